Background: an optimization exercise with open tools, aiming at small area. Do not read the settings as production practice. At most, simulation tests tie the RTL to the original design; equivalence was not proved. Runs are listed by start time; runs that overlapped did not see each other's results, and the first one shown may already differ from the original design. The series may have gaps, and a smaller design here may also do less where the tests do not look. No functional check of the RTL was part of runs 23 to 26 and 28. The clock cells of runs 14 to 24 and 26 to 29 come from the design's own scripts or RTL, not from TritonCTS. The clock port is modelled as an ideal driver, which makes a skipped or thinned clock tree look cheaper than it is; a real chip needs a root buffer or a tree. Power is estimated from default activity; no workload was simulated.

==> design.v <==
`timescale 1ns / 1ps
module lfsr # 
(
  parameter width_p = 3,
  parameter mask_p = 3'b110
)
(
  input clk,
  input rst,
  input srst,
  input en,
  input [7:0] sel_div_i,
  input [2:0] rep_i,
  output flag_o,
  output sig_o
);
  localparam BIT_CLEAR = 1'b0;
  localparam BIT_SET = 1'b1;
  reg en_last_r;
  localparam CNT_CLEAR = {{7{BIT_CLEAR}}, 1'b1};  
  reg [7:0] cnt_r;
  reg div_clk_r;
  localparam LFSR_CLEAR = {{width_p-1{BIT_CLEAR}}, 1'b1}; 
  reg [width_p - 1 : 0] result_r;
  reg feedback_r;
  reg busy_r;
  reg pos;
  localparam REP_CNT_CLEAR = 3'b001;
  reg [2:0] rep_cnt_r;
  always @ (posedge clk)
  begin
    if(rst) begin
      en_last_r <= BIT_CLEAR;
      pos <= BIT_CLEAR;
    end
    else begin
    en_last_r <= en;
    if(srst) begin
      pos <= BIT_CLEAR;
    end
    else if(~en_last_r & en) begin
      pos <= BIT_SET;
    end
    else begin
      if(div_clk_r) begin
        if(rep_cnt_r == rep_i) begin
          if((result_r == LFSR_CLEAR) && busy_r) begin
            pos <= BIT_CLEAR;
          end
        end
      end
    end
    end
  end
  always @ (posedge clk)
  begin
    if(rst) begin
      div_clk_r <= BIT_CLEAR;
      cnt_r <= CNT_CLEAR;
    end
    else if(cnt_r == sel_div_i) begin
      div_clk_r <= 1'b1;
      cnt_r <= CNT_CLEAR;
    end
    else begin
      cnt_r <= cnt_r + 1;
      div_clk_r <= BIT_CLEAR;
    end
  end
  always @ (posedge clk)
  begin
    if(rst | srst) begin
      busy_r <= BIT_CLEAR;
      result_r <= LFSR_CLEAR;
      rep_cnt_r <= REP_CNT_CLEAR;
    end
    else begin
      if(pos) begin
        if(div_clk_r) begin
          busy_r <= BIT_SET;
          result_r <= {result_r[width_p-2:0], feedback_r};
          if((result_r == LFSR_CLEAR) && busy_r) begin
            if(rep_cnt_r == rep_i) begin
              busy_r <= BIT_CLEAR;
              rep_cnt_r <= REP_CNT_CLEAR;
            end
            else begin
              rep_cnt_r <= rep_cnt_r + 1;
            end
          end
        end
      end
    end
  end
  always @*
  begin
    feedback_r <= ^~(result_r & mask_p);
  end
  assign sig_o = result_r[width_p-1]; 
  assign flag_o = busy_r; 
endmodule
`timescale 1ns / 1ps
module mul_lfsr 
(
  input clk,
  input rst,
  input srst,
  input en,
  input [7:0] sel_div_i,
  input [2:0] rep_i,
  input [3:0] order_i,
  output flag_o,
  output sig_o
);
  wire [15:0] mux_sigs;
  lfsr #(.width_p(6), .mask_p(6'b110000)) inst_lfsr0  (
    .clk(clk),
    .rst(rst),
    .srst(srst),
    .en(en),
    .sel_div_i(sel_div_i),
    .rep_i(rep_i),
    .flag_o(mux_sigs[0]),
    .sig_o(mux_sigs[1])
  );
  lfsr #(.width_p(7), .mask_p(7'b1100000)) inst_lfsr1 (
    .clk(clk),
    .rst(rst),
    .srst(srst),
    .en(en),
    .sel_div_i(sel_div_i),
    .rep_i(rep_i),
    .flag_o(mux_sigs[2]),
    .sig_o(mux_sigs[3])
  );
  lfsr #(.width_p(8), .mask_p(8'b10111000)) inst_lfsr2 (
    .clk(clk),
    .rst(rst),
    .srst(srst),
    .en(en),
    .sel_div_i(sel_div_i),
    .rep_i(rep_i),
    .flag_o(mux_sigs[4]),
    .sig_o(mux_sigs[5])
  );
  lfsr #(.width_p(9), .mask_p(9'b100010000)) inst_lfsr3 (
    .clk(clk),
    .rst(rst),
    .srst(srst),
    .en(en),
    .sel_div_i(sel_div_i),
    .rep_i(rep_i),
    .flag_o(mux_sigs[6]),
    .sig_o(mux_sigs[7])
  );
  lfsr #(.width_p(10), .mask_p(10'b1001000000)) inst_lfsr4 (
    .clk(clk),
    .rst(rst),
    .srst(srst),
    .en(en),
    .sel_div_i(sel_div_i),
    .rep_i(rep_i),
    .flag_o(mux_sigs[8]),
    .sig_o(mux_sigs[9])
  );
  lfsr #(.width_p(11), .mask_p(11'b10100000000)) inst_lfsr5 (
    .clk(clk),
    .rst(rst),
    .srst(srst),
    .en(en),
    .sel_div_i(sel_div_i),
    .rep_i(rep_i),
    .flag_o(mux_sigs[10]),
    .sig_o(mux_sigs[11])
  );
  lfsr #(.width_p(12), .mask_p(12'b100000101001)) inst_lfsr6 (
    .clk(clk),
    .rst(rst),
    .srst(srst),
    .en(en),
    .sel_div_i(sel_div_i),
    .rep_i(rep_i),
    .flag_o(mux_sigs[12]),
    .sig_o(mux_sigs[13])
  );
  lfsr #(.width_p(13), .mask_p(13'b1000000001101)) inst_lfsr7 (
    .clk(clk),
    .rst(rst),
    .srst(srst),
    .en(en),
    .sel_div_i(sel_div_i),
    .rep_i(rep_i),
    .flag_o(mux_sigs[14]),
    .sig_o(mux_sigs[15])
  );
  assign flag_o = mux_sigs[2*order_i];
  assign sig_o = mux_sigs[2*order_i + 1];
endmodule
`timescale 1 ns / 1 ps
module axis_red_pitaya_dac #
(
  parameter integer DAC_DATA_WIDTH = 14,
  parameter integer AXIS_TDATA_WIDTH = 32
)
(
  input  wire                        aclk,
  input  wire                        aresetn,
  input  wire                        locked,
  output wire                        dac_rst,
  output wire [DAC_DATA_WIDTH-1:0]   dac_dat_a,
  output wire [DAC_DATA_WIDTH-1:0]   dac_dat_b,
  output wire                        s_axis_tready,
  input  wire [AXIS_TDATA_WIDTH-1:0] s_axis_tdata,
  input  wire                        s_axis_tvalid,
  input wire [31:0]                 tx_cfg_i,
  output wire                       tx_flag_o
);
  wire lfsr_sig;
  mul_lfsr inst_mul_lfsr(
    .clk(aclk),
    .rst(~aresetn),
    .srst(tx_cfg_i[15]),
    .en(tx_cfg_i[14]),
    .sel_div_i(tx_cfg_i[7:0]),
    .rep_i(tx_cfg_i[10:8]),
    .order_i(tx_cfg_i[13:11]),
    .flag_o(tx_flag_o),
    .sig_o(lfsr_sig)
  );
  localparam fullp = 14'b00111111111111;  
  localparam fulln = 14'b10111111111111;  
  localparam zero = 14'b10000000000000;   
  reg [DAC_DATA_WIDTH-1:0] int_dat_a_reg;
  reg [DAC_DATA_WIDTH-1:0] int_dat_b_reg;
  reg int_rst_reg;
  wire [DAC_DATA_WIDTH-1:0] int_dat_a_wire;
  wire [DAC_DATA_WIDTH-1:0] int_dat_b_wire;
  assign int_dat_a_wire = s_axis_tdata[DAC_DATA_WIDTH-1:0];
  assign int_dat_b_wire = s_axis_tdata[AXIS_TDATA_WIDTH/2+DAC_DATA_WIDTH-1:AXIS_TDATA_WIDTH/2];
  always @(posedge aclk)
  begin
    if(~locked | ~s_axis_tvalid) begin
      int_dat_a_reg <= {(DAC_DATA_WIDTH){1'b0}};
      int_dat_b_reg <= {(DAC_DATA_WIDTH){1'b0}};
    end
    else begin
      int_dat_a_reg <= zero;
      if(tx_flag_o) begin
        if(lfsr_sig) begin
          int_dat_a_reg <= fullp;
        end
        else begin
          int_dat_a_reg <= fulln;
        end
      end
      if(tx_flag_o) begin
        int_dat_b_reg <= fullp; 
      end
      else begin
        int_dat_b_reg <= fulln;  
      end
    end
    int_rst_reg <= ~locked | ~s_axis_tvalid;
  end
  assign dac_rst = int_rst_reg;
  assign dac_dat_a = int_dat_a_reg;
  assign dac_dat_b = int_dat_b_reg;
  assign s_axis_tready = 1'b1;
endmodule
`timescale 1 ns / 1 ps
module axis_red_pitaya_adc #
(
  parameter integer ADC_DATA_WIDTH = 14,
  parameter integer AXIS_TDATA_WIDTH = 32
)
(
  input  wire                        adc_clk,
  input  wire [ADC_DATA_WIDTH-1:0]   adc_dat_a,
  input  wire [ADC_DATA_WIDTH-1:0]   adc_dat_b,
  output wire [AXIS_TDATA_WIDTH-1:0] m_axis_tdata
);
  localparam PADDING_WIDTH = AXIS_TDATA_WIDTH/2 - ADC_DATA_WIDTH;
  reg  [ADC_DATA_WIDTH-1:0] int_dat_a_reg;
  reg  [ADC_DATA_WIDTH-1:0] int_dat_b_reg;
  always @(posedge adc_clk)
  begin
    int_dat_a_reg <= adc_dat_a;
    int_dat_b_reg <= adc_dat_b;
  end
  assign m_axis_tdata = {
    {(PADDING_WIDTH+1){int_dat_b_reg[ADC_DATA_WIDTH-1]}}, ~int_dat_b_reg[ADC_DATA_WIDTH-2:0],
    {(PADDING_WIDTH+1){int_dat_a_reg[ADC_DATA_WIDTH-1]}}, ~int_dat_a_reg[ADC_DATA_WIDTH-2:0]};
endmodule
`timescale 1ns / 1ps
module signal_split # 
(
    parameter ADC_DATA_WIDTH = 16,
    parameter AXIS_TDATA_WIDTH = 32
)
(
    (* X_INTERFACE_PARAMETER = "FREQ_HZ 125000000" *)
    input [AXIS_TDATA_WIDTH-1:0]        S_AXIS_tdata,
    input                               S_AXIS_tvalid,
    (* X_INTERFACE_PARAMETER = "FREQ_HZ 125000000" *)
    output wire [AXIS_TDATA_WIDTH-1:0]  M_AXIS_PORT1_tdata,
    output wire                         M_AXIS_PORT1_tvalid,
    (* X_INTERFACE_PARAMETER = "FREQ_HZ 125000000" *)
    output wire [AXIS_TDATA_WIDTH-1:0]  M_AXIS_PORT2_tdata,
    output wire                         M_AXIS_PORT2_tvalid
);
    assign M_AXIS_PORT1_tdata = {{(AXIS_TDATA_WIDTH-ADC_DATA_WIDTH+1){S_AXIS_tdata[ADC_DATA_WIDTH-1]}},S_AXIS_tdata[ADC_DATA_WIDTH-1:0]};
    assign M_AXIS_PORT2_tdata = {{(AXIS_TDATA_WIDTH-ADC_DATA_WIDTH+1){S_AXIS_tdata[AXIS_TDATA_WIDTH-1]}},S_AXIS_tdata[AXIS_TDATA_WIDTH-1:ADC_DATA_WIDTH]};
    assign M_AXIS_PORT1_tvalid = S_AXIS_tvalid;
    assign M_AXIS_PORT2_tvalid = S_AXIS_tvalid;
endmodule
`timescale 1 ns / 1 ps
module axis_daq #
(
  parameter integer AXIS_TDATA_WIDTH = 32,
  parameter integer BRAM_DATA_WIDTH  = 16,
  parameter integer BRAM_ADDR_WIDTH  = 16
)
(
  input  wire                           aclk,
  input  wire                           aresetn,
  input  wire                           meas_flag_i,
  input  wire [31:0]                    daq_control,
  output wire [31:0]                    daq_status,
  output wire                           s_axis_tready,
  input  wire [AXIS_TDATA_WIDTH-1:0]    s_axis_tdata,
  input  wire                           s_axis_tvalid,
  output wire                           bram_porta_clk,
  output wire [BRAM_ADDR_WIDTH-1:0]     bram_porta_addr,
  output wire [BRAM_DATA_WIDTH-1:0]     bram_porta_wrdata,
  output wire                           bram_porta_we
);
  reg [3:0] st_reg, st_reg_next;             
  localparam st_idle             = 4'b0000;
  localparam st_triggered        = 4'b0001;
  localparam st_done             = 4'b0010;
  reg daq_done_reg;                              
  reg [BRAM_ADDR_WIDTH-1:0] bram_addr_reg;       
  reg [BRAM_DATA_WIDTH-1:0] bram_data_reg;
  reg bram_wr_reg;
  reg signed [15:0] daq_threshold_reg;
  reg [BRAM_ADDR_WIDTH-1:0] cnt_samples;
  reg daq_full_reg;
  reg rst_cnt_samples;
  reg en_cnt_samples;
  wire daq_enable;
  wire signed [15:0] s_axis_tdata_i;
  localparam C_CNT_SAMPLES_FULL = 16'hFFFF;
  localparam C_delimiter = 16'h7FFF;
  assign daq_status        =  { 31'd0 , daq_done_reg };
  assign s_axis_tready     =  1'b1;
  assign bram_porta_clk    =  aclk;
  assign bram_porta_addr   =  bram_addr_reg;
  assign bram_porta_wrdata =  bram_data_reg;
  assign bram_porta_we = bram_wr_reg;
  assign daq_enable = meas_flag_i;
  assign s_axis_tdata_i = s_axis_tdata[15:0];
  always @(posedge aclk)
  begin
    if (~aresetn)  
      st_reg <= st_idle;
    else
      st_reg <= st_reg_next;
  end
  always @*
  begin
    st_reg_next <= st_reg;
    case(st_reg)
      st_idle: if(daq_enable == 1'b1)
                  st_reg_next <= st_triggered;
      st_triggered: if(daq_full_reg == 1'b1)
                       st_reg_next <= st_done;
      st_done: if(daq_enable == 1'b0)
                  st_reg_next <= st_idle;
    endcase;
  end
  always @(posedge aclk)
  begin
    if (~aresetn) begin
      rst_cnt_samples         <=  1'b0;
      en_cnt_samples          <=  1'b0;
      daq_done_reg            <=  1'b0;
      daq_threshold_reg       <= 16'b0;
    end
    else begin
      rst_cnt_samples         <=  1'b0;
      en_cnt_samples          <=  1'b0;
      daq_done_reg            <=  1'b0;
      case(st_reg)
        st_idle: begin
        rst_cnt_samples <= 1'b1;
        if (daq_enable == 1'b1)
          daq_threshold_reg  <= daq_control[31:16];
        end
        st_triggered:
          en_cnt_samples <= 1'b1;
        st_done: begin
          daq_done_reg <= 1'b1;
          rst_cnt_samples <= 1'b1;
        end
      endcase;
    end
  end
  always @(posedge aclk)
  begin
    if (~aresetn || (st_reg == st_idle))
      bram_addr_reg <= 1'b0;
    else
      if (s_axis_tvalid == 1'b1)
        bram_addr_reg <= bram_addr_reg + 1;
  end
  always @(posedge aclk)
  begin
    bram_wr_reg <=  1'b0;
    bram_data_reg <= 32'b0;
    case(st_reg)
      st_idle: bram_wr_reg <= 1'b0;
      st_triggered: if (s_axis_tvalid == 1'b1) begin
                      if (~daq_enable) begin
                        bram_wr_reg <= 1'b1;
                        bram_data_reg <= C_delimiter;    
                      end
                      else begin
                        bram_wr_reg <= 1'b1;
                        bram_data_reg <= s_axis_tdata_i;
                      end
                    end
      st_done: bram_wr_reg <= 1'b0;
    endcase;
  end
  always @(posedge aclk)
  begin
    if (~aresetn) begin  
      cnt_samples        <= 1'b0;
      daq_full_reg       <= 1'b0;
    end
    else begin
      daq_full_reg       <= 1'b0;
      if (rst_cnt_samples == 1'b1)
        cnt_samples <= 0;
      else
        if (en_cnt_samples == 1'b1)
          cnt_samples <= cnt_samples + 1;
      if (cnt_samples == C_CNT_SAMPLES_FULL)
        daq_full_reg <= 1'b1;
    end
  end
endmodule
`timescale 1 ns / 1 ps
module fdi_core
(
  input  wire         clk,
  input  wire         aresetn,
  input  wire [15:0]  tx_cfg_i,
  input  wire         dac_locked_i,
  input  wire         dac_valid_i,
  output wire         tx_flag_o,
  output wire         dac_rst_o,
  output wire [13:0]  dac_dat_a_o,
  output wire [13:0]  dac_dat_b_o,
  input  wire [13:0]  adc_dat_a_i,
  input  wire         adc_valid_i,
  output wire         daq_done_o,
  output wire [15:0]  bram_addr_o,
  output wire [15:0]  bram_wrdata_o,
  output wire         bram_we_o
);
  wire [31:0] adc_tdata;
  wire [31:0] split_port1_tdata;
  wire [31:0] daq_status;
  axis_red_pitaya_dac inst_dac (
    .aclk(clk),
    .aresetn(aresetn),
    .locked(dac_locked_i),
    .dac_rst(dac_rst_o),
    .dac_dat_a(dac_dat_a_o),
    .dac_dat_b(dac_dat_b_o),
    .s_axis_tready(),
    .s_axis_tdata(32'd0),
    .s_axis_tvalid(dac_valid_i),
    .tx_cfg_i({16'd0, tx_cfg_i}),
    .tx_flag_o(tx_flag_o)
  );
  axis_red_pitaya_adc inst_adc (
    .adc_clk(clk),
    .adc_dat_a(adc_dat_a_i),
    .adc_dat_b(14'd0),
    .m_axis_tdata(adc_tdata)
  );
  signal_split inst_split (
    .S_AXIS_tdata(adc_tdata),
    .S_AXIS_tvalid(adc_valid_i),
    .M_AXIS_PORT1_tdata(split_port1_tdata),
    .M_AXIS_PORT1_tvalid(),
    .M_AXIS_PORT2_tdata(),
    .M_AXIS_PORT2_tvalid()
  );
  axis_daq inst_daq (
    .aclk(clk),
    .aresetn(aresetn),
    .meas_flag_i(tx_flag_o),
    .daq_control(32'd0),
    .daq_status(daq_status),
    .s_axis_tready(),
    .s_axis_tdata(split_port1_tdata),
    .s_axis_tvalid(adc_valid_i),
    .bram_porta_clk(),
    .bram_porta_addr(bram_addr_o),
    .bram_porta_wrdata(bram_wrdata_o),
    .bram_porta_we(bram_we_o)
  );
  assign daq_done_o = daq_status[0];
endmodule
==> run.sh <==
#!/bin/bash
# synth_recipe.tcl (not shown) runs the flow's synth.tcl, then flattens the netlist and writes it again
# the make line also repeats each setting of config.mk as NAME=value (left out here)
make -C /OpenROAD-flow-scripts/flow DESIGN_CONFIG=/design/flow/config.mk WORK_HOME=/design/flow/orfs CLKGATE_MAP_FILE= SYNTH_SCRIPT=/design/flow/synth_recipe.tcl finish
==> config.mk <==
export PLATFORM = sky130hd
export DESIGN_NAME = fdi_core
export DESIGN_NICKNAME = fdi_core
export VERILOG_FILES = /design/flow/design.v
export SDC_FILE = /design/flow/constraint.sdc
export NUM_CORES = 4
export LEC_CHECK = 0
export CAP_MARGIN = 20
export CORE_MARGIN = 2
export CORE_UTILIZATION = 40
export SLEW_MARGIN = 20
==> constraint.sdc <==
create_clock -name core_clock -period 8.0 [get_ports {clk}]
set_input_delay 1.6000 -clock core_clock [delete_from_list [all_inputs] [get_ports {clk}]]
set_output_delay 1.6000 -clock core_clock [all_outputs]
set_load 0.01 [all_outputs]
==> results of run 1 <==
==> worst max-delay path, delay by kind of cell <==
kind | cells | cell delay, ns
buffers and inverters | 2 | 1.09
multiplexers | 2 | 0.97
==> cell usage in the layout (no fill, tap or decap), drive strengths merged, types with 3 or more instances in the layout <==
master and n:
nand3b 11, o211ai 9, dfxtp 262, nand4 22, buf 4, o21ai 29, bufinv 4, nor4 13
mux2i 3, and3 25, nand2b 7, nor2b 13, nand2 197, clkinv 3, nor3 12, nor4b 10
and2 22, a21oi 110, xnor2 112, and4 12, o41ai 9, ha 26, clkbuf 41, clkdlybuf4s50 95
or3b 3, xor2 56, or3 7, inv 27, nor3b 12, mux4 4, or4 3, nor2 93
a32o 5, nand3 55, a31oi 7
==> cell usage after synthesis (3+ instances only) <==
cell      number  area, um2
nor4b_1        9       78.8
a21oi_1      110        551
or4_1          3       22.5
o21ai_0       26        130
xnor2_1      112        981
nor3b_1       12       90.1
and4_1        12        105
nor2_1        93        349
mux2i_1        3       30.0
nand3_1       55        275
dfxtp_1      262       5250
or3_1          7       43.8
o211ai_1       8       60.1
nand4_1       22        138
clkbuf_1      43        161
nand3b_1      11       82.6
a31oi_1        7       43.8
ha_1          26        325
or3b_1         3       26.3
inv_1         27        101
nor4_1        13       81.3
nand2b_1       7       43.8
nor3_1        12       60.1
xor2_1        56        490
o41ai_2        8        130
buf_2          7       35.0
nand2_1      197        739
buf_4         25        188
a32o_1         5       50.1
and2_1        22        138
and3_1        25        156
nor2b_1       13       81.3
o21ai_1        3       15.0
buf_1          5       18.8
==> layout make-up <==
| cell class | instances | area (um2) | share of cell area, % |
|---|---|---|---|
| inverter | 27 | 101 | 0.749 |
| multi-input combinational | 915 | 5710 | 42.2 |
| sequential | 262 | 5250 | 38.8 |
| clock buffer | 41 | 861 | 6.37 |
| timing repair buffer | 99 | 991 | 7.33 |
| tap | 378 | 473 | 3.50 |
| clock inverter | 8 | 143 | 1.05 |
==> layer usage <==
layer | global-route usage [%] | wire, um
met3 | 2.48 | 716
met5 | 0 | 0
met4 | 3.60 | 419
met1 | 20.9 | 11300
met2 | 26.3 | 11100
==> kinds of logic after synthesis <==
family | count (synthesis)
multiplexers | 9
AND/OR/NAND/NOR | 526
AO/OA/AOI/OAI | 184
buffers and inverters | 107
adder cells (fa/ha/maj) | 26
XOR/XNOR | 168
other | 1
flip-flops | 262
==> power by group <==
| part | total (mW) | internal [mW] | switching [mW] |
|---|---|---|---|
| clock | 1.38 | 0.867 | 0.510 |
| sequential | 1.36 | 1.33 | 0.0291 |
| combinational | 0.176 | 0.0835 | 0.0929 |
==> through the flow <==
| step | hold slack, ns | utilization, % | area (um2) | worst slack [ns] |
|---|---|---|---|---|
| after floorplan | 0.385 | - | 11400 | 3.82 |
| after global placement | 0.387 | 44.6 | 12500 | 2.73 |
| after detailed placement | 0.391 | 44.6 | 12500 | 2.72 |
| after CTS | 0.399 | 48.2 | 13500 | 2.72 |
| after global routing | 0.412 | 48.3 | 13500 | 2.66 |
| final | 0.397 | 48.3 | 13500 | 2.73 |
==> path summary, 6_finish.rpt <==
path	end
setup / recovery	tx_flag_o
hold / removal	inst_daq.bram_data_reg[9]
setup reg to reg	inst_daq.st_reg[1]
hold reg to reg	inst_daq.bram_data_reg[9]
==> impl_metrics.py, run 1 <==
metrics = {
    "yosys": {
        "yosysWarnings": 12,
        "synthSimpleGateAreaFrac_pct": 22.8,
        "synthArstFlopShare_pct": 0,
        "yosys-mux-area-fraction_pct": 1.34,
        "syn_area_um2": 11400,
        "synth_cell_types": 61,
        "synth.avg_cell_area_um2": 8.92,
        "ys_seq_area_share_pct": 45.8,
        "synth_xor_area_share_pct": 12.9,
        "synth_fa_ha_area_share_pct": 2.84,
        "synth_enable_flop_cells": 0,
        "synth_top_family_by_area": "simple AND/OR/NAND/NOR gates",
        "postSynthCellCount": 1283,
        "ys_ff_latch": 262,
        "synth_flop_cell": "dfxtp_1",
        "synth-compound-area-share_pct": 9.86,
    },
    "timing": {
        "final.min_clock_period_ns": 5.27,
        "slew_violations": 0,
        "hold_violations": 0,
        "setup_tns_ns": 0,
        "worst_slew_pin_slew_ns": 0.721,
        "rsz0062_at_grt": "no",
        "clock_skew_ns": 0.0120,
        "setup_violations": 0,
        "slew_headroom_pct": 51.4,
        "fin_crit_sh_pct": 65.9,
        "fmax_mhz": 190,
    },
    "critical_path": {
        "required_ns": 6.40,
        "rr_worst_depth": 4,
        "r2r-start": "inst_dac.inst_mul_lfsr.inst_lfsr6.busy_r",
        "critPathKind": "in2out",
        "path_cells": "clkdlybuf4s50_1 > mux4_1 > mux2_4 > clkdlybuf4s50_1",
        "regToRegSetupSlack_ns": 6.19,
        "crit_top_cell": "clkdlybuf4s50_1",
        "critPathMaxStageDelay_ns": 0.57,
        "critPathMaxFanout": 25,
        "end_kind": "primary output",
        "crit_start": "tx_cfg_i[11]",
        "worstPathArrival_ns": 3.67,
        "crit_slowest_cell": "clkdlybuf4s50_1",
        "start_kind": "input pin",
    },
    "global_routing": {
        "grt_max_degree": 96,
        "grt_pass1_wl_um": 39700,
        "grt_pass1_vias": 8051,
        "grt_usage_pct": 15.6,
        "antenna_found_initial": 0,
        "grt-ovfl-total": 0,
    },
    "status": {
        "status": "complete, no violations",
    },
    "cts": {
        "cts.clk_slew.worst_paths_ns": 0.05,
        "clk_latency_ns": 0.54,
        "cts_hold_buf": 0,
        "cts_buffers": 28,
        "cts_tree": "done",
        "ctsLongestPathBuffers": 3,
        "clock_sinks": 262,
        "cts_root_buf": "clkbuf_16",
        "cts_resized": 0,
        "h-tree-depth": 1,
        "cts_setup_buffers": 0,
    },
    "placed_design": {
        "post-dp-hpwl_um": 15600,
        "port_buffers": 96,
        "globalplace.congestion": 0.760,
        "placed_cells": 1680,
    },
    "routing": {
        "antenna_left": 0,
        "wire_per_inst_um": 13.6,
        "firstDrtPassIters": 6,
        "vias": 8626,
        "drt_iter0_markers": 510,
        "avgViaCountPerCell": 4.99,
        "drc_errors": 0,
        "wirelength_um": 23500,
    },
    "floorplanning": {
        "die_width_um": 173,
        "start_util_pct": 40.9,
        "io_pins": 99,
        "fp.dieH_um": 173,
        "rows": 61,
        "core_um2": 28000,
        "die_area_um2": 30000,
    },
    "min_path": {
        "min_path_type": "reg2reg",
        "min_path_cells": 1,
        "min_from": "inst_adc.int_dat_a_reg[9]",
    },
    "power_and_ir_drop": {
        "total_power_mw": 2.92,
        "powerDensity_nw_per_um2": 216,
        "ir_drop_v": 0.000145,
        "leakagePower_nw": 4.79,
    },
    "cells_and_area": {
        "drive_gt1_share_pct": 5.10,
        "layoutNonFillerInstCount": 1730,
        "num-fill-cells": 2674,
        "area_growth_syn_to_layout_pct": 18.2,
        "diodes": 0,
        "nNetsFinal": 1394,
    },
    "run": {
        "drv_cap": 0,
    },
}
==> run 2, diff against run 1 <==
==> design.v (replaced) <==
`timescale 1 ns / 1 ps
module fdi_core
(
  input  wire         clk,
  input  wire         aresetn,
  input  wire [15:0]  tx_cfg_i,
  input  wire         dac_locked_i,
  input  wire         dac_valid_i,
  output wire         tx_flag_o,
  output wire         dac_rst_o,
  output wire [13:0]  dac_dat_a_o,
  output wire [13:0]  dac_dat_b_o,
  input  wire [13:0]  adc_dat_a_i,
  input  wire         adc_valid_i,
  output wire         daq_done_o,
  output wire [15:0]  bram_addr_o,
  output wire [15:0]  bram_wrdata_o,
  output wire         bram_we_o
);
  wire       rst   = ~aresetn;
  wire       srst  = tx_cfg_i[15];
  wire       en    = tx_cfg_i[14];
  wire [2:0] ord   = tx_cfg_i[13:11];
  wire [2:0] rep_i = tx_cfg_i[10:8];
  wire [7:0] sel   = tx_cfg_i[7:0];
  reg       en_last;
  reg       pos;
  reg       busy;
  reg       div_clk;
  reg [7:0] cnt;
  reg [2:0] rep_cnt;
  reg [12:0] p;
  wire match = (cnt == sel);
  always @(posedge clk) begin
    if (rst) begin
      cnt     <= 8'd1;
      div_clk <= 1'b0;
    end else begin
      cnt     <= match ? 8'd1 : cnt + 8'd1;
      div_clk <= match;
    end
  end
  reg tap;
  always @* begin
    case (ord)
      3'd0: tap = p[1];
      3'd1: tap = p[1];
      3'd2: tap = p[2] ^ p[3] ^ p[4];
      3'd3: tap = p[4];
      3'd4: tap = p[3];
      3'd5: tap = p[2];
      3'd6: tap = p[6] ^ p[8] ^ p[11];
      default: tap = p[9] ^ p[10] ^ p[12];
    endcase
  end
  wire fb = ~(p[0] ^ tap);
  wire [7:0] ins = 8'd1 << ord;                
  wire [12:0] p_shift = {1'b0, p[12:1]} | ({13{fb}} & {ins, 5'd0});
  wire zero  = (p == 13'd0);                   
  wire shift = pos & div_clk;
  wire last  = (rep_cnt == rep_i);
  wire wrap  = div_clk & busy & zero;          
  wire term  = wrap & last;                    
  always @(posedge clk) begin
    if (rst) begin
      en_last <= 1'b0;
      pos     <= 1'b0;
    end else begin
      en_last <= en;
      if (srst)
        pos <= 1'b0;
      else if (~en_last & en)
        pos <= 1'b1;
      else if (term)
        pos <= 1'b0;
    end
  end
  always @(posedge clk) begin
    if (rst | srst) begin
      busy    <= 1'b0;
      p       <= 13'd0;
      rep_cnt <= 3'd1;
    end else if (shift) begin
      busy <= ~term;
      p    <= p_shift;
      if (wrap)
        rep_cnt <= last ? 3'd1 : rep_cnt + 3'd1;
    end
  end
  assign tx_flag_o = busy;
  wire dac_ok = dac_locked_i & dac_valid_i;
  reg  dac_rst_r, dac_a_hi, dac_a_lo, dac_b_hi;
  always @(posedge clk) begin
    dac_rst_r <= ~dac_ok;
    dac_a_hi  <= dac_ok & ~(busy & p[1]);
    dac_a_lo  <= dac_ok & busy;
    dac_b_hi  <= dac_ok & ~busy;
  end
  assign dac_rst_o   = dac_rst_r;
  assign dac_dat_a_o = {dac_a_hi, 1'b0, {12{dac_a_lo}}};
  assign dac_dat_b_o = {dac_b_hi, 1'b0, {12{~dac_rst_r}}};
  reg [13:0] adc_r;
  always @(posedge clk)
    adc_r <= adc_dat_a_i;
  reg        trig;
  reg        done;
  reg        done_r;
  reg [16:0] r;
  localparam [16:0] R_END = 17'h00408;    
  wire idle = ~trig & ~done;
  wire r_end;
  always @(posedge clk) begin
    if (rst) begin
      trig   <= 1'b0;
      done   <= 1'b0;
      done_r <= 1'b0;
    end else begin
      done_r <= done;
      if (idle & tx_flag_o)
        trig <= 1'b1;
      else if (trig & r_end) begin
        trig <= 1'b0;
        done <= 1'b1;
      end else if (done & ~tx_flag_o)
        done <= 1'b0;
    end
  end
  always @(posedge clk)
    r <= trig ? {r[15:0], r[16] ^ r[13]} : 17'd1;
  assign r_end = (r == R_END);
  reg [15:0] addr;
  reg [15:0] wdata;
  reg        we;
  always @(posedge clk) begin
    if (rst | idle)
      addr <= 16'd0;
    else if (adc_valid_i)
      addr <= addr + 16'd1;
  end
  always @(posedge clk) begin
    we    <= trig & adc_valid_i;
    wdata <= ~(trig & adc_valid_i) ? 16'd0 :
             tx_flag_o ? {{3{adc_r[13]}}, ~adc_r[12:0]} : 16'h7FFF;
  end
  assign daq_done_o    = done_r;
  assign bram_addr_o   = addr;
  assign bram_wrdata_o = wdata;
  assign bram_we_o     = we;
endmodule
==> run 2 against run 1 <==
  * First-iteration DRC count decreased by 79%
  * Hold slack improved by 0.012 ns
  * Clock-buffer cell count decreased by 32
  * Cell count decreased by 68%
  * Area after synthesis decreased by 68%
==> impl_metrics.py, run 2 <==
metrics = {
    "cells_and_area": {
        "final_cell_mix": "dfxtp_1 (98), clkdlybuf4s50_1 (96), nor2_1 (36)",
        "diodes": 0,
        "final_util_pct": 52.1,
        "postLayoutCellArea_um2": 4750,
        "drive_gt1_share_pct": 4.43,
        "final_common_cell": "dfxtp_1",
        "area_growth_syn_to_layout_pct": 28.6,
        "nNetsFinal": 485,
        "largest_register": "r",
        "largest_reg_flops": 17,
    },
    "routing": {
        "vias": 2695,
        "antenna_left": 0,
        "drt_iter0_markers": 106,
        "wirelength_um": 7220,
        "drc_errors": 0,
        "wire_per_inst_um": 12.9,
        "firstDrtPassIters": 5,
        "avgViaCountPerCell": 4.80,
    },
    "yosys": {
        "yosysWarnings": 1,
        "ys_seq_area_share_pct": 53.1,
        "synth_enable_flop_cells": 0,
        "synthTopCellsByArea": "dfxtp_1 (53%), xor2_1 (6.4%), buf_4 (5.7%), nor2_1 (3.7%), a21oi_1 (3.3%)",
        "syn_area_um2": 3690,
        "yosysMostFrequentCell": "dfxtp_1",
        "postSynthCellCount": 378,
        "synth.avg_cell_area_um2": 9.77,
        "synth_cell_types": 39,
        "synthTopCellsByCount": "dfxtp_1 (98), nor2_1 (36), buf_4 (28)",
        "yosysTopAreaCellShare_pct": 53.1,
        "synthArstFlopShare_pct": 0,
        "synth_top_area_cell": "dfxtp_1",
        "synth_flop_cell": "dfxtp_1",
        "ys_ff_latch": 98,
    },
    "critical_path": {
        "worstSetupEndpoint": "tx_flag_o",
        "worstPathArrival_ns": 1.94,
        "start_kind": "flip-flop",
        "required_ns": 6.40,
        "critPathKind": "reg2out",
        "rr_worst_depth": 5,
        "end_kind": "primary output",
        "path_cells": "clkdlybuf4s50_1",
        "r2r-start": "busy",
        "regToRegSetupSlack_ns": 5.80,
        "crit_start": "busy",
        "crit_buf_inv": 1,
        "r2r_end": "rep_cnt[2]",
        "critPathTopFamily": "flip-flops",
        "critPathMaxStageDelay_ns": 0.90,
        "path_depth": 1,
        "critPathMaxFanout": 23,
        "crit_slowest_cell": "dfxtp_1",
    },
    "global_routing": {
        "grt_pass1_vias": 2579,
        "grt_usage_pct": 15.1,
        "grt_pass1_wl_um": 12000,
        "antenna_found_initial": 0,
        "grt_max_degree": 24,
        "grt-ovfl-total": 0,
    },
    "timing": {
        "final.min_clock_period_ns": 3.54,
        "hold_violations": 0,
        "setup_tns_ns": 0,
        "clock_skew_ns": 0.0147,
        "slew_violations": 0,
        "setup_violations": 0,
        "fin_crit_sh_pct": 44.2,
        "rsz0062_at_grt": "no",
        "slew_headroom_pct": 42.0,
        "fmax_mhz": 283,
        "worst_slew_pin_slew_ns": 0.868,
    },
    "cts": {
        "h-tree-depth": 3,
        "cts_tree": "done",
        "cts_resized": 0,
        "ctsLongestPathBuffers": 2,
        "clock_sinks": 98,
        "cts_root_buf": "clkbuf_8",
        "cts_buffers": 9,
        "cts.clk_slew.worst_paths_ns": 0.11,
        "clk_latency_ns": 0.36,
        "cts_setup_buffers": 0,
        "cts_hold_buf": 0,
    },
    "floorplanning": {
        "rows": 35,
        "core_um2": 9110,
        "fp.dieH_um": 100,
        "io_pins": 99,
        "die_area_um2": 10000,
        "start_util_pct": 40.5,
        "die_width_um": 100,
    },
    "power_and_ir_drop": {
        "ir_drop_v": 0.000101,
        "leakagePower_nw": 1.74,
        "powerDensity_nw_per_um2": 181,
        "total_power_uw": 859,
    },
    "placed_design": {
        "globalplace.congestion": 0.850,
        "placed_area_um2": 4540,
        "post-dp-hpwl_um": 5250,
        "port_buffers": 96,
    },
    "run": {
        "drv_cap": 0,
    },
    "min_path": {
        "min_path_type": "reg2reg",
    },
    "status": {
        "status": "complete, no violations",
    },
}
[run 2: changes by cell type in the layout (fill, tap and decap cells not counted), sizes merged, moves of 38 or more]
cell | previous run | this run
dfxtp | 262 | 98
nor2 | 93 | 36
nand3 | 55 | 17
a21oi | 110 | 24
xnor2 | 112 | 13
nand2 | 197 | 24
[run 2: worst min path at each step]
stage          depth (start not counted)  startpoint  slack [ns]        end
4_1_cts                                1    adc_r[3]        0.41   wdata[3]
3_3_place_gp                           1    adc_r[9]        0.39   wdata[9]
6_report                               1    adc_r[4]        0.41   wdata[4]
2_1_floorplan                          1    adc_r[0]        0.39   wdata[0]
5_1_grt                                1   adc_r[10]        0.43  wdata[10]
3_5_place_dp                           1    adc_r[3]        0.39   wdata[3]
[run 2: worst reg2reg max path, cell delays in order (launching register included)]
cell and delay (ns):
dfxtp_1 0.90, nor4bb_1 0.42, and4_1 0.33, nand2b_1 0.10, o21ai_0 0.27, nor2_1 0.08
[run 2: through the flow]
step / worst slack, ns / hold WS, ns / instances
floorplan: 5.33 / 0.389 / 379
global placement: 4.72 / 0.392 / 546
detailed placement: 4.60 / 0.392 / 546
CTS: 4.41 / 0.411 / 562
global route: 4.32 / 0.427 / 562
finish: 4.46 / 0.409 / 562
[run 2: report_power, final]
part | internal, mW | switching [mW]
clock | 0.125 | 0.189
sequential | 0.495 | 0.00494
combinational | 0.0282 | 0.0175
total | 0.648 | 0.211
[run 2: routing by layer]
layer | global-route usage (%) | vias to the layer above | part of all wire (%)
li1 | - | 1374 | -
met1 | 19.4 | 1249 | 46
met2 | 24.8 | 65 | 48
met3 | 2.92 | 7 | 4.3
met4 | 6.95 | 0 | 1.4
met5 | 0 | - | 0
[run 2: layout make-up]
| cell class | count | area [um2] |
|---|---|---|
| tap | 111 | 139 |
| multi-input combinational | 232 | 1450 |
| sequential | 98 | 1960 |
| timing repair buffer | 96 | 961 |
| fill | 855 | 4360 |
| inverter | 9 | 33.8 |
| clock buffer | 9 | 124 |
| clock inverter | 7 | 81.3 |
[run 2: cell families (layout without fill, tap and decap cells)]
| kind of cell | count (synthesis) | count (layout) | synth area share (%) |
|---|---|---|---|
| AOI/OAI and AO/OA | 39 | 39 | 6.20 |
| other | 1 | 2 | 0.102 |
| DFF | 98 | 98 | 53.1 |
| buffers and inverters | 49 | 121 | 7.89 |
| and+or+nand+nor | 139 | 139 | 19.7 |
| muxes | 8 | 8 | 2.17 |
| xor gates and xnor gates | 40 | 40 | 9.49 |
| adders and majority gates | 4 | 4 | 1.36 |
==> run 3, diff against run 2 <==
==> flow/run.sh (new file) <==
#!/bin/bash
# Standard layout, with the ports buffered by the smallest buffer cell.
set -euo pipefail
bash standard.sh BUFFER_PORTS_ARGS="-buffer_cell sky130_fd_sc_hd__buf_1" finish > make_finish.log 2>&1
==> standard.sh (new file) <==
#!/bin/bash
# synth_recipe.tcl (not shown) runs the flow's synth.tcl, then flattens the netlist and writes it again
# the make line also repeats each setting of config.mk as NAME=value (left out here)
make -C /OpenROAD-flow-scripts/flow DESIGN_CONFIG=/design/flow/config.mk WORK_HOME=/design/flow/orfs CLKGATE_MAP_FILE= SYNTH_SCRIPT=/design/flow/synth_recipe.tcl "${@:-finish}"
removed: run.sh
==> run 3 against run 2 <==
  * Still clean
  * Setup slack better by 0.44 ns
  * Synthesized cell count stayed put
  * Clock power is 4% lower
  * Area after synthesis stayed put
  * Routed wire length is 3.8% lower
  * Critical path type unchanged
  * Highest routed layer unchanged
==> impl_metrics.py, run 3 <==
metrics = {
    "status": {
        "status": "complete, no violations",
    },
    "power_and_ir_drop": {
        "ir_drop_v": 0.0000794,
        "leakagePower_nw": 1.50,
        "powerDensity_nw_per_um2": 201,
    },
    "cts": {
        "cts_buffers": 9,
        "cts.clk_slew.worst_paths_ns": 0.11,
        "clk_latency_ns": 0.36,
        "cts_setup_buffers": 0,
        "cts_tree": "done",
        "ctsLongestPathBuffers": 2,
        "cts_resized": 0,
        "cts_hold_buf": 0,
        "clock_sinks": 98,
        "cts_root_buf": "clkbuf_8",
        "h-tree-depth": 3,
    },
    "cells_and_area": {
        "final_util_pct": 45.3,
        "final_cell_mix": "dfxtp_1 (98), buf_1 (96), nor2_1 (36)",
        "largest_register": "r",
        "diodes": 0,
        "largest_reg_flops": 17,
        "area_growth_syn_to_layout_pct": 11.8,
        "nNetsFinal": 485,
        "final_common_cell": "dfxtp_1",
        "num-fill-cells": 885,
        "drive_gt1_share_pct": 4.43,
    },
    "critical_path": {
        "end_kind": "primary output",
        "start_kind": "flip-flop",
        "critPathKind": "reg2out",
        "critPathMaxFanout": 23,
        "regToRegSetupSlack_ns": 5.75,
        "critPathTopFamily": "flip-flops",
        "required_ns": 6.40,
        "critPathMaxStageDelay_ns": 0.92,
        "rr_worst_depth": 5,
        "r2r-start": "busy",
        "path_cells": "buf_1",
        "crit_slowest_cell": "dfxtp_1",
        "worstPathArrival_ns": 1.50,
        "r2r_end": "rep_cnt[2]",
        "crit_buf_inv": 1,
    },
    "yosys": {
        "synth_enable_flop_cells": 0,
        "ys_seq_area_share_pct": 53.1,
        "synth_flop_cell": "dfxtp_1",
        "yosysTopAreaCellShare_pct": 53.1,
        "synthTopCellsByArea": "dfxtp_1 (53%), xor2_1 (6.4%), buf_4 (5.7%), nor2_1 (3.7%), a21oi_1 (3.3%)",
        "ys_ff_latch": 98,
        "synthArstFlopShare_pct": 0,
        "yosysMostFrequentCell": "dfxtp_1",
        "synth_top_area_cell": "dfxtp_1",
        "synthTopCellsByCount": "dfxtp_1 (98), nor2_1 (36), buf_4 (28)",
        "syn_area_um2": 3690,
        "yosysWarnings": 1,
        "synth_cell_types": 39,
        "synth.avg_cell_area_um2": 9.77,
        "postSynthCellCount": 378,
    },
    "floorplanning": {
        "io_pins": 99,
        "core_um2": 9110,
        "fp.dieH_um": 100,
        "start_util_pct": 40.5,
        "rows": 35,
        "die_width_um": 100,
        "die_area_um2": 10000,
    },
    "timing": {
        "fin_crit_sh_pct": 38.7,
        "hold_violations": 0,
        "fmax_mhz": 323,
        "whs_ns": 0.411,
        "clock_skew_ns": 0.0142,
        "slew_violations": 0,
        "worst_slew_pin_slew_ns": 0.903,
        "setup_violations": 0,
        "rsz0062_at_grt": "no",
        "slew_headroom_pct": 39.7,
        "setup_tns_ns": 0,
        "final.min_clock_period_ns": 3.10,
    },
    "routing": {
        "drc_errors": 0,
        "antenna_left": 0,
        "avgViaCountPerCell": 4.79,
        "drt_iter0_markers": 63,
        "firstDrtPassIters": 4,
        "wire_per_inst_um": 12.4,
        "vias": 2691,
        "wirelength_um": 6950,
    },
    "min_path": {
        "min_path_cells": 1,
        "min_path_type": "reg2reg",
        "min_from": "adc_r[4]",
        "holdPathEnd": "wdata[4]",
    },
    "placed_design": {
        "port_buffers": 96,
        "globalplace.congestion": 0.861,
        "post-dp-hpwl_um": 5000,
    },
    "global_routing": {
        "grt_max_degree": 24,
        "grt_usage_pct": 14.5,
        "grt_pass1_wl_um": 11600,
        "grt_pass1_vias": 2530,
        "antenna_found_initial": 0,
        "grt-ovfl-total": 0,
    },
    "run": {
        "drv_cap": 0,
    },
}
==> run 3: cell count changes in the layout (fill, tap and decap cells not counted) <==
cell	before	now
buf_1	0	96
clkdlybuf4s50_1	96	0
clkinv_2	0	1
clkinv_8	2	0
clkinvlp_4	0	1
==> run 3: logic make-up after synthesis <==
group / share of synthesized area, %
other: 0.102
buffers and inverters: 7.89
and+or+nand+nor: 19.7
adders and majority gates: 1.36
muxes: 2.17
DFF: 53.1
AOI/OAI and AO/OA: 6.20
xor gates and xnor gates: 9.49
==> run 3: cell type report <==
type                            count  area, um2  share of cell area [%]
Sequential cell                    98       1960                    47.5
Multi-Input combinational cell    232       1450                    35.1
Timing Repair Buffer               96        360                    8.73
Tap cell                          111        139                    3.36
Clock buffer                        9        124                    3.00
Clock inverter                      7       61.3                    1.49
Inverter                            9       33.8                   0.818
==> run 3: layer usage <==
metal / part of all wire (%) / GRT usage (%)
met1: 48 / 18.8
met2: 46 / 23.0
met3: 4.3 / 3.69
met4: 1.9 / 6.43
met5: 0 / 0
==> run 3: worst max path at each step <==
stage                 startpoint        end  slack [ns]  depth (start not counted)
floorplan           tx_cfg_i[11]       p[7]        5.33                          5
global placement         aresetn      p[12]        5.07                          4
detailed placement       aresetn      p[12]        4.98                          4
CTS                         busy  tx_flag_o        4.87                          1
global route                busy  tx_flag_o        4.80                          1
finish                      busy  tx_flag_o        4.90                          1
==> run 3: power breakdown <==
group / leakage (nW) / switching [mW] / internal, mW / total [mW]
sequential: 0.797 / 0.00493 / 0.495 / 0.500
combinational: 0.610 / 0.0177 / 0.0126 / 0.0303
clock: 0.0936 / 0.181 / 0.119 / 0.300
total: 1.50 / 0.204 / 0.626 / 0.830
==> run 3: metrics by stage <==
step | worst slack, ns | power [mW] | cell area (um2) | std cells
floorplan | 5.33 | 0.532 | 3700 | 379
global placement | 5.07 | 0.540 | 3940 | 546
detailed placement | 4.98 | 0.542 | 3940 | 546
CTS | 4.87 | 0.842 | 4130 | 562
global route | 4.80 | 0.865 | 4130 | 562
finish | 4.90 | 0.830 | 4130 | 562
==> run 4, diff against run 3 <==
==> run.sh (new file) <==
#!/bin/bash
# synth_recipe.tcl (not shown) runs the flow's synth.tcl, then flattens the netlist and writes it again
# the make line also repeats each setting of config.mk as NAME=value (left out here)
make -C /OpenROAD-flow-scripts/flow DESIGN_CONFIG=/design/flow/config.mk WORK_HOME=/design/flow/orfs CLKGATE_MAP_FILE= SYNTH_SCRIPT=/design/flow/synth_recipe.tcl finish
--- a/config.mk
+++ b/config.mk
@@ -6,4 +6,5 @@
 export NUM_CORES = 4
 export LEC_CHECK = 0
+export ABC_AREA = 1
 export CAP_MARGIN = 20
 export CORE_MARGIN = 2
removed: flow/run.sh
removed: standard.sh
==> run 4 against run 3 <==
  * Clock-buffer cell count increased by 1
  * Sequential cell count stayed put
  * Routed wire length rose by 13%
  * First-iteration DRC count grew 84%
  * Highest routed layer unchanged
  * Still clean
  * Sequential share of layout area decreased by 8.0 points
  * Clock skew decreased by 0.0044 ns
  * Setup slack worse by 0.30 ns
  * Via count grew 17%
  * Synthesized cell count increased by 25%
  * Critical path depth is the same
  * Die area increased by 5.7%
  * Total power rose by 3.2%
==> impl_metrics.py, run 4 <==
metrics = {
    "power_and_ir_drop": {
        "leakagePower_nw": 2.07,
        "switchingPower_uw": 206,
        "ir_drop_v": 0.000135,
        "total_power_uw": 857,
        "internal_power_uw": 651,
        "swShare_pct": 24.0,
        "power.share.sequential_pct": 58.2,
        "p_comb_share_pct": 5.6,
        "clkPwrFrac_pct": 36.3,
        "powerDensity_nw_per_um2": 173,
    },
    "yosys": {
        "synth_xor_area_share_pct": 3.36,
        "yosysWarnings": 1,
        "synth_top_family_by_area": "simple AND/OR/NAND/NOR gates",
        "synth-compound-area-share_pct": 9.53,
        "synth_enable_flop_cells": 0,
        "yosys-mux-area-fraction_pct": 0,
        "synthSimpleGateAreaFrac_pct": 22.6,
        "ys_ff_latch": 98,
        "syn_area_um2": 3910,
        "synthTopCellsByArea": "dfxtp_1 (50%), nand2_1 (6.6%), buf_4 (5.8%), inv_1 (5.8%), a21oi_1 (5.6%)",
        "postSynthCellCount": 473,
        "yosysMostFrequentCell": "dfxtp_1",
        "synth_flop_cell": "dfxtp_1",
        "synthTopCellsByCount": "dfxtp_1 (98), nand2_1 (69), inv_1 (60)",
        "yosysTopAreaCellShare_pct": 50.1,
        "synth_top_area_cell": "dfxtp_1",
        "synth_cell_types": 37,
        "ys_seq_area_share_pct": 50.1,
        "synthArstFlopShare_pct": 0,
        "synth.avg_cell_area_um2": 8.27,
        "synth_fa_ha_area_share_pct": 1.28,
    },
    "critical_path": {
        "start_kind": "flip-flop",
        "regToRegSetupSlack_ns": 6.14,
        "crit_slowest_cell": "dfxtp_1",
        "critPathTopFamily": "flip-flops",
        "required_ns": 6.40,
        "crit_buf_inv": 1,
        "critPathMaxStageDelay_ns": 0.78,
        "r2r_end": "rep_cnt[2]",
        "critPathMaxFanout": 20,
        "path_cells": "clkdlybuf4s50_1",
        "end_kind": "primary output",
        "crit_start": "busy",
        "r2r-start": "busy",
        "worstPathArrival_ns": 1.80,
        "rr_worst_depth": 5,
        "critPathKind": "reg2out",
    },
    "timing": {
        "clock_skew_ns": 0.00980,
        "setup_violations": 0,
        "fin_crit_sh_pct": 42.5,
        "whs_ns": 0.410,
        "final.min_clock_period_ns": 3.40,
        "slew_headroom_pct": 39.1,
        "worst_slew_pin_slew_ns": 0.910,
        "slew_violations": 0,
        "hold_violations": 0,
        "fmax_mhz": 294,
        "rsz0062_at_grt": "no",
        "setup_tns_ns": 0,
    },
    "placed_design": {
        "port_buffers": 96,
        "post-dp-hpwl_um": 5920,
        "globalplace.congestion": 0.822,
        "placed_cells": 663,
    },
    "floorplanning": {
        "core_um2": 9640,
        "die_width_um": 103,
        "io_pins": 99,
        "start_util_pct": 40.6,
        "rows": 36,
        "fp.dieH_um": 103,
        "die_area_um2": 10600,
    },
    "cells_and_area": {
        "final_util_pct": 51.5,
        "final_common_cell": "dfxtp_1",
        "num-fill-cells": 964,
        "diodes": 0,
        "layoutNonFillerInstCount": 679,
        "largest_reg_flops": 17,
        "drive_gt1_share_pct": 6.96,
        "nNetsFinal": 580,
        "area_growth_syn_to_layout_pct": 26.8,
        "largest_register": "r",
        "final_cell_mix": "dfxtp_1 (98), clkdlybuf4s50_1 (96), nand2_1 (69)",
    },
    "global_routing": {
        "antenna_found_initial": 0,
        "grt_max_degree": 21,
        "grt_usage_pct": 15.0,
        "grt-ovfl-total": 0,
        "grt_pass1_vias": 2824,
        "grt_pass1_wl_um": 12600,
    },
    "run": {
        "drv_cap": 0,
    },
    "routing": {
        "firstDrtPassIters": 4,
        "drt_iter0_markers": 116,
        "drc_errors": 0,
        "avgViaCountPerCell": 4.63,
        "vias": 3143,
        "wirelength_um": 7850,
        "wire_per_inst_um": 11.6,
        "antenna_left": 0,
    },
    "min_path": {
        "min_from": "adc_r[3]",
        "min_path_cells": 1,
        "holdPathEnd": "wdata[3]",
        "min_path_type": "reg2reg",
    },
    "cts": {
        "ctsLongestPathBuffers": 2,
        "clock_sinks": 98,
        "cts.clk_slew.worst_paths_ns": 0.10,
        "cts_tree": "done",
        "cts_buffers": 9,
        "cts_hold_buf": 0,
        "cts_resized": 0,
        "cts_root_buf": "clkbuf_8",
        "clk_latency_ns": 0.36,
        "cts_setup_buffers": 0,
        "h-tree-depth": 3,
    },
    "status": {
        "status": "complete, no violations",
    },
}
## run 4: final cells by class
class                      count  area (um2)  share of cell area, %
multi-input combinational    275        1450                   29.1
tap                          133         166                   3.35
timing repair buffer          96         961                   19.4
sequential                    98        1960                   39.5
clock buffer                  10         138                   2.77
inverter                      61         229                   4.61
clock inverter                 6        61.3                   1.24
## run 4: per-layer routing
layer | GRT usage [%] | up-vias | wire, um
met5 | 0 | - | 0
met1 | 18.8 | 1421 | 3490
met4 | 4.45 | 0 | 110
met2 | 25.3 | 83 | 3820
met3 | 4.34 | 13 | 430
li1 | - | 1626 | -
## run 4: how the worst max path moves through the flow
| stage | endpoint | slack, ns | depth (start not counted) |
|---|---|---|---|
| CTS | tx_flag_o | 4.56 | 1 |
| finish | tx_flag_o | 4.60 | 1 |
| detailed placement | p[3] | 4.49 | 5 |
| global route | tx_flag_o | 4.45 | 1 |
| floorplan | addr[15] | 5.38 | 10 |
| global placement | p[4] | 4.60 | 5 |
## run 4: power by group through the flow
| stage | Clock [mW] | Sequential (mW) | Combinational [mW] |
|---|---|---|---|
| 2_1_floorplan | 0 | 0.509 | 0.0255 |
| 3_3_place_gp | 0 | 0.510 | 0.0468 |
| 3_5_place_dp | 0 | 0.510 | 0.0480 |
| 4_1_cts | 0.324 | 0.499 | 0.0482 |
| 5_1_grt | 0.342 | 0.500 | 0.0526 |
| 6_report | 0.311 | 0.498 | 0.0476 |
## run 4: metrics by stage
stage	worst slack, ns	area, um2
after floorplan	5.38	3920
after global placement	4.60	4760
after detailed placement	4.49	4760
after CTS	4.56	4960
after global routing	4.45	4960
final	4.60	4960
## run 4: cell families (layout without fill, tap and decap cells)
logic type	after synthesis	in the layout
AO/OA/AOI/OAI	72	72
XOR/XNOR	15	15
AND/OR/NAND/NOR	182	182
adder cells (fa/ha/maj)	4	4
flip-flops	98	98
other	1	2
buffers and inverters	101	173
## run 4: worst reg2reg max path: cells and delay by family, from the launching register on
| kind | cells | cell delay (ns) |
|---|---|---|
| and+or+nand+nor | 4 | 0.81 |
| DFF | 1 | 0.78 |
| AOI/OAI and AO/OA | 1 | 0.17 |
==> run 5, diff against run 4 <==
==> flow/run.sh (new file) <==
#!/bin/bash
# Standard layout, with the ports buffered by the smallest buffer cell.
set -euo pipefail
bash standard.sh BUFFER_PORTS_ARGS="-buffer_cell sky130_fd_sc_hd__buf_1" finish > make_finish.log 2>&1
==> standard.sh (new file) <==
#!/bin/bash
# synth_recipe.tcl (not shown) runs the flow's synth.tcl, then flattens the netlist and writes it again
# the make line also repeats each setting of config.mk as NAME=value (left out here)
make -C /OpenROAD-flow-scripts/flow DESIGN_CONFIG=/design/flow/config.mk WORK_HOME=/design/flow/orfs CLKGATE_MAP_FILE= SYNTH_SCRIPT=/design/flow/synth_recipe.tcl "${@:-finish}"
--- a/config.mk
+++ b/config.mk
@@ -6,7 +6,7 @@
 export NUM_CORES = 4
 export LEC_CHECK = 0
-export ABC_AREA = 1
 export CAP_MARGIN = 20
 export CORE_MARGIN = 2
-export CORE_UTILIZATION = 40
+export CORE_UTILIZATION = 70
+export PLACE_DENSITY = 0.8
 export SLEW_MARGIN = 20
removed: run.sh
==> run 5 against run 4 <==
  * Non-clock buffer count grew 1
  * First-iteration DRC count grew 5.2%
  * Critical path type unchanged
  * Critical endpoint unchanged
  * Die area shrank 45%
  * Still clean on timing, DRC and antenna
  * Highest routed layer unchanged
  * Design area shrank 17%
  * Routed wire length shrank 11%
  * Setup slack gained 0.37 ns
==> impl_metrics.py, run 5 <==
metrics = {
    "status": {
        "status": "complete, no violations",
    },
    "yosys": {
        "postSynthCellCount": 378,
        "synthArstFlopShare_pct": 0,
        "yosysMostFrequentCell": "dfxtp_1",
        "ys_ff_latch": 98,
        "synth.avg_cell_area_um2": 9.77,
        "synth_xor_area_share_pct": 9.49,
        "yosysTopAreaCellShare_pct": 53.1,
        "synthSimpleGateAreaFrac_pct": 19.7,
        "synth_fa_ha_area_share_pct": 1.36,
        "synthTopCellsByCount": "dfxtp_1 (98), nor2_1 (36), buf_4 (28)",
        "synth_top_family_by_area": "simple AND/OR/NAND/NOR gates",
        "synth_cell_types": 39,
        "synth_flop_cell": "dfxtp_1",
        "yosysWarnings": 1,
        "synth_top_area_cell": "dfxtp_1",
        "yosys-mux-area-fraction_pct": 2.17,
        "ys_seq_area_share_pct": 53.1,
        "syn_area_um2": 3690,
        "synth_enable_flop_cells": 0,
        "synthTopCellsByArea": "dfxtp_1 (53%), xor2_1 (6.4%), buf_4 (5.7%), nor2_1 (3.7%), a21oi_1 (3.3%)",
        "synth-compound-area-share_pct": 6.20,
    },
    "power_and_ir_drop": {
        "ir_drop_v": 0.000217,
        "powerDensity_nw_per_um2": 213,
        "leakagePower_nw": 1.52,
        "total_power_uw": 875,
    },
    "floorplanning": {
        "core_um2": 5110,
        "start_util_pct": 72.3,
        "fp.dieH_um": 76.6,
        "io_pins": 99,
        "die_width_um": 76.6,
        "die_area_um2": 5870,
        "rows": 26,
    },
    "placed_design": {
        "placed_cells": 506,
        "globalplace.congestion": 0.851,
        "post-dp-hpwl_um": 4970,
        "port_buffers": 96,
    },
    "min_path": {
        "min_path_type": "reg2reg",
    },
    "cts": {
        "cts_buffers": 9,
        "ctsLongestPathBuffers": 2,
        "h-tree-depth": 3,
        "clk_latency_ns": 0.35,
        "cts_resized": 0,
        "cts_root_buf": "clkbuf_8",
        "cts.clk_slew.worst_paths_ns": 0.09,
        "cts_hold_buf": 0,
        "cts_tree": "done",
        "clock_sinks": 98,
        "cts_setup_buffers": 0,
    },
    "global_routing": {
        "grt_pass1_wl_um": 11300,
        "grt_max_degree": 24,
        "grt_usage_pct": 24.6,
        "grt-ovfl-total": 0,
        "antenna_found_initial": 0,
        "grt_pass1_vias": 2445,
    },
    "timing": {
        "hold_violations": 0,
        "fmax_mhz": 330,
        "worst_slew_pin_slew_ns": 0.811,
        "rsz0062_at_grt": "no",
        "fin_crit_sh_pct": 37.9,
        "clock_skew_ns": 0.00537,
        "setup_violations": 0,
        "slew_violations": 0,
        "final.min_clock_period_ns": 3.03,
        "setup_tns_ns": 0,
        "whs_ns": 0.407,
        "slew_headroom_pct": 45.9,
    },
    "cells_and_area": {
        "largest_register": "r",
        "nNetsFinal": 486,
        "final_cell_mix": "dfxtp_1 (98), buf_1 (96), nor2_1 (36)",
        "area_growth_syn_to_layout_pct": 11.4,
        "drive_gt1_share_pct": 3.98,
        "diodes": 0,
        "largest_reg_flops": 17,
        "layoutNonFillerInstCount": 522,
        "final_common_cell": "dfxtp_1",
        "final_util_pct": 80.5,
    },
    "routing": {
        "drc_errors": 0,
        "wire_per_inst_um": 13.4,
        "vias": 2756,
        "drt_iter0_markers": 122,
        "avgViaCountPerCell": 5.28,
        "antenna_left": 0,
        "wirelength_um": 7000,
        "firstDrtPassIters": 4,
    },
    "critical_path": {
        "critPathKind": "reg2out",
        "crit_slowest_cell": "dfxtp_1",
        "path_cells": "buf_1",
        "worstPathArrival_ns": 1.43,
        "required_ns": 6.40,
        "critPathMaxFanout": 23,
        "end_kind": "primary output",
        "start_kind": "flip-flop",
        "crit_buf_inv": 1,
        "critPathTopFamily": "flip-flops",
        "critPathMaxStageDelay_ns": 0.86,
    },
    "run": {
        "drv_cap": 0,
    },
}
run 5: changes by cell type after synthesis, sizes merged, moves of 7 or more:
cell   previous run  this run
inv              61         9
nand2            74        24
and3              1         8
and2              0        19
xor2             10        27
xnor2             5        13
nor3             17         2
mux2i             0         8
a21oi            44        24
nand3            25        17
o21ai            24         4
run 5: layout make-up:
type                    count  area [um2]
repair buffers             97         368
multi-input cells         232        1440
inverters                   9        33.8
clock inverters             4        73.8
flip-flops and latches     98        1960
fillers                   349         993
clock buffers              12         145
well taps                  70        87.6
run 5: metrics by stage:
step                      instance area [um2]  setup WS (ns)
after global placement                   3890           5.12
after global routing                     4110           4.85
final                                    4110           4.97
after CTS                                4110           4.97
after detailed placement                 3890           5.01
after floorplan                          3700           5.33
run 5: kinds of logic after synthesis:
family | after synthesis
and+or+nand+nor | 139
buffers and inverters | 49
muxes | 8
xor gates and xnor gates | 40
AOI/OAI and AO/OA | 39
adders and majority gates | 4
other | 1
DFF | 98
run 5: report_power, final:
part	internal [mW]	switching, mW	total [mW]	leakage, nW
clock	0.186	0.160	0.345	0.111
combinational	0.0126	0.0181	0.0308	0.614
sequential	0.494	0.00489	0.499	0.797
run 5: worst paths after layout:
check	from	end	slack [ns]	depth (start not counted)
setup / recovery	busy	tx_flag_o	4.97	1
hold / removal	adc_r[8]	wdata[8]	0.41	1
setup reg to reg	busy	rep_cnt[2]	5.88	5
hold reg to reg	adc_r[8]	wdata[8]	0.41	1
run 5: routing by layer:
layer / up-vias / global-route usage [%] / part of all wire (%)
met5: - / 0 / 0
met4: 0 / 10.2 / 1.6
met3: 14 / 6.52 / 5.4
met2: 106 / 42.4 / 51
met1: 1257 / 29.1 / 42
li1: 1379 / - / -
==> run 6, diff against run 5 <==
==> flow/run.sh (replaced) <==
#!/bin/bash
# Standard layout, with the ports buffered by the smallest buffer cell and a
# clock tree without dummy load cells.
set -euo pipefail
bash standard.sh \
  BUFFER_PORTS_ARGS="-buffer_cell sky130_fd_sc_hd__buf_1" \
  CTS_ARGS="-sink_clustering_enable -repair_clock_nets -dont_use_dummy_load -sink_clustering_size 30 -sink_clustering_max_diameter 100" \
  finish > make_finish.log 2>&1
--- a/config.mk
+++ b/config.mk
@@ -8,5 +8,4 @@
 export CAP_MARGIN = 20
 export CORE_MARGIN = 2
-export CORE_UTILIZATION = 70
-export PLACE_DENSITY = 0.8
+export CORE_UTILIZATION = 40
 export SLEW_MARGIN = 20
==> run 6 against run 5 <==
  * Synthesized cell count unchanged
  * Critical path depth is the same
  * Clock skew rose by 0.030 ns
  * Total power is 11% lower
  * Via count shrank 3.0%
  * Combinational power down 1%
  * Cell count up 6.3%
  * Area after synthesis unchanged
  * Utilization decreased by 36 points
  * Critical path type unchanged
==> impl_metrics.py, run 6 <==
metrics = {
    "status": {
        "status": "complete, no violations",
    },
    "critical_path": {
        "worstPathArrival_ns": 1.46,
        "regToRegSetupSlack_ns": 5.77,
        "start_kind": "flip-flop",
        "r2r-start": "busy",
        "crit_buf_inv": 1,
        "end_kind": "primary output",
        "worstSetupEndpoint": "tx_flag_o",
        "r2r_end": "rep_cnt[2]",
        "crit_start": "busy",
        "path_cells": "buf_1",
        "rr_worst_depth": 5,
        "required_ns": 6.40,
        "critPathMaxStageDelay_ns": 0.91,
        "critPathMaxFanout": 23,
        "crit_slowest_cell": "dfxtp_1",
        "critPathTopFamily": "flip-flops",
        "path_depth": 1,
        "critPathKind": "reg2out",
    },
    "floorplanning": {
        "die_area_um2": 10000,
        "io_pins": 99,
        "rows": 35,
        "fp.dieH_um": 100,
        "core_um2": 9110,
        "die_width_um": 100,
        "start_util_pct": 40.5,
    },
    "routing": {
        "antenna_left": 0,
        "vias": 2673,
        "avgViaCountPerCell": 4.82,
        "firstDrtPassIters": 4,
        "wirelength_um": 6910,
        "drc_errors": 0,
        "drt_iter0_markers": 54,
        "wire_per_inst_um": 12.4,
    },
    "yosys": {
        "synth.avg_cell_area_um2": 9.77,
        "synthTopCellsByCount": "dfxtp_1 (98), nor2_1 (36), buf_4 (28)",
        "postSynthCellCount": 378,
        "syn_area_um2": 3690,
        "synth_flop_cell": "dfxtp_1",
        "synthTopCellsByArea": "dfxtp_1 (53%), xor2_1 (6.4%), buf_4 (5.7%), nor2_1 (3.7%), a21oi_1 (3.3%)",
        "yosysMostFrequentCell": "dfxtp_1",
        "synth_top_area_cell": "dfxtp_1",
        "synth_enable_flop_cells": 0,
        "yosysTopAreaCellShare_pct": 53.1,
        "ys_seq_area_share_pct": 53.1,
        "synth_cell_types": 39,
        "synthArstFlopShare_pct": 0,
        "yosysWarnings": 1,
        "ys_ff_latch": 98,
    },
    "cells_and_area": {
        "diodes": 0,
        "largest_reg_flops": 17,
        "final_cell_mix": "dfxtp_1 (98), buf_1 (96), nor2_1 (36)",
        "drive_gt1_share_pct": 2.93,
        "final_util_pct": 44.6,
        "area_growth_syn_to_layout_pct": 10.1,
        "largest_register": "r",
        "final_common_cell": "dfxtp_1",
        "layoutNonFillerInstCount": 555,
        "nNetsFinal": 485,
    },
    "placed_design": {
        "post-dp-hpwl_um": 5000,
        "globalplace.congestion": 0.861,
        "placed_cells": 546,
        "port_buffers": 96,
    },
    "timing": {
        "hold_violations": 0,
        "final.min_clock_period_ns": 3.06,
        "fin_crit_sh_pct": 38.2,
        "worst_slew_pin_slew_ns": 0.898,
        "slew_violations": 0,
        "whs_ns": 0.390,
        "clock_skew_ns": 0.0357,
        "fmax_mhz": 327,
        "setup_tns_ns": 0,
        "slew_headroom_pct": 40.1,
        "setup_violations": 0,
        "rsz0062_at_grt": "no",
    },
    "cts": {
        "cts_setup_buffers": 0,
        "cts_resized": 0,
        "cts_buffers": 9,
        "cts.clk_slew.worst_paths_ns": 0.11,
        "clk_latency_ns": 0.36,
        "h-tree-depth": 3,
        "ctsLongestPathBuffers": 2,
        "cts_hold_buf": 0,
        "cts_root_buf": "clkbuf_8",
        "clock_sinks": 98,
        "cts_tree": "done",
    },
    "power_and_ir_drop": {
        "power.share.sequential_pct": 64.5,
        "swShare_pct": 21.5,
        "ir_drop_v": 0.0000746,
        "internal_power_uw": 609,
        "powerDensity_nw_per_um2": 191,
        "p_comb_share_pct": 3.9,
        "clkPwrFrac_pct": 31.6,
        "leakagePower_nw": 1.47,
        "switchingPower_uw": 166,
    },
    "min_path": {
        "min_path_type": "reg2reg",
        "min_path_cells": 1,
    },
    "global_routing": {
        "grt_use_met3_pct": 3.69,
        "use_met1_pct": 18.6,
        "grt_pass1_wl_um": 11600,
        "grt_util_met2_pct": 23.0,
        "grt_max_degree": 24,
        "grt_pass1_vias": 2511,
        "grt_usage_pct": 14.5,
        "top_usage_layer": "met2",
        "antenna_found_initial": 0,
        "grt-ovfl-total": 0,
    },
    "run": {
        "drv_cap": 0,
    },
}
-- run 6: cell count changes in the layout (fill, tap and decap cells not counted) --
cell	delta
bufinv_16	-2
inv_6	-1
buf_4	-1
clkbuf_8	-1
clkinv_2	-1
o21ai_1	-1
clkbuf_1	-2
o21ai_2	+1
-- run 6: cell type report --
type | instances | area [um2]
Tap cell | 111 | 139
Fill cell | 888 | 5040
Clock buffer | 9 | 124
Inverter | 9 | 33.8
Timing Repair Buffer | 96 | 360
Sequential cell | 98 | 1960
Multi-Input combinational cell | 232 | 1450
-- run 6: worst register-to-register path: stages, from the launching register on --
cell and delay (ns):
dfxtp_1 0.91, nor4bb_1 0.43, and4_1 0.32, nand2b_1 0.10, o21ai_0 0.27, nor2_1 0.10
-- run 6: how the worst min path moves through the flow --
stage | to | startpoint
2_1_floorplan | wdata[0] | adc_r[0]
3_3_place_gp | wdata[4] | adc_r[4]
4_1_cts | wdata[4] | adc_r[4]
6_report | wdata[4] | adc_r[4]
3_5_place_dp | wdata[12] | adc_r[12]
5_1_grt | wdata[2] | adc_r[2]
-- run 6: kinds of logic after synthesis --
family,Yosys count,share of synthesized area (%)
multiplexers,8,2.17
adder cells (fa/ha/maj),4,1.36
AO/OA/AOI/OAI,39,6.20
buffers and inverters,49,7.89
XOR/XNOR,40,9.49
flip-flops,98,53.1
other,1,0.102
AND/OR/NAND/NOR,139,19.7
-- run 6: stage by stage --
stage / instance area [um2] / power [mW] / worst slack, ns
floorplan: 3700 / 0.532 / 5.33
global placement: 3940 / 0.540 / 5.07
detailed placement: 3940 / 0.542 / 4.98
CTS: 4070 / 0.787 / 4.91
global route: 4070 / 0.809 / 4.83
finish: 4070 / 0.775 / 4.94
-- run 6: power by group through the flow --
stage / logic, mW / clock network [mW] / registers (mW)
after detailed placement: 0.0306 / 0 / 0.511
after global routing: 0.0342 / 0.274 / 0.501
after global placement: 0.0297 / 0 / 0.511
final: 0.0304 / 0.245 / 0.500
after CTS: 0.0308 / 0.256 / 0.500
after floorplan: 0.0226 / 0 / 0.510
-- run 6: metal layers --
metal | vias to the layer above | wire [um]
met4 | 0 | 171
met5 | - | 0
met2 | 69 | 3190
met3 | 14 | 276
met1 | 1221 | 3270
li1 | 1369 | -
==> run 7, diff against run 6 <==
==> flow/run.sh (replaced) <==
#!/bin/bash
# Standard layout, with the ports buffered by the smallest buffer cell and a
# clock tree without dummy load cells.
set -euo pipefail
bash standard.sh \
  BUFFER_PORTS_ARGS="-buffer_cell sky130_fd_sc_hd__buf_1" \
  CTS_ARGS="-sink_clustering_enable -repair_clock_nets -dont_use_dummy_load -sink_clustering_size 100 -sink_clustering_max_diameter 500 -buf_list sky130_fd_sc_hd__clkbuf_16" \
  finish > make_finish.log 2>&1
==> run 7 against run 6 <==
  * Setup slack improved by 0.022 ns
  * Sequential share of layout area fell by 1.2 points
  * Hold slack improved by 0.0095 ns
  * Sequential cell count did not move
  * Synthesized cell count did not move
  * Clock skew fell by 0.016 ns
  * Register-to-register slack barely moved
  * Area after synthesis did not move
  * Utilization rose by 1.1 points
  * Highest routed layer unchanged
==> impl_metrics.py, run 7 <==
metrics = {
    "routing": {
        "wirelength_um": 6960,
        "drc_errors": 0,
        "antenna_left": 0,
        "wire_per_inst_um": 12.5,
        "wl_met3_um": 290,
        "avgViaCountPerCell": 4.81,
        "highest_layer": "met4",
        "drt_iter0_markers": 81,
        "wl_met1_um": 3250,
        "vias": 2670,
        "wl_met2_um": 3270,
        "firstDrtPassIters": 4,
    },
    "floorplanning": {
        "die_width_um": 100,
        "start_util_pct": 40.5,
        "rows": 35,
        "core_um2": 9110,
        "die_area_um2": 10000,
        "fp.dieH_um": 100,
        "io_pins": 99,
    },
    "cells_and_area": {
        "diodes": 0,
        "largest_reg_flops": 17,
        "final_cell_mix": "dfxtp_1 (98), buf_1 (96), nor2_1 (36)",
        "num-fill-cells": 875,
        "final_common_cell": "dfxtp_1",
        "drive_gt1_share_pct": 2.93,
        "area_growth_syn_to_layout_pct": 12.8,
        "nNetsFinal": 485,
        "multi_input_area_um2": 1450,
        "seq_area_um2": 1960,
        "largest_register": "r",
    },
    "critical_path": {
        "r2r_end": "rep_cnt[2]",
        "path_depth": 1,
        "start_kind": "flip-flop",
        "path_cells": "buf_1",
        "critPathMaxFanout": 23,
        "end_kind": "primary output",
        "r2r-start": "busy",
        "critPathTopFamily": "flip-flops",
        "critPathKind": "reg2out",
        "worstSetupEndpoint": "tx_flag_o",
        "critPathMaxStageDelay_ns": 0.90,
        "required_ns": 6.40,
        "crit_start": "busy",
        "regToRegSetupSlack_ns": 5.76,
        "worstPathArrival_ns": 1.44,
        "crit_slowest_cell": "dfxtp_1",
        "rr_worst_depth": 5,
        "crit_buf_inv": 1,
    },
    "power_and_ir_drop": {
        "leakagePower_nw": 1.52,
        "powerDensity_nw_per_um2": 212,
        "total_power_uw": 883,
        "ir_drop_v": 0.000112,
    },
    "yosys": {
        "ys_seq_area_share_pct": 53.1,
        "yosysWarnings": 1,
        "synthTopCellsByCount": "dfxtp_1 (98), nor2_1 (36), buf_4 (28)",
        "synthTopCellsByArea": "dfxtp_1 (53%), xor2_1 (6.4%), buf_4 (5.7%), nor2_1 (3.7%), a21oi_1 (3.3%)",
        "synth_flop_cell": "dfxtp_1",
        "synthArstFlopShare_pct": 0,
        "synth_cell_types": 39,
        "yosysTopAreaCellShare_pct": 53.1,
        "ys_ff_latch": 98,
        "synth.avg_cell_area_um2": 9.77,
        "synth_top_area_cell": "dfxtp_1",
        "synth_enable_flop_cells": 0,
        "postSynthCellCount": 378,
        "yosysMostFrequentCell": "dfxtp_1",
        "syn_area_um2": 3690,
    },
    "timing": {
        "fin_crit_sh_pct": 37.9,
        "hold_violations": 0,
        "rsz0062_at_grt": "no",
        "fmax_mhz": 329,
        "whs_ns": 0.400,
        "final.min_clock_period_ns": 3.04,
        "setup_tns_ns": 0,
        "slew_violations": 0,
        "setup_violations": 0,
        "clock_skew_ns": 0.0200,
        "worst_slew_pin_slew_ns": 0.892,
        "slew_headroom_pct": 40.4,
    },
    "global_routing": {
        "grt_max_degree": 24,
        "grt_usage_pct": 14.3,
        "antenna_found_initial": 0,
        "grt-ovfl-total": 0,
        "grt_pass1_wl_um": 11600,
        "grt_pass1_vias": 2533,
    },
    "cts": {
        "clock_sinks": 98,
        "cts_root_buf": "clkbuf_16",
        "cts_hold_buf": 0,
        "cts_setup_buffers": 0,
        "cts.clk_slew.worst_paths_ns": 0.06,
        "cts_buffers": 9,
        "cts_tree": "done",
        "cts_resized": 0,
        "h-tree-depth": 3,
        "clk_latency_ns": 0.33,
        "ctsLongestPathBuffers": 2,
    },
    "placed_design": {
        "globalplace.congestion": 0.861,
        "port_buffers": 96,
        "post-dp-hpwl_um": 5000,
    },
    "status": {
        "status": "complete, no violations",
    },
    "run": {
        "drv_cap": 0,
    },
    "min_path": {
        "min_path_type": "reg2reg",
    },
}
==> run 7: changes by cell type in the layout (fill, tap and decap cells not counted) <==
| cell | previous run | this run |
|---|---|---|
| clkbuf_8 | 9 | 0 |
| clkbuf_16 | 0 | 9 |
==> run 7: worst register-to-register path: stages, from the launching register on <==
cell and delay [ns]:
dfxtp_1 0.90, nor4bb_1 0.43, and4_1 0.32, nand2b_1 0.10, o21ai_0 0.28, nor2_1 0.10
==> run 7: worst min path at each step <==
stage                     end      start  cells past startpoint  slack, ns
finish               wdata[2]   adc_r[2]                      1       0.40
detailed placement  wdata[12]  adc_r[12]                      1       0.40
global route         wdata[2]   adc_r[2]                      1       0.42
CTS                  wdata[2]   adc_r[2]                      1       0.41
floorplan            wdata[0]   adc_r[0]                      1       0.39
global placement     wdata[4]   adc_r[4]                      1       0.39
==> run 7: layout make-up <==
cell class                 instances  area share, %
sequential                        98           47.1
multi-input combinational        232           34.7
timing repair buffer              96           8.65
clock buffer                       9           5.40
tap                              111           3.33
inverter                           9          0.811
==> run 7: metal layers <==
| layer | global-route usage [%] | vias to the layer above |
|---|---|---|
| met1 | 18.4 | 1213 |
| met4 | 6.43 | 0 |
| met2 | 23.4 | 77 |
| li1 | - | 1367 |
| met3 | 2.86 | 13 |
| met5 | 0 | - |
==> run 7: cells by family after synthesis <==
logic type / count (synthesis) / synth area share (%)
buffers and inverters: 49 / 7.89
adders and majority gates: 4 / 1.36
DFF: 98 / 53.1
other: 1 / 0.102
muxes: 8 / 2.17
xor gates and xnor gates: 40 / 9.49
AOI/OAI and AO/OA: 39 / 6.20
and+or+nand+nor: 139 / 19.7
==> run 7: through the flow <==
step / std cells / area [um2] / utilization, % / worst slack, ns
finish: 555 / 4170 / 45.8 / 4.96
global route: 555 / 4170 / 45.8 / 4.87
CTS: 555 / 4170 / 45.8 / 4.93
detailed placement: 546 / 3940 / 43.3 / 4.98
global placement: 546 / 3940 / 43.2 / 5.07
floorplan: 379 / 3700 / - / 5.33
==> run 7: report_power, final <==
part | total [mW] | switching, mW | internal (mW)
clock network | 0.353 | 0.154 | 0.198
logic | 0.0305 | 0.0178 | 0.0126
registers | 0.500 | 0.00496 | 0.495
total | 0.883 | 0.177 | 0.706
==> run 8, diff against run 7 <==
--- a/design.v
+++ b/design.v
@@ -90,14 +90,13 @@
   assign tx_flag_o = busy;
   wire dac_ok = dac_locked_i & dac_valid_i;
-  reg  dac_rst_r, dac_a_hi, dac_a_lo, dac_b_hi;
+  reg  dac_rst_r, dac_a_hi, busy_d;
   always @(posedge clk) begin
     dac_rst_r <= ~dac_ok;
     dac_a_hi  <= dac_ok & ~(busy & p[1]);
-    dac_a_lo  <= dac_ok & busy;
-    dac_b_hi  <= dac_ok & ~busy;
+    busy_d    <= busy;
   end
   assign dac_rst_o   = dac_rst_r;
-  assign dac_dat_a_o = {dac_a_hi, 1'b0, {12{dac_a_lo}}};
-  assign dac_dat_b_o = {dac_b_hi, 1'b0, {12{~dac_rst_r}}};
+  assign dac_dat_a_o = {dac_a_hi, 1'b0, {12{~dac_rst_r & busy_d}}};
+  assign dac_dat_b_o = {~dac_rst_r & ~busy_d, 1'b0, {12{~dac_rst_r}}};
   reg [13:0] adc_r;
   always @(posedge clk)
==> flow/run.sh (replaced) <==
#!/bin/bash
# Layout flow: the standard synthesis, then an area-oriented re-mapping of
# the combinational logic between the unchanged flip-flops (same instances,
# names and cell type), then the standard ORFS layout with the ports buffered
# by the smallest buffer and a clock tree without dummy load cells.
set -euo pipefail
WORK=$(pwd)
PLAT=$FLOW_HOME/platforms/sky130hd
LIB=$PLAT/lib/sky130_fd_sc_hd__tt_025C_1v80.lib
RES=$WORK/orfs/results/sky130hd/fdi_core/base
YOSYS=$(command -v yosys || echo "$FLOW_HOME/../tools/install/yosys/bin/yosys")

KNOBS=(
  BUFFER_PORTS_ARGS="-buffer_cell sky130_fd_sc_hd__buf_1"
  CTS_ARGS="-sink_clustering_enable -repair_clock_nets -dont_use_dummy_load"
)

# 1. standard synthesis
bash standard.sh "${KNOBS[@]}" synth > make_synth.log 2>&1
cp "$RES/1_2_yosys.v" "$WORK/std_netlist.v"

# 2. re-map the combinational logic for area
DONT_USE=$(sed -n '/DONT_USE_CELLS += /,/^#/p' "$PLAT/config.mk" | grep -oE 'sky130_fd_sc_hd__[a-z0-9_]+' | sed 's/^/-dont_use /' | tr '\n' ' ')
cat > "$WORK/reopt.ys" <<EOS
read_liberty -ignore_miss_func $LIB
blackbox sky130_fd_sc_hd__dfxtp_1
read_verilog $WORK/std_netlist.v
hierarchy -top $FLOW_TOP
flatten
opt -purge
abc -liberty $LIB $DONT_USE -script $WORK/flow/area.abc
read_liberty -lib -ignore_redef $LIB
opt_clean -purge
splitnets
opt_clean -purge
hilomap -singleton -hicell sky130_fd_sc_hd__conb_1 HI -locell sky130_fd_sc_hd__conb_1 LO
insbuf -buf sky130_fd_sc_hd__buf_4 A X
stat -liberty $LIB
check -assert -mapped
write_verilog -nohex -nodec $WORK/reopt_netlist.v
EOS
"$YOSYS" -s "$WORK/reopt.ys" > yosys_reopt.log 2>&1

# the flip-flops must be exactly those of the standard synthesis
diff <(grep -E '^\s*sky130_fd_sc_hd__df' "$WORK/std_netlist.v" | sort) \
     <(grep -E '^\s*sky130_fd_sc_hd__df' "$WORK/reopt_netlist.v" | sort) > ff_diff.log

cp "$WORK/reopt_netlist.v" "$RES/1_2_yosys.v"
rm -f "$RES/1_synth.odb"

# 3. layout
bash standard.sh "${KNOBS[@]}" finish > make_finish.log 2>&1
==> flow/area.abc (new file) <==
strash
dc2
strash
&get -n
&deepsyn -T 60
&dch -f
&nf -a
&put
topo
==> run 8 against run 7 <==
  * Still clean
  * Sequential share of layout area up 4.1 points
  * Sequential power down 1%
  * Total power down 14%
  * Global-route usage down 0.66 points
  * Routed wire length down 8.8%
  * Sequential cell count down 1
  * Non-clock buffer count up 1
  * Clock skew up 0.0085 ns
  * Register-to-register slack better by 0.06 ns
  * Largest power group unchanged
  * Highest routed layer unchanged
==> impl_metrics.py, run 8 <==
metrics = {
    "cells_and_area": {
        "postLayoutCellArea_um2": 3800,
        "layoutNonFillerInstCount": 516,
        "final_common_cell": "dfxtp_1",
        "largest_register": "r",
        "drive_gt1_share_pct": 2.70,
        "nNetsFinal": 445,
        "diodes": 0,
        "final_cell_mix": "dfxtp_1 (97), buf_1 (96), a21oi_1 (27)",
        "largest_reg_flops": 17,
        "area_growth_syn_to_layout_pct": 8.24,
    },
    "floorplanning": {
        "fp.dieH_um": 97.6,
        "io_pins": 99,
        "start_util_pct": 40.8,
        "die_width_um": 97.6,
        "die_area_um2": 9530,
        "core_um2": 8590,
        "rows": 34,
    },
    "critical_path": {
        "critPathMaxFanout": 5,
        "critPathMaxStageDelay_ns": 0.29,
        "start_kind": "input pin",
        "regToRegSetupSlack_ns": 5.82,
        "critPathTopFamily": "simple AND/OR/NAND/NOR gates",
        "end_kind": "flip-flop",
        "critPathKind": "in2reg",
        "worstPathArrival_ns": 3.42,
        "r2r_end": "addr[14]",
        "rr_worst_depth": 7,
        "crit_start": "adc_valid_i",
        "crit_slowest_cell": "and4_1",
        "path_cells": "buf_1 > and4_1 > and4_1 > and3_1 > and4_1 > and3_1 > and3_1 > nor3_1",
        "crit_buf_inv": 1,
        "worstSetupEndpoint": "addr[14]",
        "path_depth": 8,
        "required_ns": 8.20,
        "r2r-start": "addr[0]",
    },
    "placed_design": {
        "placed_cells": 507,
        "port_buffers": 96,
        "dp_slack_ns": 4.41,
        "post-dp-hpwl_um": 4560,
        "globalplace.congestion": 0.782,
        "placed_area_um2": 3670,
    },
    "yosys": {
        "postSynthCellCount": 347,
        "yosysWarnings": 1,
        "synth.avg_cell_area_um2": 10.1,
        "syn_area_um2": 3510,
    },
    "timing": {
        "fin_crit_sh_pct": 40.3,
        "final.min_clock_period_ns": 3.22,
        "rsz0062_at_grt": "no",
        "fmax_mhz": 310,
        "setup_violations": 0,
        "clock_skew_ns": 0.0285,
        "worst_slew_pin_slew_ns": 0.918,
        "setup_tns_ns": 0,
        "hold_violations": 0,
        "setup_slack_ns": 4.78,
        "slew_violations": 0,
        "slew_headroom_pct": 38.8,
    },
    "power_and_ir_drop": {
        "total_power_uw": 759,
        "powerDensity_nw_per_um2": 200,
        "leakagePower_nw": 1.38,
        "ir_drop_v": 0.000108,
    },
    "status": {
        "status": "complete, no violations",
    },
    "global_routing": {
        "antenna_found_initial": 0,
        "grt_usage_pct": 13.7,
        "grt_pass1_wl_um": 10600,
        "grt-ovfl-total": 0,
        "grt_max_degree": 22,
        "grt_pass1_vias": 2277,
    },
    "cts": {
        "clk_latency_ns": 0.35,
        "cts_root_buf": "clkbuf_8",
        "cts_hold_buf": 0,
        "cts_tree": "done",
        "cts.clk_slew.worst_paths_ns": 0.09,
        "clock_sinks": 97,
        "h-tree-depth": 3,
        "ctsLongestPathBuffers": 2,
        "cts_setup_buffers": 0,
        "cts_resized": 0,
        "cts_buffers": 9,
    },
    "min_path": {
        "min_path_type": "reg2reg",
    },
    "routing": {
        "vias": 2469,
        "antenna_left": 0,
        "avgViaCountPerCell": 4.78,
        "drt_iter0_markers": 89,
        "wirelength_um": 6350,
        "wire_per_inst_um": 12.3,
        "firstDrtPassIters": 4,
        "drc_errors": 0,
    },
    "run": {
        "drv_cap": 0,
    },
}
==> run 8: area by class of cell <==
type,count,area (um2)
fillers,874,4800
multi-input cells,192,1180
clock buffers,9,124
well taps,108,135
repair buffers,97,368
inverters,13,48.8
flip-flops and latches,97,1940
==> run 8: layer usage <==
| layer | track usage [%] | vias to the layer above | wire, um |
|---|---|---|---|
| met5 | 0 | - | 0 |
| li1 | - | 1259 | - |
| met2 | 21.6 | 65 | 2960 |
| met1 | 17.3 | 1140 | 3000 |
| met4 | 3.21 | 0 | 49 |
| met3 | 5.97 | 5 | 338 |
==> run 8: power breakdown <==
part / switching [mW] / internal [mW] / total (mW)
Clock: 0.138 / 0.101 / 0.240
Combinational: 0.0152 / 0.0108 / 0.0259
Sequential: 0.00418 / 0.489 / 0.493
==> run 8: worst min path at each step <==
stage	depth (start not counted)	slack, ns	endpoint	start
global route	1	0.42	wdata[0]	adc_r[0]
floorplan	1	0.39	wdata[0]	adc_r[0]
finish	1	0.41	wdata[0]	adc_r[0]
global placement	1	0.39	wdata[1]	adc_r[1]
detailed placement	1	0.40	wdata[7]	adc_r[7]
CTS	1	0.41	wdata[0]	adc_r[0]
==> run 8: stage by stage <==
| step | utilization [%] | hold WS (ns) |
|---|---|---|
| 5_1_grt | 44.2 | 0.419 |
| 3_5_place_dp | 42.7 | 0.397 |
| 2_1_floorplan | - | 0.389 |
| 6_report | 44.2 | 0.407 |
| 3_3_place_gp | 42.7 | 0.391 |
| 4_1_cts | 44.2 | 0.412 |
==> run 9, diff against run 8 <==
--- a/design.v
+++ b/design.v
@@ -90,13 +90,14 @@
   assign tx_flag_o = busy;
   wire dac_ok = dac_locked_i & dac_valid_i;
-  reg  dac_rst_r, dac_a_hi, busy_d;
+  reg  dac_rst_r, dac_a_hi, dac_a_lo, dac_b_hi;
   always @(posedge clk) begin
     dac_rst_r <= ~dac_ok;
     dac_a_hi  <= dac_ok & ~(busy & p[1]);
-    busy_d    <= busy;
+    dac_a_lo  <= dac_ok & busy;
+    dac_b_hi  <= dac_ok & ~busy;
   end
   assign dac_rst_o   = dac_rst_r;
-  assign dac_dat_a_o = {dac_a_hi, 1'b0, {12{~dac_rst_r & busy_d}}};
-  assign dac_dat_b_o = {~dac_rst_r & ~busy_d, 1'b0, {12{~dac_rst_r}}};
+  assign dac_dat_a_o = {dac_a_hi, 1'b0, {12{dac_a_lo}}};
+  assign dac_dat_b_o = {dac_b_hi, 1'b0, {12{~dac_rst_r}}};
   reg [13:0] adc_r;
   always @(posedge clk)
==> flow/run.sh (replaced) <==
#!/bin/bash
# Standard layout, with the ports buffered by the smallest buffer cell and a
# clock tree without dummy load cells.
set -euo pipefail
bash standard.sh \
  BUFFER_PORTS_ARGS="-buffer_cell sky130_fd_sc_hd__buf_1" \
  CTS_ARGS="-sink_clustering_enable -repair_clock_nets -dont_use_dummy_load -buf_list sky130_fd_sc_hd__clkbuf_8 -sink_clustering_size 40 -sink_clustering_max_diameter 300 -sink_clustering_levels 1" \
  finish > make_finish.log 2>&1
removed: flow/area.abc
==> run 9 against run 8 <==
  * Via count is 8.3% higher
  * Largest power group unchanged
  * Critical path depth shrank 7
  * Maximum frequency up 5.4%
  * Sequential cell count is 1 higher
  * Setup slack better by 0.16 ns
  * Critical endpoint is now tx_flag_o
  * Sequential share of layout area decreased by 2.9 points
  * Non-clock buffer count is 1 lower
  * First-iteration DRC count decreased by 39%
  * Clock-buffer cell count did not move
  * Synthesized cell count rose by 8.9%
  * Clock power grew 2%
==> impl_metrics.py, run 9 <==
metrics = {
    "floorplanning": {
        "core_um2": 9110,
        "io_pins": 99,
        "rows": 35,
        "fp.dieH_um": 100,
        "die_width_um": 100,
        "die_area_um2": 10000,
        "start_util_pct": 40.5,
    },
    "timing": {
        "fin_crit_sh_pct": 38.2,
        "rsz0062_at_grt": "no",
        "setup_violations": 0,
        "clock_skew_ns": 0.0357,
        "setup_tns_ns": 0,
        "whs_ns": 0.390,
        "slew_headroom_pct": 40.1,
        "fmax_mhz": 327,
        "slew_violations": 0,
        "hold_violations": 0,
        "worst_slew_pin_slew_ns": 0.898,
        "final.min_clock_period_ns": 3.06,
    },
    "yosys": {
        "ys_seq_area_share_pct": 53.1,
        "syn_area_um2": 3690,
        "synth_flop_cell": "dfxtp_1",
        "synth.avg_cell_area_um2": 9.77,
        "synth_top_area_cell": "dfxtp_1",
        "synthArstFlopShare_pct": 0,
        "postSynthCellCount": 378,
        "synthTopCellsByCount": "dfxtp_1 (98), nor2_1 (36), buf_4 (28)",
        "yosysWarnings": 1,
        "synth_enable_flop_cells": 0,
        "synth_cell_types": 39,
        "ys_ff_latch": 98,
        "synthTopCellsByArea": "dfxtp_1 (53%), xor2_1 (6.4%), buf_4 (5.7%), nor2_1 (3.7%), a21oi_1 (3.3%)",
        "yosysMostFrequentCell": "dfxtp_1",
        "yosysTopAreaCellShare_pct": 53.1,
    },
    "cells_and_area": {
        "num-fill-cells": 888,
        "layoutNonFillerInstCount": 555,
        "largest_register": "r",
        "seq_area_um2": 1960,
        "final_cell_mix": "dfxtp_1 (98), buf_1 (96), nor2_1 (36)",
        "largest_reg_flops": 17,
        "multi_input_area_um2": 1450,
        "diodes": 0,
        "drive_gt1_share_pct": 2.93,
        "final_common_cell": "dfxtp_1",
        "postLayoutCellArea_um2": 4070,
        "area_growth_syn_to_layout_pct": 10.1,
        "nNetsFinal": 485,
    },
    "cts": {
        "cts.clk_slew.worst_paths_ns": 0.11,
        "h-tree-depth": 3,
        "cts_buffers": 9,
        "cts_resized": 0,
        "cts_hold_buf": 0,
        "ctsLongestPathBuffers": 2,
        "cts_setup_buffers": 0,
        "clk_latency_ns": 0.36,
        "cts_root_buf": "clkbuf_8",
        "cts_tree": "done",
        "clock_sinks": 98,
    },
    "critical_path": {
        "critPathKind": "reg2out",
        "worstPathArrival_ns": 1.46,
        "critPathMaxStageDelay_ns": 0.91,
        "regToRegSetupSlack_ns": 5.77,
        "critPathMaxFanout": 23,
        "required_ns": 6.40,
        "start_kind": "flip-flop",
        "critPathTopFamily": "flip-flops",
        "crit_slowest_cell": "dfxtp_1",
        "path_cells": "buf_1",
        "end_kind": "primary output",
        "crit_buf_inv": 1,
    },
    "placed_design": {
        "placed_area_um2": 3940,
        "placed_cells": 546,
        "globalplace.congestion": 0.861,
        "port_buffers": 96,
        "post-dp-hpwl_um": 5000,
    },
    "global_routing": {
        "antenna_found_initial": 0,
        "grt_pass1_wl_um": 11600,
        "grt-ovfl-total": 0,
        "grt_usage_pct": 14.5,
        "grt_pass1_vias": 2511,
        "grt_max_degree": 24,
    },
    "routing": {
        "drt_iter0_markers": 54,
        "vias": 2673,
        "wire_per_inst_um": 12.4,
        "drc_errors": 0,
        "firstDrtPassIters": 4,
        "avgViaCountPerCell": 4.82,
        "antenna_left": 0,
        "wirelength_um": 6910,
    },
    "status": {
        "status": "complete, no violations",
    },
    "min_path": {
        "min_path_type": "reg2reg",
    },
    "power_and_ir_drop": {
        "powerDensity_nw_per_um2": 191,
        "total_power_uw": 775,
        "ir_drop_v": 0.0000746,
        "leakagePower_nw": 1.47,
    },
    "run": {
        "drv_cap": 0,
    },
}
run 9: power by group:
group,internal (mW),leakage [nW],total (mW),switching [mW]
logic,0.0126,0.610,0.0304,0.0177
registers,0.495,0.797,0.500,0.00493
clock network,0.101,0.0647,0.245,0.144
run 9: cell families after synthesis:
group / synth area share, %
adder cells (fa/ha/maj): 1.36
multiplexers: 2.17
buffers and inverters: 7.89
flip-flops: 53.1
AND/OR/NAND/NOR: 19.7
XOR/XNOR: 9.49
AO/OA/AOI/OAI: 6.20
other: 0.102
run 9: cell type report:
cell class	instances	share of cell area [%]
inverter	9	0.831
sequential	98	48.2
tap	111	3.42
clock buffer	9	3.05
timing repair buffer	96	8.86
multi-input combinational	232	35.6
run 9: metal layers:
layer  global-route usage, %  up-vias  share of wire [%]
li1                        -     1369                  -
met2                    23.0       69                 46
met1                    18.6     1221                 47
met4                    6.43        0                2.5
met5                       0        -                  0
met3                    3.69       14                4.0
run 9: metrics by stage:
stage | utilization (%) | setup WS [ns]
2_1_floorplan | - | 5.33
3_3_place_gp | 43.2 | 5.07
3_5_place_dp | 43.3 | 4.98
4_1_cts | 44.6 | 4.91
5_1_grt | 44.6 | 4.83
6_report | 44.6 | 4.94
run 9: worst paths after layout:
check,endpoint,from,cells after the start
worst max register to register,rep_cnt[2],busy,5
worst min register to register,wdata[4],adc_r[4],1
worst max-delay path,tx_flag_o,busy,1
worst min-delay path,wdata[4],adc_r[4],1
==> run 10, diff against run 9 <==
==> flow/run.sh (replaced) <==
#!/bin/bash
# Standard layout, with the ports buffered by the smallest buffer cell and a
# clock tree without dummy load cells.
set -euo pipefail
bash standard.sh \
  BUFFER_PORTS_ARGS="-buffer_cell sky130_fd_sc_hd__buf_1" \
  CTS_ARGS="-repair_clock_nets -dont_use_dummy_load -buf_list sky130_fd_sc_hd__clkbuf_8" \
  finish > make_finish.log 2>&1
==> run 10 against run 9 <==
  * Still clean
  * Global-route usage is the same
  * Non-clock buffer count stayed put
  * Maximum frequency is the same
  * Via count did not move
  * Routed wire length unchanged
  * Cell count stayed put
  * Sequential share of layout area is the same
  * Hold slack did not move
  * Combinational power about the same
  * Setup slack unchanged
  * Synthesized cell count unchanged
  * Sequential cell count did not move
  * Critical path type unchanged
  * Critical endpoint unchanged
  * Largest cell class unchanged
  * Largest power group unchanged
==> impl_metrics.py, run 10 <==
metrics = {
    "critical_path": {
        "critPathMaxStageDelay_ns": 0.91,
        "crit_buf_inv": 1,
        "critPathKind": "reg2out",
        "path_cells": "buf_1",
        "critPathMaxFanout": 23,
        "end_kind": "primary output",
        "required_ns": 6.40,
        "worstPathArrival_ns": 1.46,
        "critPathTopFamily": "flip-flops",
        "start_kind": "flip-flop",
        "crit_slowest_cell": "dfxtp_1",
    },
    "global_routing": {
        "grt_pass1_wl_um": 11600,
        "grt_pass1_vias": 2511,
        "grt_max_degree": 24,
        "antenna_found_initial": 0,
        "grt_usage_pct": 14.5,
        "grt-ovfl-total": 0,
    },
    "timing": {
        "slew_headroom_pct": 40.1,
        "clock_skew_ns": 0.0357,
        "rsz0062_at_grt": "no",
        "whs_ns": 0.390,
        "worst_slew_pin_slew_ns": 0.898,
        "fmax_mhz": 327,
        "setup_tns_ns": 0,
        "setup_violations": 0,
        "fin_crit_sh_pct": 38.2,
        "hold_violations": 0,
        "slew_violations": 0,
        "final.min_clock_period_ns": 3.06,
    },
    "yosys": {
        "yosysMostFrequentCell": "dfxtp_1",
        "yosysWarnings": 1,
        "synth_xor_area_share_pct": 9.49,
        "synth_top_family_by_area": "simple AND/OR/NAND/NOR gates",
        "synthTopCellsByArea": "dfxtp_1 (53%), xor2_1 (6.4%), buf_4 (5.7%), nor2_1 (3.7%), a21oi_1 (3.3%)",
        "synthSimpleGateAreaFrac_pct": 19.7,
        "postSynthCellCount": 378,
        "synth_fa_ha_area_share_pct": 1.36,
        "ys_seq_area_share_pct": 53.1,
        "ys_ff_latch": 98,
        "synthArstFlopShare_pct": 0,
        "synth_top_area_cell": "dfxtp_1",
        "synth-compound-area-share_pct": 6.20,
        "synth_flop_cell": "dfxtp_1",
        "syn_area_um2": 3690,
        "synth_enable_flop_cells": 0,
        "yosysTopAreaCellShare_pct": 53.1,
        "synth_cell_types": 39,
        "synth.avg_cell_area_um2": 9.77,
        "synthTopCellsByCount": "dfxtp_1 (98), nor2_1 (36), buf_4 (28)",
        "yosys-mux-area-fraction_pct": 2.17,
    },
    "cells_and_area": {
        "diodes": 0,
        "largest_register": "r",
        "final_cell_mix": "dfxtp_1 (98), buf_1 (96), nor2_1 (36)",
        "final_util_pct": 44.6,
        "drive_gt1_share_pct": 2.93,
        "final_common_cell": "dfxtp_1",
        "nNetsFinal": 485,
        "layoutNonFillerInstCount": 555,
        "area_growth_syn_to_layout_pct": 10.1,
        "largest_reg_flops": 17,
    },
    "routing": {
        "avgViaCountPerCell": 4.82,
        "drt_iter0_markers": 54,
        "antenna_left": 0,
        "wl_met3_um": 276,
        "highest_layer": "met4",
        "wirelength_um": 6910,
        "firstDrtPassIters": 4,
        "wire_per_inst_um": 12.4,
        "drc_errors": 0,
        "wl_met2_um": 3190,
        "vias": 2673,
        "wl_met1_um": 3270,
    },
    "power_and_ir_drop": {
        "leakagePower_nw": 1.47,
        "power.share.sequential_pct": 64.5,
        "total_power_uw": 775,
        "p_comb_share_pct": 3.9,
        "clkPwrFrac_pct": 31.6,
        "switchingPower_uw": 166,
        "ir_drop_v": 0.0000746,
        "swShare_pct": 21.5,
        "powerDensity_nw_per_um2": 191,
        "internal_power_uw": 609,
    },
    "floorplanning": {
        "fp.dieH_um": 100,
        "start_util_pct": 40.5,
        "rows": 35,
        "core_um2": 9110,
        "io_pins": 99,
        "die_area_um2": 10000,
        "die_width_um": 100,
    },
    "cts": {
        "cts.clk_slew.worst_paths_ns": 0.11,
        "cts_root_buf": "clkbuf_8",
        "cts_buffers": 9,
        "cts_hold_buf": 0,
        "h-tree-depth": 3,
        "clk_latency_ns": 0.36,
        "clock_sinks": 98,
        "ctsLongestPathBuffers": 2,
        "cts_resized": 0,
        "cts_tree": "done",
        "cts_setup_buffers": 0,
    },
    "placed_design": {
        "port_buffers": 96,
        "placed_cells": 546,
        "globalplace.congestion": 0.861,
        "post-dp-hpwl_um": 5000,
    },
    "status": {
        "status": "complete, no violations",
    },
    "run": {
        "drv_cap": 0,
    },
    "min_path": {
        "min_path_type": "reg2reg",
    },
}
-- run 10: cells by family (layout without fill, tap and decap cells) --
family / Yosys count / count (layout)
compound gates: 39 / 39
xor+xnor: 40 / 40
fa+ha+maj: 4 / 4
buf+inv: 49 / 114
flops: 98 / 98
mux: 8 / 8
other cells: 1 / 2
simple gates: 139 / 139
-- run 10: path summary, 6_finish.rpt --
check | start | end | slack [ns] | depth (start not counted)
min reg2reg | adc_r[4] | wdata[4] | 0.39 | 1
max reg2reg | busy | rep_cnt[2] | 5.77 | 5
max | busy | tx_flag_o | 4.94 | 1
min | adc_r[4] | wdata[4] | 0.39 | 1
-- run 10: stage by stage --
stage,cell area (um2),setup slack [ns]
global placement,3940,5.07
global route,4070,4.83
detailed placement,3940,4.98
finish,4070,4.94
CTS,4070,4.91
floorplan,3700,5.33
-- run 10: power by group through the flow --
stage	sequential [mW]	combinational (mW)	clock, mW
2_1_floorplan	0.510	0.0226	0
6_report	0.500	0.0304	0.245
3_3_place_gp	0.511	0.0297	0
3_5_place_dp	0.511	0.0306	0
4_1_cts	0.500	0.0308	0.256
5_1_grt	0.501	0.0342	0.274
-- run 10: area by class of cell --
type	count	area, um2
Inverter	9	33.8
Sequential cell	98	1960
Timing Repair Buffer	96	360
Clock buffer	9	124
Tap cell	111	139
Multi-Input combinational cell	232	1450
Fill cell	888	5040
-- run 10: per-layer routing --
| metal | global-route usage [%] | vias to the layer above |
|---|---|---|
| met1 | 18.6 | 1221 |
| li1 | - | 1369 |
| met3 | 3.69 | 14 |
| met2 | 23.0 | 69 |
| met4 | 6.43 | 0 |
| met5 | 0 | - |
==> run 11, diff against run 10 <==
==> flow/run.sh (replaced) <==
#!/bin/bash
# Standard layout, with the ports buffered by the smallest buffer cell and a
# clock tree without dummy load cells.
set -euo pipefail
bash standard.sh \
  BUFFER_PORTS_ARGS="-buffer_cell sky130_fd_sc_hd__buf_1" \
  CTS_ARGS="-sink_clustering_enable -repair_clock_nets -dont_use_dummy_load -buf_list sky130_fd_sc_hd__clkbuf_8 -sink_clustering_size 40 -sink_clustering_max_diameter 300 -sink_buffer_max_cap_derate 1.0" \
  finish > make_finish.log 2>&1
==> run 11 against run 10 <==
  * Register-to-register slack barely moved
  * Total power did not move
  * Highest routed layer unchanged
  * Utilization did not move
  * Critical endpoint unchanged
  * Design area did not move
  * Still clean
  * Via count did not move
  * First-iteration DRC count did not move
==> impl_metrics.py, run 11 <==
metrics = {
    "routing": {
        "avgViaCountPerCell": 4.82,
        "vias": 2673,
        "wirelength_um": 6910,
        "antenna_left": 0,
        "drt_iter0_markers": 54,
        "firstDrtPassIters": 4,
        "drc_errors": 0,
        "wire_per_inst_um": 12.4,
    },
    "cts": {
        "cts_resized": 0,
        "cts_hold_buf": 0,
        "clock_sinks": 98,
        "ctsLongestPathBuffers": 2,
        "h-tree-depth": 3,
        "cts_setup_buffers": 0,
        "cts_tree": "done",
        "cts_root_buf": "clkbuf_8",
        "clk_latency_ns": 0.36,
        "cts_buffers": 9,
        "cts.clk_slew.worst_paths_ns": 0.11,
    },
    "yosys": {
        "ys_ff_latch": 98,
        "postSynthCellCount": 378,
        "synth_cell_types": 39,
        "synthTopCellsByArea": "dfxtp_1 (53%), xor2_1 (6.4%), buf_4 (5.7%), nor2_1 (3.7%), a21oi_1 (3.3%)",
        "yosysWarnings": 1,
        "synth_flop_cell": "dfxtp_1",
        "synth_enable_flop_cells": 0,
        "ys_seq_area_share_pct": 53.1,
        "synth.avg_cell_area_um2": 9.77,
        "synth_top_area_cell": "dfxtp_1",
        "syn_area_um2": 3690,
        "yosysMostFrequentCell": "dfxtp_1",
        "yosysTopAreaCellShare_pct": 53.1,
        "synthTopCellsByCount": "dfxtp_1 (98), nor2_1 (36), buf_4 (28)",
        "synthArstFlopShare_pct": 0,
    },
    "floorplanning": {
        "rows": 35,
        "die_width_um": 100,
        "io_pins": 99,
        "fp.dieH_um": 100,
        "start_util_pct": 40.5,
        "die_area_um2": 10000,
        "core_um2": 9110,
    },
    "min_path": {
        "min_path_type": "reg2reg",
    },
    "global_routing": {
        "antenna_found_initial": 0,
        "grt_max_degree": 24,
        "grt-ovfl-total": 0,
        "grt_pass1_wl_um": 11600,
        "grt_pass1_vias": 2511,
        "grt_usage_pct": 14.5,
    },
    "power_and_ir_drop": {
        "swShare_pct": 21.5,
        "switchingPower_uw": 166,
        "clkPwrFrac_pct": 31.6,
        "p_comb_share_pct": 3.9,
        "powerDensity_nw_per_um2": 191,
        "leakagePower_nw": 1.47,
        "internal_power_uw": 609,
        "ir_drop_v": 0.0000746,
        "power.share.sequential_pct": 64.5,
    },
    "cells_and_area": {
        "area_growth_syn_to_layout_pct": 10.1,
        "largest_register": "r",
        "nNetsFinal": 485,
        "diodes": 0,
        "postLayoutCellArea_um2": 4070,
        "final_cell_mix": "dfxtp_1 (98), buf_1 (96), nor2_1 (36)",
        "largest_reg_flops": 17,
        "drive_gt1_share_pct": 2.93,
        "final_common_cell": "dfxtp_1",
    },
    "placed_design": {
        "globalplace.congestion": 0.861,
        "dp_slack_ns": 4.98,
        "post-dp-hpwl_um": 5000,
        "placed_area_um2": 3940,
        "port_buffers": 96,
    },
    "timing": {
        "slew_headroom_pct": 40.1,
        "clock_skew_ns": 0.0357,
        "fmax_mhz": 327,
        "setup_violations": 0,
        "worst_slew_pin_slew_ns": 0.898,
        "rsz0062_at_grt": "no",
        "final.min_clock_period_ns": 3.06,
        "setup_slack_ns": 4.94,
        "fin_crit_sh_pct": 38.2,
        "hold_violations": 0,
        "slew_violations": 0,
        "setup_tns_ns": 0,
        "whs_ns": 0.390,
    },
    "critical_path": {
        "worstPathArrival_ns": 1.46,
        "required_ns": 6.40,
        "critPathMaxFanout": 23,
        "critPathKind": "reg2out",
        "end_kind": "primary output",
        "path_cells": "buf_1",
        "start_kind": "flip-flop",
        "critPathMaxStageDelay_ns": 0.91,
        "critPathTopFamily": "flip-flops",
        "crit_slowest_cell": "dfxtp_1",
        "crit_buf_inv": 1,
    },
    "run": {
        "drv_cap": 0,
    },
    "status": {
        "status": "complete, no violations",
    },
}
==> run 11: cell counts after synthesis <==
No cell type changed its count.
==> run 11: power by group through the flow <==
stage,sequential [mW],clock [mW],combinational [mW]
final,0.500,0.245,0.0304
after global routing,0.501,0.274,0.0342
after CTS,0.500,0.256,0.0308
after detailed placement,0.511,0,0.0306
after global placement,0.511,0,0.0297
after floorplan,0.510,0,0.0226
==> run 11: final timing paths <==
check,from,endpoint,slack [ns],depth (start not counted)
worst min register to register,adc_r[4],wdata[4],0.39,1
worst min-delay path,adc_r[4],wdata[4],0.39,1
worst max register to register,busy,rep_cnt[2],5.77,5
worst max-delay path,busy,tx_flag_o,4.94,1
==> run 11: layout make-up <==
| class | instances | area (um2) |
|---|---|---|
| clock buffers | 9 | 124 |
| well taps | 111 | 139 |
| flip-flops and latches | 98 | 1960 |
| fillers | 888 | 5040 |
| multi-input cells | 232 | 1450 |
| inverters | 9 | 33.8 |
| repair buffers | 96 | 360 |
==> run 11: kinds of logic (layout without fill, tap and decap cells) <==
family / Yosys count / count (layout) / synth area share (%)
XOR/XNOR: 40 / 40 / 9.49
AO/OA/AOI/OAI: 39 / 39 / 6.20
buffers and inverters: 49 / 114 / 7.89
multiplexers: 8 / 8 / 2.17
AND/OR/NAND/NOR: 139 / 139 / 19.7
adder cells (fa/ha/maj): 4 / 4 / 1.36
flip-flops: 98 / 98 / 53.1
other: 1 / 2 / 0.102
==> run 11: stage by stage <==
step / utilization [%] / instances / power, mW
global route: 44.6 / 555 / 0.809
floorplan: - / 379 / 0.532
detailed placement: 43.3 / 546 / 0.542
CTS: 44.6 / 555 / 0.787
finish: 44.6 / 555 / 0.775
global placement: 43.2 / 546 / 0.540
==> run 11: metal layers <==
layer / up-vias / global-route usage [%] / routed length (um) / part of all wire [%]
met1: 1221 / 18.6 / 3270 / 47
li1: 1369 / - / - / -
met5: - / 0 / 0 / 0
met4: 0 / 6.43 / 171 / 2.5
met3: 14 / 3.69 / 276 / 4.0
met2: 69 / 23.0 / 3190 / 46
==> run 12, diff against run 11 <==
==> flow/run.sh (replaced) <==
#!/bin/bash
# Standard layout, with the ports buffered by the smallest buffer cell and a
# clock tree without dummy load cells.
set -euo pipefail
bash standard.sh \
  BUFFER_PORTS_ARGS="-buffer_cell sky130_fd_sc_hd__buf_1" \
  CTS_ARGS="-sink_clustering_enable -repair_clock_nets -dont_use_dummy_load -buf_list sky130_fd_sc_hd__clkbuf_16 -sink_clustering_size 50 -sink_clustering_max_diameter 300 -sink_buffer_max_cap_derate 1.0" \
  finish > make_finish.log 2>&1
==> run 12 against run 11 <==
  * Still clean
  * Register-to-register slack is essentially flat
  * Global-route usage shrank 0.13 points
  * Maximum frequency grew 0.73%
  * Combinational power is essentially flat
  * Sequential power is essentially flat
  * Clock-buffer cell count is the same
  * Critical path type unchanged
  * Largest power group unchanged
==> impl_metrics.py, run 12 <==
metrics = {
    "status": {
        "status": "complete, no violations",
    },
    "yosys": {
        "synth_enable_flop_cells": 0,
        "synthTopCellsByArea": "dfxtp_1 (53%), xor2_1 (6.4%), buf_4 (5.7%), nor2_1 (3.7%), a21oi_1 (3.3%)",
        "ys_ff_latch": 98,
        "synth_flop_cell": "dfxtp_1",
        "postSynthCellCount": 378,
        "yosysWarnings": 1,
        "synthArstFlopShare_pct": 0,
        "synthTopCellsByCount": "dfxtp_1 (98), nor2_1 (36), buf_4 (28)",
        "synth_cell_types": 39,
        "ys_seq_area_share_pct": 53.1,
        "synth_top_area_cell": "dfxtp_1",
        "synth.avg_cell_area_um2": 9.77,
        "yosysTopAreaCellShare_pct": 53.1,
        "yosysMostFrequentCell": "dfxtp_1",
        "syn_area_um2": 3690,
    },
    "timing": {
        "slew_violations": 0,
        "clock_skew_ns": 0.0200,
        "setup_violations": 0,
        "slew_headroom_pct": 40.4,
        "whs_ns": 0.400,
        "final.min_clock_period_ns": 3.04,
        "hold_violations": 0,
        "setup_slack_ns": 4.96,
        "rsz0062_at_grt": "no",
        "setup_tns_ns": 0,
        "worst_slew_pin_slew_ns": 0.892,
        "fmax_mhz": 329,
        "fin_crit_sh_pct": 37.9,
    },
    "cells_and_area": {
        "num-fill-cells": 875,
        "largest_register": "r",
        "layoutNonFillerInstCount": 555,
        "drive_gt1_share_pct": 2.93,
        "nNetsFinal": 485,
        "area_growth_syn_to_layout_pct": 12.8,
        "multi_input_area_um2": 1450,
        "diodes": 0,
        "final_util_pct": 45.8,
        "final_cell_mix": "dfxtp_1 (98), buf_1 (96), nor2_1 (36)",
        "largest_reg_flops": 17,
        "final_common_cell": "dfxtp_1",
        "seq_area_um2": 1960,
    },
    "critical_path": {
        "crit_slowest_cell": "dfxtp_1",
        "critPathTopFamily": "flip-flops",
        "end_kind": "primary output",
        "critPathKind": "reg2out",
        "worstPathArrival_ns": 1.44,
        "crit_buf_inv": 1,
        "start_kind": "flip-flop",
        "critPathMaxFanout": 23,
        "rr_worst_depth": 5,
        "r2r-start": "busy",
        "r2r_end": "rep_cnt[2]",
        "path_cells": "buf_1",
        "regToRegSetupSlack_ns": 5.76,
        "required_ns": 6.40,
        "critPathMaxStageDelay_ns": 0.90,
    },
    "floorplanning": {
        "die_width_um": 100,
        "core_um2": 9110,
        "io_pins": 99,
        "start_util_pct": 40.5,
        "die_area_um2": 10000,
        "rows": 35,
        "fp.dieH_um": 100,
    },
    "global_routing": {
        "antenna_found_initial": 0,
        "grt-ovfl-total": 0,
        "grt_pass1_vias": 2533,
        "grt_max_degree": 24,
        "grt_pass1_wl_um": 11600,
        "grt_usage_pct": 14.3,
    },
    "routing": {
        "antenna_left": 0,
        "vias": 2670,
        "firstDrtPassIters": 4,
        "wire_per_inst_um": 12.5,
        "wl_met1_um": 3250,
        "drc_errors": 0,
        "wl_met3_um": 290,
        "highest_layer": "met4",
        "wirelength_um": 6960,
        "drt_iter0_markers": 81,
        "avgViaCountPerCell": 4.81,
        "wl_met2_um": 3270,
    },
    "cts": {
        "ctsLongestPathBuffers": 2,
        "cts_tree": "done",
        "cts_resized": 0,
        "cts_buffers": 9,
        "cts_setup_buffers": 0,
        "cts_root_buf": "clkbuf_16",
        "cts_hold_buf": 0,
        "clock_sinks": 98,
        "cts.clk_slew.worst_paths_ns": 0.06,
        "h-tree-depth": 3,
        "clk_latency_ns": 0.33,
    },
    "min_path": {
        "min_from": "adc_r[2]",
        "holdPathEnd": "wdata[2]",
        "min_path_cells": 1,
        "min_path_type": "reg2reg",
    },
    "power_and_ir_drop": {
        "leakagePower_nw": 1.52,
        "powerDensity_nw_per_um2": 212,
        "ir_drop_v": 0.000112,
    },
    "placed_design": {
        "globalplace.congestion": 0.861,
        "port_buffers": 96,
        "dp_slack_ns": 4.98,
        "post-dp-hpwl_um": 5000,
        "placed_cells": 546,
    },
    "run": {
        "drv_cap": 0,
    },
}
==> run 12: through the flow <==
step,power (mW),instance area (um2)
3_3_place_gp,0.540,3940
2_1_floorplan,0.532,3700
3_5_place_dp,0.542,3940
6_report,0.883,4170
4_1_cts,0.895,4170
5_1_grt,0.916,4170
==> run 12: where the power goes <==
group          switching [mW]  internal (mW)  total [mW]
Clock                   0.154          0.198       0.353
Combinational          0.0178         0.0126      0.0305
Sequential            0.00496          0.495       0.500
Total                   0.177          0.706       0.883
==> run 12: worst max-delay path by stage <==
stage,startpoint,cells past startpoint,slack (ns),to
3_5_place_dp,aresetn,4,4.98,p[12]
5_1_grt,busy,1,4.87,tx_flag_o
6_report,busy,1,4.96,tx_flag_o
2_1_floorplan,tx_cfg_i[11],5,5.33,p[7]
4_1_cts,busy,1,4.93,tx_flag_o
3_3_place_gp,aresetn,4,5.07,p[12]
==> run 12: routing by layer <==
metal  vias up  GRT usage, %
met5         -             0
met4         0          6.43
met3        13          2.86
met2        77          23.4
met1      1213          18.4
li1       1367             -
==> run 12: cell families (layout without fill, tap and decap cells) <==
kind of cell | after synthesis | count (layout) | synth area share (%)
multiplexers | 8 | 8 | 2.17
XOR/XNOR | 40 | 40 | 9.49
other | 1 | 2 | 0.102
buffers and inverters | 49 | 114 | 7.89
flip-flops | 98 | 98 | 53.1
adder cells (fa/ha/maj) | 4 | 4 | 1.36
AO/OA/AOI/OAI | 39 | 39 | 6.20
AND/OR/NAND/NOR | 139 | 139 | 19.7
==> run 12: area by class of cell <==
class,count,area share [%]
sequential,98,47.1
inverter,9,0.811
tap,111,3.33
clock buffer,9,5.40
multi-input combinational,232,34.7
timing repair buffer,96,8.65
==> run 13, diff against run 12 <==
--- a/design.v
+++ b/design.v
@@ -90,27 +90,27 @@
   assign tx_flag_o = busy;
   wire dac_ok = dac_locked_i & dac_valid_i;
-  reg  dac_rst_r, dac_a_hi, dac_a_lo, dac_b_hi;
+  reg  dac_rst_r, dac_a_hi, busy_d;
   always @(posedge clk) begin
     dac_rst_r <= ~dac_ok;
     dac_a_hi  <= dac_ok & ~(busy & p[1]);
-    dac_a_lo  <= dac_ok & busy;
-    dac_b_hi  <= dac_ok & ~busy;
+    busy_d    <= busy;
   end
   assign dac_rst_o   = dac_rst_r;
-  assign dac_dat_a_o = {dac_a_hi, 1'b0, {12{dac_a_lo}}};
-  assign dac_dat_b_o = {dac_b_hi, 1'b0, {12{~dac_rst_r}}};
+  assign dac_dat_a_o = {dac_a_hi, 1'b0, {12{~dac_rst_r & busy_d}}};
+  assign dac_dat_b_o = {~dac_rst_r & ~busy_d, 1'b0, {12{~dac_rst_r}}};
   reg [13:0] adc_r;
   always @(posedge clk)
     adc_r <= adc_dat_a_i;
-  reg        trig;
+  reg        ntrig;
   reg        done;
   reg        done_r;
   reg [16:0] r;
-  localparam [16:0] R_END = 17'h00408;    
-  wire idle = ~trig & ~done;
+  localparam [16:0] R_END = 17'h15402;    
+  wire trig = ~ntrig;
+  wire idle = ntrig & ~done;
   wire r_end;
   always @(posedge clk) begin
     if (rst) begin
-      trig   <= 1'b0;
+      ntrig  <= 1'b1;
       done   <= 1'b0;
       done_r <= 1'b0;
@@ -118,14 +118,14 @@
       done_r <= done;
       if (idle & tx_flag_o)
-        trig <= 1'b1;
+        ntrig <= 1'b0;
       else if (trig & r_end) begin
-        trig <= 1'b0;
-        done <= 1'b1;
+        ntrig <= 1'b1;
+        done  <= 1'b1;
       end else if (done & ~tx_flag_o)
-        done <= 1'b0;
+        done  <= 1'b0;
     end
   end
   always @(posedge clk)
-    r <= trig ? {r[15:0], r[16] ^ r[13]} : 17'd1;
+    r <= ntrig ? 17'd0 : {~r[15:0], ~(r[16] ^ r[13])};
   assign r_end = (r == R_END);
   reg [15:0] addr;
==> flow/run.sh (replaced) <==
#!/bin/bash
# Layout flow: the standard synthesis, then an area-oriented re-mapping of
# the combinational logic between the unchanged flip-flops (same instances,
# names and cell type; the smallest of a few ABC scripts is kept), then the
# standard ORFS layout with the ports buffered by the smallest buffer and a
# clock tree without dummy load cells.
set -euo pipefail
WORK=$(pwd)
PLAT=$FLOW_HOME/platforms/sky130hd
LIB=$PLAT/lib/sky130_fd_sc_hd__tt_025C_1v80.lib
RES=$WORK/orfs/results/sky130hd/fdi_core/base
YOSYS=$(command -v yosys || echo "$FLOW_HOME/../tools/install/yosys/bin/yosys")

KNOBS=(
  BUFFER_PORTS_ARGS="-buffer_cell sky130_fd_sc_hd__buf_1"
  CTS_ARGS="-sink_clustering_enable -repair_clock_nets -dont_use_dummy_load"
)

# 1. standard synthesis
bash standard.sh "${KNOBS[@]}" synth > make_synth.log 2>&1
cp "$RES/1_2_yosys.v" "$WORK/std_netlist.v"

# 2. re-map the combinational logic for area
DONT_USE=$(sed -n '/DONT_USE_CELLS += /,/^#/p' "$PLAT/config.mk" | grep -oE 'sky130_fd_sc_hd__[a-z0-9_]+' | sed 's/^/-dont_use /' | tr '\n' ' ')
best=""; best_area=""
for s in "$WORK"/flow/area*.abc; do
  n=$(basename "$s" .abc)
  cat > "$WORK/reopt_$n.ys" <<EOS
read_liberty -ignore_miss_func $LIB
blackbox sky130_fd_sc_hd__dfxtp_1
read_verilog $WORK/std_netlist.v
hierarchy -top $FLOW_TOP
flatten
opt -purge
abc -liberty $LIB $DONT_USE -script $s
read_liberty -lib -ignore_redef $LIB
opt_clean -purge
splitnets
opt_clean -purge
hilomap -singleton -hicell sky130_fd_sc_hd__conb_1 HI -locell sky130_fd_sc_hd__conb_1 LO
insbuf -buf sky130_fd_sc_hd__buf_4 A X
tee -o $WORK/reopt_$n.stat stat -liberty $LIB
check -assert -mapped
write_verilog -nohex -nodec $WORK/reopt_$n.v
EOS
  if "$YOSYS" -s "$WORK/reopt_$n.ys" > "yosys_reopt_$n.log" 2>&1; then
    a=$(grep -oE "Chip area for module .*: [0-9.]+" "$WORK/reopt_$n.stat" | grep -oE "[0-9.]+$")
    echo "$n $a" >> reopt_areas.log
    if [[ -z "$best" ]] || awk "BEGIN{exit !($a < $best_area)}"; then best=$n; best_area=$a; fi
  fi
done
echo "chosen $best $best_area" >> reopt_areas.log

# the flip-flops must be exactly those of the standard synthesis
diff <(grep -E '^\s*sky130_fd_sc_hd__df' "$WORK/std_netlist.v" | sort) \
     <(grep -E '^\s*sky130_fd_sc_hd__df' "$WORK/reopt_$best.v" | sort) > ff_diff.log

cp "$WORK/reopt_$best.v" "$RES/1_2_yosys.v"
rm -f "$RES/1_synth.odb"

# 3. layout
bash standard.sh "${KNOBS[@]}" finish > make_finish.log 2>&1
==> flow/area1.abc (new file) <==
strash
dc2
strash
&get -n
&deepsyn -T 30
&dch -f
&nf -a
&put
topo
==> flow/area2.abc (new file) <==
strash
dc2
strash
&get -n
&deepsyn -T 30
&dch -f
&nf -a -R 1000
&put
topo
==> flow/area3.abc (new file) <==
strash
dc2
strash
&get -n
&deepsyn -T 30 -S 7
&dch -f
&nf -a -R 1000
&put
topo
==> run 13 against run 12 <==
  * Clock-buffer cell count unchanged
  * Cell count decreased by 7.6%
  * Clock power is 33% lower
  * Critical path depth rose by 10
  * Global-route usage decreased by 0.74 points
  * Utilization fell by 0.75 points
  * Non-clock buffer count increased by 1
==> impl_metrics.py, run 13 <==
metrics = {
    "status": {
        "status": "complete, no violations",
    },
    "cells_and_area": {
        "largest_register": "r",
        "area_growth_syn_to_layout_pct": 8.27,
        "nNetsFinal": 445,
        "diodes": 0,
        "drive_gt1_share_pct": 2.70,
        "multi_input_area_um2": 1140,
        "final_cell_mix": "dfxtp_1 (97), buf_1 (96), nor2_1 (38)",
        "largest_reg_flops": 17,
        "seq_area_um2": 1940,
        "final_common_cell": "dfxtp_1",
        "final_util_pct": 45.0,
        "layoutNonFillerInstCount": 513,
        "num-fill-cells": 834,
    },
    "critical_path": {
        "crit_slowest_cell": "and3_1",
        "worstPathArrival_ns": 3.86,
        "critPathMaxFanout": 4,
        "crit_top_cell": "and3_1",
        "start_kind": "input pin",
        "end_kind": "flip-flop",
        "critPathMaxStageDelay_ns": 0.25,
        "required_ns": 8.20,
        "path_cells": "buf_1 > and3_1 > and3_1 > and3_1 > and3_1 > and3_1 > and2_0 > and3_1 > and2_0 > and3_1 > nor3_1",
        "critPathKind": "in2reg",
    },
    "cts": {
        "ctsLongestPathBuffers": 2,
        "cts_hold_buf": 0,
        "clock_sinks": 97,
        "h-tree-depth": 3,
        "cts_root_buf": "clkbuf_8",
        "cts.clk_slew.worst_paths_ns": 0.08,
        "cts_setup_buffers": 0,
        "cts_buffers": 9,
        "clk_latency_ns": 0.34,
        "cts_resized": 0,
        "cts_tree": "done",
    },
    "timing": {
        "final.min_clock_period_ns": 3.66,
        "hold_violations": 0,
        "fin_crit_sh_pct": 45.8,
        "setup_tns_ns": 0,
        "slew_violations": 0,
        "worst_slew_pin_slew_ns": 0.825,
        "setup_violations": 0,
        "clock_skew_ns": 0.0236,
        "rsz0062_at_grt": "no",
        "slew_headroom_pct": 44.8,
        "fmax_mhz": 273,
        "setup_slack_ns": 4.34,
    },
    "yosys": {
        "yosysWarnings": 1,
        "synth.avg_cell_area_um2": 9.94,
        "postSynthCellCount": 347,
        "syn_area_um2": 3450,
    },
    "routing": {
        "wire_per_inst_um": 12.2,
        "antenna_left": 0,
        "vias": 2426,
        "avgViaCountPerCell": 4.73,
        "firstDrtPassIters": 4,
        "drt_iter0_markers": 81,
        "drc_errors": 0,
        "wirelength_um": 6250,
    },
    "floorplanning": {
        "io_pins": 99,
        "core_um2": 8300,
        "fp.dieH_um": 96.9,
        "start_util_pct": 41.6,
        "die_width_um": 96.9,
        "die_area_um2": 9380,
        "rows": 33,
    },
    "placed_design": {
        "placed_cells": 503,
        "dp_slack_ns": 3.97,
        "post-dp-hpwl_um": 4460,
        "port_buffers": 96,
        "globalplace.congestion": 0.829,
    },
    "power_and_ir_drop": {
        "total_power_uw": 758,
        "leakagePower_nw": 1.42,
        "powerDensity_nw_per_um2": 203,
        "ir_drop_v": 0.0000830,
    },
    "run": {
        "drv_cap": 0,
    },
    "global_routing": {
        "grt_usage_pct": 13.6,
        "grt_max_degree": 21,
        "grt-ovfl-total": 0,
        "antenna_found_initial": 0,
        "grt_pass1_vias": 2352,
        "grt_pass1_wl_um": 10500,
    },
    "min_path": {
        "min_path_type": "reg2reg",
    },
}
## run 13: worst paths after layout
path | start | endpoint | slack (ns) | cells past startpoint
setup / recovery | adc_valid_i | addr[15] | 4.34 | 11
hold / removal | r[9] | r[10] | 0.38 | 1
setup reg to reg | addr[0] | addr[15] | 5.40 | 10
hold reg to reg | r[9] | r[10] | 0.38 | 1
## run 13: layout make-up
class	instances	area share (%)
Tap cell	105	3.52
Inverter	9	0.905
Multi-Input combinational cell	196	30.4
Sequential cell	97	52.0
Clock buffer	9	3.32
Timing Repair Buffer	97	9.85
## run 13: metrics by stage
stage / cell area (um2) / hold slack [ns]
6_report: 3730 / 0.378
5_1_grt: 3730 / 0.408
4_1_cts: 3720 / 0.384
3_5_place_dp: 3600 / 0.381
3_3_place_gp: 3600 / 0.383
2_1_floorplan: 3450 / 0.371
## run 13: where the power goes
| part | internal [mW] | switching, mW |
|---|---|---|
| combinational | 0.0115 | 0.0155 |
| sequential | 0.489 | 0.00381 |
| clock | 0.101 | 0.137 |
## run 13: worst max-delay path: cells and delay by family
family	cells	cell delay (ns)
buffers and inverters	1	0.17
and+or+nand+nor	10	2.10
## run 13: layer usage
layer | part of all wire (%) | wire [um] | track usage [%]
met1 | 47 | 2930 | 16.6
met2 | 46 | 2900 | 22.6
met3 | 5.2 | 327 | 3.97
met4 | 1.5 | 92 | 5.31
met5 | 0 | 0 | 0
==> run 14, diff against run 13 <==
--- a/flow/run.sh
+++ b/flow/run.sh
@@ -3,6 +3,6 @@
 # the combinational logic between the unchanged flip-flops (same instances,
 # names and cell type; the smallest of a few ABC scripts is kept), then the
-# standard ORFS layout with the ports buffered by the smallest buffer and a
-# clock tree without dummy load cells.
+# standard ORFS layout with the ports buffered by the smallest buffer and the
+# clock tree rebuilt with fewer buffers (flow/clocktree.tcl).
 set -euo pipefail
 WORK=$(pwd)
@@ -15,4 +15,8 @@
   BUFFER_PORTS_ARGS="-buffer_cell sky130_fd_sc_hd__buf_1"
   CTS_ARGS="-sink_clustering_enable -repair_clock_nets -dont_use_dummy_load"
+  POST_CTS_TCL="$(pwd)/flow/clocktree.tcl"
+  CLK_LEAVES=5
+  CLK_LEAF_CELL=sky130_fd_sc_hd__clkbuf_8
+  CLK_ROOT_CELL=sky130_fd_sc_hd__clkbuf_8
 )
 
==> flow/clocktree.tcl (new file) <==
# Replace the clock tree that CTS built with a smaller one: the clock port
# drives one root buffer (or the leaf buffers directly), which drives
# CLK_LEAVES leaf buffers, each feeding one cluster of flip-flops (k-means on
# the flip-flop locations).
set nleaf [expr {[info exists ::env(CLK_LEAVES)] ? $::env(CLK_LEAVES) : 4}]
set leaf_cell [expr {[info exists ::env(CLK_LEAF_CELL)] ? $::env(CLK_LEAF_CELL) : "sky130_fd_sc_hd__clkbuf_8"}]
set root_cell [expr {[info exists ::env(CLK_ROOT_CELL)] ? $::env(CLK_ROOT_CELL) : ""}]

set db [ord::get_db]
set block [ord::get_db_block]
set clk_net [[$block findBTerm clk] getNet]

# flip-flop clock pins
set sinks {}
foreach inst [$block getInsts] {
  if {[string match "sky130_fd_sc_hd__df*" [[$inst getMaster] getName]]} {
    lappend sinks [$inst findITerm CLK]
  }
}

# remove the CTS buffers and their nets
foreach inst [$block getInsts] {
  set m [[$inst getMaster] getName]
  if {[string match "sky130_fd_sc_hd__clkbuf*" $m] && [string match "clkbuf_*" [$inst getName]]} {
    odb::dbInst_destroy $inst
  }
}
foreach net [$block getNets] {
  if {$net ne $clk_net && [$net getSigType] eq "CLOCK" && [llength [$net getITerms]] == 0} {
    odb::dbNet_destroy $net
  }
}
foreach it $sinks { $it disconnect }

# k-means clusters of the flip-flops
set pts {}
foreach it $sinks {
  set b [[$it getInst] getBBox]
  lappend pts [list [expr {([$b xMin] + [$b xMax]) / 2}] [expr {([$b yMin] + [$b yMax]) / 2}]]
}
set n [llength $pts]
set sorted [lsort -integer -index 0 $pts]
set cent {}
for {set k 0} {$k < $nleaf} {incr k} {
  lappend cent [lindex $sorted [expr {int(($k + 0.5) * $n / $nleaf)}]]
}
for {set iter 0} {$iter < 50} {incr iter} {
  set assign {}
  foreach p $pts {
    set best 0; set bd 1e30
    for {set k 0} {$k < $nleaf} {incr k} {
      set c [lindex $cent $k]
      set d [expr {abs([lindex $p 0] - [lindex $c 0]) + abs([lindex $p 1] - [lindex $c 1])}]
      if {$d < $bd} { set bd $d; set best $k }
    }
    lappend assign $best
  }
  set newc {}
  for {set k 0} {$k < $nleaf} {incr k} {
    set sx 0; set sy 0; set cnt 0
    foreach p $pts a $assign {
      if {$a == $k} { set sx [expr {$sx + [lindex $p 0]}]; set sy [expr {$sy + [lindex $p 1]}]; incr cnt }
    }
    if {$cnt > 0} { lappend newc [list [expr {$sx / $cnt}] [expr {$sy / $cnt}]] } else { lappend newc [lindex $cent $k] }
  }
  set cent $newc
}

# build the tree
set drv_net $clk_net
if {$root_cell ne ""} {
  set sx 0; set sy 0
  foreach c $cent { set sx [expr {$sx + [lindex $c 0]}]; set sy [expr {$sy + [lindex $c 1]}] }
  set root [odb::dbInst_create $block [$db findMaster $root_cell] clkroot]
  $root setLocation [expr {int($sx / $nleaf)}] [expr {int($sy / $nleaf)}]
  $root setPlacementStatus PLACED
  [$root findITerm A] connect $clk_net
  set drv_net [odb::dbNet_create $block clknet_root]
  $drv_net setSigType CLOCK
  [$root findITerm X] connect $drv_net
}
for {set k 0} {$k < $nleaf} {incr k} {
  set c [lindex $cent $k]
  set buf [odb::dbInst_create $block [$db findMaster $leaf_cell] clkleaf_$k]
  $buf setLocation [lindex $c 0] [lindex $c 1]
  $buf setPlacementStatus PLACED
  [$buf findITerm A] connect $drv_net
  set net [odb::dbNet_create $block clknet_leaf_$k]
  $net setSigType CLOCK
  [$buf findITerm X] connect $net
  set cnt 0
  foreach it $sinks a $assign {
    if {$a == $k} { $it connect $net; incr cnt }
  }
  puts "clock leaf $k: $cnt flip-flops"
}

detailed_placement
check_placement -verbose
estimate_parasitics -placement
report_clock_skew
report_check_types -max_slew -max_capacitance -violators
==> run 14 against run 13 <==
  * Sequential share of layout area rose by 0.58 points
  * Synthesized cell count unchanged
  * Area after synthesis stayed put
  * First-iteration DRC count is 15% higher
  * Critical path depth did not move
  * Combinational power about the same
  * Hold slack worse by 0.010 ns
  * Utilization fell by 0.50 points
  * Routed wire length decreased by 0.93%
  * Register-to-register slack about the same
  * Sequential cell count unchanged
  * Global-route usage fell by 0.62 points
  * Critical endpoint unchanged
  * Largest cell class unchanged
==> impl_metrics.py, run 14 <==
metrics = {
    "status": {
        "status": "complete, no violations",
    },
    "timing": {
        "setup_slack_ns": 4.36,
        "slew_headroom_pct": 46.1,
        "clock_skew_ns": 0.0197,
        "whs_ns": 0.367,
        "fmax_mhz": 275,
        "hold_violations": 0,
        "setup_tns_ns": 0,
        "slew_violations": 0,
        "rsz0062_at_grt": "no",
        "worst_slew_pin_slew_ns": 0.808,
        "fin_crit_sh_pct": 45.5,
        "setup_violations": 0,
        "final.min_clock_period_ns": 3.64,
    },
    "critical_path": {
        "path_cells": "buf_1 > and3_1 > and3_1 > and3_1 > and3_1 > and3_1 > and2_0 > and3_1 > and2_0 > and3_1 > nor3_1",
        "start_kind": "input pin",
        "crit_top_cell": "and3_1",
        "worstPathArrival_ns": 3.86,
        "critPathMaxFanout": 4,
        "critPathKind": "in2reg",
        "required_ns": 8.22,
        "crit_slowest_cell": "and3_1",
        "critPathTopFamily": "simple AND/OR/NAND/NOR gates",
        "critPathMaxStageDelay_ns": 0.25,
        "crit_buf_inv": 1,
        "end_kind": "flip-flop",
    },
    "cells_and_area": {
        "multi_input_area_um2": 1140,
        "seq_area_um2": 1940,
        "nNetsFinal": 450,
        "largest_register": "r",
        "num-fill-cells": 835,
        "final_cell_mix": "dfxtp_1 (97), buf_1 (96), nor2_1 (38)",
        "final_common_cell": "dfxtp_1",
        "layoutNonFillerInstCount": 510,
        "largest_reg_flops": 17,
        "area_growth_syn_to_layout_pct": 7.07,
        "postLayoutCellArea_um2": 3690,
        "diodes": 0,
        "drive_gt1_share_pct": 1.98,
    },
    "yosys": {
        "yosysWarnings": 1,
        "postSynthCellCount": 347,
        "synth.avg_cell_area_um2": 9.94,
        "syn_area_um2": 3450,
    },
    "routing": {
        "wirelength_um": 6190,
        "drc_errors": 0,
        "vias": 2412,
        "wire_per_inst_um": 12.1,
        "avgViaCountPerCell": 4.73,
        "firstDrtPassIters": 4,
        "drt_iter0_markers": 93,
        "antenna_left": 0,
    },
    "cts": {
        "clock_sinks": 97,
        "cts.clk_slew.worst_paths_ns": 0.12,
        "clk_latency_ns": 0.35,
    },
    "placed_design": {
        "globalplace.congestion": 0.829,
        "placed_area_um2": 3600,
        "placed_cells": 503,
        "port_buffers": 96,
        "dp_slack_ns": 3.97,
        "post-dp-hpwl_um": 4460,
    },
    "power_and_ir_drop": {
        "ir_drop_v": 0.000127,
        "powerDensity_nw_per_um2": 195,
        "leakagePower_nw": 1.39,
    },
    "floorplanning": {
        "die_area_um2": 9380,
        "core_um2": 8300,
        "rows": 33,
        "io_pins": 99,
        "start_util_pct": 41.6,
        "die_width_um": 96.9,
        "fp.dieH_um": 96.9,
    },
    "global_routing": {
        "grt_max_degree": 24,
        "antenna_found_initial": 0,
        "grt_usage_pct": 13.0,
        "grt_pass1_wl_um": 10500,
        "grt-ovfl-total": 0,
        "grt_pass1_vias": 2325,
    },
    "run": {
        "drv_cap": 0,
    },
    "min_path": {
        "min_path_type": "reg2reg",
    },
}
[run 14: worst paths after layout]
path         slack [ns]  cells past startpoint       end   startpoint
min                0.37                      1     r[10]         r[9]
max                4.36                     11  addr[15]  adc_valid_i
min reg2reg        0.37                      1     r[10]         r[9]
max reg2reg        5.41                     10  addr[15]      addr[0]
[run 14: power by group]
group / switching, mW / internal (mW) / leakage [nW] / total [mW]
logic: 0.0155 / 0.0115 / 0.563 / 0.0270
clock network: 0.132 / 0.0688 / 0.0431 / 0.201
registers: 0.00381 / 0.489 / 0.788 / 0.493
total: 0.152 / 0.570 / 1.39 / 0.722
[run 14: per-stage QoR]
step                utilization, %  total power, mW
floorplan                        -            0.523
detailed placement            43.4            0.531
finish                        44.5            0.722
global placement              43.4            0.530
global route                  44.5            0.758
[run 14: per-layer routing]
| metal | GRT usage, % | vias up | routed length, um |
|---|---|---|---|
| met5 | 0 | - | 0 |
| met4 | 2.82 | 0 | 87 |
| met3 | 3.11 | 9 | 363 |
| met2 | 22.2 | 78 | 2840 |
| met1 | 16.7 | 1085 | 2910 |
| li1 | - | 1240 | - |
[run 14: cell type report]
type | instances | area share, %
buffer | 6 | 2.24
inverter | 9 | 0.915
multi-input combinational | 196 | 30.8
sequential | 97 | 52.6
tap | 105 | 3.56
timing repair buffer | 97 | 9.96
==> run 15, diff against run 14 <==
--- a/flow/run.sh
+++ b/flow/run.sh
@@ -16,7 +16,7 @@
   CTS_ARGS="-sink_clustering_enable -repair_clock_nets -dont_use_dummy_load"
   POST_CTS_TCL="$(pwd)/flow/clocktree.tcl"
-  CLK_LEAVES=5
-  CLK_LEAF_CELL=sky130_fd_sc_hd__clkbuf_8
-  CLK_ROOT_CELL=sky130_fd_sc_hd__clkbuf_8
+  CLK_LEAVES=6
+  CLK_LEAF_CELL=sky130_fd_sc_hd__inv_8
+  CLK_ROOT_CELL=sky130_fd_sc_hd__inv_6
 )
 
--- a/flow/clocktree.tcl
+++ b/flow/clocktree.tcl
@@ -8,4 +8,12 @@
 
 set db [ord::get_db]
+
+proc pin_of {inst dir} {
+  foreach it [$inst getITerms] {
+    if {$dir eq "in" && [$it isInputSignal]} { return $it }
+    if {$dir eq "out" && [$it isOutputSignal]} { return $it }
+  }
+  error "no $dir pin on [$inst getName]"
+}
 set block [ord::get_db_block]
 set clk_net [[$block findBTerm clk] getNet]
@@ -67,4 +75,39 @@
 }
 
+# balance: assign each flip-flop to the nearest centre with room left, the
+# flip-flops with the most to lose first
+set cap [expr {($n + $nleaf - 1) / $nleaf}]
+set order {}
+set i 0
+foreach p $pts {
+  set ds {}
+  foreach c $cent { lappend ds [expr {abs([lindex $p 0] - [lindex $c 0]) + abs([lindex $p 1] - [lindex $c 1])}] }
+  set s [lsort -real $ds]
+  lappend order [list $i [expr {[lindex $s 1] - [lindex $s 0]}] $ds]
+  incr i
+}
+set room {}
+for {set k 0} {$k < $nleaf} {incr k} { lappend room $cap }
+set assign [lrepeat $n 0]
+foreach o [lsort -real -decreasing -index 1 $order] {
+  set ds [lindex $o 2]
+  set best -1; set bd 1e30
+  for {set k 0} {$k < $nleaf} {incr k} {
+    if {[lindex $room $k] > 0 && [lindex $ds $k] < $bd} { set bd [lindex $ds $k]; set best $k }
+  }
+  lset assign [lindex $o 0] $best
+  lset room $best [expr {[lindex $room $best] - 1}]
+}
+# centre of each balanced cluster
+set newc {}
+for {set k 0} {$k < $nleaf} {incr k} {
+  set sx 0; set sy 0; set cnt 0
+  foreach p $pts a $assign {
+    if {$a == $k} { set sx [expr {$sx + [lindex $p 0]}]; set sy [expr {$sy + [lindex $p 1]}]; incr cnt }
+  }
+  lappend newc [list [expr {$sx / $cnt}] [expr {$sy / $cnt}]]
+}
+set cent $newc
+
 # build the tree
 set drv_net $clk_net
@@ -75,8 +118,8 @@
   $root setLocation [expr {int($sx / $nleaf)}] [expr {int($sy / $nleaf)}]
   $root setPlacementStatus PLACED
-  [$root findITerm A] connect $clk_net
+  [pin_of $root in] connect $clk_net
   set drv_net [odb::dbNet_create $block clknet_root]
   $drv_net setSigType CLOCK
-  [$root findITerm X] connect $drv_net
+  [pin_of $root out] connect $drv_net
 }
 for {set k 0} {$k < $nleaf} {incr k} {
@@ -85,8 +128,8 @@
   $buf setLocation [lindex $c 0] [lindex $c 1]
   $buf setPlacementStatus PLACED
-  [$buf findITerm A] connect $drv_net
+  [pin_of $buf in] connect $drv_net
   set net [odb::dbNet_create $block clknet_leaf_$k]
   $net setSigType CLOCK
-  [$buf findITerm X] connect $net
+  [pin_of $buf out] connect $net
   set cnt 0
   foreach it $sinks a $assign {
==> run 15 against run 14 <==
  * Register-to-register slack got worse by 0.03 ns
  * Critical endpoint unchanged
  * Synthesized cell count unchanged
  * Utilization shrank 0.075 points
  * Largest cell class unchanged
  * Die area did not move
  * Sequential cell count stayed put
  * Combinational power about the same
  * Design area shrank 0.17%
  * Sequential share of layout area rose by 0.089 points
  * Total power decreased by 0.30%
  * Maximum frequency is 4.4% lower
  * Hold slack improved by 0.029 ns
  * Clock skew decreased by 0.012 ns
==> impl_metrics.py, run 15 <==
metrics = {
    "global_routing": {
        "antenna_found_initial": 0,
        "grt_max_degree": 21,
        "grt-ovfl-total": 0,
        "grt_pass1_wl_um": 10500,
        "grt_pass1_vias": 2346,
        "grt_usage_pct": 13.0,
    },
    "yosys": {
        "yosysWarnings": 1,
        "syn_area_um2": 3450,
        "synth.avg_cell_area_um2": 9.94,
        "postSynthCellCount": 347,
    },
    "min_path": {
        "min_path_type": "reg2reg",
        "min_path_cells": 1,
    },
    "placed_design": {
        "globalplace.congestion": 0.829,
        "port_buffers": 96,
        "placed_cells": 503,
        "post-dp-hpwl_um": 4460,
    },
    "cells_and_area": {
        "largest_register": "r",
        "layoutNonFillerInstCount": 511,
        "drive_gt1_share_pct": 2.22,
        "area_growth_syn_to_layout_pct": 6.89,
        "largest_reg_flops": 17,
        "multi_input_area_um2": 1140,
        "seq_area_um2": 1940,
        "nNetsFinal": 451,
        "final_cell_mix": "dfxtp_1 (97), buf_1 (96), nor2_1 (38)",
        "diodes": 0,
        "final_common_cell": "dfxtp_1",
        "num-fill-cells": 840,
    },
    "timing": {
        "rsz0062_at_grt": "no",
        "fin_crit_sh_pct": 47.6,
        "setup_tns_ns": 0,
        "slew_violations": 0,
        "clock_skew_ns": 0.00777,
        "fmax_mhz": 263,
        "setup_violations": 0,
        "hold_violations": 0,
        "slew_headroom_pct": 44.7,
        "final.min_clock_period_ns": 3.81,
        "worst_slew_pin_slew_ns": 0.826,
    },
    "critical_path": {
        "worstPathArrival_ns": 3.86,
        "start_kind": "input pin",
        "end_kind": "flip-flop",
        "required_ns": 8.06,
        "critPathKind": "in2reg",
        "rr_worst_depth": 10,
        "critPathMaxFanout": 4,
    },
    "power_and_ir_drop": {
        "ir_drop_v": 0.0000914,
        "total_power_uw": 719,
        "powerDensity_nw_per_um2": 195,
        "leakagePower_nw": 1.39,
    },
    "floorplanning": {
        "die_area_um2": 9380,
        "die_width_um": 96.9,
        "start_util_pct": 41.6,
        "core_um2": 8300,
        "io_pins": 99,
        "rows": 33,
        "fp.dieH_um": 96.9,
    },
    "cts": {
        "clk_latency_ns": 0.20,
        "clock_sinks": 97,
        "cts.clk_slew.worst_paths_ns": 0.08,
    },
    "routing": {
        "wire_per_inst_um": 12.2,
        "avgViaCountPerCell": 4.76,
        "vias": 2431,
        "firstDrtPassIters": 4,
        "drt_iter0_markers": 89,
        "drc_errors": 0,
        "antenna_left": 0,
        "wirelength_um": 6220,
    },
    "status": {
        "status": "complete, no violations",
    },
    "run": {
        "drv_cap": 0,
    },
}
-- run 15: cell count changes in the layout (fill, tap and decap cells not counted), sizes merged --
cell / delta
clkbuf: -6
inv: +7
-- run 15: report_power, final --
group | switching [mW] | internal, mW
registers | 0.00381 | 0.489
logic | 0.0155 | 0.0115
clock network | 0.170 | 0.0295
-- run 15: worst paths after layout --
kind | startpoint | to | slack [ns]
worst max-delay path | adc_valid_i | addr[15] | 4.19
worst min-delay path | r[9] | r[10] | 0.40
worst max register to register | addr[0] | addr[15] | 5.38
worst min register to register | r[9] | r[10] | 0.40
-- run 15: routing by layer --
layer  GRT usage, %  share of wire [%]  vias to the layer above
met2           22.7                 47                       78
met1           16.4                 47                     1098
met3           2.89                5.2                        8
met4           3.25                1.6                        0
li1               -                  -                     1247
met5              0                  0                        -
-- run 15: cell type report --
class | count | area share (%)
inverter | 16 | 2.99
multi-input combinational | 196 | 30.8
sequential | 97 | 52.7
tap | 105 | 3.56
timing repair buffer | 97 | 9.98
-- run 15: worst max-delay path, cell delays in order --
cell and delay (ns):
buf_1 0.17, and3_1 0.25, and3_1 0.25, and3_1 0.22, and3_1 0.24, and3_1 0.21
and2_0 0.25, and3_1 0.23, and2_0 0.23, and3_1 0.18, nor3_1 0.04
-- run 15: stage by stage --
step | instance area [um2] | utilization (%) | hold WS [ns] | worst slack, ns
global route | 3690 | 44.4 | 0.421 | 3.97
global placement | 3600 | 43.4 | 0.383 | 4.08
finish | 3690 | 44.4 | 0.397 | 4.19
detailed placement | 3600 | 43.4 | 0.381 | 3.97
floorplan | 3450 | - | 0.371 | 4.37
==> run 16, diff against run 15 <==
--- a/flow/run.sh
+++ b/flow/run.sh
@@ -16,7 +16,7 @@
   CTS_ARGS="-sink_clustering_enable -repair_clock_nets -dont_use_dummy_load"
   POST_CTS_TCL="$(pwd)/flow/clocktree.tcl"
-  CLK_LEAVES=6
-  CLK_LEAF_CELL=sky130_fd_sc_hd__inv_8
-  CLK_ROOT_CELL=sky130_fd_sc_hd__inv_6
+  CLK_LEAVES=5
+  CLK_LEAF_CELL=sky130_fd_sc_hd__clkbuf_8
+  CLK_ROOT_CELL=sky130_fd_sc_hd__clkbuf_8
 )
 
==> run 16 against run 15 <==
  * Via count down 1.1%
  * Register-to-register slack is essentially flat
  * Area after synthesis unchanged
  * Largest cell class unchanged
  * Global-route usage decreased by 0.061 points
  * Setup slack improved by 0.15 ns
  * Still clean on timing, DRC and antenna
==> impl_metrics.py, run 16 <==
metrics = {
    "status": {
        "status": "complete, no violations",
    },
    "cells_and_area": {
        "multi_input_area_um2": 1140,
        "seq_area_um2": 1940,
        "nNetsFinal": 450,
        "largest_register": "r",
        "final_util_pct": 44.5,
        "final_cell_mix": "dfxtp_1 (97), buf_1 (96), nor2_1 (38)",
        "drive_gt1_share_pct": 1.98,
        "num-fill-cells": 835,
        "largest_reg_flops": 17,
        "diodes": 0,
        "final_common_cell": "dfxtp_1",
        "layoutNonFillerInstCount": 510,
        "area_growth_syn_to_layout_pct": 7.07,
        "postLayoutCellArea_um2": 3690,
    },
    "global_routing": {
        "grt_usage_pct": 13.0,
        "antenna_found_initial": 0,
        "grt_max_degree": 21,
        "grt-ovfl-total": 0,
        "grt_pass1_vias": 2309,
        "grt_pass1_wl_um": 10500,
    },
    "timing": {
        "slew_violations": 0,
        "rsz0062_at_grt": "no",
        "slew_headroom_pct": 45.2,
        "setup_slack_ns": 4.35,
        "clock_skew_ns": 0.0154,
        "whs_ns": 0.394,
        "setup_violations": 0,
        "fmax_mhz": 274,
        "worst_slew_pin_slew_ns": 0.820,
        "final.min_clock_period_ns": 3.65,
        "setup_tns_ns": 0,
        "fin_crit_sh_pct": 45.7,
        "hold_violations": 0,
    },
    "yosys": {
        "yosysWarnings": 1,
        "synth.avg_cell_area_um2": 9.94,
        "postSynthCellCount": 347,
        "syn_area_um2": 3450,
    },
    "routing": {
        "avgViaCountPerCell": 4.72,
        "drt_iter0_markers": 70,
        "antenna_left": 0,
        "firstDrtPassIters": 4,
        "drc_errors": 0,
        "vias": 2405,
        "wirelength_um": 6240,
        "wire_per_inst_um": 12.2,
    },
    "power_and_ir_drop": {
        "p_comb_share_pct": 3.7,
        "swShare_pct": 21.2,
        "ir_drop_v": 0.000122,
        "switchingPower_uw": 153,
        "total_power_uw": 723,
        "power.share.sequential_pct": 68.3,
        "internal_power_uw": 570,
        "clkPwrFrac_pct": 28.0,
        "powerDensity_nw_per_um2": 196,
        "leakagePower_nw": 1.39,
    },
    "run": {
        "drv_cap": 0,
    },
    "floorplanning": {
        "core_um2": 8300,
        "io_pins": 99,
        "fp.dieH_um": 96.9,
        "rows": 33,
        "start_util_pct": 41.6,
        "die_width_um": 96.9,
        "die_area_um2": 9380,
    },
    "min_path": {
        "min_path_type": "reg2reg",
    },
    "cts": {
        "cts.clk_slew.worst_paths_ns": 0.11,
        "clock_sinks": 97,
        "clk_latency_ns": 0.35,
    },
    "critical_path": {
        "end_kind": "flip-flop",
        "worstPathArrival_ns": 3.86,
        "critPathMaxFanout": 4,
        "start_kind": "input pin",
        "critPathKind": "in2reg",
        "required_ns": 8.21,
    },
    "placed_design": {
        "port_buffers": 96,
        "placed_cells": 503,
        "dp_slack_ns": 3.97,
        "globalplace.congestion": 0.829,
        "placed_area_um2": 3600,
        "post-dp-hpwl_um": 4460,
    },
}
-- run 16: path summary, 6_finish.rpt --
kind               start       end  slack (ns)  cells past startpoint
min reg2reg         r[9]     r[10]        0.39                      1
min                 r[9]     r[10]        0.39                      1
max          adc_valid_i  addr[15]        4.35                     11
max reg2reg      addr[0]  addr[15]        5.38                     10
-- run 16: area by class of cell --
cell class | count | share of cell area [%]
Timing Repair Buffer | 97 | 9.96
Buffer | 6 | 2.24
Multi-Input combinational cell | 196 | 30.8
Inverter | 9 | 0.915
Sequential cell | 97 | 52.6
Tap cell | 105 | 3.56
-- run 16: power by group through the flow --
stage	Sequential (mW)	Clock, mW	Combinational (mW)
final	0.493	0.202	0.0270
after global routing	0.494	0.234	0.0304
after detailed placement	0.504	0	0.0268
after global placement	0.504	0	0.0262
after floorplan	0.504	0	0.0196
-- run 16: routing by layer --
layer	up-vias	global-route usage (%)	wire length, um
met5	-	0	0
met4	0	2.49	87
met3	9	3.11	359
met2	74	22.3	2840
met1	1082	16.7	2960
li1	1240	-	-
-- run 16: worst max-delay path: stages --
cell,delay [ns]
buf_1,0.17
and3_1,0.25
and3_1,0.25
and3_1,0.22
and3_1,0.24
and3_1,0.21
and2_0,0.25
and3_1,0.23
and2_0,0.23
and3_1,0.18
nor3_1,0.04
==> run 17, diff against run 16 <==
--- a/flow/run.sh
+++ b/flow/run.sh
@@ -4,5 +4,6 @@
 # names and cell type; the smallest of a few ABC scripts is kept), then the
 # standard ORFS layout with the ports buffered by the smallest buffer and the
-# clock tree rebuilt with fewer buffers (flow/clocktree.tcl).
+# clock tree rebuilt after CTS as two levels of inverters, a root inverter
+# driving one inverter per cluster of flip-flops (flow/clocktree.tcl).
 set -euo pipefail
 WORK=$(pwd)
@@ -16,7 +17,7 @@
   CTS_ARGS="-sink_clustering_enable -repair_clock_nets -dont_use_dummy_load"
   POST_CTS_TCL="$(pwd)/flow/clocktree.tcl"
-  CLK_LEAVES=5
-  CLK_LEAF_CELL=sky130_fd_sc_hd__clkbuf_8
-  CLK_ROOT_CELL=sky130_fd_sc_hd__clkbuf_8
+  CLK_LEAVES=6
+  CLK_LEAF_CELL=sky130_fd_sc_hd__inv_8
+  CLK_ROOT_CELL=sky130_fd_sc_hd__inv_6
 )
 
--- a/flow/clocktree.tcl
+++ b/flow/clocktree.tcl
@@ -1,6 +1,7 @@
 # Replace the clock tree that CTS built with a smaller one: the clock port
-# drives one root buffer (or the leaf buffers directly), which drives
-# CLK_LEAVES leaf buffers, each feeding one cluster of flip-flops (k-means on
-# the flip-flop locations).
+# drives one root cell (CLK_ROOT_CELL; none if empty), which drives
+# CLK_LEAVES leaf cells (CLK_LEAF_CELL), each feeding one cluster of
+# flip-flops (k-means on the flip-flop locations, balanced in size). With
+# inverters for both root and leaves the flip-flops see the clock's polarity.
 set nleaf [expr {[info exists ::env(CLK_LEAVES)] ? $::env(CLK_LEAVES) : 4}]
 set leaf_cell [expr {[info exists ::env(CLK_LEAF_CELL)] ? $::env(CLK_LEAF_CELL) : "sky130_fd_sc_hd__clkbuf_8"}]
==> run 17 against run 16 <==
  * Still clean
  * Hold slack improved by 0.0031 ns
  * Maximum frequency decreased by 4.0%
  * Setup slack got worse by 0.15 ns
  * Sequential share of layout area increased by 0.089 points
  * Sequential cell count unchanged
  * First-iteration DRC count increased by 27%
  * Total power decreased by 0.48%
  * Utilization decreased by 0.075 points
  * Routed wire length decreased by 0.35%
  * Register-to-register slack about the same
  * Area after synthesis unchanged
  * Critical path type unchanged
  * Largest power group unchanged
  * Highest routed layer unchanged
==> impl_metrics.py, run 17 <==
metrics = {
    "timing": {
        "final.min_clock_period_ns": 3.81,
        "slew_headroom_pct": 44.7,
        "whs_ns": 0.397,
        "fin_crit_sh_pct": 47.6,
        "clock_skew_ns": 0.00777,
        "worst_slew_pin_slew_ns": 0.826,
        "setup_violations": 0,
        "hold_violations": 0,
        "fmax_mhz": 263,
        "rsz0062_at_grt": "no",
        "setup_tns_ns": 0,
        "slew_violations": 0,
    },
    "power_and_ir_drop": {
        "ir_drop_v": 0.0000914,
        "powerDensity_nw_per_um2": 195,
        "leakagePower_nw": 1.39,
    },
    "routing": {
        "drc_errors": 0,
        "drt_iter0_markers": 89,
        "wire_per_inst_um": 12.2,
        "wirelength_um": 6220,
        "firstDrtPassIters": 4,
        "antenna_left": 0,
        "vias": 2431,
        "avgViaCountPerCell": 4.76,
    },
    "cells_and_area": {
        "seq_area_um2": 1940,
        "largest_reg_flops": 17,
        "diodes": 0,
        "num-fill-cells": 840,
        "nNetsFinal": 451,
        "postLayoutCellArea_um2": 3690,
        "drive_gt1_share_pct": 2.22,
        "multi_input_area_um2": 1140,
        "final_common_cell": "dfxtp_1",
        "largest_register": "r",
        "final_cell_mix": "dfxtp_1 (97), buf_1 (96), nor2_1 (38)",
        "area_growth_syn_to_layout_pct": 6.89,
        "final_util_pct": 44.4,
    },
    "floorplanning": {
        "die_width_um": 96.9,
        "start_util_pct": 41.6,
        "rows": 33,
        "core_um2": 8300,
        "io_pins": 99,
        "die_area_um2": 9380,
        "fp.dieH_um": 96.9,
    },
    "yosys": {
        "yosysWarnings": 1,
        "syn_area_um2": 3450,
        "synth.avg_cell_area_um2": 9.94,
        "postSynthCellCount": 347,
    },
    "cts": {
        "cts.clk_slew.worst_paths_ns": 0.08,
        "clk_latency_ns": 0.20,
        "clock_sinks": 97,
    },
    "status": {
        "status": "complete, no violations",
    },
    "min_path": {
        "min_path_type": "reg2reg",
    },
    "critical_path": {
        "required_ns": 8.06,
        "crit_buf_inv": 1,
        "critPathTopFamily": "simple AND/OR/NAND/NOR gates",
        "critPathKind": "in2reg",
        "start_kind": "input pin",
        "crit_top_cell": "and3_1",
        "worstPathArrival_ns": 3.86,
        "critPathMaxFanout": 4,
        "critPathMaxStageDelay_ns": 0.25,
        "crit_slowest_cell": "and3_1",
        "path_cells": "buf_1 > and3_1 > and3_1 > and3_1 > and3_1 > and3_1 > and2_0 > and3_1 > and2_0 > and3_1 > nor3_1",
        "end_kind": "flip-flop",
    },
    "global_routing": {
        "grt_usage_pct": 13.0,
        "antenna_found_initial": 0,
        "grt_pass1_vias": 2346,
        "grt_pass1_wl_um": 10500,
        "grt-ovfl-total": 0,
        "grt_max_degree": 21,
    },
    "placed_design": {
        "globalplace.congestion": 0.829,
        "post-dp-hpwl_um": 4460,
        "placed_area_um2": 3600,
        "port_buffers": 96,
    },
    "run": {
        "drv_cap": 0,
    },
}
==> run 17: final timing paths <==
path,startpoint,end,slack [ns],depth (start not counted)
max reg2reg,addr[0],addr[15],5.38,10
max,adc_valid_i,addr[15],4.19,11
min reg2reg,r[9],r[10],0.40,1
min,r[9],r[10],0.40,1
==> run 17: layout make-up <==
| type | count | area share, % |
|---|---|---|
| Sequential cell | 97 | 52.7 |
| Inverter | 16 | 2.99 |
| Timing Repair Buffer | 97 | 9.98 |
| Multi-Input combinational cell | 196 | 30.8 |
| Tap cell | 105 | 3.56 |
==> run 17: layer usage <==
metal,vias to the layer above,track usage (%),part of all wire [%]
li1,1247,-,-
met1,1098,16.4,47
met2,78,22.7,47
met3,8,2.89,5.2
met4,0,3.25,1.6
met5,-,0,0
==> run 17: power by group <==
part           switching, mW  total [mW]  internal (mW)
Sequential           0.00381       0.493          0.489
Clock                  0.170       0.199         0.0295
Combinational         0.0155      0.0270         0.0115
Total                  0.189       0.719          0.530
==> run 17: metrics by stage <==
stage               std cells  setup slack (ns)  total power [mW]
floorplan                 348              4.37             0.523
detailed placement        503              3.97             0.531
global placement          503              4.08             0.530
global route              511              3.97             0.755
finish                    511              4.19             0.719
==> run 18, diff against run 17 <==
--- a/flow/run.sh
+++ b/flow/run.sh
@@ -4,6 +4,5 @@
 # names and cell type; the smallest of a few ABC scripts is kept), then the
 # standard ORFS layout with the ports buffered by the smallest buffer and the
-# clock tree rebuilt after CTS as two levels of inverters, a root inverter
-# driving one inverter per cluster of flip-flops (flow/clocktree.tcl).
+# clock tree rebuilt with fewer buffers (flow/clocktree.tcl).
 set -euo pipefail
 WORK=$(pwd)
@@ -17,7 +16,7 @@
   CTS_ARGS="-sink_clustering_enable -repair_clock_nets -dont_use_dummy_load"
   POST_CTS_TCL="$(pwd)/flow/clocktree.tcl"
-  CLK_LEAVES=6
+  CLK_LEAVES=4
   CLK_LEAF_CELL=sky130_fd_sc_hd__inv_8
-  CLK_ROOT_CELL=sky130_fd_sc_hd__inv_6
+  CLK_ROOT_CELL=sky130_fd_sc_hd__inv_4
 )
 
--- a/flow/clocktree.tcl
+++ b/flow/clocktree.tcl
@@ -1,7 +1,6 @@
 # Replace the clock tree that CTS built with a smaller one: the clock port
-# drives one root cell (CLK_ROOT_CELL; none if empty), which drives
-# CLK_LEAVES leaf cells (CLK_LEAF_CELL), each feeding one cluster of
-# flip-flops (k-means on the flip-flop locations, balanced in size). With
-# inverters for both root and leaves the flip-flops see the clock's polarity.
+# drives one root buffer (or the leaf buffers directly), which drives
+# CLK_LEAVES leaf buffers, each feeding one cluster of flip-flops (k-means on
+# the flip-flop locations).
 set nleaf [expr {[info exists ::env(CLK_LEAVES)] ? $::env(CLK_LEAVES) : 4}]
 set leaf_cell [expr {[info exists ::env(CLK_LEAF_CELL)] ? $::env(CLK_LEAF_CELL) : "sky130_fd_sc_hd__clkbuf_8"}]
==> run 18 against run 17 <==
  * Highest routed layer unchanged
  * Design area is 0.68% lower
  * Hold slack lost 0.0012 ns
  * Area after synthesis stayed put
  * Combinational power hardly changed
  * Sequential cell count stayed put
  * Synthesized cell count did not move
  * Largest power group unchanged
  * Clock skew is 0.0096 ns higher
  * Critical path depth did not move
  * Register-to-register slack is essentially flat
==> impl_metrics.py, run 18 <==
metrics = {
    "yosys": {
        "synth.avg_cell_area_um2": 9.94,
        "yosysWarnings": 1,
        "postSynthCellCount": 347,
        "syn_area_um2": 3450,
    },
    "cells_and_area": {
        "final_cell_mix": "dfxtp_1 (97), buf_1 (96), nor2_1 (38)",
        "final_common_cell": "dfxtp_1",
        "nNetsFinal": 449,
        "layoutNonFillerInstCount": 509,
        "largest_register": "r",
        "largest_reg_flops": 17,
        "diodes": 0,
        "drive_gt1_share_pct": 1.73,
        "area_growth_syn_to_layout_pct": 6.17,
    },
    "global_routing": {
        "grt_pass1_wl_um": 10500,
        "grt_max_degree": 26,
        "grt_pass1_vias": 2327,
        "antenna_found_initial": 0,
        "grt_usage_pct": 13.0,
        "grt-ovfl-total": 0,
    },
    "power_and_ir_drop": {
        "powerDensity_nw_per_um2": 190,
        "leakagePower_nw": 1.38,
        "ir_drop_v": 0.000120,
    },
    "routing": {
        "firstDrtPassIters": 4,
        "avgViaCountPerCell": 4.76,
        "antenna_left": 0,
        "vias": 2423,
        "drc_errors": 0,
        "wire_per_inst_um": 12.3,
        "drt_iter0_markers": 84,
        "wirelength_um": 6260,
    },
    "cts": {
        "clk_latency_ns": 0.23,
        "cts.clk_slew.worst_paths_ns": 0.12,
        "clock_sinks": 97,
    },
    "placed_design": {
        "port_buffers": 96,
        "globalplace.congestion": 0.829,
        "post-dp-hpwl_um": 4460,
        "placed_cells": 503,
    },
    "critical_path": {
        "crit_slowest_cell": "and3_1",
        "path_cells": "buf_1 > and3_1 > and3_1 > and3_1 > and3_1 > and3_1 > and2_0 > and3_1 > and2_0 > and3_1 > nor3_1",
        "critPathMaxFanout": 4,
        "start_kind": "input pin",
        "critPathMaxStageDelay_ns": 0.25,
        "crit_top_cell": "and3_1",
        "end_kind": "flip-flop",
        "worstPathArrival_ns": 3.86,
        "critPathKind": "in2reg",
        "crit_buf_inv": 1,
        "critPathTopFamily": "simple AND/OR/NAND/NOR gates",
        "required_ns": 8.09,
    },
    "min_path": {
        "min_path_type": "reg2reg",
    },
    "floorplanning": {
        "io_pins": 99,
        "start_util_pct": 41.6,
        "rows": 33,
        "die_width_um": 96.9,
        "fp.dieH_um": 96.9,
        "die_area_um2": 9380,
        "core_um2": 8300,
    },
    "timing": {
        "hold_violations": 0,
        "slew_violations": 0,
        "setup_tns_ns": 0,
        "rsz0062_at_grt": "no",
        "whs_ns": 0.396,
        "setup_violations": 0,
        "final.min_clock_period_ns": 3.77,
        "worst_slew_pin_slew_ns": 0.826,
        "fin_crit_sh_pct": 47.1,
        "slew_headroom_pct": 44.7,
        "clock_skew_ns": 0.0174,
        "fmax_mhz": 265,
    },
    "run": {
        "drv_cap": 0,
    },
    "status": {
        "status": "complete, no violations",
    },
}
-- run 18: path summary, 6_finish.rpt --
check | start | to | slack, ns | cells past startpoint
hold / removal | r[9] | r[10] | 0.40 | 1
setup / recovery | adc_valid_i | addr[15] | 4.23 | 11
setup reg to reg | addr[0] | addr[15] | 5.38 | 10
hold reg to reg | r[9] | r[10] | 0.40 | 1
-- run 18: final cells by class --
| class | instances | area (um2) |
|---|---|---|
| Fill cell | 840 | 4640 |
| Sequential cell | 97 | 1940 |
| Multi-Input combinational cell | 196 | 1140 |
| Timing Repair Buffer | 97 | 368 |
| Tap cell | 105 | 131 |
| Inverter | 14 | 85.1 |
-- run 18: stage by stage --
| step | setup slack, ns | power [mW] | util, % | area (um2) |
|---|---|---|---|---|
| 3_3_place_gp | 4.08 | 0.530 | 43.4 | 3600 |
| 3_5_place_dp | 3.97 | 0.531 | 43.4 | 3600 |
| 5_1_grt | 4.00 | 0.730 | 44.1 | 3660 |
| 6_report | 4.23 | 0.696 | 44.1 | 3660 |
| 2_1_floorplan | 4.37 | 0.523 | - | 3450 |
-- run 18: power by group --
part / leakage, nW / internal [mW] / total (mW) / switching [mW]
Clock: 0.0287 / 0.0205 / 0.176 / 0.155
Sequential: 0.788 / 0.490 / 0.494 / 0.00381
Combinational: 0.563 / 0.0115 / 0.0270 / 0.0155
-- run 18: metal layers --
metal | global-route usage (%) | vias up | wire, um
met3 | 2.67 | 8 | 335
met4 | 2.71 | 0 | 96
met5 | 0 | - | 0
met1 | 16.6 | 1100 | 2980
li1 | - | 1239 | -
met2 | 22.6 | 76 | 2850
==> run 19, diff against run 18 <==
--- a/flow/run.sh
+++ b/flow/run.sh
@@ -16,5 +16,5 @@
   CTS_ARGS="-sink_clustering_enable -repair_clock_nets -dont_use_dummy_load"
   POST_CTS_TCL="$(pwd)/flow/clocktree.tcl"
-  CLK_LEAVES=4
+  CLK_LEAVES=5
   CLK_LEAF_CELL=sky130_fd_sc_hd__inv_8
   CLK_ROOT_CELL=sky130_fd_sc_hd__inv_4
==> run 19 against run 18 <==
  * Still clean
  * First-iteration DRC count down 15%
  * Sequential power about the same
  * Area after synthesis unchanged
  * Global-route usage about the same
  * Sequential share of layout area down 0.16 points
  * Maximum frequency about the same
  * Synthesized cell count unchanged
  * Largest power group unchanged
  * Highest routed layer unchanged
==> impl_metrics.py, run 19 <==
metrics = {
    "status": {
        "status": "complete, no violations",
    },
    "cells_and_area": {
        "final_common_cell": "dfxtp_1",
        "largest_reg_flops": 17,
        "largest_register": "r",
        "nNetsFinal": 450,
        "layoutNonFillerInstCount": 510,
        "final_cell_mix": "dfxtp_1 (97), buf_1 (96), nor2_1 (38)",
        "drive_gt1_share_pct": 1.98,
        "diodes": 0,
        "area_growth_syn_to_layout_pct": 6.49,
        "num-fill-cells": 838,
    },
    "floorplanning": {
        "rows": 33,
        "die_width_um": 96.9,
        "io_pins": 99,
        "fp.dieH_um": 96.9,
        "core_um2": 8300,
        "start_util_pct": 41.6,
        "die_area_um2": 9380,
    },
    "min_path": {
        "min_path_cells": 1,
        "min_path_type": "reg2reg",
    },
    "critical_path": {
        "critPathMaxStageDelay_ns": 0.25,
        "critPathTopFamily": "simple AND/OR/NAND/NOR gates",
        "required_ns": 8.10,
        "rr_worst_depth": 10,
        "crit_top_cell": "and3_1",
        "worstPathArrival_ns": 3.87,
        "start_kind": "input pin",
        "end_kind": "flip-flop",
        "critPathKind": "in2reg",
        "critPathMaxFanout": 4,
        "path_cells": "buf_1 > and3_1 > and3_1 > and3_1 > and3_1 > and3_1 > and2_0 > and3_1 > and2_0 > and3_1 > nor3_1",
        "crit_slowest_cell": "and3_1",
        "path_depth": 11,
        "crit_buf_inv": 1,
    },
    "timing": {
        "slew_headroom_pct": 45.0,
        "hold_violations": 0,
        "rsz0062_at_grt": "no",
        "setup_tns_ns": 0,
        "slew_violations": 0,
        "worst_slew_pin_slew_ns": 0.821,
        "fmax_mhz": 265,
        "setup_violations": 0,
        "final.min_clock_period_ns": 3.77,
        "fin_crit_sh_pct": 47.1,
        "clock_skew_ns": 0.0123,
        "whs_ns": 0.391,
    },
    "yosys": {
        "syn_area_um2": 3450,
        "postSynthCellCount": 347,
        "synth.avg_cell_area_um2": 9.94,
        "yosysWarnings": 1,
    },
    "power_and_ir_drop": {
        "powerDensity_nw_per_um2": 193,
        "ir_drop_v": 0.000116,
        "leakagePower_nw": 1.39,
    },
    "run": {
        "drv_cap": 0,
    },
    "routing": {
        "antenna_left": 0,
        "wirelength_um": 6230,
        "vias": 2416,
        "firstDrtPassIters": 4,
        "drt_iter0_markers": 71,
        "avgViaCountPerCell": 4.74,
        "drc_errors": 0,
        "wire_per_inst_um": 12.2,
    },
    "cts": {
        "cts.clk_slew.worst_paths_ns": 0.09,
        "clk_latency_ns": 0.24,
        "clock_sinks": 97,
    },
    "placed_design": {
        "post-dp-hpwl_um": 4460,
        "placed_cells": 503,
        "globalplace.congestion": 0.829,
        "port_buffers": 96,
    },
    "global_routing": {
        "grt_pass1_wl_um": 10500,
        "grt-ovfl-total": 0,
        "antenna_found_initial": 0,
        "grt_usage_pct": 13.0,
        "grt_pass1_vias": 2330,
        "grt_max_degree": 21,
    },
}
[run 19: changes by cell type in the layout (fill, tap and decap cells not counted)]
| cell | delta |
|---|---|
| inv_8 | +1 |
[run 19: where the power goes]
group / internal (mW) / leakage, nW / total, mW / switching (mW)
clock: 0.0239 / 0.0347 / 0.187 / 0.163
combinational: 0.0115 / 0.563 / 0.0270 / 0.0155
sequential: 0.490 / 0.788 / 0.493 / 0.00384
[run 19: stage by stage]
step | worst slack, ns | instance area [um2] | total power, mW | util (%)
after floorplan | 4.37 | 3450 | 0.523 | -
after global placement | 4.08 | 3600 | 0.530 | 43.4
after detailed placement | 3.97 | 3600 | 0.531 | 43.4
after global routing | 4.02 | 3670 | 0.742 | 44.3
final | 4.23 | 3670 | 0.708 | 44.3
[run 19: final cells by class]
| cell class | instances | area (um2) | area share (%) |
|---|---|---|---|
| inverters | 15 | 96.3 | 2.62 |
| multi-input cells | 196 | 1140 | 30.9 |
| flip-flops and latches | 97 | 1940 | 52.9 |
| well taps | 105 | 131 | 3.58 |
| repair buffers | 97 | 368 | 10.0 |
[run 19: final timing paths]
check | from | endpoint | slack (ns)
worst max-delay path | adc_valid_i | addr[15] | 4.23
worst min-delay path | r[9] | r[10] | 0.39
worst max register to register | addr[0] | addr[15] | 5.38
worst min register to register | r[9] | r[10] | 0.39
[run 19: metal layers]
layer  global-route usage, %  share of wire (%)  up-vias
met2                    22.3                 45       75
li1                        -                  -     1243
met3                    3.03                5.7        8
met4                    2.49                1.5        0
met1                    16.8                 47     1090
met5                       0                  0        -
==> run 20, diff against run 19 <==
--- a/config.mk
+++ b/config.mk
@@ -6,6 +6,6 @@
 export NUM_CORES = 4
 export LEC_CHECK = 0
-export CAP_MARGIN = 20
+export CAP_MARGIN = 0
 export CORE_MARGIN = 2
 export CORE_UTILIZATION = 40
-export SLEW_MARGIN = 20
+export SLEW_MARGIN = 0
==> run 20 against run 19 <==
  * Hold slack barely moved
  * Area after synthesis did not move
  * Cell count fell by 0.20%
  * Setup slack got worse by 0.015 ns
  * Sequential cell count did not move
  * Routed wire length fell by 0.40%
  * Critical path depth did not move
  * Critical endpoint unchanged
  * Highest routed layer unchanged
==> impl_metrics.py, run 20 <==
metrics = {
    "timing": {
        "setup_violations": 0,
        "fin_crit_sh_pct": 47.3,
        "clock_skew_ns": 0.0112,
        "rsz0062_at_grt": "no",
        "setup_tns_ns": 0,
        "worst_slew_pin_slew_ns": 1.11,
        "slew_violations": 0,
        "hold_violations": 0,
        "final.min_clock_period_ns": 3.78,
        "slew_headroom_pct": 25.5,
        "fmax_mhz": 264,
    },
    "cts": {
        "clk_latency_ns": 0.24,
        "cts.clk_slew.worst_paths_ns": 0.10,
        "clock_sinks": 97,
    },
    "critical_path": {
        "start_kind": "input pin",
        "path_cells": "buf_1 > and3_1 > and3_1 > and3_1 > and3_1 > and3_1 > and2_0 > and3_1 > and2_0 > and3_1 > nor3_1",
        "crit_top_cell": "and3_1",
        "critPathMaxStageDelay_ns": 0.25,
        "end_kind": "flip-flop",
        "critPathMaxFanout": 4,
        "critPathTopFamily": "simple AND/OR/NAND/NOR gates",
        "required_ns": 8.08,
        "rr_worst_depth": 10,
        "critPathKind": "in2reg",
        "worstPathArrival_ns": 3.86,
        "path_depth": 11,
        "crit_buf_inv": 1,
        "crit_slowest_cell": "and3_1",
    },
    "floorplanning": {
        "fp.dieH_um": 96.9,
        "rows": 33,
        "start_util_pct": 41.6,
        "die_width_um": 96.9,
        "die_area_um2": 9380,
        "io_pins": 99,
        "core_um2": 8300,
    },
    "power_and_ir_drop": {
        "total_power_uw": 707,
        "ir_drop_v": 0.000116,
        "leakagePower_nw": 1.38,
        "powerDensity_nw_per_um2": 193,
    },
    "routing": {
        "firstDrtPassIters": 4,
        "wire_per_inst_um": 12.2,
        "drc_errors": 0,
        "avgViaCountPerCell": 4.78,
        "drt_iter0_markers": 76,
        "antenna_left": 0,
        "vias": 2433,
        "wirelength_um": 6210,
    },
    "cells_and_area": {
        "drive_gt1_share_pct": 1.49,
        "largest_register": "r",
        "final_cell_mix": "dfxtp_1 (97), buf_1 (96), nor2_1 (38)",
        "diodes": 0,
        "area_growth_syn_to_layout_pct": 6.17,
        "largest_reg_flops": 17,
        "postLayoutCellArea_um2": 3660,
        "final_common_cell": "dfxtp_1",
        "num-fill-cells": 836,
        "nNetsFinal": 449,
    },
    "global_routing": {
        "use_met1_pct": 16.8,
        "grt_usage_pct": 13.0,
        "antenna_found_initial": 0,
        "grt_util_met2_pct": 22.3,
        "top_usage_layer": "met2",
        "grt_pass1_wl_um": 10500,
        "grt_max_degree": 21,
        "grt_use_met3_pct": 3.03,
        "grt_pass1_vias": 2330,
        "grt-ovfl-total": 0,
    },
    "min_path": {
        "min_path_type": "reg2reg",
        "min_path_cells": 1,
    },
    "yosys": {
        "postSynthCellCount": 347,
        "synth.avg_cell_area_um2": 9.94,
        "syn_area_um2": 3450,
        "yosysWarnings": 1,
    },
    "run": {
        "drv_cap": 0,
    },
    "status": {
        "status": "complete, no violations",
    },
    "placed_design": {
        "globalplace.congestion": 0.829,
        "post-dp-hpwl_um": 4460,
        "placed_area_um2": 3600,
        "port_buffers": 96,
    },
}
run 20: through the flow:
| stage | instances | hold WS, ns | utilization [%] | worst slack (ns) |
|---|---|---|---|---|
| 5_1_grt | 509 | 0.424 | 44.1 | 3.99 |
| 3_5_place_dp | 503 | 0.381 | 43.4 | 3.97 |
| 6_report | 509 | 0.391 | 44.1 | 4.22 |
| 3_3_place_gp | 503 | 0.383 | 43.4 | 4.08 |
| 2_1_floorplan | 348 | 0.371 | - | 4.37 |
run 20: path summary, 6_finish.rpt:
path | startpoint | slack [ns] | end
max | adc_valid_i | 4.22 | addr[15]
min | r[9] | 0.39 | r[10]
max reg2reg | addr[0] | 5.36 | addr[15]
min reg2reg | r[9] | 0.39 | r[10]
run 20: area by class of cell:
class | instances | area [um2] | area share [%]
Sequential cell | 97 | 1940 | 53.0
Multi-Input combinational cell | 196 | 1130 | 30.9
Tap cell | 105 | 131 | 3.59
Timing Repair Buffer | 96 | 360 | 9.84
Inverter | 15 | 96.3 | 2.63
run 20: per-layer routing:
metal | share of wire (%) | wire (um)
met5 | 0 | 0
met1 | 47 | 2920
met2 | 45 | 2790
met3 | 6.7 | 417
met4 | 1.3 | 78
run 20: power by group:
group	internal, mW	switching (mW)	leakage (nW)
Clock	0.0239	0.163	0.0347
Sequential	0.490	0.00381	0.788
Combinational	0.0112	0.0153	0.558
Total	0.525	0.182	1.38
==> run 21, diff against run 20 <==
--- a/flow/run.sh
+++ b/flow/run.sh
@@ -16,6 +16,6 @@
   CTS_ARGS="-sink_clustering_enable -repair_clock_nets -dont_use_dummy_load"
   POST_CTS_TCL="$(pwd)/flow/clocktree.tcl"
-  CLK_LEAVES=5
-  CLK_LEAF_CELL=sky130_fd_sc_hd__inv_8
+  CLK_LEAVES=6
+  CLK_LEAF_CELL=sky130_fd_sc_hd__inv_6
   CLK_ROOT_CELL=sky130_fd_sc_hd__inv_4
 )
--- a/config.mk
+++ b/config.mk
@@ -6,6 +6,6 @@
 export NUM_CORES = 4
 export LEC_CHECK = 0
-export CAP_MARGIN = 0
+export CAP_MARGIN = 20
 export CORE_MARGIN = 2
 export CORE_UTILIZATION = 40
-export SLEW_MARGIN = 0
+export SLEW_MARGIN = 20
==> run 21 against run 20 <==
  * Still clean
  * Combinational power up 2%
  * Synthesized cell count is the same
  * Total power fell by 0.94%
  * Clock skew decreased by 0.0024 ns
  * Routed wire length increased by 0.29%
  * Hold slack improved by 0.011 ns
  * Largest cell class unchanged
==> impl_metrics.py, run 21 <==
metrics = {
    "placed_design": {
        "port_buffers": 96,
        "globalplace.congestion": 0.829,
        "placed_area_um2": 3600,
        "placed_cells": 503,
        "dp_slack_ns": 3.97,
        "post-dp-hpwl_um": 4460,
    },
    "timing": {
        "hold_violations": 0,
        "fmax_mhz": 266,
        "rsz0062_at_grt": "no",
        "setup_violations": 0,
        "setup_tns_ns": 0,
        "fin_crit_sh_pct": 47.1,
        "worst_slew_pin_slew_ns": 0.828,
        "slew_violations": 0,
        "clock_skew_ns": 0.00882,
        "setup_slack_ns": 4.23,
        "slew_headroom_pct": 44.6,
        "whs_ns": 0.401,
        "final.min_clock_period_ns": 3.77,
    },
    "cells_and_area": {
        "seq_area_um2": 1940,
        "multi_input_area_um2": 1140,
        "area_growth_syn_to_layout_pct": 6.38,
        "final_util_pct": 44.2,
        "largest_reg_flops": 17,
        "drive_gt1_share_pct": 2.22,
        "nNetsFinal": 451,
        "final_common_cell": "dfxtp_1",
        "postLayoutCellArea_um2": 3670,
        "largest_register": "r",
        "final_cell_mix": "dfxtp_1 (97), buf_1 (96), nor2_1 (38)",
        "layoutNonFillerInstCount": 511,
        "num-fill-cells": 839,
        "diodes": 0,
    },
    "routing": {
        "vias": 2434,
        "drc_errors": 0,
        "drt_iter0_markers": 90,
        "avgViaCountPerCell": 4.76,
        "firstDrtPassIters": 5,
        "antenna_left": 0,
        "wire_per_inst_um": 12.2,
        "wirelength_um": 6230,
    },
    "critical_path": {
        "end_kind": "flip-flop",
        "critPathMaxFanout": 4,
        "critPathKind": "in2reg",
        "start_kind": "input pin",
        "worstPathArrival_ns": 3.86,
        "required_ns": 8.10,
    },
    "floorplanning": {
        "rows": 33,
        "io_pins": 99,
        "die_width_um": 96.9,
        "fp.dieH_um": 96.9,
        "die_area_um2": 9380,
        "core_um2": 8300,
        "start_util_pct": 41.6,
    },
    "global_routing": {
        "grt_usage_pct": 13.0,
        "grt-ovfl-total": 0,
        "grt_pass1_vias": 2346,
        "grt_max_degree": 21,
        "antenna_found_initial": 0,
        "grt_pass1_wl_um": 10500,
    },
    "power_and_ir_drop": {
        "p_comb_share_pct": 3.9,
        "clkPwrFrac_pct": 25.7,
        "ir_drop_v": 0.0000763,
        "switchingPower_uw": 178,
        "powerDensity_nw_per_um2": 191,
        "internal_power_uw": 522,
        "total_power_uw": 700,
        "leakagePower_nw": 1.38,
        "swShare_pct": 25.4,
        "power.share.sequential_pct": 70.5,
    },
    "cts": {
        "clk_latency_ns": 0.23,
        "clock_sinks": 97,
        "cts.clk_slew.worst_paths_ns": 0.11,
    },
    "yosys": {
        "synth.avg_cell_area_um2": 9.94,
        "postSynthCellCount": 347,
        "yosysWarnings": 1,
        "syn_area_um2": 3450,
    },
    "min_path": {
        "min_path_type": "reg2reg",
    },
    "status": {
        "status": "complete, no violations",
    },
    "run": {
        "drv_cap": 0,
    },
}
[run 21: changes by cell type in the layout (fill, tap and decap cells not counted), sizes merged]
cell / delta
buf: +1
inv: +1
[run 21: final cells by class]
class	count	area share [%]
sequential	97	52.9
timing repair buffer	97	10.0
inverter	16	2.52
tap	105	3.58
multi-input combinational	196	31.0
[run 21: path summary, 6_finish.rpt]
path / start / to / slack [ns] / cells after the start
worst max register to register: addr[0] / addr[15] / 5.37 / 10
worst min-delay path: r[9] / r[10] / 0.40 / 1
worst max-delay path: adc_valid_i / addr[15] / 4.23 / 11
worst min register to register: r[9] / r[10] / 0.40 / 1
[run 21: critical path, cell delays in order]
cell and delay (ns):
buf_1 0.17, and3_1 0.25, and3_1 0.25, and3_1 0.22, and3_1 0.24, and3_1 0.21
and2_0 0.25, and3_1 0.23, and2_0 0.23, and3_1 0.18, nor3_1 0.04
[run 21: routing by layer]
| metal | up-vias | track usage, % | part of all wire [%] |
|---|---|---|---|
| li1 | 1245 | - | - |
| met1 | 1100 | 16.4 | 46 |
| met2 | 81 | 22.7 | 47 |
| met3 | 8 | 2.89 | 5.5 |
| met4 | 0 | 3.25 | 1.6 |
| met5 | - | 0 | 0 |
[run 21: power by group through the flow]
stage / clock [mW] / sequential, mW / combinational (mW)
2_1_floorplan: 0 / 0.504 / 0.0196
3_3_place_gp: 0 / 0.504 / 0.0262
3_5_place_dp: 0 / 0.504 / 0.0268
5_1_grt: 0.210 / 0.495 / 0.0304
6_report: 0.180 / 0.493 / 0.0270
==> run 22, diff against run 21 <==
--- a/flow/run.sh
+++ b/flow/run.sh
@@ -4,5 +4,6 @@
 # names and cell type; the smallest of a few ABC scripts is kept), then the
 # standard ORFS layout with the ports buffered by the smallest buffer and the
-# clock tree rebuilt with fewer buffers (flow/clocktree.tcl).
+# clock tree rebuilt after CTS as two levels of inverters, a root inverter
+# driving one inverter per cluster of flip-flops (flow/clocktree.tcl).
 set -euo pipefail
 WORK=$(pwd)
--- a/flow/clocktree.tcl
+++ b/flow/clocktree.tcl
@@ -1,6 +1,7 @@
 # Replace the clock tree that CTS built with a smaller one: the clock port
-# drives one root buffer (or the leaf buffers directly), which drives
-# CLK_LEAVES leaf buffers, each feeding one cluster of flip-flops (k-means on
-# the flip-flop locations).
+# drives one root cell (CLK_ROOT_CELL; none if empty), which drives
+# CLK_LEAVES leaf cells (CLK_LEAF_CELL), each feeding one cluster of
+# flip-flops (k-means on the flip-flop locations, balanced in size). With
+# inverters for both root and leaves the flip-flops see the clock's polarity.
 set nleaf [expr {[info exists ::env(CLK_LEAVES)] ? $::env(CLK_LEAVES) : 4}]
 set leaf_cell [expr {[info exists ::env(CLK_LEAF_CELL)] ? $::env(CLK_LEAF_CELL) : "sky130_fd_sc_hd__clkbuf_8"}]
--- a/config.mk
+++ b/config.mk
@@ -6,6 +6,6 @@
 export NUM_CORES = 4
 export LEC_CHECK = 0
-export CAP_MARGIN = 20
+export CAP_MARGIN = 0
 export CORE_MARGIN = 2
 export CORE_UTILIZATION = 40
-export SLEW_MARGIN = 20
+export SLEW_MARGIN = 0
==> run 22 against run 21 <==
  * Critical endpoint unchanged
  * Critical path depth stayed put
  * Synthesized cell count stayed put
  * Hold slack worse by 0.0011 ns
  * Sequential share of layout area is 0.16 points higher
  * Die area stayed put
  * Sequential power hardly changed
  * Via count hardly changed
  * Largest power group unchanged
  * Register-to-register slack worse by 0.02 ns
  * Clock power hardly changed
  * First-iteration DRC count is 2.2% higher
  * Routed wire length is 0.31% lower
==> impl_metrics.py, run 22 <==
metrics = {
    "status": {
        "status": "complete, no violations",
    },
    "timing": {
        "hold_violations": 0,
        "fmax_mhz": 264,
        "setup_slack_ns": 4.21,
        "slew_headroom_pct": 26.6,
        "clock_skew_ns": 0.00940,
        "final.min_clock_period_ns": 3.79,
        "worst_slew_pin_slew_ns": 1.09,
        "rsz0062_at_grt": "no",
        "slew_violations": 0,
        "setup_violations": 0,
        "fin_crit_sh_pct": 47.3,
        "setup_tns_ns": 0,
    },
    "critical_path": {
        "crit_top_cell": "and3_1",
        "start_kind": "input pin",
        "critPathKind": "in2reg",
        "crit_slowest_cell": "and3_1",
        "critPathTopFamily": "simple AND/OR/NAND/NOR gates",
        "rr_worst_depth": 10,
        "critPathMaxFanout": 4,
        "required_ns": 8.08,
        "crit_buf_inv": 1,
        "path_depth": 11,
        "r2r_end": "addr[15]",
        "end_kind": "flip-flop",
        "r2r-start": "addr[0]",
        "crit_start": "adc_valid_i",
        "critPathMaxStageDelay_ns": 0.25,
        "path_cells": "buf_1 > and3_1 > and3_1 > and3_1 > and3_1 > and3_1 > and2_0 > and3_1 > and2_0 > and3_1 > nor3_1",
        "regToRegSetupSlack_ns": 5.35,
        "worstSetupEndpoint": "addr[15]",
        "worstPathArrival_ns": 3.86,
    },
    "floorplanning": {
        "die_width_um": 96.9,
        "core_um2": 8300,
        "start_util_pct": 41.6,
        "rows": 33,
        "io_pins": 99,
        "die_area_um2": 9380,
        "fp.dieH_um": 96.9,
    },
    "power_and_ir_drop": {
        "swShare_pct": 25.5,
        "p_comb_share_pct": 3.8,
        "power.share.sequential_pct": 70.4,
        "leakagePower_nw": 1.38,
        "ir_drop_v": 0.0000764,
        "switchingPower_uw": 179,
        "internal_power_uw": 522,
        "clkPwrFrac_pct": 25.8,
        "powerDensity_nw_per_um2": 192,
    },
    "cells_and_area": {
        "seq_area_um2": 1940,
        "num-fill-cells": 837,
        "largest_reg_flops": 17,
        "nNetsFinal": 450,
        "multi_input_area_um2": 1130,
        "area_growth_syn_to_layout_pct": 6.06,
        "drive_gt1_share_pct": 1.73,
        "diodes": 0,
        "final_common_cell": "dfxtp_1",
        "largest_register": "r",
        "final_util_pct": 44.1,
        "final_cell_mix": "dfxtp_1 (97), buf_1 (96), nor2_1 (38)",
    },
    "placed_design": {
        "globalplace.congestion": 0.829,
        "port_buffers": 96,
        "post-dp-hpwl_um": 4460,
        "dp_slack_ns": 3.97,
    },
    "global_routing": {
        "antenna_found_initial": 0,
        "grt_pass1_vias": 2346,
        "grt_usage_pct": 13.0,
        "grt-ovfl-total": 0,
        "grt_pass1_wl_um": 10500,
        "grt_max_degree": 21,
    },
    "run": {
        "drv_cap": 0,
    },
    "cts": {
        "cts.clk_slew.worst_paths_ns": 0.11,
        "clock_sinks": 97,
        "clk_latency_ns": 0.23,
    },
    "min_path": {
        "min_path_type": "reg2reg",
    },
    "routing": {
        "avgViaCountPerCell": 4.77,
        "vias": 2435,
        "wirelength_um": 6210,
        "wire_per_inst_um": 12.2,
        "drc_errors": 0,
        "antenna_left": 0,
        "firstDrtPassIters": 4,
        "drt_iter0_markers": 92,
    },
    "yosys": {
        "synth.avg_cell_area_um2": 9.94,
        "postSynthCellCount": 347,
        "yosysWarnings": 1,
        "syn_area_um2": 3450,
    },
}
run 22: per-layer routing:
layer  up-vias  global-route usage [%]  routed length [um]
met3         8                    2.89                 359
li1       1245                       -                   -
met4         0                    3.25                  99
met5         -                       0                   0
met2        86                    22.7                2870
met1      1096                    16.4                2880
run 22: through the flow:
step                      hold WS (ns)  area [um2]  power (mW)  instances
after floorplan                  0.371        3450       0.523        348
after global placement           0.383        3600       0.530        503
after detailed placement         0.381        3600       0.531        503
after global routing             0.419        3660       0.736        510
final                            0.400        3660       0.701        510
run 22: worst min-delay path by stage:
stage | start | endpoint | slack, ns | cells past startpoint
2_1_floorplan | r[9] | r[10] | 0.37 | 1
3_3_place_gp | r[10] | r[11] | 0.38 | 1
3_5_place_dp | r[9] | r[10] | 0.38 | 1
5_1_grt | r[3] | r[4] | 0.42 | 1
6_report | r[9] | r[10] | 0.40 | 1
run 22: final cells by class:
class / count / area share (%)
Inverter: 16 / 2.53
Sequential cell: 97 / 53.1
Multi-Input combinational cell: 196 / 31.0
Tap cell: 105 / 3.59
Timing Repair Buffer: 96 / 9.85
run 22: power groups by stage:
stage	combinational, mW	sequential, mW	clock [mW]
2_1_floorplan	0.0196	0.504	0
3_3_place_gp	0.0262	0.504	0
3_5_place_dp	0.0268	0.504	0
5_1_grt	0.0299	0.495	0.212
6_report	0.0265	0.493	0.181
==> run 23, diff against run 22 <==
--- a/design.v
+++ b/design.v
@@ -103,29 +103,30 @@
     adc_r <= adc_dat_a_i;
   reg        ntrig;
-  reg        done;
-  reg        done_r;
   reg [16:0] r;
   localparam [16:0] R_END = 17'h15402;    
-  wire trig = ~ntrig;
-  wire idle = ntrig & ~done;
+  wire trig   = ~ntrig;
+  wire done   = ntrig & r[0];
+  wire done_r = ntrig & r[1];
+  wire idle   = ntrig & ~r[0];
   wire r_end;
   always @(posedge clk) begin
-    if (rst) begin
-      ntrig  <= 1'b1;
-      done   <= 1'b0;
-      done_r <= 1'b0;
-    end else begin
-      done_r <= done;
-      if (idle & tx_flag_o)
-        ntrig <= 1'b0;
-      else if (trig & r_end) begin
-        ntrig <= 1'b1;
-        done  <= 1'b1;
-      end else if (done & ~tx_flag_o)
-        done  <= 1'b0;
-    end
+    if (rst)
+      ntrig <= 1'b1;
+    else if (idle & tx_flag_o)
+      ntrig <= 1'b0;
+    else if (trig & r_end)
+      ntrig <= 1'b1;
   end
-  always @(posedge clk)
-    r <= ntrig ? 17'd0 : {~r[15:0], ~(r[16] ^ r[13])};
+  always @(posedge clk) begin
+    if (rst)
+      r[1:0] <= 2'd0;
+    else if (ntrig)
+      r[1:0] <= {r[0], r[0] & tx_flag_o};       
+    else if (r_end)
+      r[1:0] <= 2'b01;                           
+    else
+      r[1:0] <= {~r[0], ~(r[16] ^ r[13])};
+    r[16:2] <= ntrig ? 15'd0 : ~r[15:1];
+  end
   assign r_end = (r == R_END);
   reg [15:0] addr;
==> run 23 against run 22 <==
  * Still clean
  * Combinational power rose by 4%
  * Global-route usage rose by 0.73 points
  * Setup slack got worse by 0.18 ns
  * Synthesized cell count rose by 1.4%
  * Sequential power fell by 2%
  * Maximum frequency fell by 4.7%
  * Via count rose by 2.1%
  * First-iteration DRC count fell by 14%
==> impl_metrics.py, run 23 <==
metrics = {
    "floorplanning": {
        "rows": 33,
        "fp.dieH_um": 96.6,
        "die_width_um": 96.6,
        "core_um2": 8260,
        "io_pins": 99,
        "start_util_pct": 41.5,
        "die_area_um2": 9320,
    },
    "timing": {
        "whs_ns": 0.396,
        "final.min_clock_period_ns": 3.97,
        "slew_violations": 0,
        "slew_headroom_pct": 23.7,
        "setup_slack_ns": 4.03,
        "hold_violations": 0,
        "rsz0062_at_grt": "no",
        "fin_crit_sh_pct": 49.6,
        "setup_violations": 0,
        "setup_tns_ns": 0,
        "clock_skew_ns": 0.0210,
        "worst_slew_pin_slew_ns": 1.14,
        "fmax_mhz": 252,
    },
    "critical_path": {
        "rr_worst_depth": 12,
        "start_kind": "input pin",
        "required_ns": 8.08,
        "crit_start": "adc_valid_i",
        "regToRegSetupSlack_ns": 5.14,
        "worstSetupEndpoint": "addr[15]",
        "worstPathArrival_ns": 4.05,
        "r2r_end": "addr[15]",
        "r2r-start": "addr[0]",
        "critPathMaxFanout": 5,
        "critPathKind": "in2reg",
        "end_kind": "flip-flop",
    },
    "cells_and_area": {
        "largest_reg_flops": 17,
        "final_util_pct": 44.0,
        "nNetsFinal": 455,
        "final_cell_mix": "buf_1 (96), dfxtp_1 (95), nor2_1 (38)",
        "postLayoutCellArea_um2": 3640,
        "final_common_cell": "buf_1",
        "largest_register": "r",
        "area_growth_syn_to_layout_pct": 6.10,
        "layoutNonFillerInstCount": 515,
        "drive_gt1_share_pct": 1.71,
        "diodes": 0,
    },
    "routing": {
        "avgViaCountPerCell": 4.83,
        "vias": 2486,
        "wl_met2_um": 2790,
        "drt_iter0_markers": 79,
        "wl_met1_um": 3060,
        "wire_per_inst_um": 12.3,
        "highest_layer": "met4",
        "wirelength_um": 6330,
        "firstDrtPassIters": 4,
        "drc_errors": 0,
        "wl_met3_um": 388,
        "antenna_left": 0,
    },
    "placed_design": {
        "placed_area_um2": 3580,
        "post-dp-hpwl_um": 4540,
        "dp_slack_ns": 3.79,
        "placed_cells": 508,
        "globalplace.congestion": 0.842,
        "port_buffers": 96,
    },
    "cts": {
        "cts.clk_slew.worst_paths_ns": 0.12,
        "clk_latency_ns": 0.24,
        "clock_sinks": 95,
    },
    "status": {
        "status": "complete, no violations",
    },
    "global_routing": {
        "grt_max_degree": 23,
        "grt_pass1_vias": 2194,
        "antenna_found_initial": 0,
        "grt_usage_pct": 13.8,
        "grt_pass1_wl_um": 10300,
        "grt-ovfl-total": 0,
    },
    "yosys": {
        "yosysWarnings": 1,
        "syn_area_um2": 3430,
        "postSynthCellCount": 352,
        "synth.avg_cell_area_um2": 9.74,
    },
    "power_and_ir_drop": {
        "leakagePower_nw": 1.34,
        "total_power_uw": 696,
        "ir_drop_v": 0.0000877,
        "powerDensity_nw_per_um2": 191,
    },
    "min_path": {
        "min_from": "r[7]",
        "min_path_type": "reg2reg",
    },
    "run": {
        "drv_cap": 0,
    },
}
## run 23: worst min-delay path by stage
| stage | endpoint | slack (ns) | cells past startpoint |
|---|---|---|---|
| after global placement | wdata[5] | 0.39 | 1 |
| final | r[8] | 0.40 | 1 |
| after detailed placement | r[16] | 0.39 | 1 |
| after global routing | wdata[12] | 0.42 | 1 |
| after floorplan | r[16] | 0.37 | 1 |
## run 23: routing by layer
metal / global-route usage [%] / vias to the layer above
met4: 2.58 / 0
met5: 0 / -
met2: 22.4 / 73
met3: 2.87 / 9
li1: - / 1266
met1: 19.1 / 1138
## run 23: where the power goes
part	internal [mW]	switching [mW]	leakage [nW]
clock	0.0212	0.164	0.0316
combinational	0.0112	0.0162	0.532
sequential	0.480	0.00378	0.772
## run 23: critical path, cell delays in order
cell and delay (ns):
buf_1 0.16, and3_1 0.23, and3_1 0.20, and2_0 0.24
and3_1 0.22, and2_0 0.24, and3_1 0.22, and2_0 0.25
and3_1 0.22, and2_0 0.19, nand2_1 0.10, xor2_1 0.13
nor2_1 0.05
## run 23: cell type report
cell class	count	area (um2)
flip-flops and latches	95	1900
well taps	105	131
inverters	16	92.6
repair buffers	96	360
fillers	857	4620
multi-input cells	203	1150
==> run 24, diff against run 23 <==
--- a/design.v
+++ b/design.v
@@ -103,31 +103,36 @@
     adc_r <= adc_dat_a_i;
   reg        ntrig;
-  reg [16:0] r;
+  reg        done;
+  reg [15:0] r;
   localparam [16:0] R_END = 17'h15402;    
   wire trig   = ~ntrig;
-  wire done   = ntrig & r[0];
+  wire idle   = ntrig & ~done;
   wire done_r = ntrig & r[1];
-  wire idle   = ntrig & ~r[0];
   wire r_end;
   always @(posedge clk) begin
-    if (rst)
+    if (rst) begin
       ntrig <= 1'b1;
-    else if (idle & tx_flag_o)
-      ntrig <= 1'b0;
-    else if (trig & r_end)
-      ntrig <= 1'b1;
+      done  <= 1'b0;
+    end else if (ntrig) begin
+      if (~done & tx_flag_o)
+        ntrig <= 1'b0;                           
+      done <= done & tx_flag_o;                  
+    end else if (r_end) begin
+      ntrig <= 1'b1;                             
+      done  <= 1'b1;
+    end else
+      done  <= ~r[15];                           
   end
   always @(posedge clk) begin
     if (rst)
-      r[1:0] <= 2'd0;
+      r[1] <= 1'b0;
     else if (ntrig)
-      r[1:0] <= {r[0], r[0] & tx_flag_o};       
-    else if (r_end)
-      r[1:0] <= 2'b01;                           
+      r[1] <= done;                              
     else
-      r[1:0] <= {~r[0], ~(r[16] ^ r[13])};
-    r[16:2] <= ntrig ? 15'd0 : ~r[15:1];
+      r[1] <= ~r[0] & ~r_end;
+    r[0]    <= ~ntrig & ~(done ^ r[13]);
+    r[15:2] <= ntrig ? 14'd0 : ~r[14:1];
   end
-  assign r_end = (r == R_END);
+  assign r_end = ({done, r} == R_END);
   reg [15:0] addr;
   reg [15:0] wdata;
==> run 24 against run 23 <==
  * Register-to-register slack about the same
  * Global-route usage hardly changed
  * Setup slack lost 0.012 ns
  * Critical endpoint unchanged
  * Largest cell class unchanged
  * Clock skew decreased by 0.0080 ns
  * Still clean
  * Sequential power hardly changed
==> impl_metrics.py, run 24 <==
metrics = {
    "floorplanning": {
        "core_um2": 8260,
        "fp.dieH_um": 96.3,
        "die_area_um2": 9280,
        "io_pins": 99,
        "start_util_pct": 41.3,
        "rows": 33,
        "die_width_um": 96.3,
    },
    "min_path": {
        "min_path_type": "reg2reg",
    },
    "global_routing": {
        "grt_pass1_wl_um": 10400,
        "grt-ovfl-total": 0,
        "grt_pass1_vias": 2225,
        "antenna_found_initial": 0,
        "grt_max_degree": 20,
        "grt_usage_pct": 13.8,
    },
    "routing": {
        "wirelength_um": 6170,
        "antenna_left": 0,
        "wire_per_inst_um": 12.1,
        "avgViaCountPerCell": 4.79,
        "vias": 2444,
        "firstDrtPassIters": 4,
        "drt_iter0_markers": 47,
        "drc_errors": 0,
    },
    "cts": {
        "cts.clk_slew.worst_paths_ns": 0.11,
        "clock_sinks": 95,
        "clk_latency_ns": 0.24,
    },
    "yosys": {
        "yosysWarnings": 1,
        "synth.avg_cell_area_um2": 9.83,
        "postSynthCellCount": 347,
        "syn_area_um2": 3410,
    },
    "power_and_ir_drop": {
        "powerDensity_nw_per_um2": 191,
        "leakagePower_nw": 1.35,
        "ir_drop_v": 0.0000805,
    },
    "run": {
        "drv_cap": 0,
    },
    "critical_path": {
        "required_ns": 8.09,
        "critPathKind": "in2reg",
        "critPathMaxFanout": 5,
        "worstPathArrival_ns": 4.08,
        "start_kind": "input pin",
        "end_kind": "flip-flop",
    },
    "timing": {
        "fmax_mhz": 251,
        "setup_violations": 0,
        "slew_violations": 0,
        "setup_tns_ns": 0,
        "setup_slack_ns": 4.02,
        "clock_skew_ns": 0.0130,
        "final.min_clock_period_ns": 3.98,
        "slew_headroom_pct": 20.9,
        "fin_crit_sh_pct": 49.8,
        "rsz0062_at_grt": "no",
        "hold_violations": 0,
        "worst_slew_pin_slew_ns": 1.18,
    },
    "cells_and_area": {
        "diodes": 0,
        "area_growth_syn_to_layout_pct": 6.13,
        "drive_gt1_share_pct": 1.73,
        "final_common_cell": "buf_1",
        "final_cell_mix": "buf_1 (96), dfxtp_1 (95), nor2_1 (36)",
        "nNetsFinal": 450,
    },
    "placed_design": {
        "post-dp-hpwl_um": 4300,
        "globalplace.congestion": 0.778,
        "port_buffers": 96,
        "dp_slack_ns": 3.75,
    },
    "status": {
        "status": "complete, no violations",
    },
}
==> run 24: worst paths after layout <==
path,startpoint,endpoint,slack (ns),cells past startpoint
worst max-delay path,adc_valid_i,addr[15],4.02,12
worst min-delay path,r[14],r[15],0.40,1
worst max register to register,addr[0],addr[15],5.13,11
worst min register to register,r[14],r[15],0.40,1
==> run 24: area by class of cell <==
cell class / count / area, um2
fillers: 835 / 4640
well taps: 105 / 131
repair buffers: 96 / 360
flip-flops and latches: 95 / 1900
multi-input cells: 194 / 1120
inverters: 20 / 108
==> run 24: worst max-delay path, stage by stage <==
cell    delay [ns]
buf_1         0.15
and3_1        0.23
and3_1        0.21
and2_0        0.25
and3_1        0.23
and2_0        0.24
and3_1        0.23
and2_0        0.25
and3_1        0.23
and2_0        0.24
and3_1        0.18
nor3_1        0.04
==> run 24: power by group <==
part / internal [mW] / switching (mW) / leakage, nW
Sequential: 0.480 / 0.00376 / 0.772
Clock: 0.0210 / 0.162 / 0.0316
Combinational: 0.0112 / 0.0152 / 0.551
Total: 0.512 / 0.181 / 1.35
==> run 24: through the flow <==
stage	area [um2]	instances	hold slack (ns)	total power, mW	util [%]
2_1_floorplan	3410	348	0.378	0.513	-
3_3_place_gp	3560	503	0.384	0.520	43.1
3_5_place_dp	3560	503	0.390	0.520	43.1
5_1_grt	3620	510	0.418	0.727	43.8
6_report	3620	510	0.404	0.693	43.8
==> run 24: metal layers <==
layer	global-route usage, %	vias up	share of wire [%]
li1	-	1260	-
met1	18.1	1097	46
met2	23.2	78	45
met4	3.52	0	2.0
met5	0	-	0
met3	2.74	9	6.4
==> run 25, diff against run 24 <==
--- a/design.v
+++ b/design.v
@@ -25,9 +25,10 @@
   wire [7:0] sel   = tx_cfg_i[7:0];
   reg       en_last;
-  reg       pos;
   reg       busy;
   reg       div_clk;
   reg [7:0] cnt;
-  reg [2:0] rep_cnt;
+  reg [2:0] q;
+  wire       pos     = busy | q[0];
+  wire [2:0] rep_cnt = busy ? q : 3'd1;
   reg [12:0] p;
   wire match = (cnt == sel);
@@ -59,32 +60,45 @@
   wire zero  = (p == 13'd0);                   
   wire shift = pos & div_clk;
-  wire last  = (rep_cnt == rep_i);
+  wire last  = (q == rep_i);                   
   wire wrap  = div_clk & busy & zero;          
   wire term  = wrap & last;                    
+  reg       pos_n, busy_n;
+  reg [2:0] rep_n;
+  always @* begin
+    pos_n  = pos;
+    busy_n = busy;
+    rep_n  = rep_cnt;
+    if (srst) begin
+      pos_n = 1'b0;
+    end else if (~en_last & en) begin
+      pos_n = 1'b1;
+    end else if (term) begin
+      pos_n = 1'b0;
+    end
+    if (srst) begin
+      busy_n = 1'b0;
+      rep_n  = 3'd1;
+    end else if (shift) begin
+      busy_n = ~term;
+      if (wrap)
+        rep_n = last ? 3'd1 : rep_cnt + 3'd1;
+    end
+  end
   always @(posedge clk) begin
     if (rst) begin
       en_last <= 1'b0;
-      pos     <= 1'b0;
+      busy    <= 1'b0;
+      q       <= 3'd0;
     end else begin
       en_last <= en;
-      if (srst)
-        pos <= 1'b0;
-      else if (~en_last & en)
-        pos <= 1'b1;
-      else if (term)
-        pos <= 1'b0;
+      busy    <= busy_n;
+      q       <= busy_n ? rep_n : {2'b00, pos_n};
     end
   end
   always @(posedge clk) begin
-    if (rst | srst) begin
-      busy    <= 1'b0;
-      p       <= 13'd0;
-      rep_cnt <= 3'd1;
-    end else if (shift) begin
-      busy <= ~term;
-      p    <= p_shift;
-      if (wrap)
-        rep_cnt <= last ? 3'd1 : rep_cnt + 3'd1;
-    end
+    if (rst | srst)
+      p <= 13'd0;
+    else if (shift)
+      p <= p_shift;
   end
   assign tx_flag_o = busy;
--- a/flow/run.sh
+++ b/flow/run.sh
@@ -5,5 +5,6 @@
 # standard ORFS layout with the ports buffered by the smallest buffer and the
 # clock tree rebuilt after CTS as two levels of inverters, a root inverter
-# driving one inverter per cluster of flip-flops (flow/clocktree.tcl).
+# driving one inverter per cluster of flip-flops, the smallest such tree
+# that keeps the clock-pin slew low (flow/clocktree.tcl).
 set -euo pipefail
 WORK=$(pwd)
@@ -17,7 +18,6 @@
   CTS_ARGS="-sink_clustering_enable -repair_clock_nets -dont_use_dummy_load"
   POST_CTS_TCL="$(pwd)/flow/clocktree.tcl"
-  CLK_LEAVES=6
-  CLK_LEAF_CELL=sky130_fd_sc_hd__inv_6
-  CLK_ROOT_CELL=sky130_fd_sc_hd__inv_4
+  CLK_TREES="5 sky130_fd_sc_hd__inv_6 sky130_fd_sc_hd__inv_4 4 sky130_fd_sc_hd__inv_8 sky130_fd_sc_hd__inv_4 6 sky130_fd_sc_hd__inv_6 sky130_fd_sc_hd__inv_4 5 sky130_fd_sc_hd__inv_8 sky130_fd_sc_hd__inv_4 7 sky130_fd_sc_hd__inv_6 sky130_fd_sc_hd__inv_4 6 sky130_fd_sc_hd__inv_8 sky130_fd_sc_hd__inv_6 7 sky130_fd_sc_hd__inv_8 sky130_fd_sc_hd__inv_6 8 sky130_fd_sc_hd__inv_8 sky130_fd_sc_hd__inv_8"
+  CLK_SLEW_NS=0.110
 )
 
==> flow/clocktree.tcl (replaced) <==
# Replace the clock tree that CTS built with a smaller one: the clock port
# drives one root inverter, which drives a few leaf inverters, each feeding
# one cluster of flip-flops (k-means on the flip-flop locations, balanced in
# size). Two inverter levels give the flip-flops the clock's polarity, and
# every flip-flop sits behind the same two levels.
#
# The configurations in CLK_TREES ("leaves leaf_cell root_cell ...") are
# tried from the first; the first whose worst flip-flop clock-pin slew, with
# placement parasitics, is at most CLK_SLEW_NS is kept (else the last).

set trees [expr {[info exists ::env(CLK_TREES)] ? $::env(CLK_TREES) : "6 sky130_fd_sc_hd__inv_8 sky130_fd_sc_hd__inv_6"}]
set slew_target [expr {[info exists ::env(CLK_SLEW_NS)] ? $::env(CLK_SLEW_NS) : 0.110}]

set db [ord::get_db]
set block [ord::get_db_block]
set clk_net [[$block findBTerm clk] getNet]

proc pin_of {inst dir} {
  foreach it [$inst getITerms] {
    if {$dir eq "in" && [$it isInputSignal]} { return $it }
    if {$dir eq "out" && [$it isOutputSignal]} { return $it }
  }
  error "no $dir pin on [$inst getName]"
}

# flip-flop clock pins and their locations
set sinks {}
set pts {}
foreach inst [$block getInsts] {
  if {[string match "sky130_fd_sc_hd__df*" [[$inst getMaster] getName]]} {
    lappend sinks [$inst findITerm CLK]
    set b [$inst getBBox]
    lappend pts [list [expr {([$b xMin] + [$b xMax]) / 2}] [expr {([$b yMin] + [$b yMax]) / 2}]]
  }
}
set n [llength $pts]

# remove the clock tree cells (CTS's buffers, or a tree built here) and nets
proc remove_tree {} {
  global block clk_net sinks
  foreach inst [$block getInsts] {
    set name [$inst getName]
    set m [[$inst getMaster] getName]
    if {([string match "sky130_fd_sc_hd__clkbuf*" $m] && [string match "clkbuf_*" $name])
        || [string match "clkleaf_*" $name] || $name eq "clkroot"} {
      odb::dbInst_destroy $inst
    }
  }
  foreach net [$block getNets] {
    if {$net ne $clk_net && [$net getSigType] eq "CLOCK" && [llength [$net getITerms]] == 0} {
      odb::dbNet_destroy $net
    }
  }
  foreach it $sinks {
    if {[$it getNet] ne "NULL"} { $it disconnect }
  }
}

proc dist {p c} {
  return [expr {abs([lindex $p 0] - [lindex $c 0]) + abs([lindex $p 1] - [lindex $c 1])}]
}

# balanced k-means clusters: returns {centres assignment}
proc clusters {nleaf} {
  global pts n
  set sorted [lsort -integer -index 0 $pts]
  set cent {}
  for {set k 0} {$k < $nleaf} {incr k} {
    lappend cent [lindex $sorted [expr {int(($k + 0.5) * $n / $nleaf)}]]
  }
  for {set iter 0} {$iter < 50} {incr iter} {
    set assign {}
    foreach p $pts {
      set best 0; set bd 1e30
      for {set k 0} {$k < $nleaf} {incr k} {
        set d [dist $p [lindex $cent $k]]
        if {$d < $bd} { set bd $d; set best $k }
      }
      lappend assign $best
    }
    set cent [centres $nleaf $assign $cent]
  }
  # balance: each flip-flop to the nearest centre with room left, the
  # flip-flops with the most to lose first
  set cap [expr {($n + $nleaf - 1) / $nleaf}]
  set order {}
  set i 0
  foreach p $pts {
    set ds {}
    foreach c $cent { lappend ds [dist $p $c] }
    set s [lsort -real $ds]
    lappend order [list $i [expr {[lindex $s 1] - [lindex $s 0]}] $ds]
    incr i
  }
  set room [lrepeat $nleaf $cap]
  set assign [lrepeat $n 0]
  foreach o [lsort -real -decreasing -index 1 $order] {
    set ds [lindex $o 2]
    set best -1; set bd 1e30
    for {set k 0} {$k < $nleaf} {incr k} {
      if {[lindex $room $k] > 0 && [lindex $ds $k] < $bd} { set bd [lindex $ds $k]; set best $k }
    }
    lset assign [lindex $o 0] $best
    lset room $best [expr {[lindex $room $best] - 1}]
  }
  return [list [centres $nleaf $assign $cent] $assign]
}

proc centres {nleaf assign old} {
  global pts
  set newc {}
  for {set k 0} {$k < $nleaf} {incr k} {
    set sx 0; set sy 0; set cnt 0
    foreach p $pts a $assign {
      if {$a == $k} { set sx [expr {$sx + [lindex $p 0]}]; set sy [expr {$sy + [lindex $p 1]}]; incr cnt }
    }
    if {$cnt > 0} {
      lappend newc [list [expr {$sx / $cnt}] [expr {$sy / $cnt}]]
    } else {
      lappend newc [lindex $old $k]
    }
  }
  return $newc
}

proc build_tree {nleaf leaf_cell root_cell} {
  global db block clk_net sinks
  remove_tree
  lassign [clusters $nleaf] cent assign
  set sx 0; set sy 0
  foreach c $cent { set sx [expr {$sx + [lindex $c 0]}]; set sy [expr {$sy + [lindex $c 1]}] }
  set root [odb::dbInst_create $block [$db findMaster $root_cell] clkroot]
  $root setLocation [expr {int($sx / $nleaf)}] [expr {int($sy / $nleaf)}]
  $root setPlacementStatus PLACED
  [pin_of $root in] connect $clk_net
  set root_net [odb::dbNet_create $block clknet_root]
  $root_net setSigType CLOCK
  [pin_of $root out] connect $root_net
  for {set k 0} {$k < $nleaf} {incr k} {
    set c [lindex $cent $k]
    set leaf [odb::dbInst_create $block [$db findMaster $leaf_cell] clkleaf_$k]
    $leaf setLocation [lindex $c 0] [lindex $c 1]
    $leaf setPlacementStatus PLACED
    [pin_of $leaf in] connect $root_net
    set net [odb::dbNet_create $block clknet_leaf_$k]
    $net setSigType CLOCK
    [pin_of $leaf out] connect $net
    set cnt 0
    foreach it $sinks a $assign {
      if {$a == $k} { $it connect $net; incr cnt }
    }
    puts "clock leaf $k ($leaf_cell): $cnt flip-flops"
  }
}

proc worst_clk_slew {} {
  global block
  estimate_parasitics -placement
  set worst 0
  foreach net [$block getNets] {
    if {![string match "clknet_leaf_*" [$net getName]]} { continue }
    foreach pin [get_pins -of_objects [get_nets [$net getName]]] {
      set s [get_property $pin slew_max]
      if {$s > $worst} { set worst $s }
    }
  }
  return $worst
}

set_propagated_clock [all_clocks]
foreach {nleaf leaf_cell root_cell} $trees {
  build_tree $nleaf $leaf_cell $root_cell
  set s [worst_clk_slew]
  puts "clock tree: $nleaf x $leaf_cell, root $root_cell: worst clock-pin slew $s ns (placement estimate)"
  if {$s <= $slew_target} { break }
}

detailed_placement
check_placement -verbose
estimate_parasitics -placement
puts "clock tree kept: worst clock-pin slew [worst_clk_slew] ns after legalisation"
report_clock_skew
report_check_types -max_slew -max_capacitance -violators
==> run 25 against run 24 <==
  * The run now fails in clock tree synthesis
  * Synthesized cell count is 0.58% higher
  * Area after synthesis is 0.22% higher
==> impl_metrics.py, run 25 <==
metrics = {
    "floorplanning": {
        "die_width_um": 96.4,
        "rows": 33,
        "fp.dieH_um": 96.4,
        "io_pins": 99,
        "start_util_pct": 41.4,
    },
    "yosys": {
        "syn_area_um2": 3420,
        "postSynthCellCount": 349,
        "synth.avg_cell_area_um2": 9.79,
        "yosysWarnings": 1,
    },
    "placed_design": {
        "placed_area_um2": 3570,
        "port_buffers": 96,
        "globalplace.congestion": 0.725,
        "placed_cells": 506,
        "post-dp-hpwl_um": 4360,
    },
    "status": {
        "stop_stage": "clock tree synthesis",
        "status": "aborted with a tool error",
        "stop_error": "Error: cts.tcl, 90 can't read \"block\": no such variable",
    },
}
==> run 25: per-stage QoR <==
step | power (mW) | setup slack [ns] | util, %
floorplan | 0.509 | 4.19 | -
global placement | 0.517 | 3.86 | 43.3
detailed placement | 0.517 | 3.75 | 43.3
==> run 25: worst max path at each step <==
stage	startpoint	end
3_3_place_gp	adc_valid_i	addr[15]
3_5_place_dp	adc_valid_i	addr[15]
2_1_floorplan	adc_valid_i	addr[15]
==> run 25: power groups by stage <==
stage	clock [mW]	sequential (mW)	combinational, mW
2_1_floorplan	0	0.488	0.0210
3_3_place_gp	0	0.489	0.0278
3_5_place_dp	0	0.489	0.0282
==> run 26, diff against run 25 <==
--- a/flow/clocktree.tcl
+++ b/flow/clocktree.tcl
@@ -9,10 +9,10 @@
 # placement parasitics, is at most CLK_SLEW_NS is kept (else the last).
 
-set trees [expr {[info exists ::env(CLK_TREES)] ? $::env(CLK_TREES) : "6 sky130_fd_sc_hd__inv_8 sky130_fd_sc_hd__inv_6"}]
-set slew_target [expr {[info exists ::env(CLK_SLEW_NS)] ? $::env(CLK_SLEW_NS) : 0.110}]
+set ::trees [expr {[info exists ::env(CLK_TREES)] ? $::env(CLK_TREES) : "6 sky130_fd_sc_hd__inv_8 sky130_fd_sc_hd__inv_6"}]
+set ::slew_target [expr {[info exists ::env(CLK_SLEW_NS)] ? $::env(CLK_SLEW_NS) : 0.110}]
 
-set db [ord::get_db]
-set block [ord::get_db_block]
-set clk_net [[$block findBTerm clk] getNet]
+set ::db [ord::get_db]
+set ::block [ord::get_db_block]
+set ::clk_net [[$::block findBTerm clk] getNet]
 
 proc pin_of {inst dir} {
@@ -25,18 +25,21 @@
 
 # flip-flop clock pins and their locations
-set sinks {}
-set pts {}
-foreach inst [$block getInsts] {
+set ::sinks {}
+set ::pts {}
+foreach inst [$::block getInsts] {
   if {[string match "sky130_fd_sc_hd__df*" [[$inst getMaster] getName]]} {
-    lappend sinks [$inst findITerm CLK]
+    lappend ::sinks [$inst findITerm CLK]
     set b [$inst getBBox]
-    lappend pts [list [expr {([$b xMin] + [$b xMax]) / 2}] [expr {([$b yMin] + [$b yMax]) / 2}]]
+    lappend ::pts [list [expr {([$b xMin] + [$b xMax]) / 2}] [expr {([$b yMin] + [$b yMax]) / 2}]]
   }
 }
-set n [llength $pts]
+set ::n [llength $::pts]
 
 # remove the clock tree cells (CTS's buffers, or a tree built here) and nets
 proc remove_tree {} {
   global block clk_net sinks
+  foreach it $sinks {
+    if {[$it getNet] ne "NULL"} { $it disconnect }
+  }
   foreach inst [$block getInsts] {
     set name [$inst getName]
@@ -51,7 +54,4 @@
       odb::dbNet_destroy $net
     }
-  }
-  foreach it $sinks {
-    if {[$it getNet] ne "NULL"} { $it disconnect }
   }
 }
@@ -169,9 +169,9 @@
 
 set_propagated_clock [all_clocks]
-foreach {nleaf leaf_cell root_cell} $trees {
+foreach {nleaf leaf_cell root_cell} $::trees {
   build_tree $nleaf $leaf_cell $root_cell
   set s [worst_clk_slew]
   puts "clock tree: $nleaf x $leaf_cell, root $root_cell: worst clock-pin slew $s ns (placement estimate)"
-  if {$s <= $slew_target} { break }
+  if {$s <= $::slew_target} { break }
 }
 
==> run 26 against run 25 <==
  * The run now finishes clean
  * Synthesized cell count unchanged
  * Area after synthesis is the same
==> impl_metrics.py, run 26 <==
metrics = {
    "cells_and_area": {
        "area_growth_syn_to_layout_pct": 6.59,
        "final_cell_mix": "buf_1 (96), dfxtp_1 (94), nor2_1 (40)",
        "num-fill-cells": 845,
        "drive_gt1_share_pct": 2.20,
        "final_common_cell": "buf_1",
        "nNetsFinal": 446,
        "diodes": 0,
    },
    "critical_path": {
        "critPathMaxStageDelay_ns": 0.26,
        "critPathKind": "in2reg",
        "worstPathArrival_ns": 4.14,
        "critPathMaxFanout": 5,
        "start_kind": "input pin",
        "crit_slowest_cell": "and2_0",
        "crit_top_cell": "and3_1",
        "path_cells": "buf_1 > and3_1 > and3_1 > and2_0 > and3_1 > and2_0 > and3_1 > and2_0 > and3_1 > and2_0 > and3_1 > nor3_1",
        "crit_buf_inv": 1,
        "critPathTopFamily": "simple AND/OR/NAND/NOR gates",
        "required_ns": 8.14,
        "end_kind": "flip-flop",
    },
    "routing": {
        "drc_errors": 0,
        "avgViaCountPerCell": 4.79,
        "firstDrtPassIters": 4,
        "drt_iter0_markers": 52,
        "antenna_left": 0,
        "wirelength_um": 6090,
        "vias": 2462,
        "wire_per_inst_um": 11.8,
    },
    "timing": {
        "fmax_mhz": 250,
        "setup_slack_ns": 4.00,
        "hold_violations": 0,
        "final.min_clock_period_ns": 4.00,
        "fin_crit_sh_pct": 50.0,
        "worst_slew_pin_slew_ns": 0.936,
        "slew_violations": 0,
        "clock_skew_ns": 0.00707,
        "setup_tns_ns": 0,
        "rsz0062_at_grt": "no",
        "setup_violations": 0,
        "slew_headroom_pct": 37.4,
    },
    "status": {
        "status": "complete, no violations",
    },
    "yosys": {
        "yosysWarnings": 1,
        "syn_area_um2": 3420,
        "postSynthCellCount": 349,
        "synth.avg_cell_area_um2": 9.79,
    },
    "cts": {
        "clock_sinks": 94,
        "clk_latency_ns": 0.25,
        "cts.clk_slew.worst_paths_ns": 0.09,
    },
    "placed_design": {
        "globalplace.congestion": 0.725,
        "port_buffers": 96,
        "post-dp-hpwl_um": 4360,
        "dp_slack_ns": 3.75,
    },
    "global_routing": {
        "antenna_found_initial": 0,
        "grt_pass1_wl_um": 9690,
        "grt_pass1_vias": 2137,
        "grt-ovfl-total": 0,
        "grt_usage_pct": 12.9,
        "grt_max_degree": 25,
    },
    "power_and_ir_drop": {
        "powerDensity_nw_per_um2": 191,
        "ir_drop_v": 0.0000836,
        "leakagePower_nw": 1.37,
    },
    "floorplanning": {
        "rows": 33,
        "core_um2": 8260,
        "fp.dieH_um": 96.4,
        "io_pins": 99,
        "die_area_um2": 9300,
        "start_util_pct": 41.4,
        "die_width_um": 96.4,
    },
    "run": {
        "drv_cap": 0,
    },
    "min_path": {
        "min_path_type": "reg2reg",
    },
}
-- run 26: metal layers --
metal  part of all wire (%)  vias to the layer above  global-route usage [%]  wire length [um]
met4                    1.6                        0                    2.93                99
met1                     44                     1119                    16.2              2690
met2                     48                       65                    22.3              2920
met5                      0                        -                       0                 0
met3                    6.1                        7                    3.10               374
li1                       -                     1271                       -                 -
-- run 26: worst paths after layout --
check | slack, ns | to | depth (start not counted) | start
worst max-delay path | 4.00 | addr[15] | 12 | adc_valid_i
worst min-delay path | 0.40 | r[15] | 1 | r[14]
worst max register to register | 5.17 | addr[15] | 11 | addr[0]
worst min register to register | 0.40 | r[15] | 1 | r[14]
-- run 26: area by class of cell --
class | count | area (um2) | share of cell area, %
timing repair buffer | 97 | 368 | 10.1
tap | 105 | 131 | 3.61
sequential | 94 | 1880 | 51.7
multi-input combinational | 200 | 1160 | 31.7
inverter | 18 | 105 | 2.89
-- run 26: metrics by stage --
| step | instances | area (um2) | utilization (%) | hold slack (ns) | power, mW |
|---|---|---|---|---|---|
| floorplan | 350 | 3420 | - | 0.378 | 0.509 |
| global placement | 506 | 3570 | 43.3 | 0.386 | 0.517 |
| detailed placement | 506 | 3570 | 43.3 | 0.388 | 0.517 |
| global route | 514 | 3640 | 44.1 | 0.417 | 0.728 |
| finish | 514 | 3640 | 44.1 | 0.398 | 0.695 |
-- run 26: report_power, final --
group          switching (mW)  total [mW]  leakage (nW)  internal (mW)
registers             0.00414       0.479         0.764          0.475
logic                  0.0161      0.0280         0.572         0.0119
clock network           0.164       0.188        0.0362         0.0240
-- run 26: worst reg2reg max path, cell delays in order, from the launching register on --
cell and delay [ns]:
dfxtp_1 0.39, and3_1 0.22, and3_1 0.21, and2_0 0.24, and3_1 0.22, and2_0 0.26, and3_1 0.24, and2_0 0.25
and3_1 0.23, and2_0 0.25, and3_1 0.19, nor3_1 0.04
==> run 27, diff against run 26 <==
--- a/design.v
+++ b/design.v
@@ -104,13 +104,13 @@
   assign tx_flag_o = busy;
   wire dac_ok = dac_locked_i & dac_valid_i;
-  reg  dac_rst_r, dac_a_hi, busy_d;
+  reg  dac_lo, dac_hi;
   always @(posedge clk) begin
-    dac_rst_r <= ~dac_ok;
-    dac_a_hi  <= dac_ok & ~(busy & p[1]);
-    busy_d    <= busy;
+    dac_lo <= dac_ok & busy;
+    dac_hi <= dac_ok & ~(busy & p[1]);
   end
-  assign dac_rst_o   = dac_rst_r;
-  assign dac_dat_a_o = {dac_a_hi, 1'b0, {12{~dac_rst_r & busy_d}}};
-  assign dac_dat_b_o = {~dac_rst_r & ~busy_d, 1'b0, {12{~dac_rst_r}}};
+  wire dac_ok_r = dac_lo | dac_hi;
+  assign dac_rst_o   = ~dac_ok_r;
+  assign dac_dat_a_o = {dac_hi, 1'b0, {12{dac_lo}}};
+  assign dac_dat_b_o = {dac_hi & ~dac_lo, 1'b0, {12{dac_ok_r}}};
   reg [13:0] adc_r;
   always @(posedge clk)
--- a/flow/run.sh
+++ b/flow/run.sh
@@ -28,6 +28,6 @@
 # 2. re-map the combinational logic for area
 DONT_USE=$(sed -n '/DONT_USE_CELLS += /,/^#/p' "$PLAT/config.mk" | grep -oE 'sky130_fd_sc_hd__[a-z0-9_]+' | sed 's/^/-dont_use /' | tr '\n' ' ')
-best=""; best_area=""
-for s in "$WORK"/flow/area*.abc; do
+reopt() {
+  local s=$1 n
   n=$(basename "$s" .abc)
   cat > "$WORK/reopt_$n.ys" <<EOS
@@ -49,9 +49,20 @@
 write_verilog -nohex -nodec $WORK/reopt_$n.v
 EOS
-  if "$YOSYS" -s "$WORK/reopt_$n.ys" > "yosys_reopt_$n.log" 2>&1; then
-    a=$(grep -oE "Chip area for module .*: [0-9.]+" "$WORK/reopt_$n.stat" | grep -oE "[0-9.]+$")
-    echo "$n $a" >> reopt_areas.log
-    if [[ -z "$best" ]] || awk "BEGIN{exit !($a < $best_area)}"; then best=$n; best_area=$a; fi
-  fi
+  "$YOSYS" -s "$WORK/reopt_$n.ys" > "yosys_reopt_$n.log" 2>&1 && touch "$WORK/reopt_$n.ok"
+}
+# run the scripts NUM_CORES at a time
+jobs_max=${NUM_CORES:-4}
+for s in "$WORK"/flow/area*.abc; do
+  while [[ $(jobs -rp | wc -l) -ge $jobs_max ]]; do sleep 1; done
+  reopt "$s" &
+done
+wait
+best=""; best_area=""
+for s in "$WORK"/flow/area*.abc; do
+  n=$(basename "$s" .abc)
+  [[ -f "$WORK/reopt_$n.ok" ]] || continue
+  a=$(grep -oE "Chip area for module .*: [0-9.]+" "$WORK/reopt_$n.stat" | grep -oE "[0-9.]+$")
+  echo "$n $a" >> reopt_areas.log
+  if [[ -z "$best" ]] || awk "BEGIN{exit !($a < $best_area)}"; then best=$n; best_area=$a; fi
 done
 echo "chosen $best $best_area" >> reopt_areas.log
==> flow/area1.abc (replaced) <==
strash
dc2
strash
&get -n
&deepsyn -T 30 -S 1
&dch -f
&nf -a -R 1000
&put
topo
==> flow/area2.abc (replaced) <==
strash
dc2
strash
&get -n
&deepsyn -T 30 -S 2
&dch -f
&nf -a -R 1000
&put
topo
==> flow/area3.abc (replaced) <==
strash
dc2
strash
&get -n
&deepsyn -T 30 -S 3
&dch -f
&nf -a -R 1000
&put
topo
==> flow/area4.abc (new file) <==
strash
dc2
strash
&get -n
&deepsyn -T 30 -S 4
&dch -f
&nf -a -R 1000
&put
topo
==> flow/area5.abc (new file) <==
strash
dc2
strash
&get -n
&deepsyn -T 30 -S 5
&dch -f
&nf -a -R 1000
&put
topo
==> flow/area6.abc (new file) <==
strash
dc2
strash
&get -n
&deepsyn -T 30 -S 6
&dch -f
&nf -a -R 1000
&put
topo
==> flow/area7.abc (new file) <==
strash
dc2
strash
&get -n
&deepsyn -T 30 -S 7
&dch -f
&nf -a -R 1000
&put
topo
==> flow/area8.abc (new file) <==
strash
dc2
strash
&get -n
&deepsyn -T 30 -S 8
&dch -f
&nf -a -R 1000
&put
topo
==> run 27 against run 26 <==
  * Total power shrank 1.3%
  * Cell count shrank 0.97%
  * Design area shrank 1.2%
  * Utilization shrank 0.33 points
  * Combinational power shrank 6%
  * Routed wire length shrank 2.2%
  * First-iteration DRC count grew 27%
  * Register-to-register slack lost 0.05 ns
  * Die area shrank 1.1%
  * Global-route usage shrank 0.074 points
  * Clock skew grew 0.00099 ns
  * Sequential cell count shrank 1
  * Critical path type unchanged
==> impl_metrics.py, run 27 <==
metrics = {
    "yosys": {
        "yosysWarnings": 1,
        "postSynthCellCount": 345,
        "synth.avg_cell_area_um2": 9.80,
        "syn_area_um2": 3380,
    },
    "power_and_ir_drop": {
        "switchingPower_uw": 182,
        "leakagePower_nw": 1.35,
        "powerDensity_nw_per_um2": 191,
        "internal_power_uw": 505,
        "p_comb_share_pct": 3.8,
        "clkPwrFrac_pct": 27.2,
        "power.share.sequential_pct": 68.9,
        "swShare_pct": 26.5,
        "ir_drop_v": 0.0000828,
    },
    "cts": {
        "cts.clk_slew.worst_paths_ns": 0.10,
        "clk_latency_ns": 0.25,
        "clock_sinks": 93,
    },
    "placed_design": {
        "port_buffers": 96,
        "globalplace.congestion": 0.756,
        "post-dp-hpwl_um": 4210,
        "placed_area_um2": 3530,
        "placed_cells": 501,
    },
    "critical_path": {
        "crit_top_cell": "and3_1",
        "worstPathArrival_ns": 4.09,
        "critPathMaxStageDelay_ns": 0.25,
        "required_ns": 8.09,
        "critPathTopFamily": "simple AND/OR/NAND/NOR gates",
        "end_kind": "flip-flop",
        "crit_slowest_cell": "and2_0",
        "path_cells": "buf_1 > and3_1 > and3_1 > and2_0 > and3_1 > and2_0 > and3_1 > and2_0 > and3_1 > and2_0 > and3_1 > nor3_1",
        "crit_buf_inv": 1,
        "critPathKind": "in2reg",
        "start_kind": "input pin",
        "critPathMaxFanout": 5,
    },
    "routing": {
        "wire_per_inst_um": 11.7,
        "avgViaCountPerCell": 4.74,
        "drt_iter0_markers": 66,
        "firstDrtPassIters": 4,
        "vias": 2412,
        "wirelength_um": 5950,
        "antenna_left": 0,
        "drc_errors": 0,
    },
    "floorplanning": {
        "io_pins": 99,
        "rows": 33,
        "start_util_pct": 41.1,
        "fp.dieH_um": 95.9,
        "die_width_um": 95.9,
        "core_um2": 8220,
        "die_area_um2": 9200,
    },
    "timing": {
        "slew_violations": 0,
        "final.min_clock_period_ns": 4.00,
        "fin_crit_sh_pct": 50.0,
        "hold_violations": 0,
        "setup_tns_ns": 0,
        "fmax_mhz": 250,
        "clock_skew_ns": 0.00806,
        "worst_slew_pin_slew_ns": 1.22,
        "setup_violations": 0,
        "rsz0062_at_grt": "no",
        "slew_headroom_pct": 18.2,
    },
    "cells_and_area": {
        "final_cell_mix": "buf_1 (96), dfxtp_1 (93), nor2_1 (39)",
        "final_common_cell": "buf_1",
        "layoutNonFillerInstCount": 509,
        "drive_gt1_share_pct": 1.98,
        "area_growth_syn_to_layout_pct": 6.44,
        "nNetsFinal": 441,
        "final_util_pct": 43.8,
        "diodes": 0,
        "postLayoutCellArea_um2": 3600,
    },
    "global_routing": {
        "grt_pass1_wl_um": 9560,
        "grt_pass1_vias": 2125,
        "grt_max_degree": 23,
        "grt-ovfl-total": 0,
        "grt_usage_pct": 12.8,
        "antenna_found_initial": 0,
    },
    "min_path": {
        "min_path_type": "reg2reg",
    },
    "run": {
        "drv_cap": 0,
    },
    "status": {
        "status": "complete, no violations",
    },
}
-- run 27: final timing paths --
kind | start | endpoint | slack, ns | cells after the start
hold reg to reg | r[4] | r[5] | 0.41 | 1
setup / recovery | adc_valid_i | addr[15] | 4.00 | 12
hold / removal | r[4] | r[5] | 0.41 | 1
setup reg to reg | addr[0] | addr[15] | 5.12 | 11
-- run 27: layer usage --
layer,track usage [%],wire [um],vias to the layer above
met5,0,0,-
met4,3.45,124,0
met3,2.27,326,10
met2,22.8,2840,64
met1,15.9,2660,1082
li1,-,-,1256
-- run 27: final cells by class --
cell class	instances	area [um2]
flip-flops and latches	93	1860
multi-input cells	198	1140
repair buffers	96	360
inverters	17	101
fillers	831	4620
well taps	105	131
-- run 27: power by group through the flow --
| stage | sequential [mW] | clock (mW) | combinational, mW |
|---|---|---|---|
| 3_5_place_dp | 0.483 | 0 | 0.0266 |
| 5_1_grt | 0.474 | 0.218 | 0.0309 |
| 6_report | 0.473 | 0.187 | 0.0263 |
| 2_1_floorplan | 0.483 | 0 | 0.0197 |
| 3_3_place_gp | 0.483 | 0 | 0.0262 |
-- run 27: stage by stage --
stage | setup WS, ns | hold WS, ns | power (mW)
6_report | 4.00 | 0.408 | 0.686
3_5_place_dp | 3.75 | 0.395 | 0.510
3_3_place_gp | 3.84 | 0.391 | 0.509
5_1_grt | 3.70 | 0.422 | 0.723
2_1_floorplan | 4.20 | 0.378 | 0.502
==> run 28, diff against run 27 <==
--- a/design.v
+++ b/design.v
@@ -150,6 +150,7 @@
   assign r_end = ({done, r} == R_END);
   reg [15:0] addr;
-  reg [15:0] wdata;
-  reg        we;
+  reg [12:0] wlo;       
+  reg        wp;        
+  reg        wq;        
   always @(posedge clk) begin
     if (rst | idle)
@@ -158,12 +159,13 @@
       addr <= addr + 16'd1;
   end
+  wire tv = trig & adc_valid_i;
   always @(posedge clk) begin
-    we    <= trig & adc_valid_i;
-    wdata <= ~(trig & adc_valid_i) ? 16'd0 :
-             tx_flag_o ? {{3{adc_r[13]}}, ~adc_r[12:0]} : 16'h7FFF;
+    wlo <= ~tv ? 13'd0 : tx_flag_o ? ~adc_r[12:0] : 13'h1FFF;
+    wp  <= tv & (~tx_flag_o | adc_r[13]);
+    wq  <= tv & tx_flag_o;
   end
   assign daq_done_o    = done_r;
   assign bram_addr_o   = addr;
-  assign bram_wrdata_o = wdata;
-  assign bram_we_o     = we;
+  assign bram_wrdata_o = {wp & wq, wp, wp, wlo};
+  assign bram_we_o     = wp | wq;
 endmodule
==> run 28 against run 27 <==
  * Global-route usage down 0.31 points
  * Clock power fell by 6%
  * Cell count rose by 2.4%
  * Synthesized cell count increased by 3.8%
==> impl_metrics.py, run 28 <==
metrics = {
    "global_routing": {
        "grt_usage_pct": 12.5,
        "antenna_found_initial": 0,
        "grt-ovfl-total": 0,
        "grt_pass1_vias": 2126,
        "grt_max_degree": 23,
        "grt_pass1_wl_um": 9360,
    },
    "run": {
        "drv_cap": 0,
    },
    "cells_and_area": {
        "diodes": 0,
        "area_growth_syn_to_layout_pct": 6.17,
        "final_cell_mix": "buf_1 (96), dfxtp_1 (92), nor2_1 (44)",
        "nNetsFinal": 453,
        "final_common_cell": "buf_1",
        "drive_gt1_share_pct": 1.92,
    },
    "placed_design": {
        "globalplace.congestion": 0.785,
        "post-dp-hpwl_um": 4410,
        "dp_slack_ns": 3.83,
        "port_buffers": 96,
    },
    "routing": {
        "wirelength_um": 6010,
        "wire_per_inst_um": 11.5,
        "antenna_left": 0,
        "vias": 2476,
        "drt_iter0_markers": 45,
        "avgViaCountPerCell": 4.75,
        "firstDrtPassIters": 4,
        "drc_errors": 0,
    },
    "critical_path": {
        "start_kind": "input pin",
        "required_ns": 8.13,
        "critPathMaxFanout": 5,
        "end_kind": "flip-flop",
        "critPathKind": "in2reg",
        "worstPathArrival_ns": 4.07,
    },
    "power_and_ir_drop": {
        "leakagePower_nw": 1.33,
        "ir_drop_v": 0.0000884,
        "powerDensity_nw_per_um2": 187,
    },
    "timing": {
        "setup_tns_ns": 0,
        "rsz0062_at_grt": "no",
        "slew_headroom_pct": 41.2,
        "worst_slew_pin_slew_ns": 0.879,
        "fin_crit_sh_pct": 49.3,
        "fmax_mhz": 254,
        "clock_skew_ns": 0.00921,
        "slew_violations": 0,
        "setup_slack_ns": 4.06,
        "setup_violations": 0,
        "final.min_clock_period_ns": 3.94,
        "hold_violations": 0,
    },
    "cts": {
        "cts.clk_slew.worst_paths_ns": 0.10,
        "clk_latency_ns": 0.24,
        "clock_sinks": 92,
    },
    "floorplanning": {
        "start_util_pct": 41.2,
        "core_um2": 8220,
        "rows": 33,
        "fp.dieH_um": 96.0,
        "die_area_um2": 9220,
        "io_pins": 99,
        "die_width_um": 96.0,
    },
    "min_path": {
        "min_path_type": "reg2reg",
    },
    "yosys": {
        "postSynthCellCount": 358,
        "synth.avg_cell_area_um2": 9.46,
        "syn_area_um2": 3390,
        "yosysWarnings": 1,
    },
    "status": {
        "status": "complete, no violations",
    },
}
==> run 28: routing by layer <==
metal | track usage [%] | vias to the layer above | routed length, um
li1 | - | 1297 | -
met2 | 22.2 | 66 | 2750
met1 | 15.4 | 1104 | 2790
met5 | 0 | - | 0
met4 | 3.10 | 0 | 119
met3 | 2.66 | 9 | 358
==> run 28: power by group <==
| part | total, mW | internal, mW | switching (mW) |
|---|---|---|---|
| logic | 0.0275 | 0.0116 | 0.0159 |
| clock network | 0.176 | 0.0210 | 0.155 |
| registers | 0.468 | 0.464 | 0.00357 |
| total | 0.671 | 0.497 | 0.174 |
==> run 28: final cells by class <==
cell class              count  area (um2)
flip-flops and latches     92        1840
repair buffers             97         368
multi-input cells         209        1160
fillers                   818        4620
well taps                 105         131
inverters                  18         100
==> run 28: final timing paths <==
kind / cells after the start / endpoint / startpoint / slack [ns]
min reg2reg: 1 / r[5] / r[4] / 0.40
max reg2reg: 11 / addr[15] / addr[0] / 5.20
max: 12 / addr[15] / adc_valid_i / 4.06
min: 1 / r[5] / r[4] / 0.40
==> run 28: worst max-delay path, cell delays in order <==
cell and delay, ns:
buf_1 0.16, and3_1 0.23, and3_1 0.21, and2_0 0.24
and3_1 0.23, and2_0 0.24, and3_1 0.22, and2_0 0.23
and3_1 0.23, and2_0 0.25, and3_1 0.18, nor3_1 0.04
==> run 28: through the flow <==
stage / util, % / cell area, um2 / power (mW) / hold slack [ns] / std cells
after global placement: 43.1 / 3540 / 0.505 / 0.388 / 514
after floorplan: - / 3390 / 0.498 / 0.378 / 359
after global routing: 43.8 / 3600 / 0.701 / 0.422 / 521
after detailed placement: 43.1 / 3540 / 0.506 / 0.390 / 514
final: 43.8 / 3600 / 0.671 / 0.401 / 521
==> run 29, diff against run 28 <==
--- a/design.v
+++ b/design.v
@@ -150,7 +150,6 @@
   assign r_end = ({done, r} == R_END);
   reg [15:0] addr;
-  reg [12:0] wlo;       
-  reg        wp;        
-  reg        wq;        
+  reg [15:0] wdata;
+  reg        we;
   always @(posedge clk) begin
     if (rst | idle)
@@ -159,13 +158,12 @@
       addr <= addr + 16'd1;
   end
-  wire tv = trig & adc_valid_i;
   always @(posedge clk) begin
-    wlo <= ~tv ? 13'd0 : tx_flag_o ? ~adc_r[12:0] : 13'h1FFF;
-    wp  <= tv & (~tx_flag_o | adc_r[13]);
-    wq  <= tv & tx_flag_o;
+    we    <= trig & adc_valid_i;
+    wdata <= ~(trig & adc_valid_i) ? 16'd0 :
+             tx_flag_o ? {{3{adc_r[13]}}, ~adc_r[12:0]} : 16'h7FFF;
   end
   assign daq_done_o    = done_r;
   assign bram_addr_o   = addr;
-  assign bram_wrdata_o = {wp & wq, wp, wp, wlo};
-  assign bram_we_o     = wp | wq;
+  assign bram_wrdata_o = wdata;
+  assign bram_we_o     = we;
 endmodule
--- a/config.mk
+++ b/config.mk
@@ -8,4 +8,5 @@
 export CAP_MARGIN = 0
 export CORE_MARGIN = 2
-export CORE_UTILIZATION = 40
+export CORE_UTILIZATION = 65
+export PLACE_DENSITY = 0.75
 export SLEW_MARGIN = 0
==> run 29 against run 28 <==
  * Setup slack worse by 0.067 ns
  * Clock skew rose by 0.00061 ns
  * Via count down 2.3%
  * Routed wire length down 7.9%
  * Die area is 37% lower
  * Largest cell class unchanged
  * Total power grew 0.80%
  * Design area down 1.4%
  * Highest routed layer unchanged
  * Sequential power is 1% higher
  * Combinational power shrank 5%
==> impl_metrics.py, run 29 <==
metrics = {
    "status": {
        "status": "complete, no violations",
    },
    "min_path": {
        "min_from": "adc_r[6]",
        "min_path_type": "reg2reg",
    },
    "critical_path": {
        "worstPathArrival_ns": 4.08,
        "start_kind": "input pin",
        "end_kind": "flip-flop",
        "critPathMaxFanout": 5,
        "critPathKind": "in2reg",
        "crit_start": "adc_valid_i",
        "r2r-start": "addr[0]",
        "path_cells": "buf_1 > and3_1 > and3_1 > and2_0 > and3_1 > and2_0 > and3_1 > and2_0 > and3_1 > and2_0 > and3_1 > nor3_1",
        "required_ns": 8.07,
        "critPathMaxStageDelay_ns": 0.25,
        "crit_slowest_cell": "and2_0",
        "crit_top_cell": "and3_1",
    },
    "cells_and_area": {
        "final_cell_mix": "buf_1 (96), dfxtp_1 (93), nor2_1 (39)",
        "nNetsFinal": 439,
        "area_growth_syn_to_layout_pct": 5.00,
        "final_common_cell": "buf_1",
        "drive_gt1_share_pct": 1.49,
        "postLayoutCellArea_um2": 3550,
        "diodes": 0,
        "layoutNonFillerInstCount": 472,
        "num-fill-cells": 428,
    },
    "routing": {
        "firstDrtPassIters": 6,
        "wl_met1_um": 2400,
        "highest_layer": "met4",
        "drt_iter0_markers": 83,
        "wirelength_um": 5530,
        "antenna_left": 0,
        "wl_met2_um": 2800,
        "vias": 2420,
        "wl_met3_um": 292,
        "avgViaCountPerCell": 5.13,
        "wire_per_inst_um": 11.7,
        "drc_errors": 0,
    },
    "global_routing": {
        "grt_pass1_vias": 2178,
        "antenna_found_initial": 0,
        "grt_max_degree": 23,
        "grt_usage_pct": 19.3,
        "grt_pass1_wl_um": 9580,
        "grt-ovfl-total": 0,
    },
    "power_and_ir_drop": {
        "p_comb_share_pct": 3.9,
        "swShare_pct": 25.4,
        "leakagePower_nw": 1.35,
        "ir_drop_v": 0.000116,
        "switchingPower_uw": 172,
        "powerDensity_nw_per_um2": 191,
        "power.share.sequential_pct": 69.9,
        "total_power_uw": 676,
        "clkPwrFrac_pct": 26.2,
        "internal_power_uw": 504,
    },
    "timing": {
        "setup_slack_ns": 3.99,
        "fmax_mhz": 250,
        "worst_slew_pin_slew_ns": 1.19,
        "fin_crit_sh_pct": 50.1,
        "rsz0062_at_grt": "no",
        "setup_violations": 0,
        "hold_violations": 0,
        "clock_skew_ns": 0.00982,
        "setup_tns_ns": 0,
        "final.min_clock_period_ns": 4.01,
        "slew_violations": 0,
        "slew_headroom_pct": 19.9,
    },
    "placed_design": {
        "dp_slack_ns": 3.77,
        "placed_area_um2": 3490,
        "placed_cells": 466,
        "port_buffers": 96,
        "globalplace.congestion": 0.805,
        "post-dp-hpwl_um": 3980,
    },
    "floorplanning": {
        "die_width_um": 76.1,
        "io_pins": 99,
        "core_um2": 5070,
        "rows": 26,
        "die_area_um2": 5790,
        "start_util_pct": 66.6,
        "fp.dieH_um": 76.1,
    },
    "cts": {
        "cts.clk_slew.worst_paths_ns": 0.10,
        "clk_latency_ns": 0.23,
        "clock_sinks": 93,
    },
    "yosys": {
        "postSynthCellCount": 345,
        "yosysWarnings": 1,
        "synth.avg_cell_area_um2": 9.80,
        "syn_area_um2": 3380,
    },
    "run": {
        "drv_cap": 0,
    },
}
run 29: power by group through the flow:
| stage | Sequential (mW) | Combinational, mW | Clock, mW |
|---|---|---|---|
| finish | 0.473 | 0.0261 | 0.177 |
| detailed placement | 0.483 | 0.0263 | 0 |
| global placement | 0.483 | 0.0258 | 0 |
| global route | 0.474 | 0.0294 | 0.204 |
| floorplan | 0.483 | 0.0197 | 0 |
run 29: metal layers:
| metal | vias up | GRT usage [%] |
|---|---|---|
| met5 | - | 0 |
| met4 | 0 | 4.00 |
| met3 | 4 | 3.55 |
| met2 | 68 | 36.3 |
| met1 | 1098 | 23.0 |
| li1 | 1250 | - |
run 29: critical path, delay by kind of cell:
kind                   cells  cell delay (ns)
AND/OR/NAND/NOR           11             2.30
buffers and inverters      1             0.15
run 29: metrics by stage:
step	util (%)	hold slack, ns
finish	69.9	0.400
global route	69.9	0.423
floorplan	-	0.378
global placement	68.7	0.391
detailed placement	68.7	0.394
run 29: final cells by class:
class	count	area [um2]	share of cell area, %
sequential	93	1860	52.5
multi-input combinational	198	1140	32.2
tap	70	87.6	2.47
timing repair buffer	96	360	10.2
inverter	15	96.3	2.72
run 29: path summary, 6_finish.rpt:
check / endpoint / slack [ns] / depth (start not counted)
min reg2reg: wdata[6] / 0.40 / 1
max: addr[15] / 3.99 / 12
min: wdata[6] / 0.40 / 1
max reg2reg: addr[15] / 5.13 / 11

port drivers added, routing unchanged:
In the flow no input, the clock included, has a driving cell. The finished layouts below were timed again as built, in two steps.
Step 1 sets driving cells, clkbuf_16 on the clock port and buf_2 on the other inputs (assumed; they add their load-dependent delay and slew).
Step 2 moves the port delays by t, midway between the first and last clock arrival at a register: inputs arrive t later, outputs are due t later. That takes back most of the time a late clock gives input paths.
Slacks: no drivers / after step 1 / after step 2; pairs: no drivers / after step 1.
| run | t (ns) | setup WS [ns] | hold slack, ns | worst setup path at the end | slew at the worst register clock pin (ns) |
|---|---|---|---|---|---|
| run 1 | 0.575 | 2.726 / 2.684 / 2.684 | 0.397 / 0.397 / 0.397 | input to output | 0.06 / 0.06 |
| run 2 | 0.387 | 4.465 / 4.431 / 4.621 | 0.409 / 0.409 / 0.409 | input to register | 0.11 / 0.11 |
| run 3 | 0.385 | 4.903 / 4.871 / 4.977 | 0.411 / 0.411 / 0.411 | input to register | 0.11 / 0.11 |
| run 4 | 0.381 | 4.600 / 4.570 / 4.485 | 0.410 / 0.410 / 0.410 | input to register | 0.10 / 0.10 |
| run 5 | 0.377 | 4.971 / 4.942 / 4.985 | 0.407 / 0.407 / 0.407 | input to register | 0.09 / 0.09 |
| run 6 | 0.374 | 4.942 / 4.910 / 4.954 | 0.390 / 0.390 / 0.390 | input to register | 0.11 / 0.11 |
| run 7 | 0.358 | 4.965 / 4.927 / 4.944 | 0.400 / 0.400 / 0.400 | input to register | 0.07 / 0.07 |
| run 8 | 0.367 | 4.778 / 4.773 / 4.406 | 0.407 / 0.407 / 0.407 | input to register | 0.10 / 0.10 |
| run 9 | 0.374 | 4.942 / 4.910 / 4.954 | 0.390 / 0.390 / 0.390 | input to register | 0.11 / 0.11 |
| run 10 | 0.374 | 4.942 / 4.910 / 4.954 | 0.390 / 0.390 / 0.390 | input to register | 0.11 / 0.11 |
| run 11 | 0.374 | 4.942 / 4.910 / 4.954 | 0.390 / 0.390 / 0.390 | input to register | 0.11 / 0.11 |
| run 12 | 0.358 | 4.965 / 4.927 / 4.944 | 0.400 / 0.400 / 0.400 | input to register | 0.07 / 0.07 |
| run 13 | 0.361 | 4.339 / 4.352 / 3.991 | 0.378 / 0.378 / 0.378 | input to register | 0.09 / 0.09 |
| run 14 | 0.369 | 4.361 / 4.370 / 4.001 | 0.367 / 0.367 / 0.367 | input to register | 0.12 / 0.12 |
| run 15 | 0.235 | 4.194 / 4.216 / 3.980 | 0.397 / 0.397 / 0.397 | input to register | 0.09 / 0.09 |
| run 16 | 0.372 | 4.347 / 4.356 / 3.984 | 0.394 / 0.394 / 0.394 | input to register | 0.12 / 0.12 |
| run 17 | 0.235 | 4.194 / 4.216 / 3.980 | 0.397 / 0.397 / 0.397 | input to register | 0.09 / 0.09 |
| run 18 | 0.256 | 4.230 / 4.245 / 3.990 | 0.396 / 0.396 / 0.396 | input to register | 0.13 / 0.13 |
| run 19 | 0.271 | 4.233 / 4.247 / 3.977 | 0.391 / 0.391 / 0.391 | input to register | 0.11 / 0.11 |
| run 20 | 0.272 | 4.218 / 4.233 / 3.961 | 0.391 / 0.391 / 0.391 | input to register | 0.11 / 0.11 |
| run 21 | 0.263 | 4.234 / 4.249 / 3.986 | 0.401 / 0.401 / 0.401 | input to register | 0.11 / 0.11 |
| run 22 | 0.264 | 4.214 / 4.229 / 3.965 | 0.400 / 0.400 / 0.400 | input to register | 0.11 / 0.11 |
| run 23 | 0.268 | 4.029 / 4.040 / 3.772 | 0.396 / 0.396 / 0.396 | input to register | 0.12 / 0.12 |
| run 24 | 0.273 | 4.018 / 4.031 / 3.758 | 0.404 / 0.404 / 0.404 | input to register | 0.11 / 0.11 |
| run 26 | 0.281 | 4.003 / 4.008 / 3.727 | 0.398 / 0.398 / 0.398 | input to register | 0.10 / 0.10 |
| run 27 | 0.277 | 4.002 / 4.012 / 3.734 | 0.408 / 0.408 / 0.408 | input to register | 0.10 / 0.10 |
| run 28 | 0.266 | 4.059 / 4.060 / 3.794 | 0.401 / 0.401 / 0.401 | input to register | 0.10 / 0.10 |
| run 29 | 0.262 | 3.992 / 3.997 / 3.735 | 0.400 / 0.400 / 0.400 | input to register | 0.10 / 0.10 |
After both steps every run listed still meets setup and hold. For run 8, which loses most, drivers alone change the setup slack by -0.005 ns; drivers and shift together by -0.372 ns.
